This is an optimization exercise on Yosys and OpenROAD, whose aim is a short achievable clock period and few clock cycles, not a production implementation. Function was checked by simulation only, so behaviour that the tests miss may differ from the original. Order is by start time. A run may have started before the one above it ended, and the first run may already hold edits. The series may have gaps, and a smaller design here may also do less where the tests do not look. No activity file was given, so power comes from the tool's default toggle rates.

<file path="run.sh">
#!/bin/bash
# synth_recipe.tcl (not shown) runs the flow's synth.tcl, then flattens the netlist and writes it again
# the make line also repeats each setting of config.mk as NAME=value (left out here)
make -C /OpenROAD-flow-scripts/flow DESIGN_CONFIG=/design/flow/config.mk WORK_HOME=/design/flow/orfs CLKGATE_MAP_FILE= SYNTH_SCRIPT=/design/flow/synth_recipe.tcl finish
</file>
<file path="config.mk">
export PLATFORM = sky130hd
export DESIGN_NAME = Pipeline_CPU
export DESIGN_NICKNAME = Pipeline_CPU
export VERILOG_FILES = /design/flow/design.v
export SDC_FILE = /design/flow/constraint.sdc
export NUM_CORES = 4
export LEC_CHECK = 0
export CAP_MARGIN = 20
export CORE_MARGIN = 2
export CORE_UTILIZATION = 40
export PLACE_DENSITY = 0.6
export SLEW_MARGIN = 20
</file>
<file path="constraint.sdc">
create_clock -name core_clock -period 7.0 [get_ports {clk_i}]
set_input_delay 1.4000 -clock core_clock [delete_from_list [all_inputs] [get_ports {clk_i}]]
set_output_delay 1.4000 -clock core_clock [all_outputs]
set_load 0.01 [all_outputs]
</file>
<file path="design.v">
module Adder( src1_i, src2_i, sum_o);
input	[15:0] src1_i;
input	[15:0] src2_i;
output	[15:0] sum_o;
wire	[15:0] sum_o;
assign sum_o = src1_i + src2_i;
endmodule
module Mux2to1( data0_i, data1_i, select_i, data_o );
parameter size = 16;
input wire	[size-1:0] data0_i;
input wire	[size-1:0] data1_i;
input wire	select_i;
output wire	[size-1:0] data_o;
assign data_o = (select_i)? data1_i : data0_i;
endmodule
module Mux3to1( data0_i, data1_i, data2_i, select_i, data_o );
parameter size = 16;
input wire	[size-1:0] data0_i;
input wire	[size-1:0] data1_i;
input wire	[size-1:0] data2_i;
input wire	[2-1:0] select_i;
output reg	[size-1:0] data_o;
always@(*)
begin
    case(select_i)
        2'b00:
            data_o = data0_i;
        2'b01:
            data_o = data1_i;
        2'b10:
            data_o = data2_i;
        default:
            data_o = 16'b0;
    endcase
end
endmodule
module Program_Counter( clk_i, rst_n, pc_in_i, pc_out_o, PC_write );
input           clk_i;
input	        rst_n;
input  [16-1:0] pc_in_i;
input PC_write;
output [16-1:0] pc_out_o;
reg    [16-1:0] pc_out_o;
always @(posedge clk_i or negedge rst_n)
begin
    if(~rst_n)
        pc_out_o <= 0;
    else if (PC_write)
        pc_out_o <= pc_in_i;
    else
    begin
        pc_out_o <= pc_out_o;
    end
end
endmodule
module IFIDreg (
           clk_i,
           rst_n,
           IFIDwrite_i,
           next_PC_i,
           next_PC_o,
           instr_i,
           IFIDflush_i,
           opcode_o,  
           rsaddr_ID,  
           rtaddr_ID,  
           rdaddr_ID,  
           funct_ID  
       );
input clk_i;
input rst_n;
input [15:0] next_PC_i;
input [15:0] instr_i;
input IFIDwrite_i;
input IFIDflush_i;
output reg [15:0] next_PC_o;
output reg [2:0] opcode_o;
output reg [2:0] rsaddr_ID;
output reg [2:0] rtaddr_ID;
output reg [2:0] rdaddr_ID;
output reg [3:0] funct_ID;
always@(posedge clk_i or negedge rst_n)
begin
    if(!rst_n)
    begin
        next_PC_o <= 16'b0;
        opcode_o <= 3'b0;
        rsaddr_ID <= 3'b0;
        rtaddr_ID <= 3'b0;
        rdaddr_ID <= 3'b0;
        funct_ID <= 4'b0;
    end
    else if(IFIDflush_i)
    begin
        next_PC_o <= 16'b0;
        opcode_o <= 3'b0;
        rsaddr_ID <= 3'b0;
        rtaddr_ID <= 3'b0;
        rdaddr_ID <= 3'b0;
        funct_ID <= 4'b0;
    end
    else if(IFIDwrite_i)
    begin
        next_PC_o <= next_PC_i;
        opcode_o <= instr_i[15:13];
        rsaddr_ID <= instr_i[12:10];
        rtaddr_ID <= instr_i[9:7];
        rdaddr_ID <= instr_i[6:4];
        funct_ID <= instr_i[3:0];
    end
    else
    begin
        next_PC_o <= next_PC_o;
        opcode_o <= opcode_o;
        rsaddr_ID <= rsaddr_ID;
        rtaddr_ID <= rtaddr_ID;
        rdaddr_ID <= rdaddr_ID;
        funct_ID <= funct_ID;
    end
end
endmodule
module Reg_File( clk_i, rst_n, RSaddr_i, RTaddr_i, RDaddr_i, RDdata_i, RegWrite_i, RSdata_o, RTdata_o );
input           clk_i;
input           rst_n;
input           RegWrite_i;
input  [3-1:0]  RSaddr_i;
input  [3-1:0]  RTaddr_i;
input  [3-1:0]  RDaddr_i;
input  [16-1:0] RDdata_i;
output [16-1:0] RSdata_o;
output [16-1:0] RTdata_o;   
reg  signed [16-1:0] Reg_File [1:8-1];      
wire        [16-1:0] RSdata_o;
wire        [16-1:0] RTdata_o;
assign RSdata_o = (RSaddr_i == 3'd0) ? 16'd0 :
                  (RegWrite_i && RDaddr_i == RSaddr_i) ? RDdata_i : Reg_File[RSaddr_i] ;
assign RTdata_o = (RTaddr_i == 3'd0) ? 16'd0 :
                  (RegWrite_i && RDaddr_i == RTaddr_i) ? RDdata_i : Reg_File[RTaddr_i] ;
always @( negedge rst_n or posedge clk_i  ) begin
    if(rst_n == 0) begin
	    Reg_File[1]  <= 0; Reg_File[2]  <= 0; Reg_File[3]  <= 0;
	    Reg_File[4]  <= 0; Reg_File[5]  <= 0; Reg_File[6]  <= 0; Reg_File[7]  <= 0;
	end
    else begin
        if(RegWrite_i && RDaddr_i != 3'd0) 
            Reg_File[RDaddr_i] <= RDdata_i;	
	end
end
endmodule     
module Sign_Extend( data_i, data_o );
input	[7-1:0]     data_i;
output	[16-1:0]    data_o;
wire	[16-1:0]    data_o;
assign data_o = {{9{data_i[6]}}, data_i};  
endmodule
module Zero_Filled( data_i, data_o );
input	[7-1:0] data_i;
output	[16-1:0] data_o;
wire	[16-1:0] data_o;
assign data_o = {1'b0, data_i, 8'b00000000};
endmodule
module Decoder( instr_op_i, RegWrite_o,	ALUOp_o, ALUSrc_o, RegDst_o, Branch_o, BranchType_o, MemToReg_o, MemRead_o, MemWrite_o, Jump_o);
input	[3-1:0] instr_op_i;
output			RegWrite_o;
output	[2-1:0] ALUOp_o;
output			ALUSrc_o;
output	    	RegDst_o;
output			Branch_o;
output			BranchType_o;
output			MemToReg_o;
output			MemRead_o;
output			MemWrite_o;
output			Jump_o;
wire			RegWrite_o;
wire	[2-1:0] ALUOp_o;
wire			ALUSrc_o;
wire	    	RegDst_o;
wire			Branch_o;
wire			BranchType_o;
wire			MemToReg_o;
wire			MemRead_o;
wire			MemWrite_o;
wire			Jump_o;
reg [1:0] ALUOp;
reg regwrite;
reg alusrc;
reg regdst;
reg branch;
reg branch_type;
reg jump;
reg memread;
reg memwrite;
reg memtoreg;
always@(*)
begin
    case(instr_op_i)
        3'b000:
        begin  
            ALUOp = 2'b10;
            regwrite = 1'b1;
            alusrc = 1'b0;
            regdst = 1'b1;
            branch = 1'b0;
            branch_type = 1'b0;
            jump = 1'b0;
            memread = 1'b0;
            memwrite = 1'b0;
            memtoreg = 1'b0;
        end
        3'b001:
        begin  
            ALUOp = 2'b00;
            regwrite = 1'b1;
            alusrc = 1'b1;
            regdst = 1'b0;
            branch = 1'b0;
            branch_type = 1'b0;
            jump = 1'b0;
            memread = 1'b0;
            memwrite = 1'b0;
            memtoreg = 1'b0;
        end
        3'b010:
        begin  
            ALUOp = 2'b11;
            regwrite = 1'b1;
            alusrc = 1'b0;
            regdst = 1'b0;
            branch = 1'b0;
            branch_type = 1'b0;
            jump = 1'b0;
            memread = 1'b0;
            memwrite = 1'b0;
            memtoreg = 1'b0;
        end
        3'b011:
        begin  
            ALUOp = 2'b00;
            regwrite = 1'b1;
            alusrc = 1'b1;
            regdst = 1'b0;
            branch = 1'b0;
            branch_type = 1'b0;
            jump = 1'b0;
            memread = 1'b1;
            memwrite = 1'b0;
            memtoreg = 1'b1;
        end
        3'b100:
        begin  
            ALUOp = 2'b00;
            regwrite = 1'b0;
            alusrc = 1'b1;
            regdst = 1'b0;
            branch = 1'b0;
            branch_type = 1'b0;
            jump = 1'b0;
            memread = 1'b0;
            memwrite = 1'b1;
            memtoreg = 1'b0;
        end
        3'b101:
        begin  
            ALUOp = 2'b01;
            regwrite = 1'b0;
            alusrc = 1'b0;
            regdst = 1'b0;
            branch = 1'b1;
            branch_type = 1'b0;
            jump = 1'b0;
            memread = 1'b0;
            memwrite = 1'b0;
            memtoreg = 1'b0;
        end
        3'b110:
        begin  
            ALUOp = 2'b01;
            regwrite = 1'b0;
            alusrc = 1'b0;
            regdst = 1'b0;
            branch = 1'b1;
            branch_type = 1'b1;
            jump = 1'b0;
            memread = 1'b0;
            memwrite = 1'b0;
            memtoreg = 1'b0;
        end
        3'b111:
        begin  
            ALUOp = 2'b00;
            regwrite = 1'b0;
            alusrc = 1'b0;
            regdst = 1'b0;
            branch = 1'b0;
            branch_type = 1'b0;
            jump = 1'b1;
            memread = 1'b0;
            memwrite = 1'b0;
            memtoreg = 1'b0;
        end
    endcase
end
assign RegWrite_o = regwrite;
assign ALUOp_o = ALUOp;
assign ALUSrc_o = alusrc;
assign RegDst_o = regdst;
assign Branch_o = branch;
assign BranchType_o = branch_type;
assign Jump_o = jump;
assign MemRead_o = memread;
assign MemWrite_o = memwrite;
assign MemToReg_o = memtoreg;
endmodule
module Data_Hazard(
           rsaddr_ID,
           rtaddr_ID,
           RDaddr_EX,
           RDaddr_MEM,
           RegWrite_EX,
           RegWrite_MEM,
           DataHazard
       );
input [2:0] rsaddr_ID;
input [2:0] rtaddr_ID;
input [2:0] RDaddr_EX;
input [2:0] RDaddr_MEM;
input RegWrite_EX;
input RegWrite_MEM;
output reg DataHazard;
always@(*)
begin
    if(RegWrite_EX && ((rsaddr_ID == RDaddr_EX) | | (rtaddr_ID == RDaddr_EX)) && (RDaddr_EX != 3'b0))
    begin
        DataHazard = 1'b1;
    end
    else if (RegWrite_MEM)
    begin
        if(((rsaddr_ID == RDaddr_MEM) | | (rtaddr_ID == RDaddr_MEM)) && (RDaddr_MEM != 3'b0))
        begin
            DataHazard = 1'b1;
        end
        else
        begin
            DataHazard = 1'b0;
        end
    end
    else
    begin
        DataHazard = 1'b0;
    end
end
endmodule
module IDEXreg(
           clk_i,
           rst_n,
           PC_in_ID,
           PC_out_EX,
           RegWrite_ID,
           RegWrite_EX,
           MemtoReg_ID,
           MemtoReg_EX,
           MemRead_ID,
           MemRead_EX,
           MemWrite_ID,
           MemWrite_EX,
           Branch_ID,
           Branch_EX,
           BranchType_ID,
           BranchType_EX,
           ALUOp_ID,
           ALUOp_EX,
           ALUSrc_ID,
           ALUSrc_EX,
           Jump_ID,
           Jump_EX,
           RegDst_ID,
           RegDst_EX,
           rsdata_ID,
           rsdata_EX,
           rtdata_ID,
           rtdata_EX,
           ZeroFilled_ID,
           ZeroFilled_EX,
           SignExtend_ID,
           SignExtend_EX,
           rsaddr_ID,
           rsaddr_EX,
           rtaddr_ID,
           rtaddr_EX,
           rdaddr_ID,
           rdaddr_EX,
           funct_ID,
           funct_EX,
           IDEXflush
       );
input clk_i;
input rst_n;
input [15:0] PC_in_ID;
input RegWrite_ID;
input    MemtoReg_ID;
input     MemRead_ID;
input   MemWrite_ID;
input     Branch_ID;
input     BranchType_ID;
input  [1:0] ALUOp_ID;
input   ALUSrc_ID;
input   Jump_ID;
input    RegDst_ID;
input [15:0]   rsdata_ID;
input  [15:0]  rtdata_ID;
input [15:0]    ZeroFilled_ID;
input [15:0]    SignExtend_ID;
input [2:0]    rsaddr_ID;
input [2:0]    rtaddr_ID;
input [2:0]    rdaddr_ID;
input [3:0]   funct_ID;
input   IDEXflush;
output reg [15:0] PC_out_EX;
output reg RegWrite_EX;
output  reg   MemtoReg_EX;
output   reg   MemRead_EX;
output  reg  MemWrite_EX;
output  reg    Branch_EX;
output  reg    BranchType_EX;
output reg  [1:0] ALUOp_EX;
output  reg  ALUSrc_EX;
output  reg  Jump_EX;
output reg    RegDst_EX;
output reg  [15:0]   rsdata_EX;
output reg  [15:0]  rtdata_EX;
output  reg [15:0]    ZeroFilled_EX;
output reg [15:0]    SignExtend_EX;
output reg [2:0]    rsaddr_EX;
output reg [2:0]    rtaddr_EX;
output reg [2:0]    rdaddr_EX;
output reg [3:0]   funct_EX;
always@(posedge clk_i or negedge rst_n)
begin
    if(!rst_n)
    begin
        PC_out_EX <= 16'b0;
        RegWrite_EX <= 1'b0;
        MemtoReg_EX <= 1'b0;
        MemRead_EX <= 1'b0;
        MemWrite_EX <= 1'b0;
        Branch_EX <= 1'b0;
        BranchType_EX <= 1'b0;
        ALUOp_EX <= 2'b0;
        ALUSrc_EX <= 1'b0;
        Jump_EX <= 1'b0;
        RegDst_EX <= 1'b0;
        rsdata_EX <= 16'b0;
        rtdata_EX <= 16'b0;
        ZeroFilled_EX <= 16'b0;
        SignExtend_EX <= 16'b0;
        rsaddr_EX <= 3'b0;
        rtaddr_EX <= 3'b0;
        rdaddr_EX <= 3'b0;
        funct_EX <= 4'b0;
    end
    else if(IDEXflush)
    begin
        PC_out_EX <= 16'b0;
        RegWrite_EX <= 1'b0;
        MemtoReg_EX <= 1'b0;
        MemRead_EX <= 1'b0;
        MemWrite_EX <= 1'b0;
        Branch_EX <= 1'b0;
        BranchType_EX <= 1'b0;
        ALUOp_EX <= 2'b0;
        ALUSrc_EX <= 1'b0;
        Jump_EX <= 1'b0;
        RegDst_EX <= 1'b0;
        rsdata_EX <= 16'b0;
        rtdata_EX <= 16'b0;
        ZeroFilled_EX <= 16'b0;
        SignExtend_EX <= 16'b0;
        rsaddr_EX <= 3'b0;
        rtaddr_EX <= 3'b0;
        rdaddr_EX <= 3'b0;
        funct_EX <= 4'b0;
    end
    else
    begin
        PC_out_EX <= PC_in_ID;
        RegWrite_EX <= RegWrite_ID;
        MemtoReg_EX <= MemtoReg_ID;
        MemRead_EX <= MemRead_ID;
        MemWrite_EX <=  MemWrite_ID;
        Branch_EX <= Branch_ID;
        BranchType_EX <= BranchType_ID;
        ALUOp_EX <= ALUOp_ID;
        ALUSrc_EX <= ALUSrc_ID;
        Jump_EX <= Jump_ID;
        RegDst_EX <= RegDst_ID;
        rsdata_EX <= rsdata_ID;
        rtdata_EX <= rtdata_ID;
        ZeroFilled_EX <= ZeroFilled_ID;
        SignExtend_EX <= SignExtend_ID;
        rsaddr_EX <= rsaddr_ID;
        rtaddr_EX <= rtaddr_ID;
        rdaddr_EX <= rdaddr_ID;
        funct_EX <= funct_ID;
    end
end
endmodule
module ALU_Ctrl( funct_i, ALUOp_i, ALU_operation_o, FURslt_o);
input      [4-1:0] funct_i;
input      [2-1:0] ALUOp_i;
output     [4-1:0] ALU_operation_o;
output     [2-1:0] FURslt_o;
wire		[4-1:0] ALU_operation_o;
wire		[2-1:0] FURslt_o;
reg [3:0] aluop;
reg [1:0] furslt;
always@(*)
begin
    if(ALUOp_i == 2'b10)
    begin  
        case(funct_i)
            4'b0000:
            begin  
                aluop = 4'b0010;
                furslt = 2'b00;
            end
            4'b0001:
            begin  
                aluop = 4'b0110;
                furslt = 2'b00;
            end
            4'b0010:
            begin  
                aluop = 4'b0000;
                furslt = 2'b00;
            end
            4'b0011:
            begin  
                aluop = 4'b0001;
                furslt = 2'b00;
            end
            4'b0100:
            begin  
                aluop = 4'b1100;
                furslt = 2'b00;
            end
            4'b0101:
            begin  
                aluop = 4'b0111;
                furslt = 2'b00;
            end
            4'b0110:
            begin  
                aluop = 4'b1000;  
                furslt = 2'b01;
            end
            4'b0111:
            begin  
                aluop = 4'b0000;
                furslt = 2'b01;
            end
            default:
            begin  
                aluop = 4'b1111;
                furslt = 2'b00;
            end
        endcase
    end
    else if(ALUOp_i == 2'b00)
    begin  
        aluop = 4'b0010;
        furslt = 2'b00;
    end
    else if(ALUOp_i == 2'b11)
    begin  
        aluop = 4'b0010;
        furslt = 2'b10;
    end
    else
    begin  
        aluop = 4'b0110;
        furslt = 2'b00;
    end
end
assign ALU_operation_o = aluop;
assign FURslt_o = furslt;
endmodule
module ALU( aluSrc1, aluSrc2, ALU_operation_i, result, zero, overflow );
input	signed [15:0]  aluSrc1;
input	signed [15:0]  aluSrc2;
input	[4-1:0] ALU_operation_i;
output	[15:0]  result;
output		    zero;
output		    overflow;
wire		    zero;
wire            overflow;
wire    [16-1:0]result;
reg [15:0] result_1;
always@(*)
begin
    case(ALU_operation_i)
        4'b0010:
        begin
            result_1 = aluSrc1 + aluSrc2;
        end
        4'b0110:
        begin
            result_1 = aluSrc1 - aluSrc2;
        end
        4'b0000:
        begin
            result_1 = aluSrc1 & aluSrc2;
        end
        4'b0001:
        begin
            result_1 = aluSrc1 | aluSrc2;
        end
        4'b1100:
        begin
            result_1 = ~(aluSrc1 | aluSrc2);
        end
        4'b0111:
        begin
            result_1 = (aluSrc1 < aluSrc2)? 16'b1:16'b0;
        end
        default:
        begin
            result_1 = 16'b0;
        end
    endcase
end
assign result = result_1;
assign zero = (result == 16'b0)? 1'b1 : 1'b0;
assign overflow = (aluSrc1[15] & aluSrc2[15] & ~result[15]) | (~aluSrc1[15] & ~aluSrc2[15] & result[15]);
endmodule
module Shifter( result, leftRight, sftSrc );
output	[16-1:0] result;
input			leftRight;
input	[16-1:0] sftSrc ;
wire	[16-1:0] result;
assign result = (leftRight)? {sftSrc[14:0], 1'b0} : {1'b0, sftSrc[15:1]};
endmodule
module Shift_Left_one( data_i, data_o );
input  [16-1:0] data_i;
output [16-1:0] data_o;
wire   [16-1:0] data_o;
assign data_o = {data_i[14:0], 1'b0};
endmodule
module Shift_Left_one_extend( data_i, data_o );
input  [13-1:0] data_i;
output [14-1:0] data_o;
wire   [14-1:0] data_o;
assign data_o = {data_i, 1'b0};
endmodule
module ControlHazard(
           PCSrc,
           Jump_EX,
           ControlHazard
       );
input PCSrc;
input Jump_EX;
output ControlHazard;
assign ControlHazard = PCSrc | Jump_EX;
endmodule
module EXMEMreg(
           clk_i,
           rst_n,
           RegWrite_EX,  
           RegWrite_MEM,
           MemtoReg_EX,
           MemtoReg_MEM,
           MemRead_EX,
           MemRead_MEM,
           MemWrite_EX,
           MemWrite_MEM,
           RDaddr_EX,
           RDaddr_MEM,
           FUResult_EX,
           FUResult_MEM,
           rtdata_EX,
           rtdata_MEM
       );
input clk_i;
input rst_n;
input RegWrite_EX;
input MemtoReg_EX;
input MemRead_EX;
input MemWrite_EX;
input [2:0] RDaddr_EX;
input [15:0] FUResult_EX;
input [15:0] rtdata_EX;
output reg RegWrite_MEM;
output reg MemtoReg_MEM;
output reg MemRead_MEM;
output reg MemWrite_MEM;
output reg [2:0] RDaddr_MEM;
output reg [15:0] FUResult_MEM;
output reg [15:0] rtdata_MEM;
always@(posedge clk_i or negedge rst_n)
begin
    if(!rst_n)
    begin
        RegWrite_MEM <= 1'b0;
        MemtoReg_MEM <= 1'b0;
        MemRead_MEM <= 1'b0;
        MemWrite_MEM <= 1'b0;
        RDaddr_MEM <= 3'b0;
        FUResult_MEM <= 16'b0;
        rtdata_MEM <= 16'b0;
    end
    else
    begin
        RegWrite_MEM <= RegWrite_EX;
        MemtoReg_MEM <= MemtoReg_EX;
        MemRead_MEM <= MemRead_EX;
        MemWrite_MEM <= MemWrite_EX;
        RDaddr_MEM <= RDaddr_EX;
        FUResult_MEM <= FUResult_EX;
        rtdata_MEM <= rtdata_EX;
    end
end
endmodule
module MEMWBreg(
           clk_i,
           rst_n,
           RegWrite_MEM,
           RegWrite_WB,
           MemtoReg_MEM,
           MemtoReg_WB,
           RDaddr_MEM,
           RDaddr_WB,
           Mem_Readdata_MEM,
           Mem_Readdata_WB,
           FUResult_MEM,
           FUResult_WB
       );
input clk_i;
input rst_n;
input RegWrite_MEM;
input MemtoReg_MEM;
input [2:0] RDaddr_MEM;
input [15:0] Mem_Readdata_MEM;
input [15:0] FUResult_MEM;
output reg RegWrite_WB;
output reg MemtoReg_WB;
output reg [2:0] RDaddr_WB;
output reg [15:0] Mem_Readdata_WB;
output reg [15:0] FUResult_WB;
always@(posedge clk_i or negedge rst_n)
begin
    if(!rst_n)
    begin
        RegWrite_WB <= 1'b0;
        MemtoReg_WB <= 1'b0;
        RDaddr_WB <= 3'b0;
        Mem_Readdata_WB <= 16'b0;
        FUResult_WB <= 16'b0;
    end
    else
    begin
        RegWrite_WB <= RegWrite_MEM;
        MemtoReg_WB <= MemtoReg_MEM;
        RDaddr_WB <= RDaddr_MEM;
        Mem_Readdata_WB <= Mem_Readdata_MEM;
        FUResult_WB <= FUResult_MEM;
    end
end
endmodule
module Pipeline_CPU( clk_i, rst_n, imem_addr_o, imem_data_i,
                     dmem_addr_o, dmem_wdata_o, dmem_we_o, dmem_re_o, dmem_rdata_i );
input         clk_i;
input         rst_n;
output [15:0] imem_addr_o;    
input  [15:0] imem_data_i;    
output [15:0] dmem_addr_o;    
output [15:0] dmem_wdata_o;   
output        dmem_we_o;      
output        dmem_re_o;      
input  [15:0] dmem_rdata_i;   
wire Jump_EX;
wire DataHazard;
wire ControlHazard;
wire [2:0] RDaddr_MEM;
wire RegWrite_EX;
wire RegWrite_MEM;
wire [2:0] RDaddr_WB;
wire [15:0] RDdata_WB;
wire RegWrite_WB;
wire [15:0] Mem_Readdata_MEM;
wire [16-1:0] PC_in;
wire [16-1:0] PC_ReadAddress;
wire [16-1:0] PCadder1_sum;
wire [16-1:0] PCadder2_sum;
wire [16-1:0] Instruction;
wire  [3-1:0] RDaddr_EX;
wire [16-1:0] RDdata;
wire [16-1:0] RSdata;
wire [16-1:0] RTdata;
wire  [4-1:0] ALU_operation;
wire  [2-1:0] FUResult_Select;
wire [16-1:0] FUResult_EX;
wire [16-1:0] ALU_src2;
wire Zero;
wire Overflow;
wire [16-1:0] ALU_result;
wire ZERO;
wire PCSrc;
wire [16-1:0] Shifter_result;
wire [16-1:0] SE_shiftleft1;
wire [16-1:0] PC_branch;
wire [14-1:0] Jump_shiftleft1;
wire [16-1:0] PC_jump;
Mux2to1 mux1(
            .data0_i(PCadder1_sum),  
            .data1_i(PCadder2_sum),  
            .select_i(PCSrc),  
            .data_o(PC_branch)
        );
Mux2to1 mux2(
            .data0_i(PC_branch),
            .data1_i(PC_jump),  
            .select_i(Jump_EX),  
            .data_o(PC_in)
        );
wire PC_write;
Program_Counter PC(
                    .clk_i(clk_i),
                    .rst_n(rst_n),
                    .pc_in_i(PC_in) ,
                    .pc_out_o(PC_ReadAddress),
                    .PC_write(PC_write)
                );
assign PC_write = (DataHazard & ~ControlHazard)? 1'b0 : 1'b1;  
Adder adder_2(
          .src1_i(PC_ReadAddress),
          .src2_i(16'd2),
          .sum_o(PCadder1_sum)
      );
assign imem_addr_o = PC_ReadAddress;
assign Instruction = imem_data_i;
wire [15:0] PC_add_2_ID;
wire IFID_flush;  
wire IFIDwrite;
wire [2:0] opcode_ID;
wire [2:0] rsaddr_ID;
wire [2:0] rtaddr_ID;
wire [2:0] rdaddr_ID;
wire [3:0] funct_ID;
IFIDreg  IF_IDreg(
             .clk_i(clk_i),
             .rst_n(rst_n),
             .IFIDwrite_i(IFIDwrite),
             .next_PC_i(PCadder1_sum),
             .next_PC_o(PC_add_2_ID),
             .instr_i(Instruction),
             .IFIDflush_i(IFID_flush),
             .opcode_o(opcode_ID),  
             .rsaddr_ID(rsaddr_ID),  
             .rtaddr_ID(rtaddr_ID),  
             .rdaddr_ID(rdaddr_ID),  
             .funct_ID(funct_ID)  
         );
assign IFIDwrite = (DataHazard)? 1'b0 : 1'b1;  
assign IFID_flush = ControlHazard;  
wire [15:0] rsdata_ID;  
wire [15:0] rtdata_ID;  
Reg_File RF(
             .clk_i(clk_i),
             .rst_n(rst_n) ,
             .RSaddr_i(rsaddr_ID) ,
             .RTaddr_i(rtaddr_ID) ,
             .RDaddr_i(RDaddr_WB) ,   
             .RDdata_i(RDdata_WB)  ,  
             .RegWrite_i(RegWrite_WB),  
             .RSdata_o(rsdata_ID) , 
             .RTdata_o(rtdata_ID) 
         );
wire [6:0] instr_6_0 = {rdaddr_ID, funct_ID};
wire [16-1:0] SignExtend_ID;
Sign_Extend se(
                .data_i(instr_6_0),
                .data_o(SignExtend_ID)
            );
wire [16-1:0] ZeroFilled_ID;
Zero_Filled ZF(
                .data_i(instr_6_0),
                .data_o(ZeroFilled_ID)
            );
wire 	        RegDst_ID;
wire 			RegWrite_ID;
wire	[2-1:0] ALUOp_ID;
wire	        ALUSrc_ID;
wire	        Branch_ID;
wire		MemtoReg_ID;
wire		BranchType_ID;
wire		Jump_ID;
wire		MemRead_ID;
wire		MemWrite_ID;
Decoder dec(
            .instr_op_i(opcode_ID),
            .RegWrite_o(RegWrite_ID),
            .MemToReg_o(MemtoReg_ID),
            .MemRead_o(MemRead_ID),
            .MemWrite_o(MemWrite_ID),
            .ALUOp_o(ALUOp_ID),
            .ALUSrc_o(ALUSrc_ID),
            .RegDst_o(RegDst_ID),
            .Branch_o(Branch_ID),
            .BranchType_o(BranchType_ID),
            .Jump_o(Jump_ID)
        );
Data_Hazard DH(
                .rsaddr_ID(rsaddr_ID),
                .rtaddr_ID(rtaddr_ID),
                .RDaddr_EX(RDaddr_EX),
                .RDaddr_MEM(RDaddr_MEM),
                .RegWrite_EX(RegWrite_EX),
                .RegWrite_MEM(RegWrite_MEM),
                .DataHazard(DataHazard)
            );
wire [15:0] PC_out_EX;
wire MemtoReg_EX;
wire MemRead_EX;
wire MemWrite_EX;
wire Branch_EX;
wire BranchType_EX;
wire [1:0] ALUOp_EX;
wire ALUSrc_EX;
wire RegDst_EX;
wire [15:0] rsdata_EX;
wire [15:0] rtdata_EX;
wire [15:0] ZeroFilled_EX;
wire [15:0] SignExtend_EX;
wire [2:0] rsaddr_EX;
wire [2:0] rtaddr_EX;
wire [2:0] rdaddr_EX;
wire [3:0] funct_EX;
wire IDEXflush;
IDEXreg IDEX_reg(
            .clk_i(clk_i),
            .rst_n(rst_n),
            .PC_in_ID(PC_add_2_ID),
            .PC_out_EX(PC_out_EX),
            .RegWrite_ID(RegWrite_ID),
            .RegWrite_EX(RegWrite_EX),
            .MemtoReg_ID(MemtoReg_ID),
            .MemtoReg_EX(MemtoReg_EX),
            .MemRead_ID(MemRead_ID),
            .MemRead_EX(MemRead_EX),
            .MemWrite_ID(MemWrite_ID),
            .MemWrite_EX(MemWrite_EX),
            .Branch_ID(Branch_ID),
            .Branch_EX(Branch_EX),
            .BranchType_ID(BranchType_ID),
            .BranchType_EX(BranchType_EX),
            .ALUOp_ID(ALUOp_ID),
            .ALUOp_EX(ALUOp_EX),
            .ALUSrc_ID(ALUSrc_ID),
            .ALUSrc_EX(ALUSrc_EX),
            .Jump_ID(Jump_ID),
            .Jump_EX(Jump_EX),
            .RegDst_ID(RegDst_ID),
            .RegDst_EX(RegDst_EX),
            .rsdata_ID(rsdata_ID),
            .rsdata_EX(rsdata_EX),
            .rtdata_ID(rtdata_ID),
            .rtdata_EX(rtdata_EX),
            .ZeroFilled_ID(ZeroFilled_ID),
            .ZeroFilled_EX(ZeroFilled_EX),
            .SignExtend_ID(SignExtend_ID),
            .SignExtend_EX(SignExtend_EX),
            .rsaddr_ID(rsaddr_ID),  
            .rsaddr_EX(rsaddr_EX),
            .rtaddr_ID(rtaddr_ID),  
            .rtaddr_EX(rtaddr_EX),
            .rdaddr_ID(rdaddr_ID), 
            .rdaddr_EX(rdaddr_EX),
            .funct_ID(funct_ID),  
            .funct_EX(funct_EX),
            .IDEXflush(IDEXflush)
        );
assign IDEXflush = DataHazard | ControlHazard;  
ALU_Ctrl AC(
             .funct_i(funct_EX),
             .ALUOp_i(ALUOp_EX),
             .ALU_operation_o(ALU_operation),
             .FURslt_o(FUResult_Select)
         );
assign ZERO = (BranchType_EX)? ~Zero : Zero;
assign PCSrc = Branch_EX & ZERO;
wire [15:0] ALU_Source2;
Mux2to1 MBALU(
            .data0_i(rtdata_EX),
            .data1_i(SignExtend_EX),
            .select_i(ALUSrc_EX),
            .data_o(ALU_Source2)
        );
ALU alu_main(
        .aluSrc1(rsdata_EX),
        .aluSrc2(ALU_Source2),
        .ALU_operation_i(ALU_operation),
        .result(ALU_result),
        .zero(Zero),
        .overflow(Overflow)
    );
Shifter sf(
            .result(Shifter_result),
            .leftRight(ALU_operation[3]),
            .sftSrc(ALU_Source2)
        );
Mux3to1 mux4(
            .data0_i(ALU_result),
            .data1_i(Shifter_result),
            .data2_i(ZeroFilled_EX),
            .select_i(FUResult_Select),
            .data_o(FUResult_EX)
        );
wire [12:0] instr_12_0;
assign instr_12_0 = {rsaddr_EX, rtaddr_EX, rdaddr_EX, funct_EX};
Shift_Left_one_extend sl1e(
                          .data_i(instr_12_0),
                          .data_o(Jump_shiftleft1)
                      );
assign PC_jump = {PC_out_EX[15:14], Jump_shiftleft1};  
Shift_Left_one sl1(
                   .data_i(SignExtend_EX),
                   .data_o(SE_shiftleft1)
               );
Adder adder_sl1(
          .src1_i(PC_out_EX),
          .src2_i(SE_shiftleft1),
          .sum_o(PCadder2_sum)  
      );
assign RDaddr_EX = (RegDst_EX)? rdaddr_EX : rtaddr_EX;  
ControlHazard CH(
                  .PCSrc(PCSrc),
                  .Jump_EX(Jump_EX),
                  .ControlHazard(ControlHazard)
              );
wire MemtoReg_MEM;
wire MemRead_MEM;
wire MemWrite_MEM;
wire [15:0] FUResult_MEM;
wire [15:0] rtdata_MEM;
EXMEMreg EXMEM_reg(
             .clk_i(clk_i),
             .rst_n(rst_n),
             .RegWrite_EX(RegWrite_EX),  
             .RegWrite_MEM(RegWrite_MEM),
             .MemtoReg_EX(MemtoReg_EX),
             .MemtoReg_MEM(MemtoReg_MEM),
             .MemRead_EX(MemRead_EX),
             .MemRead_MEM(MemRead_MEM),
             .MemWrite_EX(MemWrite_EX),
             .MemWrite_MEM(MemWrite_MEM),
             .RDaddr_EX(RDaddr_EX),
             .RDaddr_MEM(RDaddr_MEM),
             .FUResult_EX(FUResult_EX),
             .FUResult_MEM(FUResult_MEM),
             .rtdata_EX(rtdata_EX),
             .rtdata_MEM(rtdata_MEM)
         );
assign dmem_addr_o = FUResult_MEM;
assign dmem_wdata_o = rtdata_MEM;
assign dmem_we_o = MemWrite_MEM;
assign dmem_re_o = MemRead_MEM;
assign Mem_Readdata_MEM = dmem_rdata_i;
wire MemtoReg_WB;
wire [15:0] Mem_Readdata_WB;
wire [15:0] FUResult_WB;
MEMWBreg MEMWB_reg(
             .clk_i(clk_i),
             .rst_n(rst_n),
             .RegWrite_MEM(RegWrite_MEM),
             .RegWrite_WB(RegWrite_WB),
             .MemtoReg_MEM(MemtoReg_MEM),
             .MemtoReg_WB(MemtoReg_WB),
             .RDaddr_MEM(RDaddr_MEM),
             .RDaddr_WB(RDaddr_WB),
             .Mem_Readdata_MEM(Mem_Readdata_MEM),
             .Mem_Readdata_WB(Mem_Readdata_WB),
             .FUResult_MEM(FUResult_MEM),
             .FUResult_WB(FUResult_WB)
         );
Mux2to1 mux5(
            .data0_i(FUResult_WB),
            .data1_i(Mem_Readdata_WB),
            .select_i(MemtoReg_WB),
            .data_o(RDdata_WB)
        );
endmodule
</file>
==> results of run 1 <==
-- critical path: stages, from the launching register on --
cell       delay, ns
dfrtp_1         0.61
clkinv_1        0.38
a21oi_1         0.45
ha_1            0.43
nor4_1          0.39
or3_1           0.18
o22ai_2         0.09
a2111oi_4       0.40
o221a_2         0.25
o22ai_1         0.08
or4_4           0.58
nor4_4          0.40
mux2_4          0.50
nor3_2          0.47
buf_4           0.30
and3_1          0.18
-- logic make-up (layout without fill, tap and decap cells) --
kind of cell | Yosys count | after routing | synth area share
AOI/OAI and AO/OA | 518 | 518 | 0.195
xor gates and xnor gates | 57 | 57 | 0.0291
muxes | 87 | 87 | 0.0647
buffers and inverters | 200 | 261 | 0.0489
and+or+nand+nor | 600 | 600 | 0.159
adders and majority gates | 76 | 76 | 0.0568
DFF | 306 | 306 | 0.447
-- layout make-up --
type                            count  area [um2]
Fill cell                        3989       22300
Multi-Input combinational cell   1338        8720
Sequential cell                   306        7660
Timing Repair Buffer              121        1130
Clock buffer                       53        1070
Tap cell                          539         674
Inverter                           72         270
Clock inverter                     15         268
-- per-layer routing --
layer / wire length [um] / up-vias
li1: - / 6576
met1: 24400 / 6991
met2: 25000 / 464
met3: 3100 / 91
met4: 1520 / 0
met5: 0 / -
-- how the worst min path moves through the flow --
stage | end | cells after the start | slack (ns)
CTS | EXMEM_reg.MemtoReg_MEM$_DFF_PN0_ | 0 | 0.35
detailed placement | EXMEM_reg.MemWrite_MEM$_DFF_PN0_ | 0 | 0.34
global route | EXMEM_reg.MemtoReg_MEM$_DFF_PN0_ | 0 | 0.38
global placement | EXMEM_reg.MemtoReg_MEM$_DFF_PN0_ | 0 | 0.34
floorplan | EXMEM_reg.MemWrite_MEM$_DFF_PN0_ | 0 | 0.33
finish | EXMEM_reg.MemtoReg_MEM$_DFF_PN0_ | 0 | 0.35
-- cells in the final DEF (no fill, tap or decap), types with 9 or more instances in the layout --
master	netlist	final
xor2_1	14	14
nor2_1	248	248
a211oi_1	34	34
buf_4	1	37
clkbuf_1	96	9
nand3_1	37	37
o21ai_0	126	125
a221oi_1	24	24
dfrtp_1	306	304
a21o_1	12	12
clkbuf_16	0	38
and3_1	17	17
nand2b_1	10	10
ha_1	73	73
mux2i_1	63	62
inv_1	69	69
o21a_1	13	13
nor2b_1	12	12
o221ai_1	9	9
a21oi_1	179	179
clkdlybuf4s50_1	0	82
nor3_1	28	26
nand2_1	169	169
o211ai_1	14	14
xnor2_1	43	43
and2_1	27	27
a22oi_1	10	10
mux4_2	18	18
-- metrics by stage --
step / utilization / hold slack [ns] / setup WS [ns]
2_1_floorplan: - / 0.331 / 2.00
3_3_place_gp: 0.438 / 0.337 / 1.39
3_5_place_dp: 0.438 / 0.337 / 1.29
4_1_cts: 0.470 / 0.346 / 1.28
5_1_grt: 0.470 / 0.379 / 0.846
6_report: 0.470 / 0.350 / 1.24
==> impl_metrics.ini, run 1 <==
[finish]
largest_reg_flops = 112
final_nets = 1986
drive_gt1_frac = 0.0877
antenna_cells = 0
largest_register = RF.Reg_File
final_area_um2 = 19800
finalNonFillerCells = 2444
syn_to_final_growth_pct = 15.5

[job]
maxCapViolCount = 0

[clocking]
cts_root_buf = clkbuf_16
cts_made_buffers = 37
clockBufferDepth = 3
htreeDepth = 2
hold_buffers = 0
cts_tree = done
clk_pin_slew_worst_paths_ns = 0.06
cts_resized = 0
cts_sinks = 306
post_cts_buffers = 0
clock_latency_ns = 0.56

[setup_path]
cp_max_fo = 29
criticalPathCategory = reg -> reg
required_ns = 7.49
cp-start-kind = register
crit_start = IDEX_reg.ALUSrc_EX$_DFF_PN0_
end_kind = register
rr_endpoint = IDEX_reg.MemWrite_EX$_DFF_PN0_
ff2ff_path_depth = 15
ff2ff_setup_slack_ns = 1.24
crit_arrival_ns = 6.25
cp-endpoint = IDEX_reg.MemWrite_EX$_DFF_PN0_
timing.rr.start = IDEX_reg.ALUSrc_EX$_DFF_PN0_

[grt]
grt_pass1_wl_um = 83500
antenna_found_initial = 0
busiest_layer = met2
grt_max_degree = 145
grt.total_usage = 0.246
met1_usage = 0.345
grt_use_met3 = 0.0336
overflow = 0
met2_usage = 0.393
grt_pass1_vias = 13900

[timing]
final-hold-violation-count = 0
rsz0062_at_grt = false
report.final.slew_viol_count = 0
max_freq_mhz = 174
worst_pin_slew_ns = 1.18
min_period_over_period = 0.823
setup_violations = 0
slew_headroom = 0.211
fin_crit_ns = 5.76
final.setup.tns_ns = 0
skew_ns = 0.0281

[yosys]
synth_warnings = 12
synthFlopType = dfrtp_1
ys_types = 90
synth_top_area_share = 0.447
seq_area_frac_synth = 0.447
async_flop_share = 1.00
synth_area_leader_cell = dfrtp_1
post-synth-top-count-cell = dfrtp_1
syn_nets = 1954
yosys-top-cells-area = dfrtp_1 (45%), nor2_1 (5.4%), ha_1 (5.3%), a21oi_1 (5.2%), nand2_1 (3.7%)
synth-seq-cells = 306
synth_commonest_cells = dfrtp_1 (306), nor2_1 (248), a21oi_1 (179)
syn_inst = 1844
synth_area_um2 = 17100
synth.avg_cell_area_um2 = 9.30
synth_edf_count = 0

[detailed_routing]
num_vias = 14100
via_per_inst = 5.78
drc = 0
postRouteAntennaNets = 0
drt-initial-drc-count = 1151
wl_per_cell_um = 22.1
dr.pass1.iters = 5
routed_wl_um = 54100

[die]
core_um2 = 42100
rows = 75
die-area_um2 = 44500
fp.dieW_um = 211
initial_core_util = 0.407
io_pins = 84
die_h_um = 211

[outcome]
status = no timing/DRC/antenna violations

[placement]
place_hpwl_um = 37000
dpl.cell_count = 2376
io_buffer_count = 83
placed_area_um2 = 18500
gp_congestion = 0.938

[hold_path]
hold_class = reg -> reg
hp-start = IDEX_reg.MemtoReg_EX$_DFF_PN0_
Testbench counts, summed over its fixed seeds: cycles 34,208.
Power of run 1 is not shown: the default activity estimate is doubtful for this run.
==> run 2, diff against run 1 <==
==> design.v (replaced) <==
module Pipeline_CPU( clk_i, rst_n, imem_addr_o, imem_data_i,
                     dmem_addr_o, dmem_wdata_o, dmem_we_o, dmem_re_o, dmem_rdata_i );
input         clk_i;
input         rst_n;
output [15:0] imem_addr_o;
input  [15:0] imem_data_i;
output [15:0] dmem_addr_o;
output [15:0] dmem_wdata_o;
output        dmem_we_o;
output        dmem_re_o;
input  [15:0] dmem_rdata_i;
reg  [14:0] pc;           
reg         d_v;          
reg  [15:0] d_ir;
reg  [14:0] d_pcp;        
reg         d_pt;         
reg  [15:0] e_a, e_b;     
reg         e_fa, e_fb;   
reg  [2:0]  e_sel;        
reg         e_sub;
reg  [2:0]  e_rd;
reg         e_we;         
reg         e_ld;
reg         e_br, e_bne, e_pt;
reg  [14:0] e_alt;        
reg  [15:0] m_addr, m_wdata;
reg         m_we, m_re;
reg  [15:0] r_last;       
reg  [15:0] rf [1:7];
wire        stall;
wire        mis;
wire [14:0] mis_pc;
wire [15:0] res;
wire [15:0] fi   = imem_data_i;
wire [14:0] pcp  = pc + 15'd1;
wire        f_j   = (fi[15:13] == 3'd7);
wire        f_beq = (fi[15:13] == 3'd5);
wire        f_bne = (fi[15:13] == 3'd6);
wire        f_eqf = (fi[12:10] == fi[9:7]);
wire        f_pt  = (f_beq & (f_eqf | fi[6])) | (f_bne & ~f_eqf);
wire [7:0]  f_lo  = {1'b0, pcp[6:0]} + {1'b0, fi[6:0]};
wire [7:0]  f_up  = pcp[14:7];
wire [7:0]  f_upp = f_up + 8'd1;
wire [7:0]  f_upm = f_up - 8'd1;
wire [7:0]  f_hi  = (fi[6] == f_lo[7]) ? f_up : (f_lo[7] ? f_upp : f_upm);
wire [14:0] f_bt  = {f_hi, f_lo[6:0]};
wire [14:0] f_jt  = {pcp[14:13], fi[12:0]};
wire [14:0] f_npc = f_j ? f_jt : (f_pt ? f_bt : pcp);
always @(posedge clk_i or negedge rst_n) begin
    if (!rst_n) begin
        pc  <= 15'd0;
        d_v <= 1'b0;
    end else if (mis) begin
        pc  <= mis_pc;
        d_v <= 1'b0;
    end else if (!stall) begin
        pc  <= f_npc;
        d_v <= ~f_j;
    end
end
always @(posedge clk_i) begin
    if (!mis && !stall) begin
        d_ir  <= fi;
        d_pcp <= pcp;
        d_pt  <= f_pt;
    end
end
assign imem_addr_o = {pc, 1'b0};
wire [2:0] op = d_ir[15:13];
wire [2:0] rs = d_ir[12:10];
wire [2:0] rt = d_ir[9:7];
wire [2:0] rd = d_ir[6:4];
wire [3:0] fn = d_ir[3:0];
wire [15:0] sext = {{9{d_ir[6]}}, d_ir[6:0]};
wire is_r   = (op == 3'd0);
wire is_ai  = (op == 3'd1);
wire is_lui = (op == 3'd2);
wire is_lw  = (op == 3'd3);
wire is_sw  = (op == 3'd4);
wire is_br  = (op == 3'd5) | (op == 3'd6);
wire [2:0] dst  = is_r ? rd : rt;
wire       wr   = (is_r | is_ai | is_lui | is_lw) & (dst != 3'd0);
wire [15:0] rs_v = (rs == 3'd0) ? 16'd0 : rf[rs];
wire [15:0] rt_v = (rt == 3'd0) ? 16'd0 : rf[rt];
wire hit_s = e_we & (rs == e_rd);
wire hit_t = e_we & (rt == e_rd);
assign stall = d_v & (is_lw | is_sw) & hit_s;
wire go = d_v & ~stall & ~mis;
reg [2:0] sel;
always @(*) begin
    if (is_r) begin
        case (fn)
            4'd0, 4'd1: sel = 3'd0;
            4'd2: sel = 3'd1;
            4'd3: sel = 3'd2;
            4'd4: sel = 3'd3;
            4'd5: sel = 3'd4;
            4'd6: sel = 3'd5;
            4'd7: sel = 3'd6;
            default: sel = 3'd7;
        endcase
    end else
        sel = 3'd0;
end
wire [15:0] d_alt = d_pt ? {1'b0, d_pcp} : ({1'b0, d_pcp} + sext);
always @(posedge clk_i or negedge rst_n) begin
    if (!rst_n) begin
        e_we <= 1'b0;
        e_br <= 1'b0;
        m_we <= 1'b0;
        m_re <= 1'b0;
    end else begin
        e_we <= go & wr;
        e_br <= go & is_br;
        m_we <= go & is_sw;
        m_re <= go & is_lw;
    end
end
always @(posedge clk_i) begin
    e_a   <= is_lui ? 16'd0 : rs_v;
    e_b   <= is_ai ? sext : is_lui ? {1'b0, d_ir[6:0], 8'd0} : rt_v;
    e_fa  <= hit_s & ~is_lui;
    e_fb  <= hit_t & (is_r | is_br);
    e_sel <= sel;
    e_sub <= is_r & ((fn == 4'd1) | (fn == 4'd5));
    e_rd  <= dst;
    e_ld  <= is_lw;
    e_bne <= op[1];
    e_pt  <= d_pt;
    e_alt <= d_alt[14:0];
    m_addr  <= rs_v + sext;
    m_wdata <= hit_t ? res : rt_v;
end
wire [15:0] a = e_fa ? r_last : e_a;
wire [15:0] b = e_fb ? r_last : e_b;
wire [15:0] sum = a + (e_sub ? ~b : b) + {15'd0, e_sub};
wire        lt  = (a[15] ^ b[15]) ? a[15] : sum[15];
reg [15:0] alu;
always @(*) begin
    case (e_sel)
        3'd0: alu = sum;
        3'd1: alu = a & b;
        3'd2: alu = a | b;
        3'd3: alu = ~(a | b);
        3'd4: alu = {15'd0, lt};
        3'd5: alu = {b[14:0], 1'b0};
        3'd6: alu = {1'b0, b[15:1]};
        default: alu = 16'd0;
    endcase
end
assign res = e_ld ? dmem_rdata_i : alu;
wire eq    = (a == b);
assign mis    = e_br & ((eq ^ e_bne) ^ e_pt);
assign mis_pc = e_alt;
always @(posedge clk_i or negedge rst_n) begin
    if (!rst_n) begin
        rf[1] <= 16'd0; rf[2] <= 16'd0; rf[3] <= 16'd0; rf[4] <= 16'd0;
        rf[5] <= 16'd0; rf[6] <= 16'd0; rf[7] <= 16'd0;
    end else if (e_we) begin
        rf[e_rd] <= res;
    end
end
always @(posedge clk_i) begin
    if (e_we) r_last <= res;
end
assign dmem_addr_o  = m_addr;
assign dmem_wdata_o = m_wdata;
assign dmem_we_o    = m_we;
assign dmem_re_o    = m_re;
endmodule
==> run 2 against run 1 <==
Count of clock-buffer cells in the layout fell by 16. Non-clock buffer count fell by 9. Cell count fell by 3.5%. First-iteration DRC count fell by 13%. Die area fell by 4.0%. Via count fell by 6.7%. Sequential share of layout area fell by 3.0 points. Register-to-register slack improved by 1.0 ns. Largest cell class unchanged. Highest routed layer unchanged.
==> impl_metrics.ini, run 2 <==
[hold_path]
hold_end = e_sel[0]$_SDFF_PN0_
hold_depth = 1
hold_class = reg -> reg

[timing]
report.final.slew_viol_count = 0
final-hold-violation-count = 0
setup_violations = 0
final.setup.tns_ns = 0
skew_ns = 0.0206
fin_crit_ns = 4.74
max_freq_mhz = 211
min_period_over_period = 0.676
rsz0062_at_grt = false
worst_pin_slew_ns = 1.12
slew_headroom = 0.247

[outcome]
status = no timing/DRC/antenna violations

[clocking]
post_cts_buffers = 0
cts_sinks = 274
hold_buffers = 0
clock_latency_ns = 0.56
cts_root_buf = clkbuf_16
cts_tree = done
cts_resized = 0
clockBufferDepth = 3
htreeDepth = 1
cts_made_buffers = 29
clk_pin_slew_worst_paths_ns = 0.06

[placement]
gp_congestion = 0.915
io_buffer_count = 82
place_hpwl_um = 34100

[die]
fp.dieW_um = 207
die_h_um = 207
initial_core_util = 0.403
io_pins = 84
rows = 74
core_um2 = 40700
die-area_um2 = 42700

[setup_path]
crit_arrival_ns = 5.19
cp_max_fo = 19
timing.rr.start = e_fb$_DFF_P_
cp-start-kind = register
ff2ff_path_depth = 12
rr_endpoint = rf[3][0]$_DFFE_PN0P_
end_kind = register
criticalPathCategory = reg -> reg
ff2ff_setup_slack_ns = 2.26
required_ns = 7.46

[detailed_routing]
via_per_inst = 5.59
drc = 0
routed_wl_um = 47800
postRouteAntennaNets = 0
dr.pass1.iters = 6
num_vias = 13200
wl_per_cell_um = 20.3
drt-initial-drc-count = 1002

[yosys]
yosys-top-cells-area = dfrtp_1 (20%), dfxtp_1 (11%), edfxtp_1 (8.8%), ha_1 (6.9%), nand2_1 (4.9%)
post-synth-top-count-cell = nand2_1
synth_commonest_cells = nand2_1 (216), dfrtp_1 (132), a21oi_1 (117)
seq_area_frac_synth = 0.403
synth-seq-cells = 274
ys_types = 87
synth_area_um2 = 16400
synth.avg_cell_area_um2 = 9.33
synth_area_leader_cell = dfrtp_1
synth_edf_count = 48
synth_warnings = 2
syn_nets = 1891
syn_inst = 1762
synthFlopType = dfrtp_1
synth_top_area_share = 0.201
async_flop_share = 0.482

[finish]
register_area_um2 = 6630
largest_register = rf
multi_input_area_um2 = 8950
syn_to_final_growth_pct = 13.0
antenna_cells = 0
final_nets = 1933
layout_commonest_cell = nand2_1
layout_common_cells = nand2_1 (216), dfrtp_1 (132), a21oi_1 (116), o21ai_1 (111), nor2_1 (101)
drive_gt1_frac = 0.108
largest_reg_flops = 112
fill_cells = 3864

[grt]
grt.total_usage = 0.223
grt_pass1_wl_um = 73600
overflow = 0
grt_pass1_vias = 12600
antenna_found_initial = 0
grt_max_degree = 72

[job]
maxCapViolCount = 0
run 2: cell types whose count changed after synthesis, moves of 18 or more:
cell / change
a21oi_1: -62
and2_1: -18
clkbuf_1: -26
dfrtp_1: -174
dfxtp_1: +94
edfxtp_1: +48
ha_1: +18
mux2_2: +27
nand2_1: +47
nor2_1: -147
o21ai_0: -56
o21ai_1: +111
xnor2_1: +21
run 2: layer usage:
metal  wire length [um]  up-vias  track usage
met5                  0        -            0
met4               1330        0       0.0714
met2              21700      402        0.353
li1                   -     6400            -
met1              21500     6301        0.312
met3               3220       73       0.0358
run 2: cell type report:
type | instances | share of cell area
Clock buffer | 37 | 0.0440
Clock inverter | 16 | 0.00647
Inverter | 93 | 0.0188
Multi-Input combinational cell | 1294 | 0.482
Sequential cell | 274 | 0.357
Tap cell | 532 | 0.0358
Timing Repair Buffer | 112 | 0.0564
run 2: worst max path at each step:
stage / endpoint / startpoint / cells after the start / slack (ns)
final: rf[3][0]$_DFFE_PN0P_ / e_fb$_DFF_P_ / 12 / 2.26
after global routing: pc[14]$_DFFE_PN0P_ / e_fb$_DFF_P_ / 11 / 1.98
after CTS: pc[14]$_DFFE_PN0P_ / e_fb$_DFF_P_ / 11 / 2.25
after detailed placement: pc[12]$_DFFE_PN0P_ / imem_data_i[1] / 15 / 1.99
after global placement: pc[12]$_DFFE_PN0P_ / imem_data_i[1] / 15 / 2.09
after floorplan: register / e_fa$_DFF_P_ / 11 / 2.01
run 2: through the flow:
stage	instances	hold slack, ns	area, um2	utilization	worst slack [ns]
final	2358	0.438	18600	0.456	2.26
after global routing	2358	0.465	18600	0.456	1.98
after CTS	2357	0.445	18600	0.456	2.25
after detailed placement	2304	0.430	17600	0.433	1.99
after global placement	2304	0.422	17600	0.433	2.09
after floorplan	1762	0.346	16400	-	2.01
run 2: worst max-delay path, cell delays in order, from the launching register on:
cell     delay, ns
dfxtp_1       1.02
mux2i_1       0.55
xnor2_1       0.13
ha_1          0.42
a21o_1        0.21
or3_4         0.34
or3_4         0.35
nor3_4        0.21
o41ai_2       0.14
a21oi_2       0.22
nor4_1        0.06
or3_1         0.72
o21ai_2       0.24
run 2: logic make-up after synthesis:
kind of cell | synth area share
xor gates and xnor gates | 0.0464
other | 0.000228
adders and majority gates | 0.0741
buffers and inverters | 0.0549
DFF | 0.403
muxes | 0.0880
AOI/OAI and AO/OA | 0.198
and+or+nand+nor | 0.135
Testbench counts for the RTL of run 2, summed over its fixed seeds: cycles 17,747.
Power of run 2 is not shown: the default activity estimate is doubtful for this run.
==> run 3, diff against run 2 <==
--- a/config.mk
+++ b/config.mk
@@ -6,7 +6,9 @@
 export NUM_CORES = 4
 export LEC_CHECK = 0
+export ABC_CLOCK_PERIOD_IN_PS = 2000
 export CAP_MARGIN = 20
 export CORE_MARGIN = 2
 export CORE_UTILIZATION = 40
 export PLACE_DENSITY = 0.6
+export SETUP_SLACK_MARGIN = 4.6
 export SLEW_MARGIN = 20
==> run 3 against run 2 <==
Fmax rose by 36%. Still clean. Register-to-register slack better by 1.2 ns. Global-route usage up 3.7 points. Cell area grew 23%. Synthesized area did not move. Synthesized cell count did not move. Setup slack better by 1.2 ns. Largest cell class unchanged.
==> impl_metrics.ini, run 3 <==
[placement]
gp_congestion = 0.897
place_hpwl_um = 34800
io_buffer_count = 82

[yosys]
yosys-top-cells-area = dfrtp_1 (20%), dfxtp_1 (11%), edfxtp_1 (8.8%), ha_1 (6.9%), nand2_1 (4.9%)
synth_area_um2 = 16400
synth_area_leader_cell = dfrtp_1
synth.avg_cell_area_um2 = 9.33
syn_inst = 1762
synth-seq-cells = 274
seq_area_frac_synth = 0.403
synthFlopType = dfrtp_1
synth_commonest_cells = nand2_1 (216), dfrtp_1 (132), a21oi_1 (117)
syn_nets = 1891
async_flop_share = 0.482
synth_edf_count = 48
synth_top_area_share = 0.201
post-synth-top-count-cell = nand2_1
ys_types = 87
synth_warnings = 2

[grt]
grt.total_usage = 0.260
overflow = 0
antenna_found_initial = 0
grt_pass1_vias = 14400
grt_pass1_wl_um = 84500
grt_max_degree = 71

[die]
io_pins = 84
die_h_um = 207
die-area_um2 = 42700
initial_core_util = 0.403
core_um2 = 40700
fp.dieW_um = 207
rows = 74

[finish]
largest_register = rf
layout_common_cells = nand2_1 (208), buf_4 (170), dfrtp_1 (118), o21ai_1 (101), nor2_1 (87)
syn_to_final_growth_pct = 39.3
drive_gt1_frac = 0.366
antenna_cells = 0
final_nets = 2162
layout_commonest_cell = nand2_1
largest_reg_flops = 112

[detailed_routing]
drt-initial-drc-count = 1211
postRouteAntennaNets = 0
num_vias = 14900
dr.pass1.iters = 7
drc = 0
routed_wl_um = 57300
wl_per_cell_um = 22.1
via_per_inst = 5.74

[timing]
setup_violations = 0
rsz0062_at_grt = true
max_freq_mhz = 286
report.final.slew_viol_count = 0
worst_pin_slew_ns = 0.922
fin_crit_ns = 3.49
slew_headroom = 0.385
final-hold-violation-count = 0
min_period_over_period = 0.499
final.setup.tns_ns = 0
skew_ns = 0.0367

[hold_path]
hold_depth = 2
hold_class = reg -> reg

[clocking]
cts_root_buf = clkbuf_16
clock_latency_ns = 0.55
clockBufferDepth = 3
cts_made_buffers = 34
hold_buffers = 0
htreeDepth = 2
cts_tree = done
cts_sinks = 274
clk_pin_slew_worst_paths_ns = 0.06

[job]
maxCapViolCount = 0

[setup_path]
ff2ff_path_depth = 16
required_ns = 7.28
timing.rr.start = e_fb$_DFF_P_
criticalPathCategory = reg -> reg
cp-start-kind = register
crit_start = e_fb$_DFF_P_
cp-endpoint = r_last[15]$_DFFE_PP_
cp_max_fo = 5
ff2ff_setup_slack_ns = 3.51
rr_endpoint = r_last[15]$_DFFE_PP_
end_kind = register
crit_arrival_ns = 3.77

[outcome]
status = no timing/DRC/antenna violations
-- run 3: cell type report --
class,instances,area (um2)
fillers,3396,17800
flip-flops and latches,274,6660
inverters,93,372
clock buffers,54,1030
well taps,532,666
clock inverters,8,62.6
repair buffers,333,3270
multi-input cells,1297,10800
-- run 3: critical path, cell delays in order, from the launching register on --
cell and delay [ns]:
dfxtp_4 0.43, buf_12 0.15, mux2i_4 0.29, xnor2_2 0.08, ha_2 0.20, a21o_1 0.19
or3_4 0.33, or3_4 0.34, nor3_4 0.22, o41ai_4 0.13, a21oi_2 0.18, buf_4 0.16
xor2_4 0.07, a21oi_4 0.18, buf_6 0.12, buf_12 0.11, inv_2 0.03
-- run 3: routing by layer --
metal | vias up | wire, um | GRT usage
li1 | 6866 | - | -
met1 | 7306 | 24300 | 0.348
met4 | 0 | 2160 | 0.104
met3 | 127 | 4060 | 0.0480
met5 | - | 0 | 0
met2 | 567 | 26700 | 0.415
-- run 3: stage by stage --
step,instance area [um2],cells,setup WS [ns],hold slack [ns],util
floorplan,17200,1762,3.20,0.346,-
global placement,18200,2301,2.41,0.427,0.446
detailed placement,18200,2301,2.34,0.424,0.446
CTS,21900,2536,3.51,0.416,0.538
global route,22900,2591,3.41,0.445,0.562
finish,22900,2591,3.51,0.415,0.562
-- run 3: worst min-delay path by stage --
stage / slack, ns / from / endpoint
6_report: 0.41 / e_alt[7]$_DFF_P_ / pc[7]$_DFFE_PN0P_
5_1_grt: 0.45 / e_alt[7]$_DFF_P_ / pc[7]$_DFFE_PN0P_
4_1_cts: 0.42 / e_alt[7]$_DFF_P_ / pc[7]$_DFFE_PN0P_
3_5_place_dp: 0.42 / e_alt[7]$_DFF_P_ / pc[7]$_DFFE_PN0P_
3_3_place_gp: 0.43 / e_alt[7]$_DFF_P_ / pc[7]$_DFFE_PN0P_
2_1_floorplan: 0.35 / d_ir[14]$_DFFE_PP_ / e_bne$_DFF_P_
-- run 3: logic make-up (layout without fill, tap and decap cells) --
logic type | after synthesis | after routing | share of synthesized area
buf+inv | 194 | 488 | 0.0549
xor+xnor | 87 | 87 | 0.0464
simple gates | 484 | 487 | 0.135
flops | 274 | 274 | 0.403
compound gates | 507 | 507 | 0.198
fa+ha+maj | 95 | 95 | 0.0741
other cells | 1 | 1 | 0.000228
mux | 120 | 120 | 0.0880
-- run 3: repair_timing --
action	in CTS	in global routing
setup endpoints to repair	291	318
gates cloned	7	3
resized for setup	507	124
endpoints found under the hold margin	0	0
pin swaps	109	85
buffers inserted	166	51
Power of run 3 is not shown: the default activity estimate is doubtful for this run.
==> run 4, diff against run 3 <==
==> design.v (replaced) <==
module Pipeline_CPU( clk_i, rst_n, imem_addr_o, imem_data_i,
                     dmem_addr_o, dmem_wdata_o, dmem_we_o, dmem_re_o, dmem_rdata_i );
input         clk_i;
input         rst_n;
output [15:0] imem_addr_o;
input  [15:0] imem_data_i;
output [15:0] dmem_addr_o;
output [15:0] dmem_wdata_o;
output        dmem_we_o;
output        dmem_re_o;
input  [15:0] dmem_rdata_i;
reg  [14:0] pc;           
reg  [14:0] pcq;          
reg         d_v;          
reg  [15:0] d_ir;
reg  [14:0] d_pcp;        
reg         d_pt;         
reg  [7:1]  d_rs, d_rt;   
reg  [7:1]  d_wd;         
reg  [15:0] e_a, e_b;     
reg  [7:0]  e_sel;        
reg         e_ld;
reg  [7:1]  e_wd;         
reg         e_br;
reg         e_inv;        
reg  [14:0] e_alt, e_alt1;  
reg  [15:0] m_addr, m_wdata;
reg         m_we, m_re;
reg  [15:0] rf [1:7];
wire        stall;
wire        mis;
wire [15:0] res;
wire [15:0] fi    = imem_data_i;
wire [2:0]  f_op  = fi[15:13];
wire        f_j   = (f_op == 3'd7);
wire        f_beq = (f_op == 3'd5);
wire        f_bne = (f_op == 3'd6);
wire        f_eqf = (fi[12:10] == fi[9:7]);
wire        f_pt  = (f_beq & (f_eqf | fi[6])) | (f_bne & ~f_eqf);
wire [7:0]  f_lo   = {1'b0, pcq[6:0]} + {1'b0, fi[6:0]};
wire [7:0]  f_lo1  = {1'b0, pcq[6:0]} + {1'b0, fi[6:0]} + 8'd1;
wire [7:0]  f_up   = pcq[14:7];
wire [7:0]  f_upp  = f_up + 8'd1;
wire [7:0]  f_upm  = f_up - 8'd1;
wire [7:0]  f_hi   = (fi[6] == f_lo[7])  ? f_up : (f_lo[7]  ? f_upp : f_upm);
wire [7:0]  f_hi1  = (fi[6] == f_lo1[7]) ? f_up : (f_lo1[7] ? f_upp : f_upm);
wire [14:0] f_bt   = {f_hi, f_lo[6:0]};
wire [14:0] f_bt1  = {f_hi1, f_lo1[6:0]};
wire [14:0] f_jt   = {pcq[14:13], fi[12:0]};
wire [13:0] f_jl1  = {1'b0, fi[12:0]} + 14'd1;
wire [1:0]  f_jh1  = f_jl1[13] ? (pcq[14:13] + 2'd1) : pcq[14:13];
wire [14:0] f_jt1  = {f_jh1, f_jl1[12:0]};
wire [14:0] f_inc  = pcq + 15'd1;
wire [14:0] f_npc  = f_j ? f_jt  : (f_pt ? f_bt  : pcq);
wire [14:0] f_npc1 = f_j ? f_jt1 : (f_pt ? f_bt1 : f_inc);
wire        f_r    = (f_op == 3'd0);
wire        f_wr   = (f_op == 3'd0) | (f_op == 3'd1) | (f_op == 3'd2) | (f_op == 3'd3);
wire [2:0]  f_dn   = f_r ? fi[6:4] : fi[9:7];
wire        f_urs  = (f_op != 3'd2) & ~f_j;                    
wire        f_urt  = f_r | (f_op == 3'd4) | f_beq | f_bne;     
wire [7:0]  f_rs1h = 8'd1 << fi[12:10];
wire [7:0]  f_rt1h = 8'd1 << fi[9:7];
wire [7:0]  f_wd1h = 8'd1 << f_dn;
always @(posedge clk_i or negedge rst_n) begin
    if (!rst_n) begin
        pc  <= 15'd0;
        pcq <= 15'd1;
        d_v <= 1'b0;
    end else if (mis) begin
        pc  <= e_alt;
        pcq <= e_alt1;
        d_v <= 1'b0;
    end else if (!stall) begin
        pc  <= f_npc;
        pcq <= f_npc1;
        d_v <= ~f_j;
    end
end
always @(posedge clk_i) begin
    if (!mis && !stall) begin
        d_ir  <= fi;
        d_pcp <= pcq;
        d_pt  <= f_pt;
        d_rs  <= f_urs ? f_rs1h[7:1] : 7'd0;
        d_rt  <= f_urt ? f_rt1h[7:1] : 7'd0;
        d_wd  <= f_wr  ? f_wd1h[7:1] : 7'd0;
    end
end
assign imem_addr_o = {pc, 1'b0};
wire [2:0] op = d_ir[15:13];
wire [3:0] fn = d_ir[3:0];
wire [15:0] sext = {{9{d_ir[6]}}, d_ir[6:0]};
wire is_r   = (op == 3'd0);
wire is_ai  = (op == 3'd1);
wire is_lui = (op == 3'd2);
wire is_lw  = (op == 3'd3);
wire is_sw  = (op == 3'd4);
wire is_br  = (op == 3'd5) | (op == 3'd6);
reg [15:0] rs_v, rt_v;
integer i;
always @(*) begin
    rs_v = 16'd0;
    rt_v = 16'd0;
    for (i = 1; i < 8; i = i + 1) begin
        rs_v = rs_v | ({16{d_rs[i]}} & rf[i]);
        rt_v = rt_v | ({16{d_rt[i]}} & rf[i]);
    end
end
wire hit_s = |(d_rs & e_wd);
wire hit_t = |(d_rt & e_wd);
assign stall = d_v & (is_lw | is_sw) & hit_s;
wire go = d_v & ~stall & ~mis;
reg [7:0] sel;
always @(*) begin
    sel = 8'd0;
    if (is_r) begin
        if (fn[3] == 1'b0) sel[fn[2:0]] = 1'b1;
    end else if (is_ai | is_lui)
        sel[0] = 1'b1;
end
wire [15:0] b_imm  = is_lui ? {1'b0, d_ir[6:0], 8'd0} : sext;
wire        b_isim = is_ai | is_lui;
wire [15:0] d_alt  = d_pt ? {1'b0, d_pcp} : ({1'b0, d_pcp} + sext);
wire [16:0] d_altx = {1'b0, d_pcp, 1'b1} + {sext, 1'b1};
wire [15:0] d_alt1 = d_pt ? ({1'b0, d_pcp} + 16'd1) : d_altx[16:1];
always @(posedge clk_i or negedge rst_n) begin
    if (!rst_n) begin
        e_wd <= 7'd0;
        e_br <= 1'b0;
        m_we <= 1'b0;
        m_re <= 1'b0;
    end else begin
        e_wd <= go ? d_wd : 7'd0;
        e_br <= go & is_br;
        m_we <= go & is_sw;
        m_re <= go & is_lw;
    end
end
always @(posedge clk_i) begin
    e_a    <= hit_s ? res : rs_v;
    e_b    <= b_isim ? b_imm : (hit_t ? res : rt_v);
    e_sel  <= sel;
    e_ld   <= is_lw;
    e_inv  <= op[1] ^ d_pt;
    e_alt  <= d_alt[14:0];
    e_alt1 <= d_alt1[14:0];
    m_addr  <= rs_v + sext;
    m_wdata <= hit_t ? res : rt_v;
end
wire [15:0] a = e_a;
wire [15:0] b = e_b;
wire [15:0] sum = a + b;
wire [15:0] dif = a - b;
wire        lt  = (a[15] ^ b[15]) ? a[15] : dif[15];
assign res = ({16{e_sel[0]}} & sum)
           | ({16{e_sel[1]}} & dif)
           | ({16{e_sel[2]}} & (a & b))
           | ({16{e_sel[3]}} & (a | b))
           | ({16{e_sel[4]}} & ~(a | b))
           | ({16{e_sel[5]}} & {15'd0, lt})
           | ({16{e_sel[6]}} & {b[14:0], 1'b0})
           | ({16{e_sel[7]}} & {1'b0, b[15:1]})
           | ({16{e_ld}}     & dmem_rdata_i);
assign mis = e_br & ((a == b) ^ e_inv);
always @(posedge clk_i or negedge rst_n) begin
    if (!rst_n) begin
        rf[1] <= 16'd0; rf[2] <= 16'd0; rf[3] <= 16'd0; rf[4] <= 16'd0;
        rf[5] <= 16'd0; rf[6] <= 16'd0; rf[7] <= 16'd0;
    end else begin
        for (i = 1; i < 8; i = i + 1)
            if (e_wd[i]) rf[i] <= res;
    end
end
assign dmem_addr_o  = m_addr;
assign dmem_wdata_o = m_wdata;
assign dmem_we_o    = m_we;
assign dmem_re_o    = m_re;
endmodule
==> run 4 against run 3 <==
Non-clock buffer count is 44 higher. Synthesized area increased by 10%. Cell area increased by 13%. Still clean. Critical path depth shrank 1. Wire length grew 22%.
==> impl_metrics.ini, run 4 <==
[outcome]
status = no timing/DRC/antenna violations

[clocking]
cts_tree = done
cts_root_buf = clkbuf_16
clock_latency_ns = 0.57
clockBufferDepth = 3
hold_buffers = 0
cts_sinks = 304
clk_pin_slew_worst_paths_ns = 0.06
htreeDepth = 2
cts_made_buffers = 38

[finish]
drive_gt1_frac = 0.377
syn_to_final_growth_pct = 42.6
antenna_cells = 0
layout_common_cells = nor2_1 (242), buf_4 (188), dfrtp_1 (152), a21oi_1 (106), a21oi_2 (100)
fill_cells = 3815
largest_reg_flops = 112
final_nets = 2474
largest_register = rf
final_area_um2 = 25900
layout_commonest_cell = nor2_1

[detailed_routing]
postRouteAntennaNets = 0
dr.pass1.iters = 8
routed_wl_um = 69700
num_vias = 18000
drt-initial-drc-count = 2107
via_per_inst = 6.06
drc = 0
wl_per_cell_um = 23.5

[die]
die-area_um2 = 47100
fp.dieW_um = 217
core_um2 = 45100
die_h_um = 217
initial_core_util = 0.403
io_pins = 84
rows = 78

[setup_path]
cp_max_fo = 8
crit_start = e_b[9]$_DFF_P_
required_ns = 7.44
cp-start-kind = register
end_kind = register
criticalPathCategory = reg -> reg
timing.rr.start = e_b[9]$_DFF_P_
crit_arrival_ns = 4.07

[yosys]
post-synth-top-count-cell = nor2_1
synth_top_area_share = 0.209
synth-seq-cells = 304
synth_area_leader_cell = dfrtp_1
async_flop_share = 0.503
syn_inst = 2064
synthFlopType = dfrtp_1
ys_types = 94
synth_warnings = 2
syn_nets = 2202
synth_edf_count = 47
synth_area_um2 = 18200
synth_commonest_cells = nor2_1 (256), a21oi_1 (230), dfrtp_1 (152)
synth.avg_cell_area_um2 = 8.80
seq_area_frac_synth = 0.403
yosys-top-cells-area = dfrtp_1 (21%), dfxtp_1 (11%), edfxtp_1 (7.8%), ha_1 (6.7%), a21oi_1 (6.3%)

[hold_path]
hp-start = e_alt1[4]$_DFF_P_
hold_class = reg -> reg

[timing]
rsz0062_at_grt = true
fin_crit_ns = 3.63
final-hold-violation-count = 0
max_freq_mhz = 275
worst_pin_slew_ns = 1.01
final.setup.tns_ns = 0
report.final.slew_viol_count = 0
min_period_over_period = 0.519
skew_ns = 0.0224
setup_violations = 0
slew_headroom = 0.327

[grt]
grt.total_usage = 0.285
grt_max_degree = 99
antenna_found_initial = 1
grt_pass1_vias = 17500
overflow = 0
grt_pass1_wl_um = 104000

[placement]
place_hpwl_um = 42100
gp_congestion = 0.899
io_buffer_count = 82
placed_area_um2 = 20000

[job]
maxCapViolCount = 0
==> run 4: changes by cell type in the layout (fill, tap and decap cells not counted), moves of 23 or more <==
cell | before | now
nand2_1 | 208 | 96
nor2_1 | 87 | 242
mux2_2 | 29 | 3
a21oi_1 | 83 | 106
dfrtp_1 | 118 | 152
o21ai_1 | 101 | 40
a21oi_2 | 30 | 100
o21ai_2 | 50 | 26
a22oi_1 | 16 | 92
nand3_1 | 26 | 72
a222oi_1 | 2 | 34
==> run 4: critical path: stages, from the launching register on <==
cell	delay [ns]
dfxtp_4	0.37
inv_4	0.04
ha_4	0.23
or3_4	0.39
or3_4	0.37
a31o_4	0.23
a21oi_4	0.15
a21oi_2	0.08
o21bai_2	0.19
fa_2	0.44
a22o_1	0.24
a221oi_2	0.16
nand3_1	0.15
a21oi_4	0.20
buf_8	0.18
a21oi_1	0.08
==> run 4: cells by family (layout without fill, tap and decap cells) <==
kind of cell / count (synthesis) / in the layout / share of synthesized area
compound gates: 657 / 657 / 0.240
buf+inv: 246 / 542 / 0.0517
mux: 43 / 43 / 0.0247
simple gates: 614 / 620 / 0.158
xor+xnor: 95 / 95 / 0.0477
flops: 304 / 304 / 0.403
fa+ha+maj: 104 / 104 / 0.0746
other cells: 1 / 1 / 0.000207
==> run 4: per-stage QoR <==
stage	hold slack, ns	instances	setup WS, ns	utilization
final	0.435	2966	3.37	0.574
after global routing	0.462	2966	3.24	0.574
after CTS	0.443	2894	3.41	0.539
after detailed placement	0.426	2620	1.73	0.444
after global placement	0.426	2620	1.82	0.444
after floorplan	0.407	2064	2.76	-
==> run 4: cell type report <==
type | instances | area, um2 | share of cell area
repair buffers | 377 | 3740 | 0.145
flip-flops and latches | 304 | 7410 | 0.286
well taps | 600 | 751 | 0.0290
clock buffers | 55 | 1110 | 0.0428
clock inverters | 15 | 160 | 0.00618
multi-input cells | 1520 | 12400 | 0.477
inverters | 95 | 374 | 0.0144
==> run 4: final timing paths <==
path	depth (start not counted)	endpoint	slack (ns)
min in group asynchronous	1	rf[6][9]$_DFFE_PN0P_	0.93
worst min-delay path	2	pcq[4]$_DFFE_PN0P_	0.44
max in group asynchronous	2	pc[4]$_DFFE_PN0P_	4.89
worst max register to register	15	rf[6][15]$_DFFE_PN0P_	3.37
worst max-delay path	15	rf[6][15]$_DFFE_PN0P_	3.37
worst min register to register	2	pcq[4]$_DFFE_PN0P_	0.44
==> run 4: routing by layer <==
| layer | GRT usage | routed length (um) | share of wire |
|---|---|---|---|
| met1 | 0.366 | 27100 | 0.39 |
| met2 | 0.463 | 32800 | 0.47 |
| met3 | 0.0495 | 6020 | 0.086 |
| met4 | 0.143 | 3830 | 0.055 |
| met5 | 0 | 0 | 0 |
==> run 4: what timing repair did <==
action | 4_1_cts | 5_1_grt
pin swaps | 173 | 150
gates cloned | 14 | 4
setup endpoints to repair | 391 | 294
endpoints found under the hold margin | 0 | 0
setup buffers | 190 | 68
resized for setup | 633 | 245
Testbench counts for the RTL of run 4, summed over its fixed seeds: cycles 17,747.
Power of run 4 is not shown: the default activity estimate is doubtful for this run.
==> run 5, diff against run 4 <==
--- a/design.v
+++ b/design.v
@@ -1,2 +1,27 @@
+module ks_add #(parameter W = 16) (a, b, cin, s, cout);
+input  [W-1:0] a;
+input  [W-1:0] b;
+input          cin;
+output [W-1:0] s;
+output         cout;
+reg [W:0] G, P, Gn, Pn;
+integer i, d;
+always @(*) begin
+    G = {a & b, cin};
+    P = {a ^ b, 1'b0};
+    for (d = 1; d <= W; d = d * 2) begin
+        Gn = G;
+        Pn = P;
+        for (i = d; i <= W; i = i + 1) begin
+            Gn[i] = G[i] | (P[i] & G[i-d]);
+            Pn[i] = P[i] & P[i-d];
+        end
+        G = Gn;
+        P = Pn;
+    end
+end
+assign s    = (a ^ b) ^ G[W-1:0];
+assign cout = G[W];
+endmodule
 module Pipeline_CPU( clk_i, rst_n, imem_addr_o, imem_data_i,
                      dmem_addr_o, dmem_wdata_o, dmem_we_o, dmem_re_o, dmem_rdata_i );
@@ -38,9 +63,11 @@
 wire        f_eqf = (fi[12:10] == fi[9:7]);
 wire        f_pt  = (f_beq & (f_eqf | fi[6])) | (f_bne & ~f_eqf);
-wire [7:0]  f_lo   = {1'b0, pcq[6:0]} + {1'b0, fi[6:0]};
-wire [7:0]  f_lo1  = {1'b0, pcq[6:0]} + {1'b0, fi[6:0]} + 8'd1;
+wire [7:0]  f_lo, f_lo1;
 wire [7:0]  f_up   = pcq[14:7];
-wire [7:0]  f_upp  = f_up + 8'd1;
-wire [7:0]  f_upm  = f_up - 8'd1;
+wire [7:0]  f_upp, f_upm;
+ks_add #(7) u_flo  (.a(pcq[6:0]), .b(fi[6:0]), .cin(1'b0), .s(f_lo[6:0]),  .cout(f_lo[7]));
+ks_add #(7) u_flo1 (.a(pcq[6:0]), .b(fi[6:0]), .cin(1'b1), .s(f_lo1[6:0]), .cout(f_lo1[7]));
+ks_add #(8) u_fupp (.a(f_up), .b(8'h00), .cin(1'b1), .s(f_upp), .cout());
+ks_add #(8) u_fupm (.a(f_up), .b(8'hff), .cin(1'b0), .s(f_upm), .cout());
 wire [7:0]  f_hi   = (fi[6] == f_lo[7])  ? f_up : (f_lo[7]  ? f_upp : f_upm);
 wire [7:0]  f_hi1  = (fi[6] == f_lo1[7]) ? f_up : (f_lo1[7] ? f_upp : f_upm);
@@ -48,8 +75,10 @@
 wire [14:0] f_bt1  = {f_hi1, f_lo1[6:0]};
 wire [14:0] f_jt   = {pcq[14:13], fi[12:0]};
-wire [13:0] f_jl1  = {1'b0, fi[12:0]} + 14'd1;
-wire [1:0]  f_jh1  = f_jl1[13] ? (pcq[14:13] + 2'd1) : pcq[14:13];
+wire [13:0] f_jl1;
+ks_add #(13) u_fjl1 (.a(fi[12:0]), .b(13'd0), .cin(1'b1), .s(f_jl1[12:0]), .cout(f_jl1[13]));
+wire [1:0]  f_jh1  = f_jl1[13] ? {pcq[14] ^ pcq[13], ~pcq[13]} : pcq[14:13];
 wire [14:0] f_jt1  = {f_jh1, f_jl1[12:0]};
-wire [14:0] f_inc  = pcq + 15'd1;
+wire [14:0] f_inc;
+ks_add #(15) u_finc (.a(pcq), .b(15'd0), .cin(1'b1), .s(f_inc), .cout());
 wire [14:0] f_npc  = f_j ? f_jt  : (f_pt ? f_bt  : pcq);
 wire [14:0] f_npc1 = f_j ? f_jt1 : (f_pt ? f_bt1 : f_inc);
@@ -121,7 +150,12 @@
 wire [15:0] b_imm  = is_lui ? {1'b0, d_ir[6:0], 8'd0} : sext;
 wire        b_isim = is_ai | is_lui;
-wire [15:0] d_alt  = d_pt ? {1'b0, d_pcp} : ({1'b0, d_pcp} + sext);
-wire [16:0] d_altx = {1'b0, d_pcp, 1'b1} + {sext, 1'b1};
-wire [15:0] d_alt1 = d_pt ? ({1'b0, d_pcp} + 16'd1) : d_altx[16:1];
+wire [14:0] d_bt, d_bt1, d_inc;
+ks_add #(15) u_dbt  (.a(d_pcp), .b(sext[14:0]), .cin(1'b0), .s(d_bt),  .cout());
+ks_add #(15) u_dbt1 (.a(d_pcp), .b(sext[14:0]), .cin(1'b1), .s(d_bt1), .cout());
+ks_add #(15) u_dinc (.a(d_pcp), .b(15'd0),      .cin(1'b1), .s(d_inc), .cout());
+wire [14:0] d_alt  = d_pt ? d_pcp : d_bt;
+wire [14:0] d_alt1 = d_pt ? d_inc : d_bt1;
+wire [15:0] d_addr;
+ks_add #(16) u_agu  (.a(rs_v), .b(sext), .cin(1'b0), .s(d_addr), .cout());
 always @(posedge clk_i or negedge rst_n) begin
     if (!rst_n) begin
@@ -143,13 +177,14 @@
     e_ld   <= is_lw;
     e_inv  <= op[1] ^ d_pt;
-    e_alt  <= d_alt[14:0];
-    e_alt1 <= d_alt1[14:0];
-    m_addr  <= rs_v + sext;
+    e_alt  <= d_alt;
+    e_alt1 <= d_alt1;
+    m_addr  <= d_addr;
     m_wdata <= hit_t ? res : rt_v;
 end
 wire [15:0] a = e_a;
 wire [15:0] b = e_b;
-wire [15:0] sum = a + b;
-wire [15:0] dif = a - b;
+wire [15:0] sum, dif;
+ks_add #(16) u_sum (.a(a), .b(b),  .cin(1'b0), .s(sum), .cout());
+ks_add #(16) u_dif (.a(a), .b(~b), .cin(1'b1), .s(dif), .cout());
 wire        lt  = (a[15] ^ b[15]) ? a[15] : dif[15];
 assign res = ({16{e_sel[0]}} & sum)
==> run 5 against run 4 <==
Die area down 2.1%. Wire length down 3.4%. Cell area down 6.4%. Largest cell class unchanged. Cell count down 4.0%. Fmax up 7.7%. Global-route usage down 0.34 points. Utilization down 2.4 points.
==> impl_metrics.ini, run 5 <==
[detailed_routing]
wl_per_cell_um = 23.7
drc = 0
via_per_inst = 6.01
dr.pass1.iters = 7
routed_wl_um = 67400
postRouteAntennaNets = 0
drt-initial-drc-count = 1804
num_vias = 17100

[die]
core_um2 = 44000
rows = 77
die_h_um = 215
fp.dieW_um = 215
initial_core_util = 0.403
die-area_um2 = 46100
io_pins = 84

[setup_path]
ff2ff_path_depth = 17
ff2ff_setup_slack_ns = 3.62
cp-start-kind = register
end_kind = register
timing.rr.start = e_b[9]$_DFF_P_
cp_max_fo = 2
crit_arrival_ns = 3.77
rr_endpoint = e_b[0]$_DFF_P_
cp-endpoint = e_b[0]$_DFF_P_
crit_start = e_b[9]$_DFF_P_
criticalPathCategory = reg -> reg
required_ns = 7.40

[finish]
layout_commonest_cell = nor2_1
fin_util = 0.551
syn_to_final_growth_pct = 36.4
largest_register = rf
layout_common_cells = nor2_1 (207), a21oi_1 (175), buf_4 (172), dfrtp_1 (147), nand2_1 (117)
final_nets = 2362
largest_reg_flops = 112
antenna_cells = 0
drive_gt1_frac = 0.320

[yosys]
post-synth-top-count-cell = a21oi_1
synth_area_um2 = 17800
seq_area_frac_synth = 0.412
synth-seq-cells = 304
synth_edf_count = 47
synth_warnings = 7
synth_area_leader_cell = dfrtp_1
yosys-top-cells-area = dfrtp_1 (21%), dfxtp_1 (12%), edfxtp_1 (7.9%), a21oi_1 (6.9%), ha_1 (6.6%)
ys_types = 92
synth_top_area_share = 0.214
syn_inst = 2009
async_flop_share = 0.503
synthFlopType = dfrtp_1
syn_nets = 2142
synth_commonest_cells = a21oi_1 (244), nor2_1 (219), dfrtp_1 (152)
synth.avg_cell_area_um2 = 8.84

[timing]
skew_ns = 0.0242
min_period_over_period = 0.482
setup_violations = 0
final.setup.tns_ns = 0
rsz0062_at_grt = true
worst_pin_slew_ns = 0.980
slew_headroom = 0.346
max_freq_mhz = 296
fin_crit_ns = 3.38
report.final.slew_viol_count = 0
final-hold-violation-count = 0

[clocking]
htreeDepth = 2
hold_buffers = 0
clockBufferDepth = 3
clock_latency_ns = 0.55
cts_made_buffers = 35
cts_root_buf = clkbuf_16
cts_sinks = 304
clk_pin_slew_worst_paths_ns = 0.06
cts_tree = done

[grt]
antenna_found_initial = 2
grt_max_degree = 81
grt_pass1_vias = 17100
grt_pass1_wl_um = 101000
overflow = 0
grt.total_usage = 0.282

[placement]
gp_congestion = 0.901
io_buffer_count = 82
place_hpwl_um = 42400

[hold_path]
hold_class = reg -> reg

[outcome]
status = no timing/DRC/antenna violations

[job]
maxCapViolCount = 0
-- run 5: critical path, stage by stage, from the launching register on --
cell	delay, ns
dfxtp_2	0.33
inv_2	0.05
ha_4	0.24
or4_4	0.56
a2111oi_4	0.22
o21ai_2	0.11
nand3_2	0.10
a21boi_2	0.07
o21ai_2	0.15
a21oi_2	0.08
fa_2	0.37
a221oi_2	0.22
o2111a_2	0.27
nand2_2	0.07
o21ai_2	0.07
inv_2	0.05
a22oi_1	0.16
o22ai_1	0.09
-- run 5: cells by family (layout without fill, tap and decap cells) --
kind of cell | count (synthesis) | after routing | synth area share
AOI/OAI and AO/OA | 666 | 666 | 0.248
and+or+nand+nor | 583 | 583 | 0.152
DFF | 304 | 304 | 0.412
buffers and inverters | 226 | 472 | 0.0493
adders and majority gates | 100 | 100 | 0.0724
xor gates and xnor gates | 100 | 100 | 0.0493
muxes | 29 | 29 | 0.0167
other | 1 | 1 | 0.000211
-- run 5: cell type report --
| cell class | count | area, um2 |
|---|---|---|
| clock buffer | 46 | 1010 |
| tap | 592 | 741 |
| timing repair inverter | 2 | 32.5 |
| fill | 3889 | 19800 |
| timing repair buffer | 322 | 3150 |
| multi-input combinational | 1479 | 11400 |
| sequential | 304 | 7400 |
| inverter | 85 | 353 |
| clock inverter | 17 | 178 |
-- run 5: worst min-delay path by stage --
| stage | endpoint | cells past startpoint | from | slack (ns) |
|---|---|---|---|---|
| detailed placement | pcq[0]$_DFFE_PN1P_ | 2 | e_alt1[0]$_DFF_P_ | 0.40 |
| global route | pcq[0]$_DFFE_PN1P_ | 2 | e_alt1[0]$_DFF_P_ | 0.41 |
| global placement | pcq[0]$_DFFE_PN1P_ | 2 | e_alt1[0]$_DFF_P_ | 0.40 |
| finish | pcq[0]$_DFFE_PN1P_ | 2 | e_alt1[0]$_DFF_P_ | 0.39 |
| CTS | pcq[0]$_DFFE_PN1P_ | 2 | e_alt1[0]$_DFF_P_ | 0.41 |
| floorplan | pcq[0]$_DFFE_PN1P_ | 2 | e_alt1[0]$_DFF_P_ | 0.39 |
-- run 5: stage by stage --
stage / setup WS (ns) / area [um2] / std cells / hold slack [ns]
after floorplan: 3.65 / 18600 / 2009 / 0.388
after global placement: 2.57 / 19600 / 2571 / 0.399
after detailed placement: 2.52 / 19600 / 2571 / 0.401
after CTS: 3.62 / 23000 / 2785 / 0.409
after global routing: 3.41 / 24200 / 2847 / 0.415
final: 3.62 / 24200 / 2847 / 0.394
-- run 5: repair_timing --
item	4_1_cts	5_1_grt
setup endpoints to repair	411	280
cloned	9	5
pin swaps	84	69
gates resized for setup	568	144
setup buffers	142	57
-- run 5: routing by layer --
metal	up-vias	part of all wire	track usage	wire length, um
met3	189	0.072	0.0391	4870
met1	8373	0.39	0.350	26500
met2	797	0.48	0.477	32200
met5	-	0	0	0
li1	7762	-	-	-
met4	0	0.057	0.146	3850
Testbench counts for the RTL of run 5, summed over its fixed seeds: cycles 17,747.
Power of run 5 is not shown: the default activity estimate is doubtful for this run.
==> run 6, diff against run 5 <==
==> flow/run.sh (new file) <==
#!/bin/bash
# Standard synthesis, then the combinational logic re-mapped by ABC for
# delay (registers untouched), then the standard layout from floorplan on.
set -euo pipefail
R=$PWD/orfs/results/$FLOW_PLATFORM/Pipeline_CPU/base
LIB=$FLOW_HOME/platforms/$FLOW_PLATFORM/lib/sky130_fd_sc_hd__tt_025C_1v80.lib

bash standard.sh $R/1_2_yosys.v > synth.log 2>&1
cp $R/1_2_yosys.v $PWD/std_synth.v
sed -e "s|@LIB@|$LIB|g" -e "s|@IN@|$PWD/std_synth.v|" -e "s|@OUT@|$R/1_2_yosys.v|" \
    -e "s|@TOP@|$FLOW_TOP|" -e "s|@ABC@|$PWD/flow/remap.abc|" flow/remap.ys.in > remap.ys
yosys -q -l remap.log remap.ys > remap.out 2>&1
bash standard.sh > layout.log 2>&1
==> flow/remap.abc (new file) <==
strash
dch -f
map -D 1500
topo
buffer -p
upsize -D 1500
dnsize -D 1500
stime -p
==> flow/remap.ys.in (new file) <==
# Re-map the combinational logic of the standard synthesis for delay.
# Flip-flops and tie cells stay the instances the standard synthesis made.
read_liberty -ignore_miss_func @LIB@
blackbox sky130_fd_sc_hd__df* sky130_fd_sc_hd__edf* sky130_fd_sc_hd__conb_1 sky130_fd_sc_hd__sdf* sky130_fd_sc_hd__dl*
read_verilog @IN@
hierarchy -top @TOP@
flatten
opt_clean
stat
abc -liberty @LIB@ -dont_use sky130_fd_sc_hd__lpflow_bleeder_1 -dont_use sky130_fd_sc_hd__lpflow_clkbufkapwr_1 -dont_use sky130_fd_sc_hd__lpflow_clkbufkapwr_16 -dont_use sky130_fd_sc_hd__lpflow_clkbufkapwr_2 -dont_use sky130_fd_sc_hd__lpflow_clkbufkapwr_4 -dont_use sky130_fd_sc_hd__lpflow_clkbufkapwr_8 -dont_use sky130_fd_sc_hd__lpflow_clkinvkapwr_1 -dont_use sky130_fd_sc_hd__lpflow_clkinvkapwr_16 -dont_use sky130_fd_sc_hd__lpflow_clkinvkapwr_2 -dont_use sky130_fd_sc_hd__lpflow_clkinvkapwr_4 -dont_use sky130_fd_sc_hd__lpflow_clkinvkapwr_8 -dont_use sky130_fd_sc_hd__lpflow_decapkapwr_12 -dont_use sky130_fd_sc_hd__lpflow_decapkapwr_3 -dont_use sky130_fd_sc_hd__lpflow_decapkapwr_4 -dont_use sky130_fd_sc_hd__lpflow_decapkapwr_6 -dont_use sky130_fd_sc_hd__lpflow_decapkapwr_8 -dont_use sky130_fd_sc_hd__lpflow_inputiso0n_1 -dont_use sky130_fd_sc_hd__lpflow_inputiso0p_1 -dont_use sky130_fd_sc_hd__lpflow_inputiso1n_1 -dont_use sky130_fd_sc_hd__lpflow_inputiso1p_1 -dont_use sky130_fd_sc_hd__lpflow_inputisolatch_1 -dont_use sky130_fd_sc_hd__lpflow_isobufsrc_1 -dont_use sky130_fd_sc_hd__lpflow_isobufsrc_16 -dont_use sky130_fd_sc_hd__lpflow_isobufsrc_2 -dont_use sky130_fd_sc_hd__lpflow_isobufsrc_4 -dont_use sky130_fd_sc_hd__lpflow_isobufsrc_8 -dont_use sky130_fd_sc_hd__lpflow_isobufsrckapwr_16 -dont_use sky130_fd_sc_hd__lpflow_lsbuf_lh_hl_isowell_tap_1 -dont_use sky130_fd_sc_hd__lpflow_lsbuf_lh_hl_isowell_tap_2 -dont_use sky130_fd_sc_hd__lpflow_lsbuf_lh_hl_isowell_tap_4 -dont_use sky130_fd_sc_hd__lpflow_lsbuf_lh_isowell_4 -dont_use sky130_fd_sc_hd__lpflow_lsbuf_lh_isowell_tap_1 -dont_use sky130_fd_sc_hd__lpflow_lsbuf_lh_isowell_tap_2 -dont_use sky130_fd_sc_hd__lpflow_lsbuf_lh_isowell_tap_4 -dont_use sky130_fd_sc_hd__probe_p_8 -dont_use sky130_fd_sc_hd__probec_p_8  -script @ABC@
opt_clean -purge
read_liberty -lib -ignore_redef @LIB@
hilomap -singleton -hicell sky130_fd_sc_hd__conb_1 HI -locell sky130_fd_sc_hd__conb_1 LO
insbuf -buf sky130_fd_sc_hd__buf_4 A X
splitnets
opt_clean -purge
stat -liberty @LIB@
check -assert -mapped
write_verilog -noattr -nohex -nodec @OUT@
==> standard.sh (new file) <==
#!/bin/bash
# synth_recipe.tcl (not shown) runs the flow's synth.tcl, then flattens the netlist and writes it again
# the make line also repeats each setting of config.mk as NAME=value (left out here)
make -C /OpenROAD-flow-scripts/flow DESIGN_CONFIG=/design/flow/config.mk WORK_HOME=/design/flow/orfs CLKGATE_MAP_FILE= SYNTH_SCRIPT=/design/flow/synth_recipe.tcl "${@:-finish}"
removed: run.sh
==> run 6 against run 5 <==
Critical path depth shrank 4. Utilization is 4.7 points higher. Cell count increased by 12%. Count of clock-buffer cells in the layout grew 3. Critical endpoint is now pcq[11]$_DFFE_PN0P_.
==> impl_metrics.ini, run 6 <==
[grt]
grt_max_degree = 83
antenna_found_initial = 0
grt.total_usage = 0.315
overflow = 0
grt_pass1_wl_um = 107000
grt_pass1_vias = 17700

[finish]
final_area_um2 = 25100
largest_register = rf
syn_to_final_growth_pct = 47.5
final_nets = 2667
fin_util = 0.597
layout_common_cells = nand2_1 (394), buf_4 (253), inv_1 (180), nor2_1 (159), dfrtp_1 (144)
largest_reg_flops = 112
fill_cells = 3539
drive_gt1_frac = 0.377
antenna_cells = 0
layout_commonest_cell = nand2_1

[placement]
place_hpwl_um = 44500
gp_congestion = 0.960
io_buffer_count = 82
preCtsSetupSlack_ns = 2.44
placed_area_um2 = 18600

[timing]
max_freq_mhz = 358
fin_crit_ns = 2.79
final.setup.tns_ns = 0
rsz0062_at_grt = true
min_period_over_period = 0.399
skew_ns = 0.0257
setup_violations = 0
worst_slack_ns = 4.21
worst_pin_slew_ns = 0.909
final-hold-violation-count = 0
report.final.slew_viol_count = 0
slew_headroom = 0.391

[clocking]
cts_made_buffers = 36
cts_tree = done
cts_root_buf = clkbuf_16
clock_latency_ns = 0.54
htreeDepth = 2
clk_pin_slew_worst_paths_ns = 0.06
clockBufferDepth = 3
cts_sinks = 304

[yosys]
synth.avg_cell_area_um2 = 7.61
syn_inst = 2233
synth_area_um2 = 17000
syn_nets = 2267
synth_warnings = 7

[setup_path]
cp_max_fo = 7
required_ns = 7.46
cp-start-kind = register
crit_arrival_ns = 3.25
criticalPathCategory = reg -> reg
end_kind = register

[die]
io_pins = 84
die-area_um2 = 44100
core_um2 = 41900
die_h_um = 210
rows = 75
fp.dieW_um = 210
initial_core_util = 0.405

[detailed_routing]
routed_wl_um = 73500
drt-initial-drc-count = 2039
via_per_inst = 5.94
postRouteAntennaNets = 0
num_vias = 19000
wl_per_cell_um = 23.0
dr.pass1.iters = 6
drc = 0

[hold_path]
hold_class = reg -> reg

[outcome]
status = no timing/DRC/antenna violations

[job]
maxCapViolCount = 0
run 6: path summary, 6_finish.rpt:
check                              startpoint              endpoint  slack, ns  depth (start not counted)
min                         e_alt1[3]$_DFF_P_    pcq[3]$_DFFE_PN0P_       0.44                          2
min reg2reg                 e_alt1[3]$_DFF_P_    pcq[3]$_DFFE_PN0P_       0.44                          2
min in group asynchronous               rst_n  rf[6][5]$_DFFE_PN0P_       0.94                          1
max                        pcq[0]$_DFFE_PN1P_   pcq[11]$_DFFE_PN0P_       4.21                         13
max reg2reg                pcq[0]$_DFFE_PN1P_   pcq[11]$_DFFE_PN0P_       4.21                         13
max in group asynchronous               rst_n  rf[5][7]$_DFFE_PN0P_       4.88                          2
run 6: what timing repair did:
| item | CTS | global route |
|---|---|---|
| pin swaps | 166 | 166 |
| gates resized for setup | 759 | 333 |
| setup endpoints to repair | 412 | 285 |
| buffers inserted | 188 | 116 |
| hold buffers | 0 | 0 |
| cloned | 18 | 3 |
run 6: worst max-delay path: stages (launching register included):
cell	delay [ns]
dfstp_2	0.61
nand2_1	0.12
nor2_2	0.22
nand2_1	0.10
nor2_1	0.27
nand2_1	0.19
nor2_1	0.25
nor2_4	0.08
inv_1	0.11
nand2_1	0.11
inv_2	0.11
a22oi_2	0.08
o311ai_1	0.34
o2bb2ai_2	0.13
run 6: final cells by class:
cell class	instances	area, um2	share of cell area
Timing Repair inverter	12	130	0.00519
Multi-Input combinational cell	1614	10900	0.433
Timing Repair Buffer	408	3670	0.146
Clock buffer	49	1030	0.0412
Inverter	257	1160	0.0461
Tap cell	539	674	0.0269
Clock inverter	17	149	0.00594
Sequential cell	304	7400	0.295
run 6: per-stage QoR:
step                      std cells  hold WS [ns]
after floorplan                2233         0.414
after global placement         2809         0.439
after detailed placement       2809         0.438
after CTS                      3081         0.444
after global routing           3200         0.460
final                          3200         0.439
run 6: metal layers:
metal	track usage	wire, um	vias to the layer above
li1	-	-	8531
met1	0.408	28400	9006
met2	0.494	32500	1140
met3	0.0599	7150	340
met4	0.184	5430	0
met5	0	0	-
Power of run 6 is not shown: the default activity estimate is doubtful for this run.
==> run 7, diff against run 6 <==
==> flow/remap.abc (replaced) <==
strash
dch -f
map -D 800
topo
buffer -p
upsize -D 800
dnsize -D 800
stime -p
==> run 7 against run 6 <==
Non-clock buffer count decreased by 105. Cell area decreased by 2.1%. Synthesized cell count increased by 2.6%. Setup slack improved by 0.096 ns. Via count increased by 0.31%. Fmax increased by 3.6%. Global-route usage increased by 0.35 points. Critical endpoint is now pcq[13]$_DFFE_PN0P_. Largest cell class unchanged.
==> impl_metrics.ini, run 7 <==
[finish]
largest_register = rf
antenna_cells = 0
fill_cells = 3844
syn_to_final_growth_pct = 41.4
layout_common_cells = nand2_1 (443), nor2_1 (177), inv_1 (165), buf_4 (163), dfrtp_1 (148)
drive_gt1_frac = 0.324
largest_reg_flops = 112
multi_input_area_um2 = 11200
final_nets = 2620
layout_commonest_cell = nand2_1
register_area_um2 = 7400

[grt]
grt_max_degree = 90
grt_use_met3 = 0.0544
grt_pass1_wl_um = 109000
grt_pass1_vias = 18100
busiest_layer = met2
met2_usage = 0.514
met1_usage = 0.420
antenna_found_initial = 0
grt.total_usage = 0.319
overflow = 0

[setup_path]
end_kind = register
cp_num_buf_inv = 2
cp_max_fo = 6
cp_cell_sequence = buf_12 > nand2_8 > o211ai_1 > nand2_1 > nand2_2 > nand2_2 > nand4_1 > nand2_2 > nand3_2 > o211ai_4 > nor2_2 > buf_4 > o21ai_2 > o22ai_1
cp_top_family = simple AND/OR/NAND/NOR gates
critical-path-slowest-cell = nand4_1
ff2ff_path_depth = 13
crit_start = imem_data_i[1]
rr_endpoint = d_rs[7]$_SDFFCE_PN0P_
critPathMaxStageDelay_ns = 0.23
timing.rr.start = e_b[7]$_DFF_P_
required_ns = 7.42
cp.depth = 14
crit_arrival_ns = 3.11
worst_path_most_repeated_cell = nand2_2
cp-start-kind = input port
criticalPathCategory = in -> reg
cp-endpoint = pcq[13]$_DFFE_PN0P_
ff2ff_setup_slack_ns = 4.43

[yosys]
syn_nets = 2325
synth.avg_cell_area_um2 = 7.57
syn_inst = 2291
synth_warnings = 7
synth_area_um2 = 17300

[clocking]
cts_root_buf = clkbuf_16
cts_made_buffers = 36
clockBufferDepth = 3
cts_tree = done
hold_buffers = 0
cts_sinks = 304
htreeDepth = 2
clock_latency_ns = 0.57
clk_pin_slew_worst_paths_ns = 0.06

[timing]
report.final.slew_viol_count = 0
fin_crit_ns = 2.69
rsz0062_at_grt = true
worst_pin_slew_ns = 1.10
final.setup.tns_ns = 0
skew_ns = 0.0356
max_freq_mhz = 371
final-hold-violation-count = 0
slew_headroom = 0.263
setup_violations = 0
min_period_over_period = 0.385

[placement]
gp_congestion = 0.965
io_buffer_count = 82
place_hpwl_um = 47700

[die]
core_um2 = 43000
rows = 76
initial_core_util = 0.403
die-area_um2 = 45000
fp.dieW_um = 212
io_pins = 84
die_h_um = 212

[detailed_routing]
via_per_inst = 5.97
drt-initial-drc-count = 2125
dr.pass1.iters = 9
routed_wl_um = 74500
postRouteAntennaNets = 0
drc = 0
wl_per_cell_um = 23.3
num_vias = 19100

[outcome]
status = no timing/DRC/antenna violations

[job]
maxCapViolCount = 0

[hold_path]
hp-start = e_alt1[2]$_DFF_P_
hold_class = reg -> reg
==> run 7: cell types whose count changed in the layout (fill, tap and decap cells not counted), sizes merged, moves of 14 or more <==
| cell | before | now |
|---|---|---|
| a21oi | 125 | 97 |
| a31oi | 23 | 40 |
| buf | 389 | 284 |
| inv | 244 | 203 |
| nand2 | 485 | 524 |
| nand3 | 73 | 141 |
| nand4 | 23 | 38 |
| nor2 | 255 | 238 |
| o211ai | 11 | 25 |
==> run 7: what timing repair did <==
action,4_1_cts,5_1_grt
endpoints found under the hold margin,0,0
gates cloned,12,9
pin swaps,115,120
setup endpoints to repair,404,276
buffers inserted,122,70
resized for setup,624,368
==> run 7: layer usage <==
layer,up-vias,wire length (um)
li1,8671,-
met1,9126,29800
met2,1017,33900
met3,262,6610
met4,0,4120
met5,-,0
==> run 7: how the worst min path moves through the flow <==
| stage | depth (start not counted) | endpoint | slack, ns |
|---|---|---|---|
| 2_1_floorplan | 2 | pc[13]$_DFFE_PN0P_ | 0.41 |
| 3_3_place_gp | 2 | pc[1]$_DFFE_PN0P_ | 0.43 |
| 3_5_place_dp | 2 | pc[1]$_DFFE_PN0P_ | 0.42 |
| 4_1_cts | 2 | pc[1]$_DFFE_PN0P_ | 0.44 |
| 5_1_grt | 2 | pcq[2]$_DFFE_PN0P_ | 0.46 |
| 6_report | 2 | pcq[2]$_DFFE_PN0P_ | 0.44 |
==> run 7: layout make-up <==
type | instances | share of cell area
inverters | 220 | 0.0401
flip-flops and latches | 304 | 0.302
repair inverters | 10 | 0.00638
multi-input cells | 1711 | 0.456
clock buffers | 50 | 0.0427
clock inverters | 14 | 0.00582
repair buffers | 303 | 0.117
well taps | 585 | 0.0299
==> run 7: worst min-delay path, stage by stage (launching register included) <==
cell	delay (ns)
dfxtp_1	0.29
nand2_1	0.06
o21ai_1	0.05
==> run 7: stage by stage <==
stage	setup WS, ns	utilization	instances	hold WS [ns]	area [um2]
after floorplan	4.15	-	2291	0.414	17800
after global placement	2.56	0.445	2920	0.428	19100
after CTS	4.39	0.521	3118	0.438	22400
after detailed placement	2.55	0.445	2920	0.422	19100
final	4.31	0.570	3197	0.439	24500
after global routing	4.23	0.570	3197	0.459	24500
Power of run 7 is not shown: the default activity estimate is doubtful for this run.
==> run 8, diff against run 7 <==
--- a/design.v
+++ b/design.v
@@ -36,5 +36,4 @@
 input  [15:0] dmem_rdata_i;
 reg  [14:0] pc;           
-reg  [14:0] pcq;          
 reg         d_v;          
 reg  [15:0] d_ir;
@@ -46,12 +45,15 @@
 reg  [7:0]  e_sel;        
 reg         e_ld;
-reg  [7:1]  e_wd;         
-reg         e_br;
+reg  [7:1]  e_wd_q;       
+reg         e_br_q;
+reg         e_kill;       
+wire [7:1]  e_wd = e_kill ? 7'd0 : e_wd_q;
+wire        e_br = e_br_q & ~e_kill;
 reg         e_inv;        
-reg  [14:0] e_alt, e_alt1;  
+reg  [14:0] e_alt;        
 reg  [15:0] m_addr, m_wdata;
 reg         m_we, m_re;
 reg  [15:0] rf [1:7];
-wire        stall;
+reg         stall;        
 wire        mis;
 wire [15:0] res;
@@ -63,24 +65,16 @@
 wire        f_eqf = (fi[12:10] == fi[9:7]);
 wire        f_pt  = (f_beq & (f_eqf | fi[6])) | (f_bne & ~f_eqf);
-wire [7:0]  f_lo, f_lo1;
+wire [14:0] pcq;
+ks_add #(15) u_finc (.a(pc), .b(15'd0), .cin(1'b1), .s(pcq), .cout());
+wire [7:0]  f_lo;
 wire [7:0]  f_up   = pcq[14:7];
 wire [7:0]  f_upp, f_upm;
 ks_add #(7) u_flo  (.a(pcq[6:0]), .b(fi[6:0]), .cin(1'b0), .s(f_lo[6:0]),  .cout(f_lo[7]));
-ks_add #(7) u_flo1 (.a(pcq[6:0]), .b(fi[6:0]), .cin(1'b1), .s(f_lo1[6:0]), .cout(f_lo1[7]));
 ks_add #(8) u_fupp (.a(f_up), .b(8'h00), .cin(1'b1), .s(f_upp), .cout());
 ks_add #(8) u_fupm (.a(f_up), .b(8'hff), .cin(1'b0), .s(f_upm), .cout());
 wire [7:0]  f_hi   = (fi[6] == f_lo[7])  ? f_up : (f_lo[7]  ? f_upp : f_upm);
-wire [7:0]  f_hi1  = (fi[6] == f_lo1[7]) ? f_up : (f_lo1[7] ? f_upp : f_upm);
 wire [14:0] f_bt   = {f_hi, f_lo[6:0]};
-wire [14:0] f_bt1  = {f_hi1, f_lo1[6:0]};
 wire [14:0] f_jt   = {pcq[14:13], fi[12:0]};
-wire [13:0] f_jl1;
-ks_add #(13) u_fjl1 (.a(fi[12:0]), .b(13'd0), .cin(1'b1), .s(f_jl1[12:0]), .cout(f_jl1[13]));
-wire [1:0]  f_jh1  = f_jl1[13] ? {pcq[14] ^ pcq[13], ~pcq[13]} : pcq[14:13];
-wire [14:0] f_jt1  = {f_jh1, f_jl1[12:0]};
-wire [14:0] f_inc;
-ks_add #(15) u_finc (.a(pcq), .b(15'd0), .cin(1'b1), .s(f_inc), .cout());
 wire [14:0] f_npc  = f_j ? f_jt  : (f_pt ? f_bt  : pcq);
-wire [14:0] f_npc1 = f_j ? f_jt1 : (f_pt ? f_bt1 : f_inc);
 wire        f_r    = (f_op == 3'd0);
 wire        f_wr   = (f_op == 3'd0) | (f_op == 3'd1) | (f_op == 3'd2) | (f_op == 3'd3);
@@ -93,19 +87,16 @@
 always @(posedge clk_i or negedge rst_n) begin
     if (!rst_n) begin
-        pc  <= 15'd0;
-        pcq <= 15'd1;
-        d_v <= 1'b0;
+        pc     <= 15'd0;
+        d_v    <= 1'b0;
     end else if (mis) begin
-        pc  <= e_alt;
-        pcq <= e_alt1;
-        d_v <= 1'b0;
+        pc     <= e_alt;
+        d_v    <= 1'b0;
     end else if (!stall) begin
-        pc  <= f_npc;
-        pcq <= f_npc1;
-        d_v <= ~f_j;
+        pc     <= f_npc;
+        d_v    <= ~f_j;
     end
 end
 always @(posedge clk_i) begin
-    if (!mis && !stall) begin
+    if (!stall) begin
         d_ir  <= fi;
         d_pcp <= pcq;
@@ -138,5 +129,11 @@
 wire hit_s = |(d_rs & e_wd);
 wire hit_t = |(d_rt & e_wd);
-assign stall = d_v & (is_lw | is_sw) & hit_s;
+wire f_mem = (f_op == 3'd3) | (f_op == 3'd4);
+always @(posedge clk_i or negedge rst_n) begin
+    if (!rst_n)
+        stall <= 1'b0;
+    else
+        stall <= ~mis & ~stall & d_v & f_mem & |(f_rs1h[7:1] & d_wd);
+end
 wire go = d_v & ~stall & ~mis;
 reg [7:0] sel;
@@ -150,21 +147,20 @@
 wire [15:0] b_imm  = is_lui ? {1'b0, d_ir[6:0], 8'd0} : sext;
 wire        b_isim = is_ai | is_lui;
-wire [14:0] d_bt, d_bt1, d_inc;
+wire [14:0] d_bt;
 ks_add #(15) u_dbt  (.a(d_pcp), .b(sext[14:0]), .cin(1'b0), .s(d_bt),  .cout());
-ks_add #(15) u_dbt1 (.a(d_pcp), .b(sext[14:0]), .cin(1'b1), .s(d_bt1), .cout());
-ks_add #(15) u_dinc (.a(d_pcp), .b(15'd0),      .cin(1'b1), .s(d_inc), .cout());
 wire [14:0] d_alt  = d_pt ? d_pcp : d_bt;
-wire [14:0] d_alt1 = d_pt ? d_inc : d_bt1;
 wire [15:0] d_addr;
 ks_add #(16) u_agu  (.a(rs_v), .b(sext), .cin(1'b0), .s(d_addr), .cout());
 always @(posedge clk_i or negedge rst_n) begin
     if (!rst_n) begin
-        e_wd <= 7'd0;
-        e_br <= 1'b0;
+        e_wd_q <= 7'd0;
+        e_br_q <= 1'b0;
+        e_kill <= 1'b0;
         m_we <= 1'b0;
         m_re <= 1'b0;
     end else begin
-        e_wd <= go ? d_wd : 7'd0;
-        e_br <= go & is_br;
+        e_wd_q <= (d_v & ~stall) ? d_wd : 7'd0;
+        e_br_q <= d_v & ~stall & is_br;
+        e_kill <= mis;
         m_we <= go & is_sw;
         m_re <= go & is_lw;
@@ -178,5 +174,4 @@
     e_inv  <= op[1] ^ d_pt;
     e_alt  <= d_alt;
-    e_alt1 <= d_alt1;
     m_addr  <= d_addr;
     m_wdata <= hit_t ? res : rt_v;
==> run 8 against run 7 <==
Fmax increased by 4.9%. Die area decreased by 9.5%. Clock skew decreased by 0.0048 ns. Cell count decreased by 11%. First-iteration DRC count decreased by 15%. Cell area decreased by 15%. Non-clock buffer count decreased by 31. Global-route usage decreased by 2.8 points. Count of clock-buffer cells in the layout decreased by 3. Critical path type is now reg -> out. Critical endpoint is now dmem_re_o.
==> impl_metrics.ini, run 8 <==
[grt]
grt_pass1_wl_um = 91600
antenna_found_initial = 0
grt_pass1_vias = 15700
grt_max_degree = 77
overflow = 0
grt.total_usage = 0.291

[finish]
largest_register = rf
antenna_cells = 0
drive_gt1_frac = 0.276
layout_commonest_cell = nand2_1
final_nets = 2347
largest_reg_flops = 112
final_area_um2 = 21000
layout_common_cells = nand2_1 (394), inv_1 (216), nor2_1 (178), buf_4 (158), dfrtp_1 (127)
syn_to_final_growth_pct = 33.7

[timing]
fin_crit_ns = 2.57
report.final.slew_viol_count = 0
final.setup.tns_ns = 0
slew_headroom = 0.457
max_freq_mhz = 389
worst_pin_slew_ns = 0.794
setup_violations = 0
min_period_over_period = 0.367
whs_ns = 0.478
final-hold-violation-count = 0
rsz0062_at_grt = true
skew_ns = 0.0308

[detailed_routing]
drt-initial-drc-count = 1806
wl_per_cell_um = 21.9
via_per_inst = 5.88
num_vias = 16800
dr.pass1.iters = 10
postRouteAntennaNets = 0
drc = 0
routed_wl_um = 62500

[clocking]
cts_sinks = 276
cts_root_buf = clkbuf_16
cts_tree = done
clk_pin_slew_worst_paths_ns = 0.06
clock_latency_ns = 0.60
clockBufferDepth = 3
htreeDepth = 1
hold_buffers = 0
cts_made_buffers = 30

[setup_path]
cp_top_family = flip-flops
cp-start-kind = register
end_kind = output pin
criticalPathCategory = reg -> out
critical-path-slowest-cell = dfrtp_1
required_ns = 5.60
cp_num_buf_inv = 1
cp_cell_sequence = buf_2
crit_arrival_ns = 1.17
cp_max_fo = 1
critPathMaxStageDelay_ns = 0.42

[placement]
io_buffer_count = 82
placed_area_um2 = 17300
gp_congestion = 0.953
place_hpwl_um = 40900

[hold_path]
hold_class = reg -> reg

[yosys]
synth.avg_cell_area_um2 = 7.62
synth_area_um2 = 15700
synth_warnings = 6
syn_inst = 2057
syn_nets = 2091

[die]
core_um2 = 38600
die_h_um = 202
rows = 72
initial_core_util = 0.406
io_pins = 84
fp.dieW_um = 202
die-area_um2 = 40800

[power_and_ir_drop]
p_per_area_nw_per_um2 = 482
power.leakage_nw = 9.12
p_total_mw = 10.1
peakVddDrop_v = 0.000229

[job]
maxCapViolCount = 0

[outcome]
status = no timing/DRC/antenna violations
[run 8: path summary, 6_finish.rpt]
check                                      start                    end  slack, ns  cells past startpoint
max reg2reg                d_rs[2]$_SDFFCE_PN0N_     m_addr[10]$_DFF_P_       4.52                     12
min reg2reg                     e_alt[8]$_DFF_P_      pc[8]$_DFFE_PN0P_       0.48                      2
min in group asynchronous                  rst_n   rf[3][1]$_DFFE_PN0P_       0.86                      1
max                               m_re$_DFF_PN0_              dmem_re_o       4.43                      1
max in group asynchronous                  rst_n  rf[4][10]$_DFFE_PN0P_       5.01                      2
min                             e_alt[8]$_DFF_P_      pc[8]$_DFFE_PN0P_       0.48                      2
[run 8: power breakdown]
| part | leakage, nW | internal (mW) | switching (mW) |
|---|---|---|---|
| sequential | 2.99 | 2.35 | 0.584 |
| combinational | 5.62 | 2.11 | 3.38 |
| clock | 0.516 | 0.992 | 0.689 |
[run 8: area by class of cell]
cell class / count / area (um2)
clock inverters: 9 / 114
clock buffers: 47 / 937
multi-input cells: 1485 / 9060
repair inverters: 1 / 7.51
flip-flops and latches: 276 / 6780
fillers: 3541 / 17700
well taps: 518 / 648
inverters: 247 / 988
repair buffers: 272 / 2430
[run 8: timing repair]
item | in CTS | in global routing
pin swaps | 72 | 96
hold endpoints to repair | 0 | 0
setup buffers | 95 | 64
setup endpoints to repair | 231 | 282
resized for setup | 445 | 271
cloned | 3 | 3
[run 8: metal layers]
layer  track usage  part of all wire
met1         0.390              0.40
met2         0.451              0.44
met5             0                 0
met4         0.143             0.056
met3        0.0547              0.10
[run 8: metrics by stage]
stage                util  cells  setup slack (ns)
global route        0.542   2855              4.41
finish              0.542   2855              4.43
global placement    0.447   2634              3.14
floorplan               -   2057              4.29
CTS                 0.505   2788              4.41
detailed placement  0.447   2634              3.10
[run 8: worst min-delay path, stage by stage, from the launching register on]
cell and delay [ns]:
dfxtp_1 0.30, nand2_1 0.06, a22oi_1 0.07
Testbench counts for the RTL of run 8, summed over its fixed seeds: cycles 17,747.
==> run 9, diff against run 8 <==
--- a/config.mk
+++ b/config.mk
@@ -9,6 +9,6 @@
 export CAP_MARGIN = 20
 export CORE_MARGIN = 2
-export CORE_UTILIZATION = 40
-export PLACE_DENSITY = 0.6
+export CORE_UTILIZATION = 55
+export PLACE_DENSITY = 0.75
 export SETUP_SLACK_MARGIN = 4.6
 export SLEW_MARGIN = 20
==> run 9 against run 8 <==
Still clean. Sequential share of layout area up 0.22 points. Combinational power up 4.2%. Global-route usage up 9.7 points. Synthesized cell count unchanged. Flip-flop and latch count unchanged. Utilization up 20 points.
==> impl_metrics.ini, run 9 <==
[detailed_routing]
wl_per_cell_um = 22.6
drc = 0
num_vias = 17600
via_per_inst = 6.46
drt-initial-drc-count = 2765
dr.pass1.iters = 8
routed_wl_um = 61600
postRouteAntennaNets = 0

[power_and_ir_drop]
power.leakage_nw = 9.14
p_per_area_nw_per_um2 = 488
peakVddDrop_v = 0.000267

[yosys]
syn_nets = 2091
synth_area_um2 = 15700
syn_inst = 2057
synth.avg_cell_area_um2 = 7.62
synth_warnings = 6

[setup_path]
criticalPathCategory = in -> reg
cp_max_fo = 6
crit_start = imem_data_i[11]
end_kind = register
cp-endpoint = pc[3]$_DFFE_PN0P_
cp_cell_sequence = buf_12 > xnor2_2 > nand3_1 > a21oi_2 > a21oi_2 > nor2_1 > nand2_2 > buf_4 > a21oi_2 > o21ai_1 > o211ai_1 > o311ai_1
ff2ff_setup_slack_ns = 4.47
ff2ff_path_depth = 13
critical-path-slowest-cell = buf_4
cp-start-kind = input port
timing.rr.start = d_rs[3]$_SDFFCE_PN0N_
critPathMaxStageDelay_ns = 0.19
worst_path_most_repeated_cell = a21oi_2
crit_arrival_ns = 2.96
required_ns = 7.41
rr_endpoint = m_addr[10]$_DFF_P_

[clocking]
hold_buffers = 0
cts_made_buffers = 30
clock_latency_ns = 0.59
htreeDepth = 1
cts_sinks = 276
clockBufferDepth = 3
clk_pin_slew_worst_paths_ns = 0.06
cts_root_buf = clkbuf_16
cts_tree = done

[timing]
max_freq_mhz = 391
setup_violations = 0
min_period_over_period = 0.365
skew_ns = 0.0534
final-hold-violation-count = 0
final.setup.tns_ns = 0
fin_crit_ns = 2.56
report.final.slew_viol_count = 0
rsz0062_at_grt = true
whs_ns = 0.460
worst_slack_ns = 4.44
slew_headroom = 0.277
worst_pin_slew_ns = 1.06

[finish]
finalNonFillerCells = 2727
final_area_um2 = 20800
antenna_cells = 0
largest_reg_flops = 112
largest_register = rf
syn_to_final_growth_pct = 33.0
final_nets = 2361
layout_common_cells = nand2_1 (399), inv_1 (213), nor2_1 (181), buf_4 (171), dfrtp_1 (128)
register_area_um2 = 6790
drive_gt1_frac = 0.281
multi_input_area_um2 = 9090
fill_cells = 2052
layout_commonest_cell = nand2_1

[die]
die_h_um = 173
initial_core_util = 0.561
die-area_um2 = 29900
fp.dieW_um = 173
io_pins = 84
rows = 61
core_um2 = 27900

[job]
maxCapViolCount = 0

[grt]
overflow = 0
grt_max_degree = 78
antenna_found_initial = 0
grt_pass1_vias = 16200
grt.total_usage = 0.388
grt_pass1_wl_um = 91600

[placement]
io_buffer_count = 82
dpl.cell_count = 2486
place_hpwl_um = 39900
preCtsSetupSlack_ns = 3.17
placed_area_um2 = 17000
gp_congestion = 1.00

[hold_path]
hold_class = reg -> reg
hold_depth = 2

[outcome]
status = no timing/DRC/antenna violations
## run 9: worst min path at each step
stage                       from            endpoint
2_1_floorplan   e_alt[2]$_DFF_P_   pc[2]$_DFFE_PN0P_
3_3_place_gp   e_alt[13]$_DFF_P_  pc[13]$_DFFE_PN0P_
3_5_place_dp   e_alt[13]$_DFF_P_  pc[13]$_DFFE_PN0P_
4_1_cts        e_alt[13]$_DFF_P_  pc[13]$_DFFE_PN0P_
5_1_grt        e_alt[13]$_DFF_P_  pc[13]$_DFFE_PN0P_
6_report       e_alt[13]$_DFF_P_  pc[13]$_DFFE_PN0P_
## run 9: power breakdown
group | total, mW | switching (mW) | leakage, nW | internal [mW]
clock | 1.51 | 0.668 | 0.444 | 0.847
combinational | 5.72 | 3.51 | 5.70 | 2.21
sequential | 2.94 | 0.594 | 2.99 | 2.35
total | 10.2 | 4.77 | 9.14 | 5.40
## run 9: cell type report
class                   instances  share of cell area
repair inverters                1            0.000360
well taps                     378              0.0227
multi-input cells            1483               0.436
flip-flops and latches        276               0.325
inverters                     247              0.0478
repair buffers                288               0.124
clock inverters                 9             0.00504
clock buffers                  45              0.0392
## run 9: per-layer routing
layer,GRT usage,up-vias,part of all wire
li1,-,7725,-
met3,0.0798,344,0.12
met1,0.513,8156,0.37
met4,0.222,0,0.074
met2,0.593,1378,0.43
met5,0,-,0
## run 9: through the flow
step                 util  power [mW]
floorplan               -        5.48
global placement    0.609        6.82
detailed placement  0.609        6.90
CTS                 0.696        9.22
global route        0.746        10.7
finish              0.746        10.2
## run 9: repair_timing
item | in CTS | in global routing
gates resized for setup | 502 | 239
gates cloned | 5 | 1
buffers inserted | 107 | 74
setup endpoints to repair | 244 | 244
hold endpoints to repair | 0 | 0
pin swaps | 78 | 66
## run 9: worst max-delay path, delay by kind of cell
kind	cells	cell delay, ns
compound gates	6	0.66
simple gates	3	0.45
buf+inv	2	0.30
xor+xnor	1	0.13
==> run 10, diff against run 9 <==
--- a/config.mk
+++ b/config.mk
@@ -9,6 +9,8 @@
 export CAP_MARGIN = 20
 export CORE_MARGIN = 2
-export CORE_UTILIZATION = 55
-export PLACE_DENSITY = 0.75
+export CORE_UTILIZATION = 40
+export CTS_CLUSTER_DIAMETER = 90
+export CTS_CLUSTER_SIZE = 24
+export PLACE_DENSITY = 0.6
 export SETUP_SLACK_MARGIN = 4.6
 export SLEW_MARGIN = 20
==> run 10 against run 9 <==
Clock skew decreased by 0.029 ns. Highest routed layer unchanged. Non-clock buffer count unchanged. Synthesized area is the same.
==> impl_metrics.ini, run 10 <==
[power_and_ir_drop]
p_per_area_nw_per_um2 = 462
internal-power_mw = 4.94
p_sw_mw = 4.60
power.leakage_nw = 8.97
p_total_mw = 9.54
power_switching_share = 0.482
clkPwrFrac = 0.115
peakVddDrop_v = 0.000231
p_comb_frac = 0.579
seq_power_share = 0.306

[finish]
final_area_um2 = 20700
layout_common_cells = nand2_1 (399), inv_1 (214), nor2_1 (178), buf_4 (169), dfrtp_1 (127)
antenna_cells = 0
largest_register = rf
final_nets = 2351
largest_reg_flops = 112
drive_gt1_frac = 0.280
finalNonFillerCells = 2846
layout_commonest_cell = nand2_1
syn_to_final_growth_pct = 31.9
fill_cells = 3569

[clocking]
cts_root_buf = clkbuf_16
cts_sinks = 276
cts_tree = done
clock_latency_ns = 0.54
cts_made_buffers = 17
clockBufferDepth = 3
clk_pin_slew_worst_paths_ns = 0.10
htreeDepth = 1
hold_buffers = 0

[timing]
report.final.slew_viol_count = 0
rsz0062_at_grt = true
fin_crit_ns = 2.54
worst_pin_slew_ns = 0.901
final.setup.tns_ns = 0
min_period_over_period = 0.363
max_freq_mhz = 393
setup_violations = 0
skew_ns = 0.0242
final-hold-violation-count = 0
slew_headroom = 0.398

[grt]
grt_pass1_wl_um = 91800
grt.total_usage = 0.291
overflow = 0
grt_max_degree = 77
antenna_found_initial = 0
grt_pass1_vias = 15700

[placement]
dpl.cell_count = 2634
io_buffer_count = 82
gp_congestion = 0.953
placed_area_um2 = 17300
place_hpwl_um = 40900

[die]
die-area_um2 = 40800
fp.dieW_um = 202
die_h_um = 202
initial_core_util = 0.406
rows = 72
io_pins = 84
core_um2 = 38600

[setup_path]
timing.rr.start = d_rs[2]$_SDFFCE_PN0N_
cp-start-kind = register
cp_max_fo = 3
end_kind = output pin
critPathMaxStageDelay_ns = 0.44
cp_cell_sequence = buf_2
crit_arrival_ns = 1.14
required_ns = 5.60
cp_top_family = flip-flops
cp_num_buf_inv = 1
crit_start = pc[14]$_DFFE_PN0P_
criticalPathCategory = reg -> out
critical-path-slowest-cell = dfrtp_1

[job]
maxCapViolCount = 0

[hold_path]
hp-start = e_alt[8]$_DFF_P_
hold_class = reg -> reg

[detailed_routing]
drc = 0
routed_wl_um = 62900
num_vias = 17000
dr.pass1.iters = 6
wl_per_cell_um = 22.1
drt-initial-drc-count = 1705
postRouteAntennaNets = 0
via_per_inst = 5.96

[yosys]
syn_nets = 2091
synth.avg_cell_area_um2 = 7.62
synth_area_um2 = 15700
synth_warnings = 6
syn_inst = 2057

[outcome]
status = no timing/DRC/antenna violations
run 10: layout make-up:
| class | count | area [um2] | share of cell area |
|---|---|---|---|
| Multi-Input combinational cell | 1486 | 9160 | 0.443 |
| Sequential cell | 276 | 6780 | 0.328 |
| Timing Repair Buffer | 288 | 2530 | 0.123 |
| Inverter | 247 | 993 | 0.0481 |
| Tap cell | 518 | 648 | 0.0314 |
| Clock buffer | 21 | 462 | 0.0223 |
| Clock inverter | 9 | 81.3 | 0.00393 |
| Timing Repair inverter | 1 | 7.51 | 0.000363 |
run 10: final timing paths:
path	slack, ns	to	depth (start not counted)
setup reg to reg	4.50	m_addr[8]$_DFF_P_	15
min in group asynchronous	0.92	rf[3][1]$_DFFE_PN0P_	1
setup / recovery	4.46	imem_addr_o[15]	1
hold / removal	0.47	pc[8]$_DFFE_PN0P_	2
hold reg to reg	0.47	pc[8]$_DFFE_PN0P_	2
max in group asynchronous	4.97	rf[7][12]$_DFFE_PN0P_	2
run 10: stage by stage:
| stage | setup WS, ns | hold slack [ns] | utilization |
|---|---|---|---|
| 2_1_floorplan | 4.29 | 0.419 | - |
| 3_3_place_gp | 3.14 | 0.446 | 0.447 |
| 3_5_place_dp | 3.10 | 0.459 | 0.447 |
| 4_1_cts | 4.45 | 0.479 | 0.499 |
| 5_1_grt | 4.40 | 0.502 | 0.535 |
| 6_report | 4.46 | 0.473 | 0.535 |
run 10: power groups by stage:
stage	registers, mW	clock network, mW	logic (mW)
2_1_floorplan	2.79	0	2.69
3_3_place_gp	2.92	0	3.96
3_5_place_dp	2.92	0	4.01
4_1_cts	2.87	1.11	4.72
5_1_grt	3.00	1.18	5.91
6_report	2.92	1.10	5.53
run 10: layer usage:
metal / GRT usage / part of all wire
met1: 0.391 / 0.40
met2: 0.452 / 0.44
met3: 0.0508 / 0.096
met4: 0.145 / 0.065
met5: 0 / 0
run 10: what timing repair did:
item,4_1_cts,5_1_grt
gates cloned,3,3
setup buffers,110,66
resized for setup,491,260
pin swaps,80,119
setup endpoints to repair,249,269
==> run 11, diff against run 10 <==
--- a/design.v
+++ b/design.v
@@ -64,5 +64,10 @@
 wire        f_bne = (f_op == 3'd6);
 wire        f_eqf = (fi[12:10] == fi[9:7]);
-wire        f_pt  = (f_beq & (f_eqf | fi[6])) | (f_bne & ~f_eqf);
+wire        f_pt0 = (f_beq & (f_eqf | fi[6])) | (f_bne & ~f_eqf);
+wire        dz_known, dz_zero;
+wire [2:0]  dz_reg;
+wire        f_mx  = ((fi[12:10] == dz_reg) & (fi[9:7] == 3'd0)) |
+                    ((fi[9:7] == dz_reg) & (fi[12:10] == 3'd0));
+wire        f_pt  = (dz_known & f_mx) ? ((f_beq | f_bne) & (f_bne ^ dz_zero)) : f_pt0;
 wire [14:0] pcq;
 ks_add #(15) u_finc (.a(pc), .b(15'd0), .cin(1'b1), .s(pcq), .cout());
@@ -137,4 +142,9 @@
 end
 wire go = d_v & ~stall & ~mis;
+wire [15:0] nsext;
+ks_add #(16) u_neg (.a(~sext), .b(16'd0), .cin(1'b1), .s(nsext), .cout());
+assign dz_reg   = d_ir[9:7];
+assign dz_known = d_v & is_ai & ~hit_s & (dz_reg != 3'd0);
+assign dz_zero  = (rs_v == nsext);
 reg [7:0] sel;
 always @(*) begin
==> run 11 against run 10 <==
Still clean. Utilization fell by 0.13 points. Clock skew grew 0.016 ns. Synthesized area grew 5.5%. Clock power grew 5%. Via count increased by 9.4%. Fmax decreased by 11%. Cell count is 5.9% higher. Sequential share of layout area decreased by 1.2 points. Cell area increased by 5.4%.
==> impl_metrics.ini, run 11 <==
[timing]
worst_slack_ns = 4.14
min_period_over_period = 0.409
worst_pin_slew_ns = 1.07
max_freq_mhz = 350
rsz0062_at_grt = true
setup_violations = 0
skew_ns = 0.0404
report.final.slew_viol_count = 0
final-hold-violation-count = 0
fin_crit_ns = 2.86
final.setup.tns_ns = 0
slew_headroom = 0.288
whs_ns = 0.442

[power_and_ir_drop]
p_per_area_nw_per_um2 = 419
peakVddDrop_v = 0.000206
power.leakage_nw = 9.53

[setup_path]
worst_path_most_repeated_cell = nand4_1
cp_max_fo = 6
critical-path-slowest-cell = edfxtp_1
ff2ff_path_depth = 16
cp_cell_sequence = buf_6 > buf_16 > nand2_4 > nand4_1 > buf_6 > o21ai_4 > nand4_1 > a211oi_2 > nand4_1 > nand4_1 > buf_6 > buf_6 > buf_4 > nand4_1 > nand3_1 > o211ai_1
timing.rr.start = d_rs[4]$_SDFFCE_PN0N_
ff2ff_setup_slack_ns = 4.14
critPathMaxStageDelay_ns = 0.46
rr_endpoint = pc[13]$_DFFE_PN0P_
criticalPathCategory = reg -> reg
cp_num_buf_inv = 6
cp-start-kind = register
crit_arrival_ns = 3.27
required_ns = 7.41
cp_top_family = simple AND/OR/NAND/NOR gates
end_kind = register

[job]
maxCapViolCount = 0

[finish]
layout_common_cells = nand2_1 (516), nor2_1 (177), inv_1 (165), buf_4 (154), dfrtp_1 (127)
fill_cells = 3809
drive_gt1_frac = 0.267
largest_register = rf
fin_util = 0.534
final_nets = 2504
largest_reg_flops = 112
syn_to_final_growth_pct = 31.7
layout_commonest_cell = nand2_1

[detailed_routing]
dr.pass1.iters = 8
drt-initial-drc-count = 2289
num_vias = 18600
drc = 0
routed_wl_um = 70700
postRouteAntennaNets = 0
via_per_inst = 6.17
wl_per_cell_um = 23.5

[yosys]
synth_area_um2 = 16500
synth.avg_cell_area_um2 = 7.44
syn_inst = 2223
synth_warnings = 6
syn_nets = 2257

[clocking]
cts_made_buffers = 17
clockBufferDepth = 3
cts_root_buf = clkbuf_16
cts_sinks = 279
clock_latency_ns = 0.56
clk_pin_slew_worst_paths_ns = 0.10
htreeDepth = 1
cts_tree = done
hold_buffers = 0

[placement]
preCtsSetupSlack_ns = 2.32
gp_congestion = 0.935
io_buffer_count = 82
place_hpwl_um = 45100

[die]
io_pins = 84
die-area_um2 = 43000
rows = 74
initial_core_util = 0.405
die_h_um = 207
core_um2 = 40800
fp.dieW_um = 207

[outcome]
status = no timing/DRC/antenna violations

[grt]
overflow = 0
grt_pass1_wl_um = 104000
grt_pass1_vias = 17000
antenna_found_initial = 1
grt_max_degree = 85
grt.total_usage = 0.310

[hold_path]
hold_depth = 2
hp-start = e_alt[0]$_DFF_P_
hold_class = reg -> reg
hold_end = pc[0]$_DFFE_PN0P_
==> run 11: where the power goes <==
part	leakage, nW	internal (mW)	switching (mW)	total, mW
Combinational	6.19	1.87	3.15	5.03
Sequential	3.06	2.34	0.603	2.94
Clock	0.278	0.538	0.627	1.16
==> run 11: area by class of cell <==
class                      instances  area, um2  share of cell area
timing repair inverter             1       5.00            0.000230
timing repair buffer             277       2510               0.115
sequential                       279       6890               0.316
multi-input combinational       1688      10300               0.472
clock buffer                      23        479              0.0220
inverter                         206        870              0.0399
tap                              532        666              0.0306
clock inverter                     6       95.1             0.00437
antenna                            1       2.50            0.000115
==> run 11: stage by stage <==
step                      cells  total power [mW]  instance area [um2]
final                      3013              9.14                21800
after CTS                  2957              8.46                20500
after global placement     2804              6.52                18000
after detailed placement   2804              6.56                18000
after floorplan            2223              5.16                16700
after global routing       3012              9.64                21800
==> run 11: worst register-to-register path, delay by kind of cell (launching register included) <==
kind / cells / cell delay [ns]
AO/OA/AOI/OAI: 3 / 0.55
buffers and inverters: 6 / 0.85
flip-flops: 1 / 0.46
AND/OR/NAND/NOR: 7 / 0.88
==> run 11: worst max-delay path by stage <==
| stage | from | endpoint | slack [ns] | depth (start not counted) |
|---|---|---|---|---|
| 4_1_cts | imem_data_i[1] | pc[8]$_DFFE_PN0P_ | 4.32 | 11 |
| 3_3_place_gp | imem_data_i[12] | pc[7]$_DFFE_PN0P_ | 2.49 | 11 |
| 5_1_grt | d_rs[4]$_SDFFCE_PN0N_ | m_addr[10]$_DFF_P_ | 4.04 | 14 |
| 2_1_floorplan | imem_data_i[1] | pc[7]$_DFFE_PN0P_ | 4.14 | 10 |
| 6_report | d_rs[4]$_SDFFCE_PN0N_ | pc[13]$_DFFE_PN0P_ | 4.14 | 16 |
| 3_5_place_dp | imem_data_i[12] | pc[7]$_DFFE_PN0P_ | 2.32 | 11 |
==> run 11: per-layer routing <==
layer  global-route usage  routed length, um  part of all wire  up-vias
met5                    0                  0                 0        -
met2                0.483              31600              0.45     1171
met1                0.422              27900              0.39     8910
met4                0.141               3530             0.050        0
li1                     -                  -                 -     8285
met3               0.0545               7630              0.11      214
==> run 11: repair_timing <==
action,in CTS,in global routing
gates cloned,7,2
pin swaps,95,90
endpoints found under the setup margin,255,247
setup buffers,117,53
gates resized for setup,554,244
Testbench counts for the RTL of run 11, summed over its fixed seeds: cycles 17,319.
==> run 12, diff against run 11 <==
--- a/design.v
+++ b/design.v
@@ -41,4 +41,6 @@
 reg         d_pt;         
 reg  [7:1]  d_rs, d_rt;   
+reg  [7:1]  d_rsm;        
+reg  [7:1]  d_rsz;        
 reg  [7:1]  d_wd;         
 reg  [15:0] e_a, e_b;     
@@ -85,5 +87,6 @@
 wire        f_wr   = (f_op == 3'd0) | (f_op == 3'd1) | (f_op == 3'd2) | (f_op == 3'd3);
 wire [2:0]  f_dn   = f_r ? fi[6:4] : fi[9:7];
-wire        f_urs  = (f_op != 3'd2) & ~f_j;                    
+wire        f_mem  = (f_op == 3'd3) | (f_op == 3'd4);
+wire        f_urs  = (f_op != 3'd2) & ~f_j & ~f_mem;           
 wire        f_urt  = f_r | (f_op == 3'd4) | f_beq | f_bne;     
 wire [7:0]  f_rs1h = 8'd1 << fi[12:10];
@@ -108,4 +111,6 @@
         d_pt  <= f_pt;
         d_rs  <= f_urs ? f_rs1h[7:1] : 7'd0;
+        d_rsm <= f_mem ? f_rs1h[7:1] : 7'd0;
+        d_rsz <= (f_op == 3'd1) ? f_rs1h[7:1] : 7'd0;
         d_rt  <= f_urt ? f_rt1h[7:1] : 7'd0;
         d_wd  <= f_wr  ? f_wd1h[7:1] : 7'd0;
@@ -122,11 +127,15 @@
 wire is_sw  = (op == 3'd4);
 wire is_br  = (op == 3'd5) | (op == 3'd6);
-reg [15:0] rs_v, rt_v;
+reg [15:0] rs_v, rt_v, rm_v, rz_v;
 integer i;
 always @(*) begin
     rs_v = 16'd0;
+    rm_v = 16'd0;
+    rz_v = 16'd0;
     rt_v = 16'd0;
     for (i = 1; i < 8; i = i + 1) begin
         rs_v = rs_v | ({16{d_rs[i]}} & rf[i]);
+        rm_v = rm_v | ({16{d_rsm[i]}} & rf[i]);
+        rz_v = rz_v | ({16{d_rsz[i]}} & rf[i]);
         rt_v = rt_v | ({16{d_rt[i]}} & rf[i]);
     end
@@ -134,5 +143,4 @@
 wire hit_s = |(d_rs & e_wd);
 wire hit_t = |(d_rt & e_wd);
-wire f_mem = (f_op == 3'd3) | (f_op == 3'd4);
 always @(posedge clk_i or negedge rst_n) begin
     if (!rst_n)
@@ -146,5 +154,5 @@
 assign dz_reg   = d_ir[9:7];
 assign dz_known = d_v & is_ai & ~hit_s & (dz_reg != 3'd0);
-assign dz_zero  = (rs_v == nsext);
+assign dz_zero  = (rz_v == nsext);
 reg [7:0] sel;
 always @(*) begin
@@ -161,5 +169,5 @@
 wire [14:0] d_alt  = d_pt ? d_pcp : d_bt;
 wire [15:0] d_addr;
-ks_add #(16) u_agu  (.a(rs_v), .b(sext), .cin(1'b0), .s(d_addr), .cout());
+ks_add #(16) u_agu  (.a(rm_v), .b(sext), .cin(1'b0), .s(d_addr), .cout());
 always @(posedge clk_i or negedge rst_n) begin
     if (!rst_n) begin
==> run 12 against run 11 <==
Via count increased by 9.8%. Clock skew decreased by 0.017 ns. Count of clock-buffer cells in the layout up 2. Non-clock buffer count up 11. Largest cell class unchanged. Largest power group unchanged.
==> impl_metrics.ini, run 12 <==
[finish]
syn_to_final_growth_pct = 30.6
largest_reg_flops = 112
drive_gt1_frac = 0.269
layout_common_cells = nand2_1 (458), inv_1 (221), nor2_1 (210), buf_4 (161), o21ai_0 (138)
layout_commonest_cell = nand2_1
antenna_cells = 0
final_nets = 2692
fill_cells = 4198
largest_register = rf

[setup_path]
ff2ff_path_depth = 13
cp-start-kind = register
cp-endpoint = pc[0]$_DFFE_PN0P_
rr_endpoint = pc[0]$_DFFE_PN0P_
criticalPathCategory = reg -> reg
required_ns = 7.44
cp_num_buf_inv = 3
end_kind = register
ff2ff_setup_slack_ns = 4.31
cp_max_fo = 7
cp_top_family = simple AND/OR/NAND/NOR gates
critical-path-slowest-cell = edfxtp_1
cp.depth = 13
timing.rr.start = d_rsz[5]$_SDFFCE_PP0N_
crit_start = d_rsz[5]$_SDFFCE_PP0N_
cp_cell_sequence = buf_4 > buf_4 > a22oi_2 > nand2_1 > nor2_1 > nand4_1 > a22oi_2 > nand4_4 > nand2_8 > buf_12 > nand3_4 > o311ai_2 > o21ai_1
critPathMaxStageDelay_ns = 0.42
crit_arrival_ns = 3.13

[timing]
worst_pin_slew_ns = 1.15
rsz0062_at_grt = true
skew_ns = 0.0232
final.setup.tns_ns = 0
max_freq_mhz = 372
fin_crit_ns = 2.69
whs_ns = 0.452
final-hold-violation-count = 0
slew_headroom = 0.230
setup_violations = 0
report.final.slew_viol_count = 0
min_period_over_period = 0.384

[yosys]
syn_inst = 2395
syn_nets = 2429
synth_area_um2 = 18100
synth_warnings = 6
synth.avg_cell_area_um2 = 7.56

[die]
fp.dieW_um = 217
die_h_um = 217
io_pins = 84
rows = 77
die-area_um2 = 47000
initial_core_util = 0.408
core_um2 = 44400

[power_and_ir_drop]
power.leakage_nw = 9.95
peakVddDrop_v = 0.000202
p_per_area_nw_per_um2 = 383
p_total_mw = 9.06

[detailed_routing]
routed_wl_um = 82000
wl_per_cell_um = 25.2
dr.pass1.iters = 8
via_per_inst = 6.26
postRouteAntennaNets = 0
drc = 0
num_vias = 20400
drt-initial-drc-count = 2477

[grt]
grt_pass1_vias = 19000
grt.total_usage = 0.334
antenna_found_initial = 1
grt_pass1_wl_um = 118000
grt_max_degree = 75
overflow = 0

[placement]
gp_congestion = 1.01
io_buffer_count = 82
place_hpwl_um = 55600

[clocking]
cts_root_buf = clkbuf_16
hold_buffers = 0
clk_pin_slew_worst_paths_ns = 0.10
clock_latency_ns = 0.55
cts_made_buffers = 19
cts_tree = done
clockBufferDepth = 3
cts_sinks = 293
htreeDepth = 1

[job]
maxCapViolCount = 0

[outcome]
status = no timing/DRC/antenna violations

[hold_path]
hold_depth = 2
hold_class = reg -> reg
[run 12: power breakdown]
group,total (mW),internal (mW),switching [mW]
sequential,3.14,2.41,0.734
combinational,4.67,1.73,2.94
clock,1.25,0.567,0.685
total,9.06,4.70,4.36
[run 12: timing repair]
item                       CTS  global route
gates cloned                 4             5
pin swaps                   68           123
resized for setup          521           251
setup endpoints to repair  330           229
buffers inserted           120            65
[run 12: cell type report]
type	instances	area, um2	area share
Timing Repair inverter	2	10.0	0.000423
Multi-Input combinational cell	1775	11200	0.472
Inverter	279	1140	0.0482
Clock inverter	8	95.1	0.00402
Tap cell	592	741	0.0313
Clock buffer	25	529	0.0224
Sequential cell	293	7290	0.308
Timing Repair Buffer	288	2680	0.113
[run 12: worst min-delay path: stages (launching register included)]
cell,delay [ns]
dfxtp_1,0.31
nand2_1,0.06
o21ai_1,0.06
[run 12: per-layer routing]
metal  up-vias  share of wire  global-route usage
li1       9061              -                   -
met1      9696           0.38               0.428
met2      1307           0.43               0.515
met4         0          0.072               0.201
met5         -              0                   0
met3       340           0.11              0.0751
[run 12: worst min-delay path by stage]
| stage | slack [ns] | start | end |
|---|---|---|---|
| after floorplan | 0.41 | e_alt[7]$_DFF_P_ | pc[7]$_DFFE_PN0P_ |
| after global placement | 0.44 | d_pcp[14]$_DFFE_PN_ | e_alt[14]$_DFF_P_ |
| after detailed placement | 0.44 | e_alt[0]$_DFF_P_ | pc[0]$_DFFE_PN0P_ |
| after CTS | 0.47 | e_alt[0]$_DFF_P_ | pc[0]$_DFFE_PN0P_ |
| after global routing | 0.49 | e_alt[0]$_DFF_P_ | pc[0]$_DFFE_PN0P_ |
| final | 0.45 | e_alt[0]$_DFF_P_ | pc[0]$_DFFE_PN0P_ |
[run 12: through the flow]
stage / setup slack (ns) / instance area (um2) / cells / util
after floorplan: 4.19 / 18300 / 2395 / -
after global placement: 2.98 / 19700 / 3035 / 0.443
after detailed placement: 2.84 / 19700 / 3035 / 0.443
after CTS: 4.41 / 22100 / 3192 / 0.497
after global routing: 4.22 / 23700 / 3262 / 0.533
final: 4.31 / 23700 / 3262 / 0.533
Testbench counts for the RTL of run 12, summed over its fixed seeds: cycles 17,319.
==> run 13, diff against run 12 <==
--- a/design.v
+++ b/design.v
@@ -66,10 +66,8 @@
 wire        f_bne = (f_op == 3'd6);
 wire        f_eqf = (fi[12:10] == fi[9:7]);
-wire        f_pt0 = (f_beq & (f_eqf | fi[6])) | (f_bne & ~f_eqf);
 wire        dz_known, dz_zero;
 wire [2:0]  dz_reg;
-wire        f_mx  = ((fi[12:10] == dz_reg) & (fi[9:7] == 3'd0)) |
-                    ((fi[9:7] == dz_reg) & (fi[12:10] == 3'd0));
-wire        f_pt  = (dz_known & f_mx) ? ((f_beq | f_bne) & (f_bne ^ dz_zero)) : f_pt0;
+wire        dz_exit = dz_known & dz_zero;
+wire        f_pt  = (f_beq & (f_eqf | fi[6])) | (f_bne & ~f_eqf & ~(fi[6] & dz_exit));
 wire [14:0] pcq;
 ks_add #(15) u_finc (.a(pc), .b(15'd0), .cin(1'b1), .s(pcq), .cout());
==> run 13 against run 12 <==
Non-clock buffer count rose by 5. Sequential share of layout area rose by 0.75 points. Worst hold slack improved by 0.0024 ns. Combinational power fell by 2%. Highest routed layer is now met5. Sequential power fell by 2%. Critical path type is now in -> reg. Critical path depth did not move. Utilization rose by 0.076 points. Fmax rose by 0.43%. Still clean on timing, DRC and antenna.
==> impl_metrics.ini, run 13 <==
[detailed_routing]
num_vias = 19500
drc = 0
wl_per_cell_um = 25.4
postRouteAntennaNets = 0
routed_wl_um = 79800
drt-initial-drc-count = 2439
via_per_inst = 6.20
dr.pass1.iters = 7

[grt]
overflow = 0
grt.total_usage = 0.339
grt_pass1_vias = 17900
grt_max_degree = 76
grt_pass1_wl_um = 115000
antenna_found_initial = 1

[power_and_ir_drop]
clkPwrFrac = 0.135
p_per_area_nw_per_um2 = 384
internal-power_mw = 4.65
p_comb_frac = 0.518
peakVddDrop_v = 0.000212
p_total_mw = 8.86
p_sw_mw = 4.22
seq_power_share = 0.347
power_switching_share = 0.476
power.leakage_nw = 9.64

[setup_path]
critical-path-slowest-cell = nand3b_1
cp-start-kind = input port
cp_cell_sequence = buf_8 > xnor2_4 > nand3_2 > nand3b_1 > nand4_1 > nor3_4 > nand4_1 > buf_6 > nand4_4 > o21bai_4 > nand3_1 > nand3_1 > nand3_1
rr_endpoint = pc[13]$_DFFE_PN0P_
cp_max_fo = 3
timing.rr.start = d_rsz[7]$_SDFFCE_PP0N_
ff2ff_setup_slack_ns = 4.32
critPathMaxStageDelay_ns = 0.26
cp_num_buf_inv = 2
ff2ff_path_depth = 15
required_ns = 7.46
worst_path_most_repeated_cell = nand3_1
cp_top_family = simple AND/OR/NAND/NOR gates
criticalPathCategory = in -> reg
end_kind = register
crit_arrival_ns = 3.14

[timing]
rsz0062_at_grt = true
skew_ns = 0.0365
final.setup.tns_ns = 0
worst_slack_ns = 4.32
setup_violations = 0
final-hold-violation-count = 0
report.final.slew_viol_count = 0
max_freq_mhz = 373
worst_pin_slew_ns = 0.953
fin_crit_ns = 2.68
min_period_over_period = 0.383
slew_headroom = 0.364
whs_ns = 0.454

[clocking]
cts_root_buf = clkbuf_16
clockBufferDepth = 3
htreeDepth = 1
cts_sinks = 293
cts_made_buffers = 18
clock_latency_ns = 0.57
clk_pin_slew_worst_paths_ns = 0.10
cts_tree = done

[finish]
layout_commonest_cell = nand2_1
largest_register = rf
final_area_um2 = 23100
antenna_cells = 0
finalNonFillerCells = 3147
largest_reg_flops = 112
final_nets = 2584
syn_to_final_growth_pct = 31.2
fin_util = 0.533
drive_gt1_frac = 0.273
layout_common_cells = nand2_1 (448), inv_1 (212), nor2_1 (202), buf_4 (168), o21ai_0 (137)

[die]
rows = 76
die-area_um2 = 45700
fp.dieW_um = 214
initial_core_util = 0.406
core_um2 = 43300
io_pins = 84
die_h_um = 214

[placement]
preCtsSetupSlack_ns = 2.78
place_hpwl_um = 52800
placed_area_um2 = 19200
dpl.cell_count = 2926
gp_congestion = 0.988
io_buffer_count = 82

[yosys]
syn_nets = 2317
synth.avg_cell_area_um2 = 7.70
synth_warnings = 6
syn_inst = 2283
synth_area_um2 = 17600

[hold_path]
hp-start = e_alt[11]$_DFF_P_
hold_class = reg -> reg
hold_depth = 2
hold_end = pc[11]$_DFFE_PN0P_

[outcome]
status = no timing/DRC/antenna violations

[job]
maxCapViolCount = 0
## run 13: layer usage
layer	GRT usage	part of all wire
met4	0.160	0.051
met2	0.500	0.43
met1	0.464	0.40
met3	0.0888	0.12
met5	0	0.00016
## run 13: worst max path at each step
stage	start	endpoint	depth (start not counted)
after floorplan	dmem_rdata_i[12]	e_b[12]$_DFF_P_	12
after global placement	imem_data_i[8]	pc[9]$_DFFE_PN0P_	10
after detailed placement	imem_data_i[8]	pc[9]$_DFFE_PN0P_	10
after CTS	imem_data_i[9]	pc[4]$_DFFE_PN0P_	12
after global routing	d_rsz[4]$_SDFFCE_PP0N_	pc[4]$_DFFE_PN0P_	13
final	imem_data_i[9]	pc[13]$_DFFE_PN0P_	13
## run 13: final cells by class
type                            instances  area, um2
Clock inverter                         10        104
Fill cell                            4097      20200
Sequential cell                       293       7290
Multi-Input combinational cell       1682      10700
Tap cell                              585        732
Timing Repair Buffer                  293       2690
Clock buffer                           22        465
Inverter                              260       1090
Timing Repair inverter                  2       10.0
## run 13: worst register-to-register path: stages, from the launching register on
cell      delay (ns)
edfxtp_1        0.46
buf_4           0.20
buf_4           0.15
a22oi_1         0.19
nand2_2         0.12
o22ai_1         0.21
nand2_1         0.16
nand4_1         0.15
nor2_2          0.07
nand4_1         0.12
buf_6           0.16
nand4_4         0.13
o21bai_4        0.15
nand3_1         0.10
nand3_1         0.13
nand3_1         0.07
## run 13: power by group through the flow
stage / Sequential [mW] / Clock (mW) / Combinational, mW
global placement: 3.10 / 0 / 3.27
global route: 3.14 / 1.25 / 4.93
CTS: 3.01 / 1.19 / 3.90
floorplan: 2.90 / 0 / 2.21
finish: 3.08 / 1.19 / 4.59
detailed placement: 3.10 / 0 / 3.31
## run 13: timing repair
item,CTS,global route
gates resized for setup,518,289
setup buffers,123,59
pin swaps,82,130
endpoints found under the setup margin,260,307
hold buffers,0,0
cloned,4,3
Testbench counts for the RTL of run 13, summed over its fixed seeds: cycles 17,319.
==> run 14, diff against run 13 <==
--- a/design.v
+++ b/design.v
@@ -41,6 +41,4 @@
 reg         d_pt;         
 reg  [7:1]  d_rs, d_rt;   
-reg  [7:1]  d_rsm;        
-reg  [7:1]  d_rsz;        
 reg  [7:1]  d_wd;         
 reg  [15:0] e_a, e_b;     
@@ -66,7 +64,5 @@
 wire        f_bne = (f_op == 3'd6);
 wire        f_eqf = (fi[12:10] == fi[9:7]);
-wire        dz_known, dz_zero;
-wire [2:0]  dz_reg;
-wire        dz_exit = dz_known & dz_zero;
+wire        dz_exit;
 wire        f_pt  = (f_beq & (f_eqf | fi[6])) | (f_bne & ~f_eqf & ~(fi[6] & dz_exit));
 wire [14:0] pcq;
@@ -85,6 +81,5 @@
 wire        f_wr   = (f_op == 3'd0) | (f_op == 3'd1) | (f_op == 3'd2) | (f_op == 3'd3);
 wire [2:0]  f_dn   = f_r ? fi[6:4] : fi[9:7];
-wire        f_mem  = (f_op == 3'd3) | (f_op == 3'd4);
-wire        f_urs  = (f_op != 3'd2) & ~f_j & ~f_mem;           
+wire        f_urs  = (f_op != 3'd2) & ~f_j;                    
 wire        f_urt  = f_r | (f_op == 3'd4) | f_beq | f_bne;     
 wire [7:0]  f_rs1h = 8'd1 << fi[12:10];
@@ -109,6 +104,4 @@
         d_pt  <= f_pt;
         d_rs  <= f_urs ? f_rs1h[7:1] : 7'd0;
-        d_rsm <= f_mem ? f_rs1h[7:1] : 7'd0;
-        d_rsz <= (f_op == 3'd1) ? f_rs1h[7:1] : 7'd0;
         d_rt  <= f_urt ? f_rt1h[7:1] : 7'd0;
         d_wd  <= f_wr  ? f_wd1h[7:1] : 7'd0;
@@ -125,15 +118,11 @@
 wire is_sw  = (op == 3'd4);
 wire is_br  = (op == 3'd5) | (op == 3'd6);
-reg [15:0] rs_v, rt_v, rm_v, rz_v;
+reg [15:0] rs_v, rt_v;
 integer i;
 always @(*) begin
     rs_v = 16'd0;
-    rm_v = 16'd0;
-    rz_v = 16'd0;
     rt_v = 16'd0;
     for (i = 1; i < 8; i = i + 1) begin
         rs_v = rs_v | ({16{d_rs[i]}} & rf[i]);
-        rm_v = rm_v | ({16{d_rsm[i]}} & rf[i]);
-        rz_v = rz_v | ({16{d_rsz[i]}} & rf[i]);
         rt_v = rt_v | ({16{d_rt[i]}} & rf[i]);
     end
@@ -141,4 +130,5 @@
 wire hit_s = |(d_rs & e_wd);
 wire hit_t = |(d_rt & e_wd);
+wire f_mem = (f_op == 3'd3) | (f_op == 3'd4);
 always @(posedge clk_i or negedge rst_n) begin
     if (!rst_n)
@@ -148,9 +138,14 @@
 end
 wire go = d_v & ~stall & ~mis;
-wire [15:0] nsext;
-ks_add #(16) u_neg (.a(~sext), .b(16'd0), .cin(1'b1), .s(nsext), .cout());
-assign dz_reg   = d_ir[9:7];
-assign dz_known = d_v & is_ai & ~hit_s & (dz_reg != 3'd0);
-assign dz_zero  = (rz_v == nsext);
+reg  [7:1] rf_one;
+always @(posedge clk_i or negedge rst_n) begin
+    if (!rst_n)
+        rf_one <= 7'd0;
+    else
+        for (i = 1; i < 8; i = i + 1)
+            rf_one[i] <= (rf[i] == 16'd1) & ~e_wd[i];
+end
+assign dz_exit = d_v & is_ai & (d_ir[6:0] == 7'h7f) & (d_ir[12:10] == d_ir[9:7])
+               & |(d_rs & rf_one) & ~hit_s;
 reg [7:0] sel;
 always @(*) begin
@@ -167,5 +162,5 @@
 wire [14:0] d_alt  = d_pt ? d_pcp : d_bt;
 wire [15:0] d_addr;
-ks_add #(16) u_agu  (.a(rm_v), .b(sext), .cin(1'b0), .s(d_addr), .cout());
+ks_add #(16) u_agu  (.a(rs_v), .b(sext), .cin(1'b0), .s(d_addr), .cout());
 always @(posedge clk_i or negedge rst_n) begin
     if (!rst_n) begin
==> run 14 against run 13 <==
Still clean. Clock power is 7% lower. Power is 6.6% higher. Worst hold slack better by 0.027 ns. Die area is 4.2% lower. Sequential share of layout area is 0.88 points higher. Utilization is 0.60 points lower. Sequential power hardly changed. Register-to-register slack better by 0.06 ns. Flip-flop and latch count is 4 lower.
==> impl_metrics.ini, run 14 <==
[finish]
antenna_cells = 0
register_area_um2 = 7150
final_area_um2 = 22000
layout_commonest_cell = nand2_1
syn_to_final_growth_pct = 30.8
final_nets = 2464
fill_cells = 3937
drive_gt1_frac = 0.277
largest_register = rf
fin_util = 0.527
largest_reg_flops = 112
layout_common_cells = nand2_1 (413), inv_1 (224), nor2_1 (181), buf_4 (137), dfrtp_1 (137)
finalNonFillerCells = 2979
multi_input_area_um2 = 10300

[detailed_routing]
drt-initial-drc-count = 2154
postRouteAntennaNets = 0
num_vias = 18200
routed_wl_um = 69500
drc = 0
wl_per_cell_um = 23.3
via_per_inst = 6.12
dr.pass1.iters = 6

[yosys]
syn_inst = 2211
syn_nets = 2245
synth_warnings = 6
synth_area_um2 = 16800
synth.avg_cell_area_um2 = 7.61

[clocking]
clockBufferDepth = 3
cts_made_buffers = 17
clock_latency_ns = 0.54
hold_buffers = 0
clk_pin_slew_worst_paths_ns = 0.10
cts_root_buf = clkbuf_16
cts_sinks = 289
cts_tree = done
htreeDepth = 1

[placement]
place_hpwl_um = 47500
dpl.cell_count = 2796
placed_area_um2 = 18400
io_buffer_count = 82
gp_congestion = 0.965
preCtsSetupSlack_ns = 2.67

[grt]
overflow = 0
grt_max_degree = 99
grt.total_usage = 0.307
antenna_found_initial = 2
grt_pass1_vias = 17000
grt_pass1_wl_um = 103000

[setup_path]
crit_arrival_ns = 3.15
criticalPathCategory = in -> reg
cp_top_family = simple AND/OR/NAND/NOR gates
critPathMaxStageDelay_ns = 0.44
required_ns = 7.42
worst_path_most_repeated_cell = nand4_1
end_kind = register
cp-start-kind = input port
cp_cell_sequence = buf_12 > xnor3_2 > nand4_1 > buf_6 > nand3b_4 > buf_4 > nand2_8 > nand4_1 > o31ai_2 > nand4_1 > nand4_1 > nand3_2
cp_num_buf_inv = 3
cp_max_fo = 7
critical-path-slowest-cell = xnor3_2

[power_and_ir_drop]
power.leakage_nw = 9.47
p_per_area_nw_per_um2 = 429
peakVddDrop_v = 0.000212
p_total_mw = 9.45

[hold_path]
hold_class = reg -> reg

[timing]
whs_ns = 0.482
worst_slack_ns = 4.27
final-hold-violation-count = 0
fin_crit_ns = 2.73
skew_ns = 0.0418
worst_pin_slew_ns = 0.964
report.final.slew_viol_count = 0
rsz0062_at_grt = true
final.setup.tns_ns = 0
max_freq_mhz = 366
min_period_over_period = 0.390
setup_violations = 0
slew_headroom = 0.357

[outcome]
status = no timing/DRC/antenna violations

[die]
initial_core_util = 0.403
die_h_um = 209
core_um2 = 41800
fp.dieW_um = 209
rows = 75
die-area_um2 = 43700
io_pins = 84

[job]
maxCapViolCount = 0
run 14: metal layers:
metal / routed length, um / GRT usage / up-vias
li1: - / - / 8201
met1: 28000 / 0.416 / 8763
met2: 31200 / 0.484 / 1040
met3: 6630 / 0.0517 / 219
met4: 3600 / 0.132 / 4
met5: 34 / 0 / -
run 14: timing repair:
| action | in CTS | in global routing |
|---|---|---|
| setup buffers | 98 | 47 |
| endpoints found under the setup margin | 251 | 254 |
| cloned | 4 | 5 |
| gates resized for setup | 520 | 290 |
| pin swaps | 88 | 118 |
run 14: worst min-delay path: stages (launching register included):
cell and delay, ns:
dfxtp_1 0.33, nand2_1 0.06, o21ai_1 0.06
run 14: worst paths after layout:
kind                              startpoint               endpoint  slack, ns  depth (start not counted)
max                           imem_data_i[4]     pc[14]$_DFFE_PN0P_       4.27                         12
min                         e_alt[2]$_DFF_P_      pc[2]$_DFFE_PN0P_       0.48                          2
max reg2reg                pc[4]$_DFFE_PN0P_     pc[14]$_DFFE_PN0P_       4.38                         14
min reg2reg                 e_alt[2]$_DFF_P_      pc[2]$_DFFE_PN0P_       0.48                          2
max in group asynchronous              rst_n      pc[3]$_DFFE_PN0P_       5.03                          2
min in group asynchronous              rst_n  rf[7][10]$_DFFE_PN0P_       0.93                          1
run 14: layout make-up:
type / instances / area share
inverter: 261 / 0.0473
tap: 539 / 0.0306
multi-input combinational: 1607 / 0.470
clock inverter: 6 / 0.00267
timing repair buffer: 253 / 0.104
timing repair inverter: 1 / 0.000341
sequential: 289 / 0.325
clock buffer: 23 / 0.0214
run 14: power by group:
part           switching, mW  total, mW  internal [mW]
logic                   3.34       5.27           1.93
registers              0.671       3.06           2.39
clock network          0.618       1.11          0.494
Testbench counts for the RTL of run 14, summed over its fixed seeds: cycles 17,319.
==> run 15, diff against run 14 <==
--- a/design.v
+++ b/design.v
@@ -69,7 +69,7 @@
 ks_add #(15) u_finc (.a(pc), .b(15'd0), .cin(1'b1), .s(pcq), .cout());
 wire [7:0]  f_lo;
-wire [7:0]  f_up   = pcq[14:7];
+wire [7:0]  f_up   = pc[14:7];
 wire [7:0]  f_upp, f_upm;
-ks_add #(7) u_flo  (.a(pcq[6:0]), .b(fi[6:0]), .cin(1'b0), .s(f_lo[6:0]),  .cout(f_lo[7]));
+ks_add #(7) u_flo  (.a(pc[6:0]), .b(fi[6:0]), .cin(1'b1), .s(f_lo[6:0]),  .cout(f_lo[7]));
 ks_add #(8) u_fupp (.a(f_up), .b(8'h00), .cin(1'b1), .s(f_upp), .cout());
 ks_add #(8) u_fupm (.a(f_up), .b(8'hff), .cin(1'b0), .s(f_upm), .cout());
==> run 15 against run 14 <==
Still clean on timing, DRC and antenna. Sequential share of layout area increased by 1.2 points. Clock power barely moved. Non-clock buffer count fell by 9. Flip-flop and latch count unchanged. Sequential power fell by 2%. Via count decreased by 5.7%. Utilization fell by 0.70 points. Largest cell class unchanged. Highest routed layer is now met4.
==> impl_metrics.ini, run 15 <==
[finish]
largest_register = rf
layout_commonest_cell = nand2_1
layout_common_cells = nand2_1 (433), inv_1 (177), nor2_1 (171), o21ai_0 (153), buf_4 (135)
antenna_cells = 0
drive_gt1_frac = 0.271
final_nets = 2354
syn_to_final_growth_pct = 28.7
largest_reg_flops = 112

[setup_path]
crit_arrival_ns = 3.14
end_kind = register
cp_cell_sequence = buf_12 > nand2_2 > nand4_1 > o21bai_1 > nand2_1 > nand4_1 > nand2_2 > a31oi_4 > nand4_1 > nand4_1 > nand2_2 > o311ai_2
cp_max_fo = 6
required_ns = 7.44
cp_top_family = simple AND/OR/NAND/NOR gates
cp_num_buf_inv = 1
ff2ff_setup_slack_ns = 4.29
cp-start-kind = register
worst_path_most_repeated_cell = nand4_1
critPathMaxStageDelay_ns = 0.51
critical-path-slowest-cell = edfxtp_1
criticalPathCategory = reg -> reg

[clocking]
cts_tree = done
cts_made_buffers = 17
clock_latency_ns = 0.54
cts_sinks = 289
htreeDepth = 1
clk_pin_slew_worst_paths_ns = 0.10
cts_root_buf = clkbuf_16
clockBufferDepth = 3
hold_buffers = 0

[grt]
grt.total_usage = 0.301
grt_pass1_wl_um = 97800
met2_usage = 0.471
grt_max_degree = 81
antenna_found_initial = 0
busiest_layer = met2
overflow = 0
grt_use_met3 = 0.0429
met1_usage = 0.407
grt_pass1_vias = 16300

[timing]
final.setup.tns_ns = 0
setup_violations = 0
slew_headroom = 0.286
final-hold-violation-count = 0
rsz0062_at_grt = true
report.final.slew_viol_count = 0
max_freq_mhz = 369
skew_ns = 0.0329
worst_pin_slew_ns = 1.07
min_period_over_period = 0.387
fin_crit_ns = 2.71

[power_and_ir_drop]
peakVddDrop_v = 0.000198
p_per_area_nw_per_um2 = 396
power.leakage_nw = 9.18
p_total_mw = 8.40

[placement]
place_hpwl_um = 44700
io_buffer_count = 82
gp_congestion = 0.992

[die]
core_um2 = 40700
die_h_um = 207
rows = 74
io_pins = 84
initial_core_util = 0.404
fp.dieW_um = 207
die-area_um2 = 42800

[yosys]
synth_warnings = 6
syn_nets = 2133
synth_area_um2 = 16500
syn_inst = 2099
synth.avg_cell_area_um2 = 7.85

[detailed_routing]
wl_per_cell_um = 23.0
dr.pass1.iters = 9
via_per_inst = 6.01
routed_wl_um = 65900
postRouteAntennaNets = 0
num_vias = 17200
drc = 0
drt-initial-drc-count = 1857

[outcome]
status = no timing/DRC/antenna violations

[job]
maxCapViolCount = 0

[hold_path]
hold_class = reg -> reg
-- run 15: stage by stage --
| step | setup slack [ns] | util | hold WS, ns | cells | instance area, um2 |
|---|---|---|---|---|---|
| 6_report | 4.29 | 0.520 | 0.442 | 2863 | 21200 |
| 5_1_grt | 4.27 | 0.520 | 0.484 | 2863 | 21200 |
| 4_1_cts | 4.46 | 0.490 | 0.441 | 2813 | 20000 |
| 3_5_place_dp | 2.95 | 0.441 | 0.448 | 2680 | 18000 |
| 3_3_place_gp | 3.00 | 0.441 | 0.443 | 2680 | 18000 |
| 2_1_floorplan | 4.22 | - | 0.410 | 2099 | 16600 |
-- run 15: path summary, 6_finish.rpt --
| path | to | start | depth (start not counted) |
|---|---|---|---|
| hold / removal | pc[7]$_DFFE_PN0P_ | e_alt[7]$_DFF_P_ | 2 |
| min in group asynchronous | rf[6][5]$_DFFE_PN0P_ | rst_n | 1 |
| setup / recovery | m_addr[14]$_DFF_P_ | d_rs[3]$_SDFFCE_PN0N_ | 12 |
| setup reg to reg | m_addr[14]$_DFF_P_ | d_rs[3]$_SDFFCE_PN0N_ | 12 |
| max in group asynchronous | rf[1][12]$_DFFE_PN0P_ | rst_n | 2 |
| hold reg to reg | pc[7]$_DFFE_PN0P_ | e_alt[7]$_DFF_P_ | 2 |
-- run 15: power breakdown --
part | leakage [nW] | internal (mW) | switching [mW]
registers | 3.21 | 2.35 | 0.645
logic | 5.71 | 1.62 | 2.67
clock network | 0.258 | 0.496 | 0.625
-- run 15: area by class of cell --
class                      instances  area [um2]
tap                              532         666
inverter                         232         956
clock inverter                     4        57.6
sequential                       289        7130
multi-input combinational       1533        9640
timing repair buffer             244        2250
timing repair inverter             3        15.0
fill                            3861       19500
clock buffer                      26         479
-- run 15: what timing repair did --
action                                  CTS  global route
pin swaps                                90            91
endpoints found under the setup margin  251           244
gates cloned                              6             3
resized for setup                       512           192
setup buffers                            97            47
-- run 15: layer usage --
| layer | vias to the layer above | share of wire |
|---|---|---|
| met5 | - | 0 |
| met2 | 963 | 0.45 |
| met1 | 8238 | 0.40 |
| met3 | 200 | 0.095 |
| li1 | 7796 | - |
| met4 | 0 | 0.058 |
-- run 15: worst min-delay path, cell delays in order (launching register included) --
cell     delay, ns
dfxtp_1       0.31
nand2_1       0.06
nand2_1       0.05
Testbench counts for the RTL of run 15, summed over its fixed seeds: cycles 17,319.
==> run 16, diff against run 15 <==
--- a/design.v
+++ b/design.v
@@ -64,6 +64,5 @@
 wire        f_bne = (f_op == 3'd6);
 wire        f_eqf = (fi[12:10] == fi[9:7]);
-wire        dz_exit;
-wire        f_pt  = (f_beq & (f_eqf | fi[6])) | (f_bne & ~f_eqf & ~(fi[6] & dz_exit));
+wire        f_pt  = (f_beq & (f_eqf | fi[6])) | (f_bne & ~f_eqf);
 wire [14:0] pcq;
 ks_add #(15) u_finc (.a(pc), .b(15'd0), .cin(1'b1), .s(pcq), .cout());
@@ -138,14 +137,4 @@
 end
 wire go = d_v & ~stall & ~mis;
-reg  [7:1] rf_one;
-always @(posedge clk_i or negedge rst_n) begin
-    if (!rst_n)
-        rf_one <= 7'd0;
-    else
-        for (i = 1; i < 8; i = i + 1)
-            rf_one[i] <= (rf[i] == 16'd1) & ~e_wd[i];
-end
-assign dz_exit = d_v & is_ai & (d_ir[6:0] == 7'h7f) & (d_ir[12:10] == d_ir[9:7])
-               & |(d_rs & rf_one) & ~hit_s;
 reg [7:0] sel;
 always @(*) begin
==> run 16 against run 15 <==
Still clean on timing, DRC and antenna. Fmax is 7.8% higher. First-iteration DRC count is 12% lower. Synthesized area is 3.6% lower. Cell area is 5.9% lower. Clock skew is 0.0032 ns higher. Flip-flop and latch count is 13 lower. Sequential power is 5% lower. Sequential share of layout area is 0.27 points higher. Cell count is 2.8% lower. Power is 3.1% lower.
==> impl_metrics.ini, run 16 <==
[outcome]
status = no timing/DRC/antenna violations

[yosys]
synth_warnings = 6
synth_area_um2 = 15900
syn_nets = 2102
syn_inst = 2068
synth.avg_cell_area_um2 = 7.68

[setup_path]
cp_cell_sequence = buf_12 > xor2_4 > a21oi_2 > nand2_2 > nor2_4 > clkinv_4 > a31oi_4 > buf_6 > buf_16 > o211ai_1 > a21oi_1
cp_max_fo = 6
required_ns = 7.45
end_kind = register
critPathMaxStageDelay_ns = 0.24
criticalPathCategory = in -> reg
critical-path-slowest-cell = a31oi_4
crit_arrival_ns = 2.96
cp-start-kind = input port

[hold_path]
hold_class = reg -> reg

[grt]
grt_max_degree = 83
grt_pass1_vias = 15600
overflow = 0
grt_pass1_wl_um = 91500
grt.total_usage = 0.286
antenna_found_initial = 1

[finish]
largest_register = rf
layout_common_cells = nand2_1 (423), nor2_1 (247), inv_1 (158), o21ai_0 (127), dfrtp_1 (127)
multi_input_area_um2 = 9070
syn_to_final_growth_pct = 25.7
drive_gt1_frac = 0.248
fin_util = 0.513
register_area_um2 = 6770
final_nets = 2287
antenna_cells = 0
largest_reg_flops = 112
fill_cells = 3774
layout_commonest_cell = nand2_1

[power_and_ir_drop]
p_per_area_nw_per_um2 = 408
peakVddDrop_v = 0.000185
internal-power_mw = 4.38
power.leakage_nw = 8.64
power_switching_share = 0.461
p_comb_frac = 0.512
seq_power_share = 0.349
p_sw_mw = 3.75
clkPwrFrac = 0.139

[job]
maxCapViolCount = 0

[timing]
max_freq_mhz = 398
slew_headroom = 0.481
rsz0062_at_grt = true
report.final.slew_viol_count = 0
final.setup.tns_ns = 0
setup_violations = 0
worst_pin_slew_ns = 0.779
fin_crit_ns = 2.51
skew_ns = 0.0361
min_period_over_period = 0.359
final-hold-violation-count = 0

[detailed_routing]
drc = 0
dr.pass1.iters = 6
via_per_inst = 5.90
drt-initial-drc-count = 1633
routed_wl_um = 60400
wl_per_cell_um = 21.7
num_vias = 16400
postRouteAntennaNets = 0

[clocking]
clockBufferDepth = 3
cts_root_buf = clkbuf_16
clock_latency_ns = 0.54
cts_made_buffers = 17
cts_tree = done
cts_sinks = 276
htreeDepth = 1
clk_pin_slew_worst_paths_ns = 0.10

[placement]
place_hpwl_um = 41200
gp_congestion = 0.963
io_buffer_count = 82

[die]
core_um2 = 38900
die-area_um2 = 41300
io_pins = 84
initial_core_util = 0.408
fp.dieW_um = 203
die_h_um = 203
rows = 72
==> run 16: power groups by stage <==
stage	Combinational [mW]	Clock, mW	Sequential, mW
finish	4.17	1.13	2.84
global route	4.52	1.20	2.91
CTS	3.88	1.14	2.81
detailed placement	3.37	0	2.88
global placement	3.35	0	2.88
floorplan	2.34	0	2.73
==> run 16: timing repair <==
action	CTS	global route
setup endpoints to repair	245	221
cloned	3	1
buffers inserted	93	23
resized for setup	490	142
hold endpoints to repair	0	0
hold buffers	0	0
pin swaps	81	56
==> run 16: through the flow <==
step	hold slack, ns	cell area, um2	instances	total power, mW	worst slack, ns
final	0.459	19900	2782	8.14	4.49
after global routing	0.460	19900	2782	8.62	4.40
after CTS	0.457	19300	2758	7.83	4.49
after detailed placement	0.438	17400	2632	6.25	3.05
after global placement	0.442	17400	2632	6.23	3.09
after floorplan	0.402	16100	2068	5.07	4.27
==> run 16: metal layers <==
| layer | up-vias | GRT usage | routed length [um] |
|---|---|---|---|
| met2 | 869 | 0.471 | 27800 |
| met1 | 7836 | 0.381 | 24700 |
| met5 | - | 0 | 13 |
| met4 | 2 | 0.116 | 2760 |
| li1 | 7540 | - | - |
| met3 | 179 | 0.0372 | 5130 |
==> run 16: worst paths after layout <==
kind                                               to  depth (start not counted)  slack, ns                   from
min in group asynchronous       rf[7][12]$_DFFE_PN0P_                          1       0.92                  rst_n
max in group asynchronous          pc[12]$_DFFE_PN0P_                          2       4.95                  rst_n
worst max register to register        e_b[14]$_DFF_P_                          9       4.54  d_rt[6]$_SDFFCE_PN0N_
worst max-delay path                pc[8]$_DFFE_PN0P_                         11       4.49         imem_data_i[9]
worst min register to register      pc[0]$_DFFE_PN0P_                          2       0.46       e_alt[0]$_DFF_P_
worst min-delay path                pc[0]$_DFFE_PN0P_                          2       0.46       e_alt[0]$_DFF_P_
==> run 16: final cells by class <==
class	count	share of cell area
repair inverters	3	0.00100
repair buffers	220	0.101
well taps	518	0.0325
multi-input cells	1519	0.455
clock inverters	7	0.00489
clock buffers	23	0.0235
inverters	216	0.0432
flip-flops and latches	276	0.339
==> run 16: critical path: cells and delay by family <==
family	cells	cell delay (ns)
compound gates	4	0.59
buf+inv	4	0.50
xor+xnor	1	0.18
simple gates	2	0.28
Testbench counts for the RTL of run 16, summed over its fixed seeds: cycles 17,747.
==> run 17, diff against run 16 <==
--- a/design.v
+++ b/design.v
@@ -41,4 +41,5 @@
 reg         d_pt;         
 reg  [7:1]  d_rs, d_rt;   
+reg  [7:1]  d_rsm;        
 reg  [7:1]  d_wd;         
 reg  [15:0] e_a, e_b;     
@@ -64,5 +65,6 @@
 wire        f_bne = (f_op == 3'd6);
 wire        f_eqf = (fi[12:10] == fi[9:7]);
-wire        f_pt  = (f_beq & (f_eqf | fi[6])) | (f_bne & ~f_eqf);
+wire        dz_exit;
+wire        f_pt  = (f_beq & (f_eqf | fi[6])) | (f_bne & ~f_eqf & ~(fi[6] & dz_exit));
 wire [14:0] pcq;
 ks_add #(15) u_finc (.a(pc), .b(15'd0), .cin(1'b1), .s(pcq), .cout());
@@ -80,5 +82,6 @@
 wire        f_wr   = (f_op == 3'd0) | (f_op == 3'd1) | (f_op == 3'd2) | (f_op == 3'd3);
 wire [2:0]  f_dn   = f_r ? fi[6:4] : fi[9:7];
-wire        f_urs  = (f_op != 3'd2) & ~f_j;                    
+wire        f_mem  = (f_op == 3'd3) | (f_op == 3'd4);
+wire        f_urs  = (f_op != 3'd2) & ~f_j & ~f_mem;           
 wire        f_urt  = f_r | (f_op == 3'd4) | f_beq | f_bne;     
 wire [7:0]  f_rs1h = 8'd1 << fi[12:10];
@@ -103,4 +106,5 @@
         d_pt  <= f_pt;
         d_rs  <= f_urs ? f_rs1h[7:1] : 7'd0;
+        d_rsm <= f_mem ? f_rs1h[7:1] : 7'd0;
         d_rt  <= f_urt ? f_rt1h[7:1] : 7'd0;
         d_wd  <= f_wr  ? f_wd1h[7:1] : 7'd0;
@@ -117,11 +121,13 @@
 wire is_sw  = (op == 3'd4);
 wire is_br  = (op == 3'd5) | (op == 3'd6);
-reg [15:0] rs_v, rt_v;
+reg [15:0] rs_v, rt_v, rm_v;
 integer i;
 always @(*) begin
     rs_v = 16'd0;
+    rm_v = 16'd0;
     rt_v = 16'd0;
     for (i = 1; i < 8; i = i + 1) begin
         rs_v = rs_v | ({16{d_rs[i]}} & rf[i]);
+        rm_v = rm_v | ({16{d_rsm[i]}} & rf[i]);
         rt_v = rt_v | ({16{d_rt[i]}} & rf[i]);
     end
@@ -129,5 +135,4 @@
 wire hit_s = |(d_rs & e_wd);
 wire hit_t = |(d_rt & e_wd);
-wire f_mem = (f_op == 3'd3) | (f_op == 3'd4);
 always @(posedge clk_i or negedge rst_n) begin
     if (!rst_n)
@@ -137,4 +142,14 @@
 end
 wire go = d_v & ~stall & ~mis;
+reg  [7:1] rf_one;
+always @(posedge clk_i or negedge rst_n) begin
+    if (!rst_n)
+        rf_one <= 7'd0;
+    else
+        for (i = 1; i < 8; i = i + 1)
+            rf_one[i] <= (rf[i] == 16'd1) & ~e_wd[i];
+end
+assign dz_exit = d_v & is_ai & (d_ir[6:0] == 7'h7f) & (d_ir[12:10] == d_ir[9:7])
+               & |(d_rs & rf_one) & ~hit_s;
 reg [7:0] sel;
 always @(*) begin
@@ -151,5 +166,5 @@
 wire [14:0] d_alt  = d_pt ? d_pcp : d_bt;
 wire [15:0] d_addr;
-ks_add #(16) u_agu  (.a(rs_v), .b(sext), .cin(1'b0), .s(d_addr), .cout());
+ks_add #(16) u_agu  (.a(rm_v), .b(sext), .cin(1'b0), .s(d_addr), .cout());
 always @(posedge clk_i or negedge rst_n) begin
     if (!rst_n) begin
==> run 17 against run 16 <==
Worst hold slack better by 0.030 ns. Synthesized cell count is 7.4% higher. Fmax is 7.0% lower. Sequential power is 14% higher. Synthesized area is 7.3% higher. Non-clock buffer count is 37 higher. Flip-flop and latch count is 20 higher. Combinational power is 23% higher. Clock skew is 0.012 ns lower. Count of clock-buffer cells in the layout is 2 higher. Largest power group unchanged. Highest routed layer unchanged.
==> impl_metrics.ini, run 17 <==
[setup_path]
required_ns = 7.42
crit_arrival_ns = 3.12
cp_cell_sequence = buf_6 > or2_1 > nand2_2 > inv_2 > nand4_4 > nand4_1 > nand4_1 > buf_4 > buf_6 > nand2_4 > o21ai_4 > nand2_2 > o2111ai_2 > nand3_2
cp_max_fo = 5
critical-path-slowest-cell = or2_1
end_kind = register
critPathMaxStageDelay_ns = 0.24
criticalPathCategory = in -> reg
ff2ff_path_depth = 11
timing.rr.start = d_rs[1]$_SDFFCE_PN0N_
cp-start-kind = input port
ff2ff_setup_slack_ns = 4.40
rr_endpoint = pc[5]$_DFFE_PN0P_

[hold_path]
hp-start = e_alt[14]$_DFF_P_
hold_end = pc[14]$_DFFE_PN0P_
hold_class = reg -> reg
hold_depth = 2

[clocking]
hold_buffers = 0
cts_made_buffers = 17
cts_tree = done
clockBufferDepth = 3
clk_pin_slew_worst_paths_ns = 0.10
clock_latency_ns = 0.55
htreeDepth = 1
cts_sinks = 296
cts_root_buf = clkbuf_16

[finish]
layout_common_cells = nand2_1 (421), nor2_1 (215), inv_1 (189), o21ai_0 (137)
largest_reg_flops = 112
drive_gt1_frac = 0.258
largest_register = rf
layout_commonest_cell = nand2_1
finalNonFillerCells = 3000
antenna_cells = 0
syn_to_final_growth_pct = 29.7
final_nets = 2485

[yosys]
syn_inst = 2222
synth_area_um2 = 17000
synth_warnings = 6
syn_nets = 2256
synth.avg_cell_area_um2 = 7.67

[detailed_routing]
routed_wl_um = 76200
drc = 0
maxUsedRoutingLayer = met5
via_per_inst = 6.29
met1_length_um = 30200
drt-initial-drc-count = 2614
route.met3.wl_um = 8380
postRouteAntennaNets = 0
dr.pass1.iters = 7
met2_length_um = 32700
wl_per_cell_um = 25.4
num_vias = 18900

[timing]
final-hold-violation-count = 0
setup_violations = 0
fin_crit_ns = 2.70
min_period_over_period = 0.386
worst_slack_ns = 4.30
final.setup.tns_ns = 0
skew_ns = 0.0241
rsz0062_at_grt = true
report.final.slew_viol_count = 0
slew_headroom = 0.258
max_freq_mhz = 370
worst_pin_slew_ns = 1.11

[die]
initial_core_util = 0.406
core_um2 = 41900
rows = 75
io_pins = 84
die-area_um2 = 44300
die_h_um = 210
fp.dieW_um = 210

[grt]
grt_pass1_vias = 17400
grt_max_degree = 82
grt_pass1_wl_um = 110000
antenna_found_initial = 1
grt.total_usage = 0.331
overflow = 0

[power_and_ir_drop]
peakVddDrop_v = 0.000182
p_per_area_nw_per_um2 = 432
power.leakage_nw = 9.28
p_total_mw = 9.54

[placement]
gp_congestion = 1.05
place_hpwl_um = 50800
preCtsSetupSlack_ns = 2.63
dpl.cell_count = 2817
io_buffer_count = 82

[job]
maxCapViolCount = 0

[outcome]
status = no timing/DRC/antenna violations
-- run 17: worst max path at each step --
stage | endpoint | slack (ns) | depth (start not counted) | startpoint
floorplan | pc[9]$_DFFE_PN0P_ | 4.16 | 10 | imem_data_i[3]
global placement | pc[9]$_DFFE_PN0P_ | 2.65 | 10 | imem_data_i[12]
detailed placement | pc[9]$_DFFE_PN0P_ | 2.63 | 10 | imem_data_i[12]
CTS | pc[11]$_DFFE_PN0P_ | 4.38 | 11 | imem_data_i[1]
global route | pc[11]$_DFFE_PN0P_ | 4.22 | 11 | imem_data_i[0]
finish | pc[11]$_DFFE_PN0P_ | 4.30 | 14 | imem_data_i[3]
-- run 17: power breakdown --
group / switching, mW / internal (mW) / leakage [nW] / total (mW)
Sequential: 0.791 / 2.44 / 3.29 / 3.24
Combinational: 3.24 / 1.89 / 5.71 / 5.13
Clock: 0.638 / 0.535 / 0.268 / 1.17
-- run 17: worst max-delay path: cells and delay by family --
kind / cells / cell delay [ns]
buffers and inverters: 4 / 0.40
AO/OA/AOI/OAI: 2 / 0.30
AND/OR/NAND/NOR: 8 / 1.00
-- run 17: repair_timing --
action,in CTS,in global routing
endpoints found under the setup margin,273,286
gates cloned,5,3
pin swaps,88,117
resized for setup,484,267
buffers inserted,82,63
-- run 17: routing by layer --
metal  up-vias  GRT usage
met5         -          0
li1       8305          -
met3       302     0.0603
met2      1245      0.497
met1      9017      0.451
met4         2      0.181
-- run 17: layout make-up --
| cell class | count | area [um2] |
|---|---|---|
| repair inverters | 2 | 12.5 |
| inverters | 239 | 956 |
| multi-input cells | 1638 | 10200 |
| repair buffers | 257 | 2390 |
| flip-flops and latches | 296 | 7340 |
| fillers | 3961 | 19900 |
| clock buffers | 25 | 487 |
| well taps | 539 | 674 |
| clock inverters | 4 | 63.8 |
-- run 17: per-stage QoR --
step / cell area (um2) / hold slack (ns) / util
after CTS: 20500 / 0.484 / 0.488
after global routing: 22100 / 0.518 / 0.527
after floorplan: 17200 / 0.413 / -
final: 22100 / 0.489 / 0.527
after global placement: 18600 / 0.471 / 0.444
after detailed placement: 18600 / 0.463 / 0.444
Testbench counts for the RTL of run 17, summed over its fixed seeds: cycles 17,319.
==> run 18, diff against run 17 <==
--- a/design.v
+++ b/design.v
@@ -143,13 +143,15 @@
 wire go = d_v & ~stall & ~mis;
 reg  [7:1] rf_one;
+always @(*)
+    for (i = 1; i < 8; i = i + 1)
+        rf_one[i] = (rf[i] == 16'd1) & ~e_wd[i] & ~(d_v & d_wd[i]);
+reg dz_q;
 always @(posedge clk_i or negedge rst_n) begin
     if (!rst_n)
-        rf_one <= 7'd0;
-    else
-        for (i = 1; i < 8; i = i + 1)
-            rf_one[i] <= (rf[i] == 16'd1) & ~e_wd[i];
-end
-assign dz_exit = d_v & is_ai & (d_ir[6:0] == 7'h7f) & (d_ir[12:10] == d_ir[9:7])
-               & |(d_rs & rf_one) & ~hit_s;
+        dz_q <= 1'b0;
+    else if (!stall)
+        dz_q <= (f_op == 3'd1) & (fi[6:0] == 7'h7f) & f_eqf & |(f_rs1h[7:1] & rf_one);
+end
+assign dz_exit = dz_q;
 reg [7:0] sel;
 always @(*) begin
==> run 18 against run 17 <==
Sequential share of layout area decreased by 3.2 points. Utilization increased by 3.5 points. Worst hold slack worse by 0.023 ns. Largest cell class unchanged.
==> impl_metrics.ini, run 18 <==
[outcome]
status = no timing/DRC/antenna violations

[setup_path]
critical-path-slowest-cell = dfrtp_2
critPathMaxStageDelay_ns = 0.47
cp_num_buf_inv = 1
cp_max_fo = 3
criticalPathCategory = reg -> out
cp-start-kind = register
end_kind = output pin
cp_top_family = flip-flops
cp_cell_sequence = buf_6
crit_arrival_ns = 1.16
required_ns = 5.60

[power_and_ir_drop]
peakVddDrop_v = 0.000237
p_per_area_nw_per_um2 = 467
power.leakage_nw = 9.85

[finish]
layout_common_cells = nand2_1 (365), inv_1 (222), buf_4 (195), nor2_1 (181), dfrtp_1 (128)
syn_to_final_growth_pct = 39.4
largest_register = rf
largest_reg_flops = 112
fill_cells = 3891
final_nets = 2575
layout_commonest_cell = nand2_1
drive_gt1_frac = 0.329

[timing]
setup_violations = 0
slew_headroom = 0.406
skew_ns = 0.0393
rsz0062_at_grt = true
worst_slack_ns = 4.44
worst_pin_slew_ns = 0.882
report.final.slew_viol_count = 0
final.setup.tns_ns = 0
max_freq_mhz = 391
final-hold-violation-count = 0
fin_crit_ns = 2.56
min_period_over_period = 0.365

[yosys]
synth_area_um2 = 16800
synth_warnings = 6
synth.avg_cell_area_um2 = 7.51
syn_inst = 2235
syn_nets = 2269

[detailed_routing]
dr.pass1.iters = 8
routed_wl_um = 88900
drc = 0
postRouteAntennaNets = 0
num_vias = 19600
via_per_inst = 6.32
drt-initial-drc-count = 2331
wl_per_cell_um = 28.8

[clocking]
htreeDepth = 1
cts_root_buf = clkbuf_16
cts_sinks = 284
clk_pin_slew_worst_paths_ns = 0.10
clockBufferDepth = 3
cts_made_buffers = 18
hold_buffers = 0
cts_tree = done
clock_latency_ns = 0.57

[placement]
io_buffer_count = 82
gp_congestion = 1.04
preCtsSetupSlack_ns = 2.86
place_hpwl_um = 62200

[die]
fp.dieW_um = 209
core_um2 = 41700
rows = 75
die-area_um2 = 43600
io_pins = 84
initial_core_util = 0.403
die_h_um = 209

[grt]
grt.total_usage = 0.392
grt_pass1_vias = 18100
overflow = 0
grt_max_degree = 75
antenna_found_initial = 3
grt_pass1_wl_um = 126000

[hold_path]
hold_class = reg -> reg

[job]
maxCapViolCount = 0
[run 18: per-layer routing]
layer / vias up / GRT usage / share of wire
met5: - / 0 / 0.00031
met4: 4 / 0.223 / 0.070
met2: 1236 / 0.601 / 0.44
met3: 325 / 0.0933 / 0.11
li1: 8482 / - / -
met1: 9504 / 0.509 / 0.38
[run 18: final cells by class]
type	count	area (um2)	share of cell area
antenna	1	2.50	0.000107
clock buffer	25	519	0.0222
clock inverter	7	90.1	0.00385
inverter	294	1260	0.0538
multi-input combinational	1597	10600	0.451
sequential	284	7030	0.300
tap	539	674	0.0288
timing repair buffer	342	3240	0.139
timing repair inverter	4	22.5	0.000962
[run 18: timing repair]
action,CTS,global route
endpoints found under the setup margin,334,227
buffers inserted,153,81
gates resized for setup,682,320
pin swaps,120,130
cloned,6,2
[run 18: power by group]
part,internal [mW],switching (mW)
registers,2.39,0.887
clock network,0.553,0.679
logic,2.37,4.05
[run 18: worst paths after layout]
| check | to | start | depth (start not counted) | slack [ns] |
|---|---|---|---|---|
| setup / recovery | imem_addr_o[6] | pc[5]$_DFFE_PN0P_ | 1 | 4.44 |
| hold / removal | pc[5]$_DFFE_PN0P_ | e_alt[5]$_DFF_P_ | 2 | 0.47 |
| setup reg to reg | e_a[0]$_DFF_P_ | e_a[6]$_DFF_P_ | 15 | 4.45 |
| hold reg to reg | pc[5]$_DFFE_PN0P_ | e_alt[5]$_DFF_P_ | 2 | 0.47 |
| max in group asynchronous | rf[6][2]$_DFFE_PN0P_ | rst_n | 2 | 4.88 |
| min in group asynchronous | m_we$_DFF_PN0_ | rst_n | 1 | 0.86 |
[run 18: worst register-to-register path, stage by stage (launching register included)]
cell and delay [ns]:
dfxtp_4 0.38, inv_2 0.07, nor2_4 0.05, nor2_4 0.26, buf_6 0.16, nand3_2 0.07
o211ai_1 0.10, buf_4 0.17, nand4_1 0.20, nand4_1 0.17, nand4_1 0.09, o211ai_1 0.24
nand2_2 0.14, buf_12 0.18, inv_8 0.09, a21oi_4 0.07
[run 18: metrics by stage]
step,hold slack (ns),total power [mW],instance area [um2],std cells,util
after floorplan,0.410,5.65,17000,2235,-
after global placement,0.451,7.67,18300,2818,0.440
after detailed placement,0.460,7.68,18300,2818,0.440
after CTS,0.464,9.87,21500,3009,0.515
after global routing,0.488,11.4,23400,3092,0.562
final,0.467,10.9,23400,3093,0.562
Testbench counts for the RTL of run 18, summed over its fixed seeds: cycles 17,319.

## port drivers added, routing unchanged
No port has a modelled driver above. Below, the same layouts with a new extraction and two added sets of constraints. Step 1, drivers: a clkbuf_16 drives clk_i and a buf_2 each remaining input, both assumed. Step 2 adds t to the input delays and takes it off the output delays; t is the mean of the earliest and latest rising clock arrival at the registers after step 1. Input paths then give back, and output paths get back, about the clock's delay inside the block. Slacks: ideal ports / drivers / drivers and shift; pairs: ideal ports / drivers.
| run | t (ns) | slack for setup (ns) | worst hold slack (ns) | cell pins on the clock port's net |
|---|---|---|---|---|
| run 1 | 0.590 | 1.238 / 1.238 / 1.238 | 0.350 / 0.350 / 0.350 | 1 |
| run 2 | 0.613 | 2.265 / 2.265 / 1.953 | 0.438 / 0.438 / 0.438 | 1 |
| run 3 | 0.587 | 3.507 / 3.507 / 3.022 | 0.415 / 0.415 / 0.415 | 1 |
| run 4 | 0.621 | 3.366 / 3.366 / 2.786 | 0.435 / 0.435 / 0.435 | 1 |
| run 5 | 0.592 | 3.624 / 3.624 / 3.506 | 0.394 / 0.394 / 0.394 | 1 |
| run 6 | 0.589 | 4.210 / 4.210 / 3.638 | 0.439 / 0.439 / 0.439 | 1 |
| run 7 | 0.607 | 4.306 / 4.304 / 3.697 | 0.439 / 0.439 / 0.439 | 1 |
| run 8 | 0.643 | 4.432 / 4.372 / 3.924 | 0.478 / 0.478 / 0.478 | 1 |
| run 9 | 0.619 | 4.443 / 4.409 / 3.829 | 0.460 / 0.460 / 0.460 | 1 |
| run 10 | 0.583 | 4.457 / 4.400 / 3.911 | 0.473 / 0.473 / 0.473 | 1 |
| run 11 | 0.593 | 4.139 / 4.139 / 3.685 | 0.442 / 0.442 / 0.442 | 1 |
| run 12 | 0.597 | 4.309 / 4.307 / 3.710 | 0.452 / 0.452 / 0.452 | 1 |
| run 13 | 0.610 | 4.321 / 4.323 / 3.713 | 0.454 / 0.454 / 0.454 | 1 |
| run 14 | 0.586 | 4.269 / 4.270 / 3.684 | 0.482 / 0.482 / 0.482 | 1 |
| run 15 | 0.578 | 4.293 / 4.293 / 3.873 | 0.442 / 0.442 / 0.442 | 1 |
| run 16 | 0.574 | 4.489 / 4.436 / 3.915 | 0.459 / 0.459 / 0.459 | 1 |
| run 17 | 0.593 | 4.299 / 4.319 / 3.727 | 0.489 / 0.489 / 0.489 | 1 |
| run 18 | 0.609 | 4.442 / 4.385 / 3.903 | 0.467 / 0.467 / 0.467 | 1 |
After both steps every run listed still meets setup and hold. For run 9, which loses most, drivers alone change the setup slack by -0.034 ns; drivers and shift together by -0.614 ns.
